Source: an optimization exercise on an open RTL-to-GDS flow (aim: small area and a short achievable clock period). Production flows keep margins and buffers that such runs may drop. Only simulation tests tie the RTL to the original design; equivalence was not proved. Order is by start time. A run may have started before the one above it ended, and the first run may already hold edits. Some runs may be left out. An edit can pass the tests and still lose a function that they never use. Power is estimated from default activity; no workload was simulated.

`flow/run.sh`:
```
#!/bin/bash
# synth_recipe.tcl (not shown) runs the flow's synth.tcl, then flattens the netlist and writes it again
# the make line also repeats each setting of config.mk as NAME=value (left out here)
make -C /OpenROAD-flow-scripts/flow DESIGN_CONFIG=/design/flow/config.mk WORK_HOME=/design/flow/orfs CLKGATE_MAP_FILE= SYNTH_SCRIPT=/design/flow/synth_recipe.tcl finish
```
`flow/config.mk`:
```
export PLATFORM = sky130hd
export DESIGN_NAME = systolic_array_top
export DESIGN_NICKNAME = systolic_array_top
export VERILOG_FILES = /design/flow/design.v
export SDC_FILE = /design/flow/constraint.sdc
export NUM_CORES = 4
export LEC_CHECK = 0
export CAP_MARGIN = 20
export CORE_MARGIN = 2
export CORE_UTILIZATION = 40
export PLACE_DENSITY = 0.6
export SLEW_MARGIN = 20
```
`flow/constraint.sdc`:
```
create_clock -name core_clock -period 10.0 [get_ports {clk}]
set_input_delay 2.0000 -clock core_clock [delete_from_list [all_inputs] [get_ports {clk}]]
set_output_delay 2.0000 -clock core_clock [all_outputs]
set_load 0.01 [all_outputs]
```
`flow/design.v`:
```
module mac
#(
  parameter IFMAP_WIDTH = 16,
  parameter WEIGHT_WIDTH = 16,
  parameter OFMAP_WIDTH = 32
)(
  input clk,
  input rst_n,
  input en,
  input weight_wen,
  input signed [IFMAP_WIDTH - 1 : 0] ifmap_in,
  input signed [WEIGHT_WIDTH - 1 : 0] weight_in,
  input signed [OFMAP_WIDTH - 1 : 0] ofmap_in,
  output signed [IFMAP_WIDTH - 1 : 0] ifmap_out,
  output signed [OFMAP_WIDTH - 1 : 0] ofmap_out
);
  reg signed [WEIGHT_WIDTH - 1 : 0] weight_r;
  reg signed [IFMAP_WIDTH - 1 : 0] ifmap_r;
  reg signed [OFMAP_WIDTH - 1 : 0] ofmap_r;
  always @(posedge clk) begin
    if (!rst_n) begin
      weight_r <= 0;
      ifmap_r <= 0;
      ofmap_r <= 0;
    end else begin
      if (weight_wen) begin
        weight_r <= weight_in;
      end
      if (en) begin
        ifmap_r <= ifmap_in;
        ofmap_r <= weight_r * ifmap_in + ofmap_in;
      end
    end
  end
  assign ifmap_out = ifmap_r;
  assign ofmap_out = ofmap_r;
endmodule
module en_reg #(parameter DATA_WIDTH) (
  input clk,
  input rst_n,
  input en,
  input [DATA_WIDTH - 1 : 0] din,
  output [DATA_WIDTH - 1 : 0] dout
);
  reg [DATA_WIDTH - 1 : 0] r;
  always @ (posedge clk) begin
    if (rst_n) begin
      if (en) begin
        r <= din;
      end
    end else begin
      r <= 0;
    end
  end
  assign dout = r;
endmodule
module skew_registers
#(
  parameter DATA_WIDTH = 16,
  parameter N = 4
)(
  input clk,
  input rst_n,
  input en,
  input signed [N - 1 : 0] [DATA_WIDTH - 1 : 0] din,
  output signed [N - 1 : 0] [DATA_WIDTH - 1 : 0] dout
);
  wire signed [N : 0][N - 1 : 0] [DATA_WIDTH - 1 : 0] d_w;
  genvar y, x;
  generate
    for (y = 0; y < N; y = y + 1) begin: row
      for (x = 0; x < y; x = x + 1) begin: col
        if (x == 0) begin
          assign d_w[x][y] = din[y];
        end
        if (x == y - 1) begin
          assign dout[y] = d_w[x + 1][y];
        end
        en_reg #(.DATA_WIDTH(DATA_WIDTH)) skew_r (
          .clk(clk),
          .rst_n(rst_n),
          .en(en),
          .din(d_w[x][y]),
          .dout(d_w[x + 1][y])
        );
      end
    end
  endgenerate
  assign dout[0] = din[0];
endmodule
module systolic_array
#( 
  parameter IFMAP_WIDTH = 16,
  parameter WEIGHT_WIDTH = 16,
  parameter OFMAP_WIDTH = 32,
  parameter ARRAY_HEIGHT = 4,
  parameter ARRAY_WIDTH = 4
)(
  input clk,
  input rst_n,
  input en,
  input weight_en,
  input [ARRAY_HEIGHT - 1 : 0] weight_wen,
  input signed [ARRAY_HEIGHT - 1 : 0] [IFMAP_WIDTH - 1 : 0] ifmap_in,
  input signed [ARRAY_WIDTH - 1 : 0] [WEIGHT_WIDTH - 1 : 0] weight_in,
  input signed [ARRAY_WIDTH - 1 : 0] [OFMAP_WIDTH - 1 : 0] ofmap_in,
  output signed [ARRAY_WIDTH - 1 : 0] [OFMAP_WIDTH - 1 : 0] ofmap_out
);
  wire signed [ARRAY_WIDTH - 1 : 0] [WEIGHT_WIDTH - 1 : 0] weight_in_skewed;
  skew_registers
  #(
    .DATA_WIDTH(WEIGHT_WIDTH),
    .N(ARRAY_WIDTH)
  ) weight_in_skew_registers_inst (
    .clk(clk),
    .rst_n(rst_n),
    .en(weight_en),
    .din(weight_in),
    .dout(weight_in_skewed)
  );
  wire [ARRAY_WIDTH - 1 : 0][ARRAY_HEIGHT - 1 : 0] weight_wen_w; 
  genvar x, y; 
  generate
    for (x = 0; x < ARRAY_WIDTH; x = x + 1) begin: row_reg
      for (y = 0; y < ARRAY_HEIGHT; y = y + 1) begin: col_reg
        if (x == 0) begin
          assign weight_wen_w[x][y] = weight_wen[y];
        end else begin
          en_reg #(.DATA_WIDTH(1)) skew_r (
            .clk(clk),
            .rst_n(rst_n),
            .en(weight_en),
            .din(weight_wen_w[x - 1][y]),
            .dout(weight_wen_w[x][y])
          );
        end
      end
    end
  endgenerate
wire signed [ARRAY_WIDTH - 1 : 0][ARRAY_HEIGHT - 1 : 0] [IFMAP_WIDTH - 1 : 0] ifmap_w;
wire signed [ARRAY_WIDTH - 1 : 0][ARRAY_HEIGHT - 1 : 0] [OFMAP_WIDTH - 1 : 0] ofmap_w;
generate
  for (x = 0; x < ARRAY_WIDTH; x = x + 1) begin: col
    for (y = 0; y < ARRAY_HEIGHT; y = y + 1) begin: row
      if (x == 0 && y == 0) begin
        mac #(
          .IFMAP_WIDTH(IFMAP_WIDTH),
          .WEIGHT_WIDTH(WEIGHT_WIDTH),
          .OFMAP_WIDTH(OFMAP_WIDTH)
        ) mac_inst (
          .clk(clk),
          .rst_n(rst_n),
          .en(en),
          .weight_wen(weight_wen_w[x][y]),
          .ifmap_in(ifmap_in[y]),
          .weight_in(weight_in_skewed[x]),
          .ofmap_in(ofmap_in[x]),
          .ifmap_out(ifmap_w[x][y]),
          .ofmap_out(ofmap_w[x][y])
        );
      end else if (x == 0) begin
        mac #(
          .IFMAP_WIDTH(IFMAP_WIDTH),
          .WEIGHT_WIDTH(WEIGHT_WIDTH),
          .OFMAP_WIDTH(OFMAP_WIDTH)
        ) mac_inst (
          .clk(clk),
          .rst_n(rst_n),
          .en(en),
          .weight_wen(weight_wen_w[x][y]),
          .ifmap_in(ifmap_in[y]),
          .weight_in(weight_in_skewed[x]),
          .ofmap_in(ofmap_w[x][y-1]),
          .ifmap_out(ifmap_w[x][y]),
          .ofmap_out(ofmap_w[x][y])
        );
      end else if (y == 0) begin
        mac #(
          .IFMAP_WIDTH(IFMAP_WIDTH),
          .WEIGHT_WIDTH(WEIGHT_WIDTH),
          .OFMAP_WIDTH(OFMAP_WIDTH)
        ) mac_inst (
          .clk(clk),
          .rst_n(rst_n),
          .en(en),
          .weight_wen(weight_wen_w[x][y]),
          .ifmap_in(ifmap_w[x-1][y]),
          .weight_in(weight_in_skewed[x]),
          .ofmap_in(ofmap_in[x]),
          .ifmap_out(ifmap_w[x][y]),
          .ofmap_out(ofmap_w[x][y])
        );
      end else begin
        mac #(
          .IFMAP_WIDTH(IFMAP_WIDTH),
          .WEIGHT_WIDTH(WEIGHT_WIDTH),
          .OFMAP_WIDTH(OFMAP_WIDTH)
        ) mac_inst (
          .clk(clk),
          .rst_n(rst_n),
          .en(en),
          .weight_wen(weight_wen_w[x][y]),
          .ifmap_in(ifmap_w[x-1][y]),
          .weight_in(weight_in_skewed[x]),
          .ofmap_in(ofmap_w[x][y-1]),
          .ifmap_out(ifmap_w[x][y]),
          .ofmap_out(ofmap_w[x][y])
        );
      end
    end
  end
endgenerate
generate
  for (x = 0; x < ARRAY_WIDTH; x = x + 1) begin: output_conn
    assign ofmap_out[x] = ofmap_w[x][ARRAY_HEIGHT - 1];
  end
endgenerate
endmodule
module systolic_array_with_skew
#( 
  parameter IFMAP_WIDTH = 16,
  parameter WEIGHT_WIDTH = 16,
  parameter OFMAP_WIDTH = 32,
  parameter ARRAY_HEIGHT = 4,
  parameter ARRAY_WIDTH = 4
)(
  input clk,
  input rst_n,
  input en,
  input weight_en,
  input [ARRAY_HEIGHT - 1 : 0] weight_wen,
  input signed [ARRAY_HEIGHT - 1 : 0] [IFMAP_WIDTH - 1 : 0] ifmap_in,
  input signed [ARRAY_WIDTH - 1 : 0] [WEIGHT_WIDTH - 1 : 0] weight_in,
  input signed [ARRAY_WIDTH - 1 : 0] [OFMAP_WIDTH - 1 : 0] ofmap_in,
  output signed [ARRAY_WIDTH - 1 : 0] [OFMAP_WIDTH - 1 : 0] ofmap_out
);
  wire signed [ARRAY_HEIGHT - 1 : 0] [IFMAP_WIDTH - 1 : 0] ifmap;
  wire signed [ARRAY_WIDTH - 1 : 0] [OFMAP_WIDTH - 1 : 0] ofmap;
  wire signed [ARRAY_WIDTH - 1 : 0] [OFMAP_WIDTH - 1 : 0] ofmap_reversed;
  wire signed [ARRAY_WIDTH - 1 : 0] [OFMAP_WIDTH - 1 : 0] ofmap_out_reversed;
  skew_registers
  #(
    .DATA_WIDTH(IFMAP_WIDTH),
    .N(ARRAY_HEIGHT)
  ) ifmap_skew_registers (
    .clk(clk),
    .rst_n(rst_n),
    .en(en),
    .din(ifmap_in),
    .dout(ifmap)
  );
  systolic_array
  #( 
    .IFMAP_WIDTH(IFMAP_WIDTH),
    .WEIGHT_WIDTH(WEIGHT_WIDTH),
    .OFMAP_WIDTH(OFMAP_WIDTH),
    .ARRAY_HEIGHT(ARRAY_HEIGHT),
    .ARRAY_WIDTH(ARRAY_WIDTH)
  ) systolic_array_inst (
    .clk(clk),
    .rst_n(rst_n),
    .en(en),
    .weight_en(weight_en),
    .weight_wen(weight_wen),
    .ifmap_in(ifmap),
    .weight_in(weight_in),
    .ofmap_in(ofmap_in),
    .ofmap_out(ofmap)
  );
  skew_registers
  #(
    .DATA_WIDTH(OFMAP_WIDTH),
    .N(ARRAY_WIDTH)
  ) ofmap_skew_registers (
    .clk(clk),
    .rst_n(rst_n),
    .en(en),
    .din(ofmap_reversed),
    .dout(ofmap_out_reversed)
  );
  genvar x;
  generate
    for (x = 0; x < ARRAY_WIDTH; x++) begin: reverse 
      assign ofmap_reversed[x] = ofmap[ARRAY_WIDTH - 1 - x];
      assign ofmap_out[x] = ofmap_out_reversed[ARRAY_WIDTH - 1 - x];
    end
  endgenerate
endmodule
module systolic_array_top
#(
  parameter IFMAP_WIDTH = 16,
  parameter WEIGHT_WIDTH = 16,
  parameter OFMAP_WIDTH = 32,
  parameter ARRAY_HEIGHT = 4,
  parameter ARRAY_WIDTH = 4
)(
  input clk,
  input rst_n,
  input en,
  input weight_en,
  input [ARRAY_HEIGHT - 1 : 0] weight_wen,
  input [ARRAY_HEIGHT*IFMAP_WIDTH - 1 : 0] ifmap_in,
  input [ARRAY_WIDTH*WEIGHT_WIDTH - 1 : 0] weight_in,
  input [ARRAY_WIDTH*OFMAP_WIDTH - 1 : 0] ofmap_in,
  output [ARRAY_WIDTH*OFMAP_WIDTH - 1 : 0] ofmap_out
);
  systolic_array_with_skew
  #(
    .IFMAP_WIDTH(IFMAP_WIDTH),
    .WEIGHT_WIDTH(WEIGHT_WIDTH),
    .OFMAP_WIDTH(OFMAP_WIDTH),
    .ARRAY_HEIGHT(ARRAY_HEIGHT),
    .ARRAY_WIDTH(ARRAY_WIDTH)
  ) systolic_array_with_skew_inst (
    .clk(clk),
    .rst_n(rst_n),
    .en(en),
    .weight_en(weight_en),
    .weight_wen(weight_wen),
    .ifmap_in(ifmap_in),
    .weight_in(weight_in),
    .ofmap_in(ofmap_in),
    .ofmap_out(ofmap_out)
  );
endmodule
```
==> results.py, run 1 <==
metrics = {
    "sta": {
        "unrepaired_setup_endpoints_after_global_routing": "false",
        "tns_ns": 0,
        "slew_violations": 0,
        "worst-slew-pin-transition_ns": 1.17,
        "post-route-min-period_ns": 7.81,
        "maxSlewHeadroom": 0.219,
        "maximum_clock_frequency_mhz": 128,
        "finClkSkew_ns": 0.0777,
        "timing.final.setup_violations": 0,
        "post-route-period-util": 0.781,
        "hold_viol": 0,
    },
    "yosys": {
        "postSynthAreaPerCell_sq_um": 9.36,
        "synth-seq-area-share": 0.123,
        "synth_top_area_frac": 0.425,
        "post_synthesis_instance_area_sq_um": 220000,
        "synthFlopType": "dfxtp_1",
        "synth-edff-count": 0,
        "yosys_register_bits": 1356,
        "synth_fp_nets": 30000,
        "synthCells": 23500,
        "synth.yosys.warnings": 4,
        "synth_top_area_cell": "fa_1",
        "ys_top_cells_by_area": "fa_1 (42%), dfxtp_1 (12%), inv_1 (9.2%)",
        "count_of_distinct_cell_types_in_the_synthesized_netlist": 88,
        "ys_async_sr_fraction": 0,
    },
    "place": {
        "gp_congestion": 0.902,
        "buffer_ports.inserted": 391,
        "dp.final_hpwl_mm": 481,
    },
    "worst_setup_path": {
        "crit_path_end_kind": "flop",
        "path_max_fanout": 17,
        "cp-start-kind": "primary input",
        "worst-endpoint-arrival_ns": 8.61,
        "cell_by_cell_trace_of_the_critical_path": "clkdlybuf4s50_1, nand2_1, fa_1, inv_1, fa_1, inv_1, fa_1, inv_1, fa_1, fa_1, inv_1, fa_1, inv_1, ha_1, o21a_1, o2111ai_1, a211oi_1, nor2_1, o21ai_1, a311oi_1, xnor2_1, o21ai_1",
        "timing.critical_path.buf_inv": 6,
        "critical_path_required_ns": 10.80,
        "critPathTopFamily": "adder cells",
        "criticalPathCategory": "primary input to flop",
        "cp_slowest_cell": "clkdlybuf4s50_1",
        "critical-path-top-cell-by-count": "fa_1",
        "slowest_delay_ns": 1.12,
    },
    "grt": {
        "maximum_number_of_pins_on_one_net_before_global_route_repair": 174,
        "grt-ovfl-total": 0,
        "grt_antenna_before_repair": 35,
        "track_usage": 0.220,
        "grt_pass1_wl_mm": 959,
        "vias_in_the_first_global_route": 162000,
    },
    "route": {
        "drt_first_pass_iters": 6,
        "wl_met1_mm": 283,
        "wl_met2_mm": 266,
        "drcViolationCount": 0,
        "avgRoutedWirePerCell_um": 19.8,
        "top_signal_layer_used": "met5",
        "routed-wl-met3_mm": 41.8,
        "num_vias": 152000,
        "vias_per_cell": 4.96,
        "drt.antenna.violating_nets": 0,
        "wirelength_mm": 605,
        "drt_iter0_markers": 9414,
    },
    "clock_network": {
        "clock_sink_count": 1356,
        "clock_root_buffer_master": "clkbuf_16",
        "tritoncts.num_buffers": 182,
        "number_of_post_cts_setup_repair_buffers": 0,
        "cts_repair_resize_count": 0,
        "cts_tree": "yes",
        "clk_pin_slew_worst_paths_ns": 0.06,
        "ctsHtreeMaxLevel": 4,
        "holdBufCountCts": 0,
        "clock_path_buffers": 4,
        "clock_latency_ns": 0.93,
    },
    "final_layout": {
        "design.final.nets": 29700,
        "finish.utilization": 0.431,
        "drive_gt1_frac": 0.0222,
        "syn_to_final_growth_pct": 7.35,
    },
    "pwr": {
        "power.combinational.fraction": 0.358,
        "p_int_uw": 12800,
        "power_leakage_uw": 0.122,
        "clock_power_share": 0.338,
        "share_seq_of_total_power": 0.304,
        "max-vdd-ir-drop_v": 0.000166,
        "powerDensity_nw_per_um2": 86.8,
        "power_switching_share": 0.376,
        "netSwitchingPower_uw": 7720,
    },
    "outcome": {
        "run_status": "timing/DRC/antenna clean",
    },
    "die": {
        "die-area_sq_um": 557000,
        "die_y_um": 746,
        "initial_core_util": 0.402,
        "row_count": 272,
        "die_w_um": 746,
        "number_of_top_level_pins": 392,
        "floorplan.core_area_sq_um": 549000,
    },
    "hold_path": {
        "hp-class": "flop to flop",
    },
    "run": {
        "timing.max_cap.violations": 0,
    },
}
==> Yosys cell counts (10+ instances only) <==
library cell	count
o21a_1	86
a311oi_1	13
o41ai_1	15
and3_1	39
a31o_2	11
nand4_1	28
a2111oi_0	14
a31oi_1	46
o21bai_1	55
and2_1	1962
mux2i_1	1051
buf_4	128
nor3b_1	12
nand3_1	103
nand2_1	2223
buf_1	42
o211ai_1	36
xnor2_1	410
o21ai_1	188
nor3_1	96
dfxtp_1	1356
a21o_1	160
nor2_1	1597
o21ai_0	161
ha_1	1568
nand2b_1	113
o31a_1	14
o31ai_1	32
or2_2	11
fa_1	4672
nor4_1	14
a21oi_1	387
o2111ai_1	12
or3_1	37
a21boi_1	10
a211oi_1	108
clkbuf_1	901
inv_1	5394
xor2_1	173
a211o_1	19
nor2b_1	61
==> final cells by class <==
cell class / count / area [sq um]
inverter: 5394 / 20300
multi-input combinational: 15700 / 168000
sequential: 1356 / 27100
fill: 53400 / 312000
clock inverter: 92 / 1080
tap: 7261 / 9080
antenna: 14 / 35.0
clock buffer: 239 / 5130
timing repair buffer: 555 / 5310
==> cell usage in the layout (no fill, tap or decap), types with 388 or more instances in the layout <==
cell type and n:
mux2i_1 1051, fa_1 4672, xnor2_1 410, clkdlybuf4s50_1 388, nand2_1 2222, inv_1 5392
dfxtp_1 1355, and2_1 1962, ha_1 1568, nor2_1 1595
==> power by group through the flow <==
stage                     registers (uW)  logic (uW)  clock network, uW
final                               6240        7350               6940
after global routing                6260        8360               7350
after CTS                           6230        7390               7170
after detailed placement            6340        7350                  0
after global placement              6340        7220                  0
after floorplan                     5970        5500                  0
==> cells by family (layout without fill, tap and decap cells) <==
family,Yosys count,count (layout),synth area share
buffers and inverters,6465,6280,0.112
and+or+nand+nor,6338,6338,0.136
adders and majority gates,6240,6240,0.514
AOI/OAI and AO/OA,1490,1490,0.0438
DFF,1356,1356,0.123
muxes,1054,1054,0.0479
xor gates and xnor gates,583,583,0.0232
other,0,14,0
==> tightest hold or removal path, cell delays in order (launching register included) <==
cell and delay, ns:
dfxtp_1 0.31, nand2_1 0.05, o21ai_1 0.05
==> metrics by stage <==
stage,power [uW],cells,setup WS [ns],instance area [sq um],hold slack (ns)
after floorplan,11500,23500,2.39,220000,0.420
after global placement,13600,30300,1.36,230000,0.437
after detailed placement,13700,30300,1.31,230000,0.441
after CTS,20800,30600,2.32,236000,0.445
after global routing,22000,30600,1.96,236000,0.466
final,20500,30600,2.19,236000,0.447
==> final timing paths <==
| kind | startpoint | endpoint | slack [ns] | cells past startpoint |
|---|---|---|---|---|
| worst min-delay path | flop | flop | 0.45 | 2 |
| worst max-delay path | ifmap_in[7] | flop | 2.19 | 22 |
| worst max register to register | flop | flop | 2.50 | 22 |
| worst min register to register | flop | flop | 0.45 | 2 |
==> metal layers <==
layer | up-vias | track usage
li1 | 69300 | -
met1 | 77700 | 0.318
met2 | 4254 | 0.345
met3 | 714 | 0.0376
met4 | 8 | 0.0486
met5 | - | 0
==> run 2: changes to the inputs <==
==> flow/design.v (replaced) <==
module mac_core (
  input  [15:0] a,
  input  [7:0] neg, input [7:0] one, input [7:0] two,
  input  [31:0] p,
  output [31:0] s
);
  wire [16:0] ae = {a[15], a};
  wire [17:0] a2 = {a[15], a, 1'b0};
  wire [16:0] x0 = (({17{one[0]}} & ae) | ({17{two[0]}} & a2[16:0])) ^ {17{neg[0]}};
  wire [16:0] x1 = (({17{one[1]}} & ae) | ({17{two[1]}} & a2[16:0])) ^ {17{neg[1]}};
  wire [16:0] x2 = (({17{one[2]}} & ae) | ({17{two[2]}} & a2[16:0])) ^ {17{neg[2]}};
  wire [16:0] x3 = (({17{one[3]}} & ae) | ({17{two[3]}} & a2[16:0])) ^ {17{neg[3]}};
  wire [16:0] x4 = (({17{one[4]}} & ae) | ({17{two[4]}} & a2[16:0])) ^ {17{neg[4]}};
  wire [16:0] x5 = (({17{one[5]}} & ae) | ({17{two[5]}} & a2[16:0])) ^ {17{neg[5]}};
  wire [16:0] x6 = (({17{one[6]}} & ae) | ({17{two[6]}} & a2[16:0])) ^ {17{neg[6]}};
  wire [16:0] x7 = (({17{one[7]}} & ae) | ({17{two[7]}} & a2[16:0])) ^ {17{neg[7]}};
  wire t0s = p[14] ^ neg[7];
  wire t0c = p[14] & neg[7];
  wire t1s = p[15] ^ x0[15];
  wire t1c = p[15] & x0[15];
  wire t2s = ~(p[16] ^ ~x0[16]);
  wire t2c = p[16] | ~x0[16];
  wire t3s = ~p[17];
  wire t3c = p[17];
  wire t4s = p[8] ^ neg[4];
  wire t4c = p[8] & neg[4];
  wire t5s = p[9] ^ x0[9];
  wire t5c = p[9] & x0[9];
  wire t6s = p[10] ^ neg[5] ^ x0[10];
  wire t6c = (p[10] & neg[5]) | (x0[10] & (p[10] ^ neg[5]));
  wire t7s = x1[8] ^ x2[6];
  wire t7c = x1[8] & x2[6];
  wire t8s = p[11] ^ x0[11] ^ x1[9];
  wire t8c = (p[11] & x0[11]) | (x1[9] & (p[11] ^ x0[11]));
  wire t9s = x2[7] ^ x3[5];
  wire t9c = x2[7] & x3[5];
  wire t10s = p[12] ^ neg[6] ^ x0[12];
  wire t10c = (p[12] & neg[6]) | (x0[12] & (p[12] ^ neg[6]));
  wire t11s = x1[10] ^ x2[8] ^ x3[6];
  wire t11c = (x1[10] & x2[8]) | (x3[6] & (x1[10] ^ x2[8]));
  wire t12s = x4[4] ^ x5[2];
  wire t12c = x4[4] & x5[2];
  wire t13s = p[13] ^ x0[13] ^ x1[11];
  wire t13c = (p[13] & x0[13]) | (x1[11] & (p[13] ^ x0[13]));
  wire t14s = x2[9] ^ x3[7] ^ x4[5];
  wire t14c = (x2[9] & x3[7]) | (x4[5] & (x2[9] ^ x3[7]));
  wire t15s = x5[3] ^ x6[1];
  wire t15c = x5[3] & x6[1];
  wire t16s = t0s ^ x0[14] ^ x1[12];
  wire t16c = (t0s & x0[14]) | (x1[12] & (t0s ^ x0[14]));
  wire t17s = x2[10] ^ x3[8] ^ x4[6];
  wire t17c = (x2[10] & x3[8]) | (x4[6] & (x2[10] ^ x3[8]));
  wire t18s = x5[4] ^ x6[2] ^ x7[0];
  wire t18c = (x5[4] & x6[2]) | (x7[0] & (x5[4] ^ x6[2]));
  wire t19s = t0c ^ x1[13] ^ x2[11];
  wire t19c = (t0c & x1[13]) | (x2[11] & (t0c ^ x1[13]));
  wire t20s = x3[9] ^ x4[7] ^ x5[5];
  wire t20c = (x3[9] & x4[7]) | (x5[5] & (x3[9] ^ x4[7]));
  wire t21s = x6[3] ^ x7[1] ^ t1s;
  wire t21c = (x6[3] & x7[1]) | (t1s & (x6[3] ^ x7[1]));
  wire t22s = x1[14] ^ x2[12] ^ x3[10];
  wire t22c = (x1[14] & x2[12]) | (x3[10] & (x1[14] ^ x2[12]));
  wire t23s = x4[8] ^ x5[6] ^ x6[4];
  wire t23c = (x4[8] & x5[6]) | (x6[4] & (x4[8] ^ x5[6]));
  wire t24s = x7[2] ^ t1c ^ t2s;
  wire t24c = (x7[2] & t1c) | (t2s & (x7[2] ^ t1c));
  wire t25s = t3s ^ x1[15] ^ x2[13];
  wire t25c = (t3s & x1[15]) | (x2[13] & (t3s ^ x1[15]));
  wire t26s = x3[11] ^ x4[9] ^ x5[7];
  wire t26c = (x3[11] & x4[9]) | (x5[7] & (x3[11] ^ x4[9]));
  wire t27s = x6[5] ^ x7[3] ^ t2c;
  wire t27c = (x6[5] & x7[3]) | (t2c & (x6[5] ^ x7[3]));
  wire t28s = t3c ^ p[18] ^ ~x1[16];
  wire t28c = (t3c & p[18]) | (~x1[16] & (t3c ^ p[18]));
  wire t29s = x2[14] ^ x3[12] ^ x4[10];
  wire t29c = (x2[14] & x3[12]) | (x4[10] & (x2[14] ^ x3[12]));
  wire t30s = x5[8] ^ x6[6] ^ x7[4];
  wire t30c = (x5[8] & x6[6]) | (x7[4] & (x5[8] ^ x6[6]));
  wire t31s = ~(p[19] ^ x2[15]);
  wire t31c = p[19] | x2[15];
  wire t32s = x3[13] ^ x4[11] ^ x5[9];
  wire t32c = (x3[13] & x4[11]) | (x5[9] & (x3[13] ^ x4[11]));
  wire t33s = x6[7] ^ x7[5];
  wire t33c = x6[7] & x7[5];
  wire t34s = p[20] ^ ~x2[16] ^ x3[14];
  wire t34c = (p[20] & ~x2[16]) | (x3[14] & (p[20] ^ ~x2[16]));
  wire t35s = x4[12] ^ x5[10] ^ x6[8];
  wire t35c = (x4[12] & x5[10]) | (x6[8] & (x4[12] ^ x5[10]));
  wire t36s = ~(p[21] ^ x3[15]);
  wire t36c = p[21] | x3[15];
  wire t37s = x4[13] ^ x5[11];
  wire t37c = x4[13] & x5[11];
  wire t38s = p[22] ^ ~x3[16] ^ x4[14];
  wire t38c = (p[22] & ~x3[16]) | (x4[14] & (p[22] ^ ~x3[16]));
  wire t39s = ~p[23];
  wire t39c = p[23];
  wire t40s = p[4] ^ neg[2];
  wire t40c = p[4] & neg[2];
  wire t41s = p[5] ^ x0[5];
  wire t41c = p[5] & x0[5];
  wire t42s = p[6] ^ neg[3] ^ x0[6];
  wire t42c = (p[6] & neg[3]) | (x0[6] & (p[6] ^ neg[3]));
  wire t43s = x1[4] ^ x2[2];
  wire t43c = x1[4] & x2[2];
  wire t44s = p[7] ^ x0[7] ^ x1[5];
  wire t44c = (p[7] & x0[7]) | (x1[5] & (p[7] ^ x0[7]));
  wire t45s = x2[3] ^ x3[1];
  wire t45c = x2[3] & x3[1];
  wire t46s = t4s ^ x0[8] ^ x1[6];
  wire t46c = (t4s & x0[8]) | (x1[6] & (t4s ^ x0[8]));
  wire t47s = x2[4] ^ x3[2] ^ x4[0];
  wire t47c = (x2[4] & x3[2]) | (x4[0] & (x2[4] ^ x3[2]));
  wire t48s = t4c ^ x1[7] ^ x2[5];
  wire t48c = (t4c & x1[7]) | (x2[5] & (t4c ^ x1[7]));
  wire t49s = x3[3] ^ x4[1] ^ t5s;
  wire t49c = (x3[3] & x4[1]) | (t5s & (x3[3] ^ x4[1]));
  wire t50s = x3[4] ^ x4[2] ^ x5[0];
  wire t50c = (x3[4] & x4[2]) | (x5[0] & (x3[4] ^ x4[2]));
  wire t51s = t5c ^ t7s ^ t6s;
  wire t51c = (t5c & t7s) | (t6s & (t5c ^ t7s));
  wire t52s = x4[3] ^ x5[1] ^ t7c;
  wire t52c = (x4[3] & x5[1]) | (t7c & (x4[3] ^ x5[1]));
  wire t53s = t9s ^ t6c ^ t8s;
  wire t53c = (t9s & t6c) | (t8s & (t9s ^ t6c));
  wire t54s = x6[0] ^ t9c ^ t12s;
  wire t54c = (x6[0] & t9c) | (t12s & (x6[0] ^ t9c));
  wire t55s = t8c ^ t10s ^ t11s;
  wire t55c = (t8c & t10s) | (t11s & (t8c ^ t10s));
  wire t56s = t12c ^ t15s ^ t10c;
  wire t56c = (t12c & t15s) | (t10c & (t12c ^ t15s));
  wire t57s = t11c ^ t13s ^ t14s;
  wire t57c = (t11c & t13s) | (t14s & (t11c ^ t13s));
  wire t58s = t15c ^ t13c ^ t14c;
  wire t58c = (t15c & t13c) | (t14c & (t15c ^ t13c));
  wire t59s = t16s ^ t17s ^ t18s;
  wire t59c = (t16s & t17s) | (t18s & (t16s ^ t17s));
  wire t60s = t16c ^ t17c ^ t18c;
  wire t60c = (t16c & t17c) | (t18c & (t16c ^ t17c));
  wire t61s = t19s ^ t20s ^ t21s;
  wire t61c = (t19s & t20s) | (t21s & (t19s ^ t20s));
  wire t62s = t19c ^ t20c ^ t22s;
  wire t62c = (t19c & t20c) | (t22s & (t19c ^ t20c));
  wire t63s = t23s ^ t21c ^ t24s;
  wire t63c = (t23s & t21c) | (t24s & (t23s ^ t21c));
  wire t64s = t22c ^ t23c ^ t25s;
  wire t64c = (t22c & t23c) | (t25s & (t22c ^ t23c));
  wire t65s = t26s ^ t24c ^ t27s;
  wire t65c = (t26s & t24c) | (t27s & (t26s ^ t24c));
  wire t66s = t25c ^ t26c ^ t28s;
  wire t66c = (t25c & t26c) | (t28s & (t25c ^ t26c));
  wire t67s = t29s ^ t30s ^ t27c;
  wire t67c = (t29s & t30s) | (t27c & (t29s ^ t30s));
  wire t68s = t31s ^ t33s ^ t28c;
  wire t68c = (t31s & t33s) | (t28c & (t31s ^ t33s));
  wire t69s = t29c ^ t30c ^ t32s;
  wire t69c = (t29c & t30c) | (t32s & (t29c ^ t30c));
  wire t70s = x7[6] ^ t31c ^ t33c;
  wire t70c = (x7[6] & t31c) | (t33c & (x7[6] ^ t31c));
  wire t71s = t32c ^ t34s ^ t35s;
  wire t71c = (t32c & t34s) | (t35s & (t32c ^ t34s));
  wire t72s = x6[9] ^ x7[7] ^ t36s;
  wire t72c = (x6[9] & x7[7]) | (t36s & (x6[9] ^ x7[7]));
  wire t73s = t37s ^ t34c ^ t35c;
  wire t73c = (t37s & t34c) | (t35c & (t37s ^ t34c));
  wire t74s = x5[12] ^ x6[10] ^ x7[8];
  wire t74c = (x5[12] & x6[10]) | (x7[8] & (x5[12] ^ x6[10]));
  wire t75s = t36c ^ t37c ^ t38s;
  wire t75c = (t36c & t37c) | (t38s & (t36c ^ t37c));
  wire t76s = t39s ^ x4[15] ^ x5[13];
  wire t76c = (t39s & x4[15]) | (x5[13] & (t39s ^ x4[15]));
  wire t77s = x6[11] ^ x7[9] ^ t38c;
  wire t77c = (x6[11] & x7[9]) | (t38c & (x6[11] ^ x7[9]));
  wire t78s = t39c ^ p[24] ^ ~x4[16];
  wire t78c = (t39c & p[24]) | (~x4[16] & (t39c ^ p[24]));
  wire t79s = x5[14] ^ x6[12] ^ x7[10];
  wire t79c = (x5[14] & x6[12]) | (x7[10] & (x5[14] ^ x6[12]));
  wire t80s = ~(p[25] ^ x5[15]);
  wire t80c = p[25] | x5[15];
  wire t81s = x6[13] ^ x7[11];
  wire t81c = x6[13] & x7[11];
  wire t82s = p[26] ^ ~x5[16] ^ x6[14];
  wire t82c = (p[26] & ~x5[16]) | (x6[14] & (p[26] ^ ~x5[16]));
  wire t83s = ~p[27];
  wire t83c = p[27];
  wire t84s = p[2] ^ neg[1];
  wire t84c = p[2] & neg[1];
  wire t85s = p[3] ^ x0[3];
  wire t85c = p[3] & x0[3];
  wire t86s = t40s ^ x0[4] ^ x1[2];
  wire t86c = (t40s & x0[4]) | (x1[2] & (t40s ^ x0[4]));
  wire t87s = t40c ^ x1[3] ^ x2[1];
  wire t87c = (t40c & x1[3]) | (x2[1] & (t40c ^ x1[3]));
  wire t88s = x3[0] ^ t41c ^ t43s;
  wire t88c = (x3[0] & t41c) | (t43s & (x3[0] ^ t41c));
  wire t89s = t43c ^ t45s ^ t42c;
  wire t89c = (t43c & t45s) | (t42c & (t43c ^ t45s));
  wire t90s = t45c ^ t44c ^ t46s;
  wire t90c = (t45c & t44c) | (t46s & (t45c ^ t44c));
  wire t91s = t46c ^ t47c ^ t48s;
  wire t91c = (t46c & t47c) | (t48s & (t46c ^ t47c));
  wire t92s = t48c ^ t50s ^ t49c;
  wire t92c = (t48c & t50s) | (t49c & (t48c ^ t50s));
  wire t93s = t50c ^ t52s ^ t51c;
  wire t93c = (t50c & t52s) | (t51c & (t50c ^ t52s));
  wire t94s = t52c ^ t54s ^ t53c;
  wire t94c = (t52c & t54s) | (t53c & (t52c ^ t54s));
  wire t95s = t54c ^ t55c ^ t56s;
  wire t95c = (t54c & t55c) | (t56s & (t54c ^ t55c));
  wire t96s = t56c ^ t57c ^ t58s;
  wire t96c = (t56c & t57c) | (t58s & (t56c ^ t57c));
  wire t97s = t58c ^ t59c ^ t60s;
  wire t97c = (t58c & t59c) | (t60s & (t58c ^ t59c));
  wire t98s = t60c ^ t62s ^ t61c;
  wire t98c = (t60c & t62s) | (t61c & (t60c ^ t62s));
  wire t99s = t62c ^ t64s ^ t63c;
  wire t99c = (t62c & t64s) | (t63c & (t62c ^ t64s));
  wire t100s = t64c ^ t66s ^ t65c;
  wire t100c = (t64c & t66s) | (t65c & (t64c ^ t66s));
  wire t101s = t66c ^ t68s ^ t69s;
  wire t101c = (t66c & t68s) | (t69s & (t66c ^ t68s));
  wire t102s = t70s ^ t68c ^ t69c;
  wire t102c = (t70s & t68c) | (t69c & (t70s ^ t68c));
  wire t103s = t70c ^ t72s ^ t71c;
  wire t103c = (t70c & t72s) | (t71c & (t70c ^ t72s));
  wire t104s = t74s ^ t72c ^ t73c;
  wire t104c = (t74s & t72c) | (t73c & (t74s ^ t72c));
  wire t105s = t74c ^ t76s ^ t75c;
  wire t105c = (t74c & t76s) | (t75c & (t74c ^ t76s));
  wire t106s = t76c ^ t78s ^ t79s;
  wire t106c = (t76c & t78s) | (t79s & (t76c ^ t78s));
  wire t107s = t80s ^ t81s ^ t78c;
  wire t107c = (t80s & t81s) | (t78c & (t80s ^ t81s));
  wire t108s = x7[12] ^ t80c ^ t81c;
  wire t108c = (x7[12] & t80c) | (t81c & (x7[12] ^ t80c));
  wire t109s = t83s ^ x6[15] ^ x7[13];
  wire t109c = (t83s & x6[15]) | (x7[13] & (t83s ^ x6[15]));
  wire t110s = t83c ^ p[28] ^ ~x6[16];
  wire t110c = (t83c & p[28]) | (~x6[16] & (t83c ^ p[28]));
  wire t111s = ~p[29];
  wire t111c = p[29];
  wire t112s = p[0] ^ neg[0];
  wire t112c = p[0] & neg[0];
  wire t113s = p[1] ^ x0[1];
  wire t113c = p[1] & x0[1];
  wire t114s = t84s ^ x0[2] ^ x1[0];
  wire t114c = (t84s & x0[2]) | (x1[0] & (t84s ^ x0[2]));
  wire t115s = t84c ^ x1[1] ^ t85s;
  wire t115c = (t84c & x1[1]) | (t85s & (t84c ^ x1[1]));
  wire t116s = x2[0] ^ t85c ^ t86s;
  wire t116c = (x2[0] & t85c) | (t86s & (x2[0] ^ t85c));
  wire t117s = t41s ^ t86c ^ t87s;
  wire t117c = (t41s & t86c) | (t87s & (t41s ^ t86c));
  wire t118s = t87c ^ t42s ^ t88s;
  wire t118c = (t87c & t42s) | (t88s & (t87c ^ t42s));
  wire t119s = t44s ^ t88c ^ t89s;
  wire t119c = (t44s & t88c) | (t89s & (t44s ^ t88c));
  wire t120s = t47s ^ t89c ^ t90s;
  wire t120c = (t47s & t89c) | (t90s & (t47s ^ t89c));
  wire t121s = t49s ^ t90c ^ t91s;
  wire t121c = (t49s & t90c) | (t91s & (t49s ^ t90c));
  wire t122s = t91c ^ t51s ^ t92s;
  wire t122c = (t91c & t51s) | (t92s & (t91c ^ t51s));
  wire t123s = t53s ^ t92c ^ t93s;
  wire t123c = (t53s & t92c) | (t93s & (t53s ^ t92c));
  wire t124s = t55s ^ t93c ^ t94s;
  wire t124c = (t55s & t93c) | (t94s & (t55s ^ t93c));
  wire t125s = t57s ^ t94c ^ t95s;
  wire t125c = (t57s & t94c) | (t95s & (t57s ^ t94c));
  wire t126s = t59s ^ t95c ^ t96s;
  wire t126c = (t59s & t95c) | (t96s & (t59s ^ t95c));
  wire t127s = t61s ^ t96c ^ t97s;
  wire t127c = (t61s & t96c) | (t97s & (t61s ^ t96c));
  wire t128s = t63s ^ t97c ^ t98s;
  wire t128c = (t63s & t97c) | (t98s & (t63s ^ t97c));
  wire t129s = t65s ^ t98c ^ t99s;
  wire t129c = (t65s & t98c) | (t99s & (t65s ^ t98c));
  wire t130s = t67s ^ t99c ^ t100s;
  wire t130c = (t67s & t99c) | (t100s & (t67s ^ t99c));
  wire t131s = t67c ^ t101s ^ t100c;
  wire t131c = (t67c & t101s) | (t100c & (t67c ^ t101s));
  wire t132s = t71s ^ t101c ^ t102s;
  wire t132c = (t71s & t101c) | (t102s & (t71s ^ t101c));
  wire t133s = t73s ^ t102c ^ t103s;
  wire t133c = (t73s & t102c) | (t103s & (t73s ^ t102c));
  wire t134s = t75s ^ t103c ^ t104s;
  wire t134c = (t75s & t103c) | (t104s & (t75s ^ t103c));
  wire t135s = t77s ^ t104c ^ t105s;
  wire t135c = (t77s & t104c) | (t105s & (t77s ^ t104c));
  wire t136s = t77c ^ t106s ^ t105c;
  wire t136c = (t77c & t106s) | (t105c & (t77c ^ t106s));
  wire t137s = t79c ^ t106c ^ t107s;
  wire t137c = (t79c & t106c) | (t107s & (t79c ^ t106c));
  wire t138s = t82s ^ t108s ^ t107c;
  wire t138c = (t82s & t108s) | (t107c & (t82s ^ t108s));
  wire t139s = t82c ^ t109s ^ t108c;
  wire t139c = (t82c & t109s) | (t108c & (t82c ^ t109s));
  wire t140s = x7[14] ^ t109c ^ t110s;
  wire t140c = (x7[14] & t109c) | (t110s & (x7[14] ^ t109c));
  wire t141s = t111s ^ x7[15] ^ t110c;
  wire t141c = (t111s & x7[15]) | (t110c & (t111s ^ x7[15]));
  wire t142s = t111c ^ p[30] ^ ~x7[16];
  wire t142c = (t111c & p[30]) | (~x7[16] & (t111c ^ p[30]));
  wire t143s = ~p[31];
  wire t143c = p[31];
  wire [31:0] r0 = {t142c, t141c, t140c, t139c, t138c, t137c, t136c, t135c, t134c, t133c, t132c, t131c, t130c, t129c, t128c, t127c, t126c, t125c, t124c, t123c, t122c, t121c, t120c, t119c, t118c, t117c, t116c, t115c, t114c, t113c, t112c, t112s};
  wire [31:0] r1 = {t143s, t142s, t141s, t140s, t139s, t138s, t137s, t136s, t135s, t134s, t133s, t132s, t131s, t130s, t129s, t128s, t127s, t126s, t125s, t124s, t123s, t122s, t121s, t120s, t119s, t118s, t117s, t116s, t115s, t114s, t113s, x0[0]};
  assign s = r0 + r1;
endmodule
module mac_core_pin (
  input  [15:0] a,
  input  [7:0] neg, input [7:0] one, input [7:0] two,
  input  [31:0] p,
  output [31:0] s
);
  wire [16:0] ae = {a[15], a};
  wire [17:0] a2 = {a[15], a, 1'b0};
  wire [16:0] x0 = (({17{one[0]}} & ae) | ({17{two[0]}} & a2[16:0])) ^ {17{neg[0]}};
  wire [16:0] x1 = (({17{one[1]}} & ae) | ({17{two[1]}} & a2[16:0])) ^ {17{neg[1]}};
  wire [16:0] x2 = (({17{one[2]}} & ae) | ({17{two[2]}} & a2[16:0])) ^ {17{neg[2]}};
  wire [16:0] x3 = (({17{one[3]}} & ae) | ({17{two[3]}} & a2[16:0])) ^ {17{neg[3]}};
  wire [16:0] x4 = (({17{one[4]}} & ae) | ({17{two[4]}} & a2[16:0])) ^ {17{neg[4]}};
  wire [16:0] x5 = (({17{one[5]}} & ae) | ({17{two[5]}} & a2[16:0])) ^ {17{neg[5]}};
  wire [16:0] x6 = (({17{one[6]}} & ae) | ({17{two[6]}} & a2[16:0])) ^ {17{neg[6]}};
  wire [16:0] x7 = (({17{one[7]}} & ae) | ({17{two[7]}} & a2[16:0])) ^ {17{neg[7]}};
  wire t0s = neg[7] ^ x0[14];
  wire t0c = neg[7] & x0[14];
  wire t1s = x0[15] ^ x1[13];
  wire t1c = x0[15] & x1[13];
  wire t2s = ~(~x0[16] ^ x1[14]);
  wire t2c = ~x0[16] | x1[14];
  wire t3s = ~x1[15];
  wire t3c = x1[15];
  wire t4s = neg[4] ^ x0[8];
  wire t4c = neg[4] & x0[8];
  wire t5s = x0[9] ^ x1[7];
  wire t5c = x0[9] & x1[7];
  wire t6s = neg[5] ^ x0[10] ^ x1[8];
  wire t6c = (neg[5] & x0[10]) | (x1[8] & (neg[5] ^ x0[10]));
  wire t7s = x2[6] ^ x3[4];
  wire t7c = x2[6] & x3[4];
  wire t8s = x0[11] ^ x1[9] ^ x2[7];
  wire t8c = (x0[11] & x1[9]) | (x2[7] & (x0[11] ^ x1[9]));
  wire t9s = x3[5] ^ x4[3];
  wire t9c = x3[5] & x4[3];
  wire t10s = neg[6] ^ x0[12] ^ x1[10];
  wire t10c = (neg[6] & x0[12]) | (x1[10] & (neg[6] ^ x0[12]));
  wire t11s = x2[8] ^ x3[6] ^ x4[4];
  wire t11c = (x2[8] & x3[6]) | (x4[4] & (x2[8] ^ x3[6]));
  wire t12s = x5[2] ^ x6[0];
  wire t12c = x5[2] & x6[0];
  wire t13s = x0[13] ^ x1[11] ^ x2[9];
  wire t13c = (x0[13] & x1[11]) | (x2[9] & (x0[13] ^ x1[11]));
  wire t14s = x3[7] ^ x4[5] ^ x5[3];
  wire t14c = (x3[7] & x4[5]) | (x5[3] & (x3[7] ^ x4[5]));
  wire t15s = x6[1] ^ p[13];
  wire t15c = x6[1] & p[13];
  wire t16s = x1[12] ^ x2[10] ^ x3[8];
  wire t16c = (x1[12] & x2[10]) | (x3[8] & (x1[12] ^ x2[10]));
  wire t17s = x4[6] ^ x5[4] ^ x6[2];
  wire t17c = (x4[6] & x5[4]) | (x6[2] & (x4[6] ^ x5[4]));
  wire t18s = x7[0] ^ t0s ^ p[14];
  wire t18c = (x7[0] & t0s) | (p[14] & (x7[0] ^ t0s));
  wire t19s = x2[11] ^ x3[9] ^ x4[7];
  wire t19c = (x2[11] & x3[9]) | (x4[7] & (x2[11] ^ x3[9]));
  wire t20s = x5[5] ^ x6[3] ^ x7[1];
  wire t20c = (x5[5] & x6[3]) | (x7[1] & (x5[5] ^ x6[3]));
  wire t21s = t0c ^ t1s ^ p[15];
  wire t21c = (t0c & t1s) | (p[15] & (t0c ^ t1s));
  wire t22s = x2[12] ^ x3[10] ^ x4[8];
  wire t22c = (x2[12] & x3[10]) | (x4[8] & (x2[12] ^ x3[10]));
  wire t23s = x5[6] ^ x6[4] ^ x7[2];
  wire t23c = (x5[6] & x6[4]) | (x7[2] & (x5[6] ^ x6[4]));
  wire t24s = t1c ^ t2s ^ p[16];
  wire t24c = (t1c & t2s) | (p[16] & (t1c ^ t2s));
  wire t25s = x2[13] ^ x3[11] ^ x4[9];
  wire t25c = (x2[13] & x3[11]) | (x4[9] & (x2[13] ^ x3[11]));
  wire t26s = x5[7] ^ x6[5] ^ x7[3];
  wire t26c = (x5[7] & x6[5]) | (x7[3] & (x5[7] ^ x6[5]));
  wire t27s = t3s ^ t2c ^ p[17];
  wire t27c = (t3s & t2c) | (p[17] & (t3s ^ t2c));
  wire t28s = t3c ^ ~x1[16] ^ x2[14];
  wire t28c = (t3c & ~x1[16]) | (x2[14] & (t3c ^ ~x1[16]));
  wire t29s = x3[12] ^ x4[10] ^ x5[8];
  wire t29c = (x3[12] & x4[10]) | (x5[8] & (x3[12] ^ x4[10]));
  wire t30s = x6[6] ^ x7[4] ^ p[18];
  wire t30c = (x6[6] & x7[4]) | (p[18] & (x6[6] ^ x7[4]));
  wire t31s = ~(x2[15] ^ x3[13]);
  wire t31c = x2[15] | x3[13];
  wire t32s = x4[11] ^ x5[9] ^ x6[7];
  wire t32c = (x4[11] & x5[9]) | (x6[7] & (x4[11] ^ x5[9]));
  wire t33s = x7[5] ^ p[19];
  wire t33c = x7[5] & p[19];
  wire t34s = ~x2[16] ^ x3[14] ^ x4[12];
  wire t34c = (~x2[16] & x3[14]) | (x4[12] & (~x2[16] ^ x3[14]));
  wire t35s = x5[10] ^ x6[8] ^ x7[6];
  wire t35c = (x5[10] & x6[8]) | (x7[6] & (x5[10] ^ x6[8]));
  wire t36s = ~(x3[15] ^ x4[13]);
  wire t36c = x3[15] | x4[13];
  wire t37s = x5[11] ^ x6[9];
  wire t37c = x5[11] & x6[9];
  wire t38s = ~x3[16] ^ x4[14] ^ x5[12];
  wire t38c = (~x3[16] & x4[14]) | (x5[12] & (~x3[16] ^ x4[14]));
  wire t39s = ~x4[15];
  wire t39c = x4[15];
  wire t40s = neg[2] ^ x0[4];
  wire t40c = neg[2] & x0[4];
  wire t41s = x0[5] ^ x1[3];
  wire t41c = x0[5] & x1[3];
  wire t42s = neg[3] ^ x0[6] ^ x1[4];
  wire t42c = (neg[3] & x0[6]) | (x1[4] & (neg[3] ^ x0[6]));
  wire t43s = x2[2] ^ x3[0];
  wire t43c = x2[2] & x3[0];
  wire t44s = x0[7] ^ x1[5] ^ x2[3];
  wire t44c = (x0[7] & x1[5]) | (x2[3] & (x0[7] ^ x1[5]));
  wire t45s = x3[1] ^ p[7];
  wire t45c = x3[1] & p[7];
  wire t46s = x1[6] ^ x2[4] ^ x3[2];
  wire t46c = (x1[6] & x2[4]) | (x3[2] & (x1[6] ^ x2[4]));
  wire t47s = x4[0] ^ t4s ^ p[8];
  wire t47c = (x4[0] & t4s) | (p[8] & (x4[0] ^ t4s));
  wire t48s = x2[5] ^ x3[3] ^ x4[1];
  wire t48c = (x2[5] & x3[3]) | (x4[1] & (x2[5] ^ x3[3]));
  wire t49s = t4c ^ t5s ^ p[9];
  wire t49c = (t4c & t5s) | (p[9] & (t4c ^ t5s));
  wire t50s = x4[2] ^ x5[0] ^ t5c;
  wire t50c = (x4[2] & x5[0]) | (t5c & (x4[2] ^ x5[0]));
  wire t51s = t7s ^ t6s ^ p[10];
  wire t51c = (t7s & t6s) | (p[10] & (t7s ^ t6s));
  wire t52s = x5[1] ^ t7c ^ t9s;
  wire t52c = (x5[1] & t7c) | (t9s & (x5[1] ^ t7c));
  wire t53s = t6c ^ t8s ^ p[11];
  wire t53c = (t6c & t8s) | (p[11] & (t6c ^ t8s));
  wire t54s = t9c ^ t12s ^ t8c;
  wire t54c = (t9c & t12s) | (t8c & (t9c ^ t12s));
  wire t55s = t10s ^ t11s ^ p[12];
  wire t55c = (t10s & t11s) | (p[12] & (t10s ^ t11s));
  wire t56s = t12c ^ t10c ^ t11c;
  wire t56c = (t12c & t10c) | (t11c & (t12c ^ t10c));
  wire t57s = t13s ^ t14s ^ t15s;
  wire t57c = (t13s & t14s) | (t15s & (t13s ^ t14s));
  wire t58s = t13c ^ t14c ^ t16s;
  wire t58c = (t13c & t14c) | (t16s & (t13c ^ t14c));
  wire t59s = t17s ^ t15c ^ t18s;
  wire t59c = (t17s & t15c) | (t18s & (t17s ^ t15c));
  wire t60s = t16c ^ t17c ^ t19s;
  wire t60c = (t16c & t17c) | (t19s & (t16c ^ t17c));
  wire t61s = t20s ^ t18c ^ t21s;
  wire t61c = (t20s & t18c) | (t21s & (t20s ^ t18c));
  wire t62s = t19c ^ t20c ^ t22s;
  wire t62c = (t19c & t20c) | (t22s & (t19c ^ t20c));
  wire t63s = t23s ^ t21c ^ t24s;
  wire t63c = (t23s & t21c) | (t24s & (t23s ^ t21c));
  wire t64s = t22c ^ t23c ^ t25s;
  wire t64c = (t22c & t23c) | (t25s & (t22c ^ t23c));
  wire t65s = t26s ^ t24c ^ t27s;
  wire t65c = (t26s & t24c) | (t27s & (t26s ^ t24c));
  wire t66s = t25c ^ t26c ^ t28s;
  wire t66c = (t25c & t26c) | (t28s & (t25c ^ t26c));
  wire t67s = t29s ^ t27c ^ t30s;
  wire t67c = (t29s & t27c) | (t30s & (t29s ^ t27c));
  wire t68s = t31s ^ t28c ^ t29c;
  wire t68c = (t31s & t28c) | (t29c & (t31s ^ t28c));
  wire t69s = t32s ^ t33s ^ t30c;
  wire t69c = (t32s & t33s) | (t30c & (t32s ^ t33s));
  wire t70s = t31c ^ t32c ^ t34s;
  wire t70c = (t31c & t32c) | (t34s & (t31c ^ t32c));
  wire t71s = t35s ^ p[20] ^ t33c;
  wire t71c = (t35s & p[20]) | (t33c & (t35s ^ p[20]));
  wire t72s = x7[7] ^ t36s ^ t37s;
  wire t72c = (x7[7] & t36s) | (t37s & (x7[7] ^ t36s));
  wire t73s = t34c ^ t35c ^ p[21];
  wire t73c = (t34c & t35c) | (p[21] & (t34c ^ t35c));
  wire t74s = x6[10] ^ x7[8] ^ t36c;
  wire t74c = (x6[10] & x7[8]) | (t36c & (x6[10] ^ x7[8]));
  wire t75s = t37c ^ t38s ^ p[22];
  wire t75c = (t37c & t38s) | (p[22] & (t37c ^ t38s));
  wire t76s = x5[13] ^ x6[11] ^ x7[9];
  wire t76c = (x5[13] & x6[11]) | (x7[9] & (x5[13] ^ x6[11]));
  wire t77s = t39s ^ t38c ^ p[23];
  wire t77c = (t39s & t38c) | (p[23] & (t39s ^ t38c));
  wire t78s = t39c ^ ~x4[16] ^ x5[14];
  wire t78c = (t39c & ~x4[16]) | (x5[14] & (t39c ^ ~x4[16]));
  wire t79s = x6[12] ^ x7[10] ^ p[24];
  wire t79c = (x6[12] & x7[10]) | (p[24] & (x6[12] ^ x7[10]));
  wire t80s = ~(x5[15] ^ x6[13]);
  wire t80c = x5[15] | x6[13];
  wire t81s = x7[11] ^ p[25];
  wire t81c = x7[11] & p[25];
  wire t82s = ~x5[16] ^ x6[14] ^ x7[12];
  wire t82c = (~x5[16] & x6[14]) | (x7[12] & (~x5[16] ^ x6[14]));
  wire t83s = ~x6[15];
  wire t83c = x6[15];
  wire t84s = neg[1] ^ x0[2];
  wire t84c = neg[1] & x0[2];
  wire t85s = x0[3] ^ x1[1];
  wire t85c = x0[3] & x1[1];
  wire t86s = x1[2] ^ x2[0] ^ t40s;
  wire t86c = (x1[2] & x2[0]) | (t40s & (x1[2] ^ x2[0]));
  wire t87s = x2[1] ^ t40c ^ t41s;
  wire t87c = (x2[1] & t40c) | (t41s & (x2[1] ^ t40c));
  wire t88s = t41c ^ t43s ^ t42s;
  wire t88c = (t41c & t43s) | (t42s & (t41c ^ t43s));
  wire t89s = t43c ^ t42c ^ t44s;
  wire t89c = (t43c & t42c) | (t44s & (t43c ^ t42c));
  wire t90s = t44c ^ t46s ^ t45c;
  wire t90c = (t44c & t46s) | (t45c & (t44c ^ t46s));
  wire t91s = t46c ^ t48s ^ t47c;
  wire t91c = (t46c & t48s) | (t47c & (t46c ^ t48s));
  wire t92s = t48c ^ t50s ^ t49c;
  wire t92c = (t48c & t50s) | (t49c & (t48c ^ t50s));
  wire t93s = t50c ^ t52s ^ t51c;
  wire t93c = (t50c & t52s) | (t51c & (t50c ^ t52s));
  wire t94s = t52c ^ t54s ^ t53c;
  wire t94c = (t52c & t54s) | (t53c & (t52c ^ t54s));
  wire t95s = t54c ^ t56s ^ t55c;
  wire t95c = (t54c & t56s) | (t55c & (t54c ^ t56s));
  wire t96s = t56c ^ t58s ^ t57c;
  wire t96c = (t56c & t58s) | (t57c & (t56c ^ t58s));
  wire t97s = t58c ^ t60s ^ t59c;
  wire t97c = (t58c & t60s) | (t59c & (t58c ^ t60s));
  wire t98s = t60c ^ t62s ^ t61c;
  wire t98c = (t60c & t62s) | (t61c & (t60c ^ t62s));
  wire t99s = t62c ^ t64s ^ t63c;
  wire t99c = (t62c & t64s) | (t63c & (t62c ^ t64s));
  wire t100s = t64c ^ t66s ^ t65c;
  wire t100c = (t64c & t66s) | (t65c & (t64c ^ t66s));
  wire t101s = t66c ^ t68s ^ t67c;
  wire t101c = (t66c & t68s) | (t67c & (t66c ^ t68s));
  wire t102s = t68c ^ t70s ^ t71s;
  wire t102c = (t68c & t70s) | (t71s & (t68c ^ t70s));
  wire t103s = t72s ^ t70c ^ t73s;
  wire t103c = (t72s & t70c) | (t73s & (t72s ^ t70c));
  wire t104s = t72c ^ t74s ^ t73c;
  wire t104c = (t72c & t74s) | (t73c & (t72c ^ t74s));
  wire t105s = t76s ^ t74c ^ t75c;
  wire t105c = (t76s & t74c) | (t75c & (t76s ^ t74c));
  wire t106s = t76c ^ t78s ^ t77c;
  wire t106c = (t76c & t78s) | (t77c & (t76c ^ t78s));
  wire t107s = t80s ^ t78c ^ t81s;
  wire t107c = (t80s & t78c) | (t81s & (t80s ^ t78c));
  wire t108s = t80c ^ t82s ^ p[26];
  wire t108c = (t80c & t82s) | (p[26] & (t80c ^ t82s));
  wire t109s = x7[13] ^ t83s ^ t82c;
  wire t109c = (x7[13] & t83s) | (t82c & (x7[13] ^ t83s));
  wire t110s = t83c ^ ~x6[16] ^ x7[14];
  wire t110c = (t83c & ~x6[16]) | (x7[14] & (t83c ^ ~x6[16]));
  wire t111s = ~x7[15];
  wire t111c = x7[15];
  wire t112s = neg[0] ^ x0[0];
  wire t112c = neg[0] & x0[0];
  wire t113s = x0[1] ^ p[1];
  wire t113c = x0[1] & p[1];
  wire t114s = x1[0] ^ t84s ^ p[2];
  wire t114c = (x1[0] & t84s) | (p[2] & (x1[0] ^ t84s));
  wire t115s = t84c ^ t85s ^ p[3];
  wire t115c = (t84c & t85s) | (p[3] & (t84c ^ t85s));
  wire t116s = t85c ^ t86s ^ p[4];
  wire t116c = (t85c & t86s) | (p[4] & (t85c ^ t86s));
  wire t117s = t86c ^ t87s ^ p[5];
  wire t117c = (t86c & t87s) | (p[5] & (t86c ^ t87s));
  wire t118s = t87c ^ p[6] ^ t88s;
  wire t118c = (t87c & p[6]) | (t88s & (t87c ^ p[6]));
  wire t119s = t88c ^ t89s ^ t45s;
  wire t119c = (t88c & t89s) | (t45s & (t88c ^ t89s));
  wire t120s = t89c ^ t47s ^ t90s;
  wire t120c = (t89c & t47s) | (t90s & (t89c ^ t47s));
  wire t121s = t49s ^ t90c ^ t91s;
  wire t121c = (t49s & t90c) | (t91s & (t49s ^ t90c));
  wire t122s = t51s ^ t91c ^ t92s;
  wire t122c = (t51s & t91c) | (t92s & (t51s ^ t91c));
  wire t123s = t53s ^ t92c ^ t93s;
  wire t123c = (t53s & t92c) | (t93s & (t53s ^ t92c));
  wire t124s = t55s ^ t93c ^ t94s;
  wire t124c = (t55s & t93c) | (t94s & (t55s ^ t93c));
  wire t125s = t57s ^ t94c ^ t95s;
  wire t125c = (t57s & t94c) | (t95s & (t57s ^ t94c));
  wire t126s = t95c ^ t59s ^ t96s;
  wire t126c = (t95c & t59s) | (t96s & (t95c ^ t59s));
  wire t127s = t61s ^ t96c ^ t97s;
  wire t127c = (t61s & t96c) | (t97s & (t61s ^ t96c));
  wire t128s = t63s ^ t97c ^ t98s;
  wire t128c = (t63s & t97c) | (t98s & (t63s ^ t97c));
  wire t129s = t65s ^ t98c ^ t99s;
  wire t129c = (t65s & t98c) | (t99s & (t65s ^ t98c));
  wire t130s = t67s ^ t99c ^ t100s;
  wire t130c = (t67s & t99c) | (t100s & (t67s ^ t99c));
  wire t131s = t69s ^ t100c ^ t101s;
  wire t131c = (t69s & t100c) | (t101s & (t69s ^ t100c));
  wire t132s = t69c ^ t102s ^ t101c;
  wire t132c = (t69c & t102s) | (t101c & (t69c ^ t102s));
  wire t133s = t71c ^ t103s ^ t102c;
  wire t133c = (t71c & t103s) | (t102c & (t71c ^ t103s));
  wire t134s = t75s ^ t103c ^ t104s;
  wire t134c = (t75s & t103c) | (t104s & (t75s ^ t103c));
  wire t135s = t77s ^ t104c ^ t105s;
  wire t135c = (t77s & t104c) | (t105s & (t77s ^ t104c));
  wire t136s = t79s ^ t105c ^ t106s;
  wire t136c = (t79s & t105c) | (t106s & (t79s ^ t105c));
  wire t137s = t79c ^ t107s ^ t106c;
  wire t137c = (t79c & t107s) | (t106c & (t79c ^ t107s));
  wire t138s = t81c ^ t108s ^ t107c;
  wire t138c = (t81c & t108s) | (t107c & (t81c ^ t108s));
  wire t139s = p[27] ^ t109s ^ t108c;
  wire t139c = (p[27] & t109s) | (t108c & (p[27] ^ t109s));
  wire t140s = t110s ^ p[28] ^ t109c;
  wire t140c = (t110s & p[28]) | (t109c & (t110s ^ p[28]));
  wire t141s = t111s ^ t110c ^ p[29];
  wire t141c = (t111s & t110c) | (p[29] & (t111s ^ t110c));
  wire t142s = t111c ^ ~x7[16] ^ p[30];
  wire t142c = (t111c & ~x7[16]) | (p[30] & (t111c ^ ~x7[16]));
  wire t143s = ~p[31];
  wire t143c = p[31];
  wire [31:0] r0 = {t142c, t141c, t140c, t139c, t138c, t137c, t136c, t135c, t134c, t133c, t132c, t131c, t130c, t129c, t128c, t127c, t126c, t125c, t124c, t123c, t122c, t121c, t120c, t119c, t118c, t117c, t116c, t115c, t114c, t113c, t112c, t112s};
  wire [31:0] r1 = {t143s, t142s, t141s, t140s, t139s, t138s, t137s, t136s, t135s, t134s, t133s, t132s, t131s, t130s, t129s, t128s, t127s, t126s, t125s, t124s, t123s, t122s, t121s, t120s, t119s, t118s, t117s, t116s, t115s, t114s, t113s, p[0]};
  assign s = r0 + r1;
endmodule
module en_reg #(parameter DATA_WIDTH = 1) (
  input clk,
  input rst_n,
  input en,
  input [DATA_WIDTH - 1 : 0] din,
  output [DATA_WIDTH - 1 : 0] dout
);
  reg [DATA_WIDTH - 1 : 0] r;
  always @(posedge clk) begin
    if (!rst_n) r <= 0;
    else if (en) r <= din;
  end
  assign dout = r;
endmodule
module delay_line #(parameter DATA_WIDTH = 1, parameter N = 1) (
  input clk,
  input rst_n,
  input en,
  input [DATA_WIDTH - 1 : 0] din,
  output [DATA_WIDTH - 1 : 0] dout
);
  wire [DATA_WIDTH - 1 : 0] d [0 : N];
  assign d[0] = din;
  genvar i;
  generate
    for (i = 0; i < N; i = i + 1) begin : st
      en_reg #(.DATA_WIDTH(DATA_WIDTH)) r (
        .clk(clk), .rst_n(rst_n), .en(en), .din(d[i]), .dout(d[i + 1]));
    end
  endgenerate
  assign dout = d[N];
endmodule
module booth_enc (
  input  [15:0] w,
  output [7:0] neg,
  output [7:0] one,
  output [7:0] two
);
  wire [16:0] b = {w, 1'b0};
  genvar i;
  generate
    for (i = 0; i < 8; i = i + 1) begin : dig
      wire b0 = b[2 * i];
      wire b1 = b[2 * i + 1];
      wire b2 = b[2 * i + 2];
      assign one[i] = b1 ^ b0;
      assign two[i] = (b2 & ~b1 & ~b0) | (~b2 & b1 & b0);
      assign neg[i] = b2 & ~(b1 & b0);
    end
  endgenerate
endmodule
module mac_pe #(parameter PIN = 0) (
  input clk,
  input rst_n,
  input en,
  input wen,
  input [23:0] wenc_in,
  input [15:0] ifmap_in,
  input [31:0] ofmap_in,
  output [15:0] ifmap_out,
  output [31:0] ofmap_out
);
  reg [23:0] wenc_r;
  reg [15:0] ifmap_r;
  reg [31:0] ofmap_r;
  wire [31:0] sum;
  generate
    if (PIN) begin : cin
      mac_core_pin core (.a(ifmap_in), .neg(wenc_r[7:0]), .one(wenc_r[15:8]),
                         .two(wenc_r[23:16]), .p(ofmap_in), .s(sum));
    end else begin : creg
      mac_core core (.a(ifmap_in), .neg(wenc_r[7:0]), .one(wenc_r[15:8]),
                     .two(wenc_r[23:16]), .p(ofmap_in), .s(sum));
    end
  endgenerate
  always @(posedge clk) begin
    if (!rst_n) begin
      wenc_r <= 0;
      ifmap_r <= 0;
      ofmap_r <= 0;
    end else begin
      if (wen) wenc_r <= wenc_in;
      if (en) begin
        ifmap_r <= ifmap_in;
        ofmap_r <= sum;
      end
    end
  end
  assign ifmap_out = ifmap_r;
  assign ofmap_out = ofmap_r;
endmodule
module mac_pe_late (
  input clk,
  input rst_n,
  input en,
  input wen,
  input [15:0] weight_in,
  input [15:0] ifmap_in,
  input [31:0] late_in,
  output [15:0] ifmap_out,
  output [31:0] late_out
);
  reg [15:0] weight_r;
  reg [23:0] wsnap_r;
  reg [15:0] ifmap_r;
  reg [31:0] late_r;
  wire [7:0] neg, one, two;
  wire [31:0] sum;
  booth_enc enc (.w(weight_r), .neg(neg), .one(one), .two(two));
  mac_core core (.a(ifmap_r), .neg(wsnap_r[7:0]), .one(wsnap_r[15:8]),
                 .two(wsnap_r[23:16]), .p(late_in), .s(sum));
  always @(posedge clk) begin
    if (!rst_n) begin
      weight_r <= 0;
      wsnap_r <= 0;
      ifmap_r <= 0;
      late_r <= 0;
    end else begin
      if (wen) weight_r <= weight_in;
      if (en) begin
        wsnap_r <= {two, one, neg};
        ifmap_r <= ifmap_in;
        late_r <= sum;
      end
    end
  end
  assign ifmap_out = ifmap_r;
  assign late_out = late_r;
endmodule
module systolic_array_top (
  input clk,
  input rst_n,
  input en,
  input weight_en,
  input [3:0] weight_wen,
  input [63:0] ifmap_in,
  input [63:0] weight_in,
  input [127:0] ofmap_in,
  output [127:0] ofmap_out
);
  genvar x, y;
  wire [15:0] a_in [0:3];
  generate
    for (y = 0; y < 4; y = y + 1) begin : iskew
      delay_line #(.DATA_WIDTH(16), .N(y)) d (
        .clk(clk), .rst_n(rst_n), .en(en),
        .din(ifmap_in[16 * y +: 16]), .dout(a_in[y]));
    end
  endgenerate
  wire [23:0] wenc [1:3];
  generate
    for (x = 1; x < 4; x = x + 1) begin : wskew
      wire [15:0] w;
      wire [7:0] neg, one, two;
      delay_line #(.DATA_WIDTH(16), .N(x)) d (
        .clk(clk), .rst_n(rst_n), .en(weight_en),
        .din(weight_in[16 * x +: 16]), .dout(w));
      booth_enc enc (.w(w), .neg(neg), .one(one), .two(two));
      assign wenc[x] = {two, one, neg};
    end
  endgenerate
  wire [3:0] wen [0:3];
  assign wen[0] = weight_wen;
  generate
    for (x = 1; x < 4; x = x + 1) begin : wenskew
      en_reg #(.DATA_WIDTH(4)) r (
        .clk(clk), .rst_n(rst_n), .en(weight_en),
        .din(wen[x - 1]), .dout(wen[x]));
    end
  endgenerate
  wire [15:0] ifm [0:3][0:3];    
  wire [31:0] psum [0:3][0:3];   
  wire [31:0] ofmap_in0_r;
  en_reg #(.DATA_WIDTH(32)) pin0 (
    .clk(clk), .rst_n(rst_n), .en(en),
    .din(ofmap_in[31:0]), .dout(ofmap_in0_r));
  generate
    for (y = 0; y < 4; y = y + 1) begin : c0
      mac_pe_late pe (
        .clk(clk), .rst_n(rst_n), .en(en), .wen(weight_wen[y]),
        .weight_in(weight_in[15:0]), .ifmap_in(a_in[y]),
        .late_in(y == 0 ? ofmap_in0_r : psum[0][y == 0 ? 0 : y - 1]),
        .ifmap_out(ifm[0][y]), .late_out(psum[0][y]));
    end
  endgenerate
  generate
    for (x = 1; x < 4; x = x + 1) begin : cx
      for (y = 0; y < 4; y = y + 1) begin : ry
        mac_pe #(.PIN(y == 0)) pe (
          .clk(clk), .rst_n(rst_n), .en(en), .wen(wen[x][y]),
          .wenc_in(wenc[x]), .ifmap_in(ifm[x - 1][y]),
          .ofmap_in(y == 0 ? ofmap_in[32 * x +: 32] : psum[x][y == 0 ? 0 : y - 1]),
          .ifmap_out(ifm[x][y]), .ofmap_out(psum[x][y]));
      end
    end
  endgenerate
  generate
    for (x = 0; x < 4; x = x + 1) begin : oskew
      delay_line #(.DATA_WIDTH(32), .N(x == 0 ? 2 : 3 - x)) d (
        .clk(clk), .rst_n(rst_n), .en(en),
        .din(psum[x][3]), .dout(ofmap_out[32 * x +: 32]));
    end
  endgenerate
endmodule
==> results.py, run 2 <==
metrics = {
    "route": {
        "drt.antenna.violating_nets": 0,
        "top_signal_layer_used": "met5",
        "wirelength_mm": 506,
        "routed-wl-met3_mm": 46.2,
        "drt_first_pass_iters": 8,
        "drcViolationCount": 0,
        "wl_met2_mm": 205,
        "num_vias": 128000,
        "drt_iter0_markers": 12200,
        "vias_per_cell": 5.42,
        "avgRoutedWirePerCell_um": 21.4,
        "wl_met1_mm": 244,
    },
    "grt": {
        "vias_in_the_first_global_route": 125000,
        "grt_antenna_before_repair": 20,
        "maximum_number_of_pins_on_one_net_before_global_route_repair": 210,
        "grt-ovfl-total": 0,
        "grt_pass1_wl_mm": 779,
        "track_usage": 0.232,
    },
    "place": {
        "buffer_ports.inserted": 391,
        "placed_cell_area_sq_um": 174000,
        "gp_congestion": 0.906,
        "dp.final_hpwl_mm": 374,
    },
    "sta": {
        "maximum_clock_frequency_mhz": 153,
        "tns_ns": 0,
        "unrepaired_setup_endpoints_after_global_routing": "false",
        "post-route-min-period_ns": 6.52,
        "finClkSkew_ns": 0.102,
        "timing.final.setup_violations": 0,
        "post-route-period-util": 0.652,
        "hold_viol": 0,
        "slew_violations": 0,
        "maxSlewHeadroom": 0.167,
        "worst-slew-pin-transition_ns": 1.25,
    },
    "yosys": {
        "synth-edff-count": 0,
        "synth_top_family_by_area": "adder cells",
        "netlist_top_cells_count": "inv_1 (2391), a22oi_1 (1923), fa_1 (1872), xnor2_1 (1809), nor2_1 (1658)",
        "synth_xor_area_frac": 0.137,
        "synth_top_area_cell": "fa_1",
        "synth_adder_area_share": 0.292,
        "synth-seq-area-share": 0.185,
        "synth_top_area_frac": 0.223,
        "ys_top_cells_by_area": "fa_1 (22%), dfxtp_1 (18%), xnor2_1 (9.4%)",
        "synthCells": 18800,
        "synth.yosys.warnings": 14,
        "fraction_of_the_mapped_netlist_area_in_compound_gates": 0.159,
        "synth_fp_nets": 21900,
        "postSynthAreaPerCell_sq_um": 8.91,
        "synth.mux.area_fraction": 0.0665,
        "post_synthesis_instance_area_sq_um": 168000,
        "synthFlopType": "dfxtp_1",
        "synth_most_common_cell": "inv_1",
        "synthesized_area_fraction_occupied_by_and_or_nand_nor_cells": 0.0680,
        "yosys_register_bits": 1548,
        "ys_async_sr_fraction": 0,
        "count_of_distinct_cell_types_in_the_synthesized_netlist": 93,
    },
    "run": {
        "timing.max_cap.violations": 0,
    },
    "final_layout": {
        "area_of_all_sequential_standard_cells_sq_um": 31000,
        "syn_to_final_growth_pct": 7.99,
        "number_of_flip_flops_under_the_largest_register_name": 384,
        "largest_registers": "cx.ry.pe.ofmap_r (384), cx.ry.pe.wenc_r (288), oskew.d.st.r.r (160)",
        "multi_input_area_sq_um": 121000,
        "fin_area_sq_um": 181000,
        "layout_commonest_cell": "inv_1",
        "nFillCells": 40800,
        "design.final.nets": 21000,
        "drive_gt1_frac": 0.0397,
        "final_cell_mix": "inv_1 (2390), a22oi_1 (1923), fa_1 (1872)",
        "max_flop_register": "cx.ry.pe.ofmap_r",
    },
    "die": {
        "row_count": 237,
        "initial_core_util": 0.402,
        "floorplan.core_area_sq_um": 417000,
        "number_of_top_level_pins": 392,
        "die_w_um": 652,
        "die-area_sq_um": 425000,
        "die_y_um": 652,
    },
    "worst_setup_path": {
        "criticalPathCategory": "primary input to flop",
        "crit_path_end_kind": "flop",
        "cell_by_cell_trace_of_the_critical_path": "clkdlybuf4s50_1, fa_1, fa_1, fa_1, inv_1, fa_1, inv_1, ha_1, and2_4, a21o_1, a221oi_2, o21ai_1, a41o_1, o21ai_2, a21oi_2, a221o_1, a211o_1, or4_1, o21ai_1",
        "critical-path-top-cell-by-count": "fa_1",
        "cp_slowest_cell": "fa_1",
        "slowest_delay_ns": 0.54,
        "worst-endpoint-arrival_ns": 7.37,
        "regToRegSetupSlack_ns": 3.51,
        "path_max_fanout": 6,
        "cp-start-kind": "primary input",
        "critical_path_required_ns": 10.84,
    },
    "clock_network": {
        "clock_path_buffers": 4,
        "clock_latency_ns": 0.99,
        "clk_pin_slew_worst_paths_ns": 0.06,
        "clock_root_buffer_master": "clkbuf_16",
        "number_of_post_cts_setup_repair_buffers": 0,
        "clock_sink_count": 1548,
        "cts_tree": "yes",
        "cts_repair_resize_count": 0,
        "ctsHtreeMaxLevel": 4,
        "holdBufCountCts": 0,
        "tritoncts.num_buffers": 191,
    },
    "pwr": {
        "powerDensity_nw_per_um2": 160,
        "max-vdd-ir-drop_v": 0.000154,
        "power_leakage_uw": 0.0774,
    },
    "hold_path": {
        "hp-class": "flop to flop",
    },
    "outcome": {
        "run_status": "timing/DRC/antenna clean",
    },
}
==> run 2: cell count changes after synthesis, sizes merged, moves of 157 or more <==
cell,previous run,this run
clkbuf,901,1508
xnor2,410,1809
nand2,2223,592
o21ai,349,508
ha,1568,913
a22oi,6,1923
a21oi,387,544
xor2,173,816
inv,5394,2421
fa,4672,1872
dfxtp,1356,1548
and2,1963,21
==> run 2: worst paths after layout <==
kind / cells after the start / from / end
worst min-delay path: 2 / cx[3].ry[3].pe.ofmap_r[31] / cx[3].ry[3].pe.ofmap_r[31]
worst min register to register: 2 / cx[3].ry[3].pe.ofmap_r[31] / cx[3].ry[3].pe.ofmap_r[31]
worst max register to register: 20 / c0[0].pe.ifmap_r[4] / c0[0].pe.late_r[30]
worst max-delay path: 19 / ofmap_in[78] / cx[2].ry[0].pe.ofmap_r[31]
==> run 2: stage by stage <==
stage	hold slack, ns	std cells	power (uW)	utilization	worst slack, ns
2_1_floorplan	0.425	18800	17900	-	3.29
3_3_place_gp	0.434	23300	21500	0.418	2.50
3_5_place_dp	0.439	23300	21700	0.418	2.54
4_1_cts	0.446	23600	29200	0.434	3.54
5_1_grt	0.463	23600	31300	0.434	3.23
6_report	0.442	23600	29100	0.434	3.48
==> run 2: area by class of cell <==
cell class / count / area share
timing repair buffer: 697 / 0.0349
tap: 5497 / 0.0380
antenna: 7 / 0.0000967
clock inverter: 89 / 0.00667
multi-input combinational: 13100 / 0.669
clock buffer: 257 / 0.0299
inverter: 2424 / 0.0503
sequential: 1548 / 0.171
==> run 2: cells by family after synthesis <==
group	after synthesis
multiplexers	1114
buffers and inverters	4158
adder cells (fa/ha/maj)	2785
XOR/XNOR	2625
flip-flops	1548
AO/OA/AOI/OAI	3867
AND/OR/NAND/NOR	2737
==> run 2: critical path, delay by kind of cell <==
kind | cells | cell delay [ns]
buf+inv | 3 | 0.55
simple gates | 2 | 0.60
fa+ha+maj | 5 | 2.39
compound gates | 9 | 1.81
==> run 2: power breakdown <==
| group | switching [uW] | internal [uW] |
|---|---|---|
| Sequential | 717 | 6790 |
| Combinational | 8210 | 5930 |
| Clock | 3020 | 4390 |
| Total | 11900 | 17100 |
==> run 2: per-layer routing <==
metal	vias to the layer above	global-route usage
met3	614	0.0543
met1	62500	0.352
met2	4901	0.331
met5	-	0
li1	60100	-
met4	12	0.0488
==> run 3: changes to the inputs <==
==> flow/design.v (replaced) <==
module mac_core (
  input  [15:0] a,
  input  [7:0] neg, input [7:0] one, input [7:0] two,
  input  [31:0] p,
  input  [6:0] pc,
  output [6:0] sc,
  output [31:0] s
);
  wire [16:0] ae = {a[15], a};
  wire [17:0] a2 = {a[15], a, 1'b0};
  wire [16:0] x0 = (({17{one[0]}} & ae) | ({17{two[0]}} & a2[16:0])) ^ {17{neg[0]}};
  wire [16:0] x1 = (({17{one[1]}} & ae) | ({17{two[1]}} & a2[16:0])) ^ {17{neg[1]}};
  wire [16:0] x2 = (({17{one[2]}} & ae) | ({17{two[2]}} & a2[16:0])) ^ {17{neg[2]}};
  wire [16:0] x3 = (({17{one[3]}} & ae) | ({17{two[3]}} & a2[16:0])) ^ {17{neg[3]}};
  wire [16:0] x4 = (({17{one[4]}} & ae) | ({17{two[4]}} & a2[16:0])) ^ {17{neg[4]}};
  wire [16:0] x5 = (({17{one[5]}} & ae) | ({17{two[5]}} & a2[16:0])) ^ {17{neg[5]}};
  wire [16:0] x6 = (({17{one[6]}} & ae) | ({17{two[6]}} & a2[16:0])) ^ {17{neg[6]}};
  wire [16:0] x7 = (({17{one[7]}} & ae) | ({17{two[7]}} & a2[16:0])) ^ {17{neg[7]}};
  wire t0s = p[12] ^ pc[2];
  wire t0c = p[12] & pc[2];
  wire t1s = p[14] ^ neg[7];
  wire t1c = p[14] & neg[7];
  wire t2s = p[15] ^ x0[15];
  wire t2c = p[15] & x0[15];
  wire t3s = ~(p[16] ^ pc[3]);
  wire t3c = p[16] | pc[3];
  wire t4s = ~x0[16] ^ x1[14];
  wire t4c = ~x0[16] & x1[14];
  wire t5s = ~(p[17] ^ x1[15]);
  wire t5c = p[17] | x1[15];
  wire t6s = p[8] ^ pc[1] ^ neg[4];
  wire t6c = (p[8] & pc[1]) | (neg[4] & (p[8] ^ pc[1]));
  wire t7s = p[9] ^ x0[9];
  wire t7c = p[9] & x0[9];
  wire t8s = p[10] ^ neg[5] ^ x0[10];
  wire t8c = (p[10] & neg[5]) | (x0[10] & (p[10] ^ neg[5]));
  wire t9s = x1[8] ^ x2[6];
  wire t9c = x1[8] & x2[6];
  wire t10s = p[11] ^ x0[11] ^ x1[9];
  wire t10c = (p[11] & x0[11]) | (x1[9] & (p[11] ^ x0[11]));
  wire t11s = x2[7] ^ x3[5];
  wire t11c = x2[7] & x3[5];
  wire t12s = neg[6] ^ t0s ^ x0[12];
  wire t12c = (neg[6] & t0s) | (x0[12] & (neg[6] ^ t0s));
  wire t13s = x1[10] ^ x2[8] ^ x3[6];
  wire t13c = (x1[10] & x2[8]) | (x3[6] & (x1[10] ^ x2[8]));
  wire t14s = x4[4] ^ x5[2];
  wire t14c = x4[4] & x5[2];
  wire t15s = p[13] ^ t0c ^ x0[13];
  wire t15c = (p[13] & t0c) | (x0[13] & (p[13] ^ t0c));
  wire t16s = x1[11] ^ x2[9] ^ x3[7];
  wire t16c = (x1[11] & x2[9]) | (x3[7] & (x1[11] ^ x2[9]));
  wire t17s = x4[5] ^ x5[3] ^ x6[1];
  wire t17c = (x4[5] & x5[3]) | (x6[1] & (x4[5] ^ x5[3]));
  wire t18s = t1s ^ x0[14] ^ x1[12];
  wire t18c = (t1s & x0[14]) | (x1[12] & (t1s ^ x0[14]));
  wire t19s = x2[10] ^ x3[8] ^ x4[6];
  wire t19c = (x2[10] & x3[8]) | (x4[6] & (x2[10] ^ x3[8]));
  wire t20s = x5[4] ^ x6[2] ^ x7[0];
  wire t20c = (x5[4] & x6[2]) | (x7[0] & (x5[4] ^ x6[2]));
  wire t21s = t1c ^ x1[13] ^ x2[11];
  wire t21c = (t1c & x1[13]) | (x2[11] & (t1c ^ x1[13]));
  wire t22s = x3[9] ^ x4[7] ^ x5[5];
  wire t22c = (x3[9] & x4[7]) | (x5[5] & (x3[9] ^ x4[7]));
  wire t23s = x6[3] ^ x7[1] ^ t2s;
  wire t23c = (x6[3] & x7[1]) | (t2s & (x6[3] ^ x7[1]));
  wire t24s = t3s ^ x2[12] ^ x3[10];
  wire t24c = (t3s & x2[12]) | (x3[10] & (t3s ^ x2[12]));
  wire t25s = x4[8] ^ x5[6] ^ x6[4];
  wire t25c = (x4[8] & x5[6]) | (x6[4] & (x4[8] ^ x5[6]));
  wire t26s = x7[2] ^ t2c ^ t4s;
  wire t26c = (x7[2] & t2c) | (t4s & (x7[2] ^ t2c));
  wire t27s = t3c ^ x2[13] ^ x3[11];
  wire t27c = (t3c & x2[13]) | (x3[11] & (t3c ^ x2[13]));
  wire t28s = x4[9] ^ x5[7] ^ x6[5];
  wire t28c = (x4[9] & x5[7]) | (x6[5] & (x4[9] ^ x5[7]));
  wire t29s = x7[3] ^ t4c ^ t5s;
  wire t29c = (x7[3] & t4c) | (t5s & (x7[3] ^ t4c));
  wire t30s = p[18] ^ ~x1[16] ^ x2[14];
  wire t30c = (p[18] & ~x1[16]) | (x2[14] & (p[18] ^ ~x1[16]));
  wire t31s = x3[12] ^ x4[10] ^ x5[8];
  wire t31c = (x3[12] & x4[10]) | (x5[8] & (x3[12] ^ x4[10]));
  wire t32s = x6[6] ^ x7[4] ^ t5c;
  wire t32c = (x6[6] & x7[4]) | (t5c & (x6[6] ^ x7[4]));
  wire t33s = ~(p[19] ^ x2[15]);
  wire t33c = p[19] | x2[15];
  wire t34s = x3[13] ^ x4[11] ^ x5[9];
  wire t34c = (x3[13] & x4[11]) | (x5[9] & (x3[13] ^ x4[11]));
  wire t35s = x6[7] ^ x7[5];
  wire t35c = x6[7] & x7[5];
  wire t36s = p[20] ^ pc[4] ^ ~x2[16];
  wire t36c = (p[20] & pc[4]) | (~x2[16] & (p[20] ^ pc[4]));
  wire t37s = x3[14] ^ x4[12] ^ x5[10];
  wire t37c = (x3[14] & x4[12]) | (x5[10] & (x3[14] ^ x4[12]));
  wire t38s = x6[8] ^ x7[6];
  wire t38c = x6[8] & x7[6];
  wire t39s = ~(p[21] ^ x3[15]);
  wire t39c = p[21] | x3[15];
  wire t40s = x4[13] ^ x5[11] ^ x6[9];
  wire t40c = (x4[13] & x5[11]) | (x6[9] & (x4[13] ^ x5[11]));
  wire t41s = p[22] ^ ~x3[16] ^ x4[14];
  wire t41c = (p[22] & ~x3[16]) | (x4[14] & (p[22] ^ ~x3[16]));
  wire t42s = ~p[23];
  wire t42c = p[23];
  wire t43s = p[24] ^ pc[5];
  wire t43c = p[24] & pc[5];
  wire t44s = p[4] ^ pc[0] ^ neg[2];
  wire t44c = (p[4] & pc[0]) | (neg[2] & (p[4] ^ pc[0]));
  wire t45s = p[5] ^ x0[5];
  wire t45c = p[5] & x0[5];
  wire t46s = p[6] ^ neg[3] ^ x0[6];
  wire t46c = (p[6] & neg[3]) | (x0[6] & (p[6] ^ neg[3]));
  wire t47s = x1[4] ^ x2[2];
  wire t47c = x1[4] & x2[2];
  wire t48s = p[7] ^ x0[7] ^ x1[5];
  wire t48c = (p[7] & x0[7]) | (x1[5] & (p[7] ^ x0[7]));
  wire t49s = x2[3] ^ x3[1];
  wire t49c = x2[3] & x3[1];
  wire t50s = x0[8] ^ x1[6] ^ x2[4];
  wire t50c = (x0[8] & x1[6]) | (x2[4] & (x0[8] ^ x1[6]));
  wire t51s = x3[2] ^ x4[0] ^ t6s;
  wire t51c = (x3[2] & x4[0]) | (t6s & (x3[2] ^ x4[0]));
  wire t52s = x1[7] ^ x2[5] ^ x3[3];
  wire t52c = (x1[7] & x2[5]) | (x3[3] & (x1[7] ^ x2[5]));
  wire t53s = x4[1] ^ t6c ^ t7s;
  wire t53c = (x4[1] & t6c) | (t7s & (x4[1] ^ t6c));
  wire t54s = x3[4] ^ x4[2] ^ x5[0];
  wire t54c = (x3[4] & x4[2]) | (x5[0] & (x3[4] ^ x4[2]));
  wire t55s = t7c ^ t9s ^ t8s;
  wire t55c = (t7c & t9s) | (t8s & (t7c ^ t9s));
  wire t56s = x4[3] ^ x5[1] ^ t9c;
  wire t56c = (x4[3] & x5[1]) | (t9c & (x4[3] ^ x5[1]));
  wire t57s = t11s ^ t8c ^ t10s;
  wire t57c = (t11s & t8c) | (t10s & (t11s ^ t8c));
  wire t58s = x6[0] ^ t11c ^ t14s;
  wire t58c = (x6[0] & t11c) | (t14s & (x6[0] ^ t11c));
  wire t59s = t10c ^ t12s ^ t13s;
  wire t59c = (t10c & t12s) | (t13s & (t10c ^ t12s));
  wire t60s = t14c ^ t12c ^ t13c;
  wire t60c = (t14c & t12c) | (t13c & (t14c ^ t12c));
  wire t61s = t15s ^ t16s ^ t17s;
  wire t61c = (t15s & t16s) | (t17s & (t15s ^ t16s));
  wire t62s = t15c ^ t16c ^ t17c;
  wire t62c = (t15c & t16c) | (t17c & (t15c ^ t16c));
  wire t63s = t18s ^ t19s ^ t20s;
  wire t63c = (t18s & t19s) | (t20s & (t18s ^ t19s));
  wire t64s = t18c ^ t19c ^ t20c;
  wire t64c = (t18c & t19c) | (t20c & (t18c ^ t19c));
  wire t65s = t21s ^ t22s ^ t23s;
  wire t65c = (t21s & t22s) | (t23s & (t21s ^ t22s));
  wire t66s = t21c ^ t22c ^ t24s;
  wire t66c = (t21c & t22c) | (t24s & (t21c ^ t22c));
  wire t67s = t25s ^ t23c ^ t26s;
  wire t67c = (t25s & t23c) | (t26s & (t25s ^ t23c));
  wire t68s = t24c ^ t25c ^ t27s;
  wire t68c = (t24c & t25c) | (t27s & (t24c ^ t25c));
  wire t69s = t28s ^ t26c ^ t29s;
  wire t69c = (t28s & t26c) | (t29s & (t28s ^ t26c));
  wire t70s = t27c ^ t28c ^ t30s;
  wire t70c = (t27c & t28c) | (t30s & (t27c ^ t28c));
  wire t71s = t31s ^ t29c ^ t32s;
  wire t71c = (t31s & t29c) | (t32s & (t31s ^ t29c));
  wire t72s = t33s ^ t35s ^ t30c;
  wire t72c = (t33s & t35s) | (t30c & (t33s ^ t35s));
  wire t73s = t31c ^ t34s ^ t32c;
  wire t73c = (t31c & t34s) | (t32c & (t31c ^ t34s));
  wire t74s = t33c ^ t35c ^ t38s;
  wire t74c = (t33c & t35c) | (t38s & (t33c ^ t35c));
  wire t75s = t34c ^ t36s ^ t37s;
  wire t75c = (t34c & t36s) | (t37s & (t34c ^ t36s));
  wire t76s = x7[7] ^ t38c ^ t39s;
  wire t76c = (x7[7] & t38c) | (t39s & (x7[7] ^ t38c));
  wire t77s = t36c ^ t37c ^ t40s;
  wire t77c = (t36c & t37c) | (t40s & (t36c ^ t37c));
  wire t78s = x5[12] ^ x6[10] ^ x7[8];
  wire t78c = (x5[12] & x6[10]) | (x7[8] & (x5[12] ^ x6[10]));
  wire t79s = t39c ^ t40c ^ t41s;
  wire t79c = (t39c & t40c) | (t41s & (t39c ^ t40c));
  wire t80s = t42s ^ x4[15] ^ x5[13];
  wire t80c = (t42s & x4[15]) | (x5[13] & (t42s ^ x4[15]));
  wire t81s = x6[11] ^ x7[9] ^ t41c;
  wire t81c = (x6[11] & x7[9]) | (t41c & (x6[11] ^ x7[9]));
  wire t82s = t42c ^ t43s ^ ~x4[16];
  wire t82c = (t42c & t43s) | (~x4[16] & (t42c ^ t43s));
  wire t83s = x5[14] ^ x6[12] ^ x7[10];
  wire t83c = (x5[14] & x6[12]) | (x7[10] & (x5[14] ^ x6[12]));
  wire t84s = ~(p[25] ^ t43c);
  wire t84c = p[25] | t43c;
  wire t85s = x5[15] ^ x6[13] ^ x7[11];
  wire t85c = (x5[15] & x6[13]) | (x7[11] & (x5[15] ^ x6[13]));
  wire t86s = p[26] ^ ~x5[16] ^ x6[14];
  wire t86c = (p[26] & ~x5[16]) | (x6[14] & (p[26] ^ ~x5[16]));
  wire t87s = ~p[27];
  wire t87c = p[27];
  wire t88s = p[28] ^ pc[6];
  wire t88c = p[28] & pc[6];
  wire t89s = p[2] ^ neg[1];
  wire t89c = p[2] & neg[1];
  wire t90s = p[3] ^ x0[3];
  wire t90c = p[3] & x0[3];
  wire t91s = x0[4] ^ x1[2] ^ x2[0];
  wire t91c = (x0[4] & x1[2]) | (x2[0] & (x0[4] ^ x1[2]));
  wire t92s = x1[3] ^ x2[1] ^ t44c;
  wire t92c = (x1[3] & x2[1]) | (t44c & (x1[3] ^ x2[1]));
  wire t93s = x3[0] ^ t45c ^ t47s;
  wire t93c = (x3[0] & t45c) | (t47s & (x3[0] ^ t45c));
  wire t94s = t47c ^ t49s ^ t46c;
  wire t94c = (t47c & t49s) | (t46c & (t47c ^ t49s));
  wire t95s = t49c ^ t48c ^ t50s;
  wire t95c = (t49c & t48c) | (t50s & (t49c ^ t48c));
  wire t96s = t50c ^ t52s ^ t51c;
  wire t96c = (t50c & t52s) | (t51c & (t50c ^ t52s));
  wire t97s = t52c ^ t54s ^ t53c;
  wire t97c = (t52c & t54s) | (t53c & (t52c ^ t54s));
  wire t98s = t54c ^ t56s ^ t55c;
  wire t98c = (t54c & t56s) | (t55c & (t54c ^ t56s));
  wire t99s = t56c ^ t58s ^ t57c;
  wire t99c = (t56c & t58s) | (t57c & (t56c ^ t58s));
  wire t100s = t58c ^ t59c ^ t60s;
  wire t100c = (t58c & t59c) | (t60s & (t58c ^ t59c));
  wire t101s = t60c ^ t61c ^ t62s;
  wire t101c = (t60c & t61c) | (t62s & (t60c ^ t61c));
  wire t102s = t62c ^ t63c ^ t64s;
  wire t102c = (t62c & t63c) | (t64s & (t62c ^ t63c));
  wire t103s = t64c ^ t66s ^ t65c;
  wire t103c = (t64c & t66s) | (t65c & (t64c ^ t66s));
  wire t104s = t66c ^ t68s ^ t67c;
  wire t104c = (t66c & t68s) | (t67c & (t66c ^ t68s));
  wire t105s = t68c ^ t70s ^ t69c;
  wire t105c = (t68c & t70s) | (t69c & (t68c ^ t70s));
  wire t106s = t70c ^ t72s ^ t71c;
  wire t106c = (t70c & t72s) | (t71c & (t70c ^ t72s));
  wire t107s = t74s ^ t72c ^ t75s;
  wire t107c = (t74s & t72c) | (t75s & (t74s ^ t72c));
  wire t108s = t74c ^ t76s ^ t75c;
  wire t108c = (t74c & t76s) | (t75c & (t74c ^ t76s));
  wire t109s = t78s ^ t76c ^ t77c;
  wire t109c = (t78s & t76c) | (t77c & (t78s ^ t76c));
  wire t110s = t78c ^ t80s ^ t79c;
  wire t110c = (t78c & t80s) | (t79c & (t78c ^ t80s));
  wire t111s = t80c ^ t82s ^ t83s;
  wire t111c = (t80c & t82s) | (t83s & (t80c ^ t82s));
  wire t112s = t84s ^ t82c ^ t83c;
  wire t112c = (t84s & t82c) | (t83c & (t84s ^ t82c));
  wire t113s = t84c ^ x7[12] ^ t85c;
  wire t113c = (t84c & x7[12]) | (t85c & (t84c ^ x7[12]));
  wire t114s = t87s ^ x6[15] ^ x7[13];
  wire t114c = (t87s & x6[15]) | (x7[13] & (t87s ^ x6[15]));
  wire t115s = t87c ^ t88s ^ ~x6[16];
  wire t115c = (t87c & t88s) | (~x6[16] & (t87c ^ t88s));
  wire t116s = ~(p[29] ^ t88c);
  wire t116c = p[29] | t88c;
  wire t117s = p[0] ^ neg[0];
  wire t117c = p[0] & neg[0];
  wire t118s = p[1] ^ x0[1];
  wire t118c = p[1] & x0[1];
  wire t119s = t89s ^ x0[2] ^ x1[0];
  wire t119c = (t89s & x0[2]) | (x1[0] & (t89s ^ x0[2]));
  wire t120s = t89c ^ x1[1] ^ t90s;
  wire t120c = (t89c & x1[1]) | (t90s & (t89c ^ x1[1]));
  wire t121s = t44s ^ t90c ^ t91s;
  wire t121c = (t44s & t90c) | (t91s & (t44s ^ t90c));
  wire t122s = t45s ^ t91c ^ t92s;
  wire t122c = (t45s & t91c) | (t92s & (t45s ^ t91c));
  wire t123s = t46s ^ t92c ^ t93s;
  wire t123c = (t46s & t92c) | (t93s & (t46s ^ t92c));
  wire t124s = t48s ^ t93c ^ t94s;
  wire t124c = (t48s & t93c) | (t94s & (t48s ^ t93c));
  wire t125s = t51s ^ t94c ^ t95s;
  wire t125c = (t51s & t94c) | (t95s & (t51s ^ t94c));
  wire t126s = t53s ^ t95c ^ t96s;
  wire t126c = (t53s & t95c) | (t96s & (t53s ^ t95c));
  wire t127s = t55s ^ t96c ^ t97s;
  wire t127c = (t55s & t96c) | (t97s & (t55s ^ t96c));
  wire t128s = t57s ^ t97c ^ t98s;
  wire t128c = (t57s & t97c) | (t98s & (t57s ^ t97c));
  wire t129s = t59s ^ t98c ^ t99s;
  wire t129c = (t59s & t98c) | (t99s & (t59s ^ t98c));
  wire t130s = t61s ^ t99c ^ t100s;
  wire t130c = (t61s & t99c) | (t100s & (t61s ^ t99c));
  wire t131s = t63s ^ t100c ^ t101s;
  wire t131c = (t63s & t100c) | (t101s & (t63s ^ t100c));
  wire t132s = t65s ^ t101c ^ t102s;
  wire t132c = (t65s & t101c) | (t102s & (t65s ^ t101c));
  wire t133s = t67s ^ t102c ^ t103s;
  wire t133c = (t67s & t102c) | (t103s & (t67s ^ t102c));
  wire t134s = t69s ^ t103c ^ t104s;
  wire t134c = (t69s & t103c) | (t104s & (t69s ^ t103c));
  wire t135s = t71s ^ t104c ^ t105s;
  wire t135c = (t71s & t104c) | (t105s & (t71s ^ t104c));
  wire t136s = t73s ^ t105c ^ t106s;
  wire t136c = (t73s & t105c) | (t106s & (t73s ^ t105c));
  wire t137s = t73c ^ t107s ^ t106c;
  wire t137c = (t73c & t107s) | (t106c & (t73c ^ t107s));
  wire t138s = t77s ^ t107c ^ t108s;
  wire t138c = (t77s & t107c) | (t108s & (t77s ^ t107c));
  wire t139s = t79s ^ t108c ^ t109s;
  wire t139c = (t79s & t108c) | (t109s & (t79s ^ t108c));
  wire t140s = t81s ^ t109c ^ t110s;
  wire t140c = (t81s & t109c) | (t110s & (t81s ^ t109c));
  wire t141s = t81c ^ t111s ^ t110c;
  wire t141c = (t81c & t111s) | (t110c & (t81c ^ t111s));
  wire t142s = t85s ^ t111c ^ t112s;
  wire t142c = (t85s & t111c) | (t112s & (t85s ^ t111c));
  wire t143s = t86s ^ t112c ^ t113s;
  wire t143c = (t86s & t112c) | (t113s & (t86s ^ t112c));
  wire t144s = t86c ^ t114s ^ t113c;
  wire t144c = (t86c & t114s) | (t113c & (t86c ^ t114s));
  wire t145s = x7[14] ^ t114c ^ t115s;
  wire t145c = (x7[14] & t114c) | (t115s & (x7[14] ^ t114c));
  wire t146s = x7[15] ^ t116s ^ t115c;
  wire t146c = (x7[15] & t116s) | (t115c & (x7[15] ^ t116s));
  wire t147s = p[30] ^ t116c ^ ~x7[16];
  wire t147c = (p[30] & t116c) | (~x7[16] & (p[30] ^ t116c));
  wire t148s = ~p[31];
  wire t148c = p[31];
  wire [31:0] r0 = {t147c, t146c, t145c, t144c, t143c, t142c, t141c, t140c, t139c, t138c, t137c, t136c, t135c, t134c, t133c, t132c, t131c, t130c, t129c, t128c, t127c, t126c, t125c, t124c, t123c, t122c, t121c, t120c, t119c, t118c, t117c, t117s};
  wire [31:0] r1 = {t148s, t147s, t146s, t145s, t144s, t143s, t142s, t141s, t140s, t139s, t138s, t137s, t136s, t135s, t134s, t133s, t132s, t131s, t130s, t129s, t128s, t127s, t126s, t125s, t124s, t123s, t122s, t121s, t120s, t119s, t118s, x0[0]};
  assign {sc[0], s[3:0]} = {1'b0, r0[3:0]} + {1'b0, r1[3:0]};
  assign {sc[1], s[7:4]} = {1'b0, r0[7:4]} + {1'b0, r1[7:4]};
  assign {sc[2], s[11:8]} = {1'b0, r0[11:8]} + {1'b0, r1[11:8]};
  assign {sc[3], s[15:12]} = {1'b0, r0[15:12]} + {1'b0, r1[15:12]};
  assign {sc[4], s[19:16]} = {1'b0, r0[19:16]} + {1'b0, r1[19:16]};
  assign {sc[5], s[23:20]} = {1'b0, r0[23:20]} + {1'b0, r1[23:20]};
  assign {sc[6], s[27:24]} = {1'b0, r0[27:24]} + {1'b0, r1[27:24]};
  assign s[31:28] = r0[31:28] + r1[31:28];
endmodule
module mac_core_np (
  input  [15:0] a,
  input  [7:0] neg, input [7:0] one, input [7:0] two,
  output [6:0] sc,
  output [31:0] s
);
  wire [16:0] ae = {a[15], a};
  wire [17:0] a2 = {a[15], a, 1'b0};
  wire [16:0] x0 = (({17{one[0]}} & ae) | ({17{two[0]}} & a2[16:0])) ^ {17{neg[0]}};
  wire [16:0] x1 = (({17{one[1]}} & ae) | ({17{two[1]}} & a2[16:0])) ^ {17{neg[1]}};
  wire [16:0] x2 = (({17{one[2]}} & ae) | ({17{two[2]}} & a2[16:0])) ^ {17{neg[2]}};
  wire [16:0] x3 = (({17{one[3]}} & ae) | ({17{two[3]}} & a2[16:0])) ^ {17{neg[3]}};
  wire [16:0] x4 = (({17{one[4]}} & ae) | ({17{two[4]}} & a2[16:0])) ^ {17{neg[4]}};
  wire [16:0] x5 = (({17{one[5]}} & ae) | ({17{two[5]}} & a2[16:0])) ^ {17{neg[5]}};
  wire [16:0] x6 = (({17{one[6]}} & ae) | ({17{two[6]}} & a2[16:0])) ^ {17{neg[6]}};
  wire [16:0] x7 = (({17{one[7]}} & ae) | ({17{two[7]}} & a2[16:0])) ^ {17{neg[7]}};
  wire t0s = neg[5] ^ x0[10];
  wire t0c = neg[5] & x0[10];
  wire t1s = x0[11] ^ x1[9];
  wire t1c = x0[11] & x1[9];
  wire t2s = neg[6] ^ x0[12] ^ x1[10];
  wire t2c = (neg[6] & x0[12]) | (x1[10] & (neg[6] ^ x0[12]));
  wire t3s = x2[8] ^ x3[6];
  wire t3c = x2[8] & x3[6];
  wire t4s = x0[13] ^ x1[11] ^ x2[9];
  wire t4c = (x0[13] & x1[11]) | (x2[9] & (x0[13] ^ x1[11]));
  wire t5s = x3[7] ^ x4[5];
  wire t5c = x3[7] & x4[5];
  wire t6s = neg[7] ^ x0[14] ^ x1[12];
  wire t6c = (neg[7] & x0[14]) | (x1[12] & (neg[7] ^ x0[14]));
  wire t7s = x2[10] ^ x3[8] ^ x4[6];
  wire t7c = (x2[10] & x3[8]) | (x4[6] & (x2[10] ^ x3[8]));
  wire t8s = x5[4] ^ x6[2];
  wire t8c = x5[4] & x6[2];
  wire t9s = x0[15] ^ x1[13] ^ x2[11];
  wire t9c = (x0[15] & x1[13]) | (x2[11] & (x0[15] ^ x1[13]));
  wire t10s = x3[9] ^ x4[7] ^ x5[5];
  wire t10c = (x3[9] & x4[7]) | (x5[5] & (x3[9] ^ x4[7]));
  wire t11s = x6[3] ^ x7[1];
  wire t11c = x6[3] & x7[1];
  wire t12s = ~(~x0[16] ^ x1[14]);
  wire t12c = ~x0[16] | x1[14];
  wire t13s = x2[12] ^ x3[10] ^ x4[8];
  wire t13c = (x2[12] & x3[10]) | (x4[8] & (x2[12] ^ x3[10]));
  wire t14s = x5[6] ^ x6[4] ^ x7[2];
  wire t14c = (x5[6] & x6[4]) | (x7[2] & (x5[6] ^ x6[4]));
  wire t15s = ~(x1[15] ^ x2[13]);
  wire t15c = x1[15] | x2[13];
  wire t16s = x3[11] ^ x4[9] ^ x5[7];
  wire t16c = (x3[11] & x4[9]) | (x5[7] & (x3[11] ^ x4[9]));
  wire t17s = x6[5] ^ x7[3];
  wire t17c = x6[5] & x7[3];
  wire t18s = ~x1[16] ^ x2[14] ^ x3[12];
  wire t18c = (~x1[16] & x2[14]) | (x3[12] & (~x1[16] ^ x2[14]));
  wire t19s = x4[10] ^ x5[8] ^ x6[6];
  wire t19c = (x4[10] & x5[8]) | (x6[6] & (x4[10] ^ x5[8]));
  wire t20s = ~(x2[15] ^ x3[13]);
  wire t20c = x2[15] | x3[13];
  wire t21s = x4[11] ^ x5[9];
  wire t21c = x4[11] & x5[9];
  wire t22s = ~x2[16] ^ x3[14] ^ x4[12];
  wire t22c = (~x2[16] & x3[14]) | (x4[12] & (~x2[16] ^ x3[14]));
  wire t23s = ~x3[15];
  wire t23c = x3[15];
  wire t24s = neg[3] ^ x0[6];
  wire t24c = neg[3] & x0[6];
  wire t25s = x0[7] ^ x1[5];
  wire t25c = x0[7] & x1[5];
  wire t26s = neg[4] ^ x0[8] ^ x1[6];
  wire t26c = (neg[4] & x0[8]) | (x1[6] & (neg[4] ^ x0[8]));
  wire t27s = x2[4] ^ x3[2];
  wire t27c = x2[4] & x3[2];
  wire t28s = x0[9] ^ x1[7] ^ x2[5];
  wire t28c = (x0[9] & x1[7]) | (x2[5] & (x0[9] ^ x1[7]));
  wire t29s = x3[3] ^ x4[1];
  wire t29c = x3[3] & x4[1];
  wire t30s = x1[8] ^ x2[6] ^ x3[4];
  wire t30c = (x1[8] & x2[6]) | (x3[4] & (x1[8] ^ x2[6]));
  wire t31s = x4[2] ^ x5[0] ^ t0s;
  wire t31c = (x4[2] & x5[0]) | (t0s & (x4[2] ^ x5[0]));
  wire t32s = x2[7] ^ x3[5] ^ x4[3];
  wire t32c = (x2[7] & x3[5]) | (x4[3] & (x2[7] ^ x3[5]));
  wire t33s = x5[1] ^ t0c ^ t1s;
  wire t33c = (x5[1] & t0c) | (t1s & (x5[1] ^ t0c));
  wire t34s = x4[4] ^ x5[2] ^ x6[0];
  wire t34c = (x4[4] & x5[2]) | (x6[0] & (x4[4] ^ x5[2]));
  wire t35s = t1c ^ t3s ^ t2s;
  wire t35c = (t1c & t3s) | (t2s & (t1c ^ t3s));
  wire t36s = x5[3] ^ x6[1] ^ t3c;
  wire t36c = (x5[3] & x6[1]) | (t3c & (x5[3] ^ x6[1]));
  wire t37s = t5s ^ t2c ^ t4s;
  wire t37c = (t5s & t2c) | (t4s & (t5s ^ t2c));
  wire t38s = x7[0] ^ t5c ^ t8s;
  wire t38c = (x7[0] & t5c) | (t8s & (x7[0] ^ t5c));
  wire t39s = t4c ^ t6s ^ t7s;
  wire t39c = (t4c & t6s) | (t7s & (t4c ^ t6s));
  wire t40s = t8c ^ t11s ^ t6c;
  wire t40c = (t8c & t11s) | (t6c & (t8c ^ t11s));
  wire t41s = t7c ^ t9s ^ t10s;
  wire t41c = (t7c & t9s) | (t10s & (t7c ^ t9s));
  wire t42s = t11c ^ t12s ^ t9c;
  wire t42c = (t11c & t12s) | (t9c & (t11c ^ t12s));
  wire t43s = t10c ^ t13s ^ t14s;
  wire t43c = (t10c & t13s) | (t14s & (t10c ^ t13s));
  wire t44s = t12c ^ t15s ^ t17s;
  wire t44c = (t12c & t15s) | (t17s & (t12c ^ t15s));
  wire t45s = t13c ^ t14c ^ t16s;
  wire t45c = (t13c & t14c) | (t16s & (t13c ^ t14c));
  wire t46s = x7[4] ^ t15c ^ t17c;
  wire t46c = (x7[4] & t15c) | (t17c & (x7[4] ^ t15c));
  wire t47s = t16c ^ t18s ^ t19s;
  wire t47c = (t16c & t18s) | (t19s & (t16c ^ t18s));
  wire t48s = x6[7] ^ x7[5] ^ t20s;
  wire t48c = (x6[7] & x7[5]) | (t20s & (x6[7] ^ x7[5]));
  wire t49s = t21s ^ t18c ^ t19c;
  wire t49c = (t21s & t18c) | (t19c & (t21s ^ t18c));
  wire t50s = x5[10] ^ x6[8] ^ x7[6];
  wire t50c = (x5[10] & x6[8]) | (x7[6] & (x5[10] ^ x6[8]));
  wire t51s = t20c ^ t21c ^ t22s;
  wire t51c = (t20c & t21c) | (t22s & (t20c ^ t21c));
  wire t52s = x4[13] ^ x5[11] ^ x6[9];
  wire t52c = (x4[13] & x5[11]) | (x6[9] & (x4[13] ^ x5[11]));
  wire t53s = x7[7] ^ t23s ^ t22c;
  wire t53c = (x7[7] & t23s) | (t22c & (x7[7] ^ t23s));
  wire t54s = t23c ^ ~x3[16] ^ x4[14];
  wire t54c = (t23c & ~x3[16]) | (x4[14] & (t23c ^ ~x3[16]));
  wire t55s = x5[12] ^ x6[10] ^ x7[8];
  wire t55c = (x5[12] & x6[10]) | (x7[8] & (x5[12] ^ x6[10]));
  wire t56s = ~(x4[15] ^ x5[13]);
  wire t56c = x4[15] | x5[13];
  wire t57s = x6[11] ^ x7[9];
  wire t57c = x6[11] & x7[9];
  wire t58s = ~x4[16] ^ x5[14] ^ x6[12];
  wire t58c = (~x4[16] & x5[14]) | (x6[12] & (~x4[16] ^ x5[14]));
  wire t59s = ~x5[15];
  wire t59c = x5[15];
  wire t60s = neg[2] ^ x0[4];
  wire t60c = neg[2] & x0[4];
  wire t61s = x0[5] ^ x1[3];
  wire t61c = x0[5] & x1[3];
  wire t62s = x1[4] ^ x2[2] ^ x3[0];
  wire t62c = (x1[4] & x2[2]) | (x3[0] & (x1[4] ^ x2[2]));
  wire t63s = x2[3] ^ x3[1] ^ t24c;
  wire t63c = (x2[3] & x3[1]) | (t24c & (x2[3] ^ x3[1]));
  wire t64s = x4[0] ^ t25c ^ t27s;
  wire t64c = (x4[0] & t25c) | (t27s & (x4[0] ^ t25c));
  wire t65s = t27c ^ t29s ^ t26c;
  wire t65c = (t27c & t29s) | (t26c & (t27c ^ t29s));
  wire t66s = t29c ^ t28c ^ t30s;
  wire t66c = (t29c & t28c) | (t30s & (t29c ^ t28c));
  wire t67s = t30c ^ t32s ^ t31c;
  wire t67c = (t30c & t32s) | (t31c & (t30c ^ t32s));
  wire t68s = t32c ^ t34s ^ t33c;
  wire t68c = (t32c & t34s) | (t33c & (t32c ^ t34s));
  wire t69s = t34c ^ t36s ^ t35c;
  wire t69c = (t34c & t36s) | (t35c & (t34c ^ t36s));
  wire t70s = t36c ^ t38s ^ t37c;
  wire t70c = (t36c & t38s) | (t37c & (t36c ^ t38s));
  wire t71s = t38c ^ t39c ^ t40s;
  wire t71c = (t38c & t39c) | (t40s & (t38c ^ t39c));
  wire t72s = t40c ^ t41c ^ t42s;
  wire t72c = (t40c & t41c) | (t42s & (t40c ^ t41c));
  wire t73s = t44s ^ t42c ^ t43c;
  wire t73c = (t44s & t42c) | (t43c & (t44s ^ t42c));
  wire t74s = t44c ^ t46s ^ t45c;
  wire t74c = (t44c & t46s) | (t45c & (t44c ^ t46s));
  wire t75s = t46c ^ t48s ^ t47c;
  wire t75c = (t46c & t48s) | (t47c & (t46c ^ t48s));
  wire t76s = t50s ^ t48c ^ t49c;
  wire t76c = (t50s & t48c) | (t49c & (t50s ^ t48c));
  wire t77s = t50c ^ t52s ^ t51c;
  wire t77c = (t50c & t52s) | (t51c & (t50c ^ t52s));
  wire t78s = t52c ^ t54s ^ t55s;
  wire t78c = (t52c & t54s) | (t55s & (t52c ^ t54s));
  wire t79s = t56s ^ t57s ^ t54c;
  wire t79c = (t56s & t57s) | (t54c & (t56s ^ t57s));
  wire t80s = x7[10] ^ t56c ^ t57c;
  wire t80c = (x7[10] & t56c) | (t57c & (x7[10] ^ t56c));
  wire t81s = x6[13] ^ x7[11] ^ t59s;
  wire t81c = (x6[13] & x7[11]) | (t59s & (x6[13] ^ x7[11]));
  wire t82s = t59c ^ ~x5[16] ^ x6[14];
  wire t82c = (t59c & ~x5[16]) | (x6[14] & (t59c ^ ~x5[16]));
  wire t83s = ~x6[15];
  wire t83c = x6[15];
  wire t84s = neg[1] ^ x0[2];
  wire t84c = neg[1] & x0[2];
  wire t85s = x0[3] ^ x1[1];
  wire t85c = x0[3] & x1[1];
  wire t86s = x1[2] ^ x2[0] ^ t60s;
  wire t86c = (x1[2] & x2[0]) | (t60s & (x1[2] ^ x2[0]));
  wire t87s = x2[1] ^ t60c ^ t61s;
  wire t87c = (x2[1] & t60c) | (t61s & (x2[1] ^ t60c));
  wire t88s = t61c ^ t24s ^ t62s;
  wire t88c = (t61c & t24s) | (t62s & (t61c ^ t24s));
  wire t89s = t25s ^ t62c ^ t63s;
  wire t89c = (t25s & t62c) | (t63s & (t25s ^ t62c));
  wire t90s = t26s ^ t63c ^ t64s;
  wire t90c = (t26s & t63c) | (t64s & (t26s ^ t63c));
  wire t91s = t28s ^ t64c ^ t65s;
  wire t91c = (t28s & t64c) | (t65s & (t28s ^ t64c));
  wire t92s = t31s ^ t65c ^ t66s;
  wire t92c = (t31s & t65c) | (t66s & (t31s ^ t65c));
  wire t93s = t33s ^ t66c ^ t67s;
  wire t93c = (t33s & t66c) | (t67s & (t33s ^ t66c));
  wire t94s = t35s ^ t67c ^ t68s;
  wire t94c = (t35s & t67c) | (t68s & (t35s ^ t67c));
  wire t95s = t37s ^ t68c ^ t69s;
  wire t95c = (t37s & t68c) | (t69s & (t37s ^ t68c));
  wire t96s = t39s ^ t69c ^ t70s;
  wire t96c = (t39s & t69c) | (t70s & (t39s ^ t69c));
  wire t97s = t41s ^ t70c ^ t71s;
  wire t97c = (t41s & t70c) | (t71s & (t41s ^ t70c));
  wire t98s = t43s ^ t71c ^ t72s;
  wire t98c = (t43s & t71c) | (t72s & (t43s ^ t71c));
  wire t99s = t45s ^ t72c ^ t73s;
  wire t99c = (t45s & t72c) | (t73s & (t45s ^ t72c));
  wire t100s = t47s ^ t73c ^ t74s;
  wire t100c = (t47s & t73c) | (t74s & (t47s ^ t73c));
  wire t101s = t49s ^ t74c ^ t75s;
  wire t101c = (t49s & t74c) | (t75s & (t49s ^ t74c));
  wire t102s = t51s ^ t75c ^ t76s;
  wire t102c = (t51s & t75c) | (t76s & (t51s ^ t75c));
  wire t103s = t53s ^ t76c ^ t77s;
  wire t103c = (t53s & t76c) | (t77s & (t53s ^ t76c));
  wire t104s = t53c ^ t78s ^ t77c;
  wire t104c = (t53c & t78s) | (t77c & (t53c ^ t78s));
  wire t105s = t55c ^ t78c ^ t79s;
  wire t105c = (t55c & t78c) | (t79s & (t55c ^ t78c));
  wire t106s = t58s ^ t80s ^ t79c;
  wire t106c = (t58s & t80s) | (t79c & (t58s ^ t80s));
  wire t107s = t58c ^ t81s ^ t80c;
  wire t107c = (t58c & t81s) | (t80c & (t58c ^ t81s));
  wire t108s = x7[12] ^ t81c ^ t82s;
  wire t108c = (x7[12] & t81c) | (t82s & (x7[12] ^ t81c));
  wire t109s = x7[13] ^ t83s ^ t82c;
  wire t109c = (x7[13] & t83s) | (t82c & (x7[13] ^ t83s));
  wire t110s = t83c ^ ~x6[16] ^ x7[14];
  wire t110c = (t83c & ~x6[16]) | (x7[14] & (t83c ^ ~x6[16]));
  wire t111s = ~x7[15];
  wire t111c = x7[15];
  wire [31:0] r0 = {1'b1, t111c, t110c, t109c, t108c, t107c, t106c, t105c, t104c, t103c, t102c, t101c, t100c, t99c, t98c, t97c, t96c, t95c, t94c, t93c, t92c, t91c, t90c, t89c, t88c, t87c, t86c, t85c, t84c, t84s, x0[1], neg[0]};
  wire [31:0] r1 = {1'b0, ~x7[16], t111s, t110s, t109s, t108s, t107s, t106s, t105s, t104s, t103s, t102s, t101s, t100s, t99s, t98s, t97s, t96s, t95s, t94s, t93s, t92s, t91s, t90s, t89s, t88s, t87s, t86s, t85s, x1[0], 1'b0, x0[0]};
  assign {sc[0], s[3:0]} = {1'b0, r0[3:0]} + {1'b0, r1[3:0]};
  assign {sc[1], s[7:4]} = {1'b0, r0[7:4]} + {1'b0, r1[7:4]};
  assign {sc[2], s[11:8]} = {1'b0, r0[11:8]} + {1'b0, r1[11:8]};
  assign {sc[3], s[15:12]} = {1'b0, r0[15:12]} + {1'b0, r1[15:12]};
  assign {sc[4], s[19:16]} = {1'b0, r0[19:16]} + {1'b0, r1[19:16]};
  assign {sc[5], s[23:20]} = {1'b0, r0[23:20]} + {1'b0, r1[23:20]};
  assign {sc[6], s[27:24]} = {1'b0, r0[27:24]} + {1'b0, r1[27:24]};
  assign s[31:28] = r0[31:28] + r1[31:28];
endmodule
module mac_core_q (
  input  [15:0] a,
  input  [7:0] neg, input [7:0] one, input [7:0] two,
  input  [31:0] p,
  input  [31:0] q,
  input  [6:0] pc,
  output [6:0] sc,
  output [31:0] s
);
  wire [16:0] ae = {a[15], a};
  wire [17:0] a2 = {a[15], a, 1'b0};
  wire [16:0] x0 = (({17{one[0]}} & ae) | ({17{two[0]}} & a2[16:0])) ^ {17{neg[0]}};
  wire [16:0] x1 = (({17{one[1]}} & ae) | ({17{two[1]}} & a2[16:0])) ^ {17{neg[1]}};
  wire [16:0] x2 = (({17{one[2]}} & ae) | ({17{two[2]}} & a2[16:0])) ^ {17{neg[2]}};
  wire [16:0] x3 = (({17{one[3]}} & ae) | ({17{two[3]}} & a2[16:0])) ^ {17{neg[3]}};
  wire [16:0] x4 = (({17{one[4]}} & ae) | ({17{two[4]}} & a2[16:0])) ^ {17{neg[4]}};
  wire [16:0] x5 = (({17{one[5]}} & ae) | ({17{two[5]}} & a2[16:0])) ^ {17{neg[5]}};
  wire [16:0] x6 = (({17{one[6]}} & ae) | ({17{two[6]}} & a2[16:0])) ^ {17{neg[6]}};
  wire [16:0] x7 = (({17{one[7]}} & ae) | ({17{two[7]}} & a2[16:0])) ^ {17{neg[7]}};
  wire t0s = p[12] ^ q[12] ^ pc[2];
  wire t0c = (p[12] & q[12]) | (pc[2] & (p[12] ^ q[12]));
  wire t1s = p[13] ^ q[13];
  wire t1c = p[13] & q[13];
  wire t2s = p[14] ^ q[14] ^ neg[7];
  wire t2c = (p[14] & q[14]) | (neg[7] & (p[14] ^ q[14]));
  wire t3s = x0[14] ^ x1[12];
  wire t3c = x0[14] & x1[12];
  wire t4s = p[15] ^ q[15] ^ x0[15];
  wire t4c = (p[15] & q[15]) | (x0[15] & (p[15] ^ q[15]));
  wire t5s = x1[13] ^ x2[11];
  wire t5c = x1[13] & x2[11];
  wire t6s = ~(p[16] ^ q[16]);
  wire t6c = p[16] | q[16];
  wire t7s = pc[3] ^ ~x0[16] ^ x1[14];
  wire t7c = (pc[3] & ~x0[16]) | (x1[14] & (pc[3] ^ ~x0[16]));
  wire t8s = x2[12] ^ x3[10];
  wire t8c = x2[12] & x3[10];
  wire t9s = ~(p[17] ^ q[17]);
  wire t9c = p[17] | q[17];
  wire t10s = x1[15] ^ x2[13] ^ x3[11];
  wire t10c = (x1[15] & x2[13]) | (x3[11] & (x1[15] ^ x2[13]));
  wire t11s = p[18] ^ q[18] ^ ~x1[16];
  wire t11c = (p[18] & q[18]) | (~x1[16] & (p[18] ^ q[18]));
  wire t12s = ~p[19];
  wire t12c = p[19];
  wire t13s = p[20] ^ q[20];
  wire t13c = p[20] & q[20];
  wire t14s = p[4] ^ q[4];
  wire t14c = p[4] & q[4];
  wire t15s = p[6] ^ q[6];
  wire t15c = p[6] & q[6];
  wire t16s = p[7] ^ q[7];
  wire t16c = p[7] & q[7];
  wire t17s = p[8] ^ q[8] ^ pc[1];
  wire t17c = (p[8] & q[8]) | (pc[1] & (p[8] ^ q[8]));
  wire t18s = neg[4] ^ x0[8] ^ x1[6];
  wire t18c = (neg[4] & x0[8]) | (x1[6] & (neg[4] ^ x0[8]));
  wire t19s = p[9] ^ q[9] ^ x0[9];
  wire t19c = (p[9] & q[9]) | (x0[9] & (p[9] ^ q[9]));
  wire t20s = x1[7] ^ x2[5];
  wire t20c = x1[7] & x2[5];
  wire t21s = p[10] ^ q[10] ^ neg[5];
  wire t21c = (p[10] & q[10]) | (neg[5] & (p[10] ^ q[10]));
  wire t22s = x0[10] ^ x1[8] ^ x2[6];
  wire t22c = (x0[10] & x1[8]) | (x2[6] & (x0[10] ^ x1[8]));
  wire t23s = x3[4] ^ x4[2];
  wire t23c = x3[4] & x4[2];
  wire t24s = p[11] ^ q[11] ^ x0[11];
  wire t24c = (p[11] & q[11]) | (x0[11] & (p[11] ^ q[11]));
  wire t25s = x1[9] ^ x2[7] ^ x3[5];
  wire t25c = (x1[9] & x2[7]) | (x3[5] & (x1[9] ^ x2[7]));
  wire t26s = x4[3] ^ x5[1];
  wire t26c = x4[3] & x5[1];
  wire t27s = neg[6] ^ x0[12] ^ x1[10];
  wire t27c = (neg[6] & x0[12]) | (x1[10] & (neg[6] ^ x0[12]));
  wire t28s = x2[8] ^ x3[6] ^ x4[4];
  wire t28c = (x2[8] & x3[6]) | (x4[4] & (x2[8] ^ x3[6]));
  wire t29s = x5[2] ^ x6[0] ^ t0s;
  wire t29c = (x5[2] & x6[0]) | (t0s & (x5[2] ^ x6[0]));
  wire t30s = t1s ^ x0[13] ^ x1[11];
  wire t30c = (t1s & x0[13]) | (x1[11] & (t1s ^ x0[13]));
  wire t31s = x2[9] ^ x3[7] ^ x4[5];
  wire t31c = (x2[9] & x3[7]) | (x4[5] & (x2[9] ^ x3[7]));
  wire t32s = x5[3] ^ x6[1] ^ t0c;
  wire t32c = (x5[3] & x6[1]) | (t0c & (x5[3] ^ x6[1]));
  wire t33s = t1c ^ x2[10] ^ x3[8];
  wire t33c = (t1c & x2[10]) | (x3[8] & (t1c ^ x2[10]));
  wire t34s = x4[6] ^ x5[4] ^ x6[2];
  wire t34c = (x4[6] & x5[4]) | (x6[2] & (x4[6] ^ x5[4]));
  wire t35s = x7[0] ^ t2s ^ t3s;
  wire t35c = (x7[0] & t2s) | (t3s & (x7[0] ^ t2s));
  wire t36s = x3[9] ^ x4[7] ^ x5[5];
  wire t36c = (x3[9] & x4[7]) | (x5[5] & (x3[9] ^ x4[7]));
  wire t37s = x6[3] ^ x7[1] ^ t2c;
  wire t37c = (x6[3] & x7[1]) | (t2c & (x6[3] ^ x7[1]));
  wire t38s = t3c ^ t5s ^ t4s;
  wire t38c = (t3c & t5s) | (t4s & (t3c ^ t5s));
  wire t39s = t6s ^ x4[8] ^ x5[6];
  wire t39c = (t6s & x4[8]) | (x5[6] & (t6s ^ x4[8]));
  wire t40s = x6[4] ^ x7[2] ^ t5c;
  wire t40c = (x6[4] & x7[2]) | (t5c & (x6[4] ^ x7[2]));
  wire t41s = t8s ^ t4c ^ t7s;
  wire t41c = (t8s & t4c) | (t7s & (t8s ^ t4c));
  wire t42s = t6c ^ t9s ^ x4[9];
  wire t42c = (t6c & t9s) | (x4[9] & (t6c ^ t9s));
  wire t43s = x5[7] ^ x6[5] ^ x7[3];
  wire t43c = (x5[7] & x6[5]) | (x7[3] & (x5[7] ^ x6[5]));
  wire t44s = t8c ^ t7c ^ t10s;
  wire t44c = (t8c & t7c) | (t10s & (t8c ^ t7c));
  wire t45s = t9c ^ x2[14] ^ x3[12];
  wire t45c = (t9c & x2[14]) | (x3[12] & (t9c ^ x2[14]));
  wire t46s = x4[10] ^ x5[8] ^ x6[6];
  wire t46c = (x4[10] & x5[8]) | (x6[6] & (x4[10] ^ x5[8]));
  wire t47s = x7[4] ^ t10c ^ t11s;
  wire t47c = (x7[4] & t10c) | (t11s & (x7[4] ^ t10c));
  wire t48s = q[19] ^ t12s ^ x2[15];
  wire t48c = (q[19] & t12s) | (x2[15] & (q[19] ^ t12s));
  wire t49s = x3[13] ^ x4[11] ^ x5[9];
  wire t49c = (x3[13] & x4[11]) | (x5[9] & (x3[13] ^ x4[11]));
  wire t50s = x6[7] ^ x7[5] ^ t11c;
  wire t50c = (x6[7] & x7[5]) | (t11c & (x6[7] ^ x7[5]));
  wire t51s = t12c ^ pc[4] ^ t13s;
  wire t51c = (t12c & pc[4]) | (t13s & (t12c ^ pc[4]));
  wire t52s = ~x2[16] ^ x3[14] ^ x4[12];
  wire t52c = (~x2[16] & x3[14]) | (x4[12] & (~x2[16] ^ x3[14]));
  wire t53s = x5[10] ^ x6[8] ^ x7[6];
  wire t53c = (x5[10] & x6[8]) | (x7[6] & (x5[10] ^ x6[8]));
  wire t54s = ~(p[21] ^ q[21]);
  wire t54c = p[21] | q[21];
  wire t55s = t13c ^ x3[15] ^ x4[13];
  wire t55c = (t13c & x3[15]) | (x4[13] & (t13c ^ x3[15]));
  wire t56s = x5[11] ^ x6[9] ^ x7[7];
  wire t56c = (x5[11] & x6[9]) | (x7[7] & (x5[11] ^ x6[9]));
  wire t57s = p[22] ^ q[22] ^ ~x3[16];
  wire t57c = (p[22] & q[22]) | (~x3[16] & (p[22] ^ q[22]));
  wire t58s = x4[14] ^ x5[12] ^ x6[10];
  wire t58c = (x4[14] & x5[12]) | (x6[10] & (x4[14] ^ x5[12]));
  wire t59s = ~(p[23] ^ q[23]);
  wire t59c = p[23] | q[23];
  wire t60s = x4[15] ^ x5[13];
  wire t60c = x4[15] & x5[13];
  wire t61s = p[24] ^ q[24] ^ pc[5];
  wire t61c = (p[24] & q[24]) | (pc[5] & (p[24] ^ q[24]));
  wire t62s = ~x4[16] ^ x5[14];
  wire t62c = ~x4[16] & x5[14];
  wire t63s = ~(p[25] ^ q[25]);
  wire t63c = p[25] | q[25];
  wire t64s = p[2] ^ q[2];
  wire t64c = p[2] & q[2];
  wire t65s = p[3] ^ q[3];
  wire t65c = p[3] & q[3];
  wire t66s = pc[0] ^ neg[2] ^ t14s;
  wire t66c = (pc[0] & neg[2]) | (t14s & (pc[0] ^ neg[2]));
  wire t67s = x0[4] ^ x1[2];
  wire t67c = x0[4] & x1[2];
  wire t68s = p[5] ^ q[5] ^ t14c;
  wire t68c = (p[5] & q[5]) | (t14c & (p[5] ^ q[5]));
  wire t69s = x0[5] ^ x1[3] ^ x2[1];
  wire t69c = (x0[5] & x1[3]) | (x2[1] & (x0[5] ^ x1[3]));
  wire t70s = neg[3] ^ t15s ^ x0[6];
  wire t70c = (neg[3] & t15s) | (x0[6] & (neg[3] ^ t15s));
  wire t71s = x1[4] ^ x2[2] ^ x3[0];
  wire t71c = (x1[4] & x2[2]) | (x3[0] & (x1[4] ^ x2[2]));
  wire t72s = t15c ^ t16s ^ x0[7];
  wire t72c = (t15c & t16s) | (x0[7] & (t15c ^ t16s));
  wire t73s = x1[5] ^ x2[3] ^ x3[1];
  wire t73c = (x1[5] & x2[3]) | (x3[1] & (x1[5] ^ x2[3]));
  wire t74s = t16c ^ x2[4] ^ x3[2];
  wire t74c = (t16c & x2[4]) | (x3[2] & (t16c ^ x2[4]));
  wire t75s = x4[0] ^ t17s ^ t18s;
  wire t75c = (x4[0] & t17s) | (t18s & (x4[0] ^ t17s));
  wire t76s = x3[3] ^ x4[1] ^ t17c;
  wire t76c = (x3[3] & x4[1]) | (t17c & (x3[3] ^ x4[1]));
  wire t77s = t20s ^ t18c ^ t19s;
  wire t77c = (t20s & t18c) | (t19s & (t20s ^ t18c));
  wire t78s = x5[0] ^ t21s ^ t20c;
  wire t78c = (x5[0] & t21s) | (t20c & (x5[0] ^ t21s));
  wire t79s = t23s ^ t19c ^ t22s;
  wire t79c = (t23s & t19c) | (t22s & (t23s ^ t19c));
  wire t80s = t21c ^ t23c ^ t26s;
  wire t80c = (t21c & t23c) | (t26s & (t21c ^ t23c));
  wire t81s = t22c ^ t24s ^ t25s;
  wire t81c = (t22c & t24s) | (t25s & (t22c ^ t24s));
  wire t82s = t26c ^ t24c ^ t25c;
  wire t82c = (t26c & t24c) | (t25c & (t26c ^ t24c));
  wire t83s = t27s ^ t28s ^ t29s;
  wire t83c = (t27s & t28s) | (t29s & (t27s ^ t28s));
  wire t84s = t27c ^ t28c ^ t30s;
  wire t84c = (t27c & t28c) | (t30s & (t27c ^ t28c));
  wire t85s = t31s ^ t29c ^ t32s;
  wire t85c = (t31s & t29c) | (t32s & (t31s ^ t29c));
  wire t86s = t30c ^ t31c ^ t32c;
  wire t86c = (t30c & t31c) | (t32c & (t30c ^ t31c));
  wire t87s = t33s ^ t34s ^ t35s;
  wire t87c = (t33s & t34s) | (t35s & (t33s ^ t34s));
  wire t88s = t33c ^ t34c ^ t36s;
  wire t88c = (t33c & t34c) | (t36s & (t33c ^ t34c));
  wire t89s = t37s ^ t35c ^ t38s;
  wire t89c = (t37s & t35c) | (t38s & (t37s ^ t35c));
  wire t90s = t36c ^ t39s ^ t37c;
  wire t90c = (t36c & t39s) | (t37c & (t36c ^ t39s));
  wire t91s = t40s ^ t38c ^ t41s;
  wire t91c = (t40s & t38c) | (t41s & (t40s ^ t38c));
  wire t92s = t39c ^ t42s ^ t43s;
  wire t92c = (t39c & t42s) | (t43s & (t39c ^ t42s));
  wire t93s = t40c ^ t41c ^ t44s;
  wire t93c = (t40c & t41c) | (t44s & (t40c ^ t41c));
  wire t94s = t42c ^ t43c ^ t45s;
  wire t94c = (t42c & t43c) | (t45s & (t42c ^ t43c));
  wire t95s = t46s ^ t44c ^ t47s;
  wire t95c = (t46s & t44c) | (t47s & (t46s ^ t44c));
  wire t96s = t45c ^ t46c ^ t48s;
  wire t96c = (t45c & t46c) | (t48s & (t45c ^ t46c));
  wire t97s = t49s ^ t47c ^ t50s;
  wire t97c = (t49s & t47c) | (t50s & (t49s ^ t47c));
  wire t98s = t51s ^ t48c ^ t49c;
  wire t98c = (t51s & t48c) | (t49c & (t51s ^ t48c));
  wire t99s = t52s ^ t53s ^ t50c;
  wire t99c = (t52s & t53s) | (t50c & (t52s ^ t53s));
  wire t100s = t54s ^ t51c ^ t52c;
  wire t100c = (t54s & t51c) | (t52c & (t54s ^ t51c));
  wire t101s = t53c ^ t55s ^ t56s;
  wire t101c = (t53c & t55s) | (t56s & (t53c ^ t55s));
  wire t102s = t54c ^ x7[8] ^ t55c;
  wire t102c = (t54c & x7[8]) | (t55c & (t54c ^ x7[8]));
  wire t103s = t56c ^ t57s ^ t58s;
  wire t103c = (t56c & t57s) | (t58s & (t56c ^ t57s));
  wire t104s = t59s ^ x6[11] ^ x7[9];
  wire t104c = (t59s & x6[11]) | (x7[9] & (t59s ^ x6[11]));
  wire t105s = t60s ^ t57c ^ t58c;
  wire t105c = (t60s & t57c) | (t58c & (t60s ^ t57c));
  wire t106s = t59c ^ x6[12] ^ x7[10];
  wire t106c = (t59c & x6[12]) | (x7[10] & (t59c ^ x6[12]));
  wire t107s = t61s ^ t60c ^ t62s;
  wire t107c = (t61s & t60c) | (t62s & (t61s ^ t60c));
  wire t108s = t63s ^ x5[15] ^ x6[13];
  wire t108c = (t63s & x5[15]) | (x6[13] & (t63s ^ x5[15]));
  wire t109s = x7[11] ^ t61c ^ t62c;
  wire t109c = (x7[11] & t61c) | (t62c & (x7[11] ^ t61c));
  wire t110s = p[26] ^ q[26] ^ t63c;
  wire t110c = (p[26] & q[26]) | (t63c & (p[26] ^ q[26]));
  wire t111s = ~x5[16] ^ x6[14] ^ x7[12];
  wire t111c = (~x5[16] & x6[14]) | (x7[12] & (~x5[16] ^ x6[14]));
  wire t112s = ~(p[27] ^ q[27]);
  wire t112c = p[27] | q[27];
  wire t113s = x6[15] ^ x7[13];
  wire t113c = x6[15] & x7[13];
  wire t114s = p[28] ^ q[28] ^ pc[6];
  wire t114c = (p[28] & q[28]) | (pc[6] & (p[28] ^ q[28]));
  wire t115s = ~x6[16] ^ x7[14];
  wire t115c = ~x6[16] & x7[14];
  wire t116s = ~(p[29] ^ q[29]);
  wire t116c = p[29] | q[29];
  wire t117s = p[0] ^ q[0];
  wire t117c = p[0] & q[0];
  wire t118s = p[1] ^ q[1];
  wire t118c = p[1] & q[1];
  wire t119s = neg[1] ^ t64s ^ x0[2];
  wire t119c = (neg[1] & t64s) | (x0[2] & (neg[1] ^ t64s));
  wire t120s = t64c ^ t65s ^ x0[3];
  wire t120c = (t64c & t65s) | (x0[3] & (t64c ^ t65s));
  wire t121s = t65c ^ x2[0] ^ t67s;
  wire t121c = (t65c & x2[0]) | (t67s & (t65c ^ x2[0]));
  wire t122s = t67c ^ t66c ^ t68s;
  wire t122c = (t67c & t66c) | (t68s & (t67c ^ t66c));
  wire t123s = t68c ^ t69c ^ t70s;
  wire t123c = (t68c & t69c) | (t70s & (t68c ^ t69c));
  wire t124s = t70c ^ t71c ^ t72s;
  wire t124c = (t70c & t71c) | (t72s & (t70c ^ t71c));
  wire t125s = t72c ^ t73c ^ t74s;
  wire t125c = (t72c & t73c) | (t74s & (t72c ^ t73c));
  wire t126s = t74c ^ t76s ^ t75c;
  wire t126c = (t74c & t76s) | (t75c & (t74c ^ t76s));
  wire t127s = t76c ^ t78s ^ t77c;
  wire t127c = (t76c & t78s) | (t77c & (t76c ^ t78s));
  wire t128s = t78c ^ t80s ^ t79c;
  wire t128c = (t78c & t80s) | (t79c & (t78c ^ t80s));
  wire t129s = t80c ^ t81c ^ t82s;
  wire t129c = (t80c & t81c) | (t82s & (t80c ^ t81c));
  wire t130s = t82c ^ t84s ^ t83c;
  wire t130c = (t82c & t84s) | (t83c & (t82c ^ t84s));
  wire t131s = t84c ^ t85c ^ t86s;
  wire t131c = (t84c & t85c) | (t86s & (t84c ^ t85c));
  wire t132s = t86c ^ t88s ^ t87c;
  wire t132c = (t86c & t88s) | (t87c & (t86c ^ t88s));
  wire t133s = t88c ^ t90s ^ t89c;
  wire t133c = (t88c & t90s) | (t89c & (t88c ^ t90s));
  wire t134s = t92s ^ t90c ^ t91c;
  wire t134c = (t92s & t90c) | (t91c & (t92s ^ t90c));
  wire t135s = t92c ^ t94s ^ t93c;
  wire t135c = (t92c & t94s) | (t93c & (t92c ^ t94s));
  wire t136s = t94c ^ t96s ^ t95c;
  wire t136c = (t94c & t96s) | (t95c & (t94c ^ t96s));
  wire t137s = t96c ^ t98s ^ t97c;
  wire t137c = (t96c & t98s) | (t97c & (t96c ^ t98s));
  wire t138s = t98c ^ t100s ^ t101s;
  wire t138c = (t98c & t100s) | (t101s & (t98c ^ t100s));
  wire t139s = t100c ^ t101c ^ t102s;
  wire t139c = (t100c & t101c) | (t102s & (t100c ^ t101c));
  wire t140s = t104s ^ t102c ^ t103c;
  wire t140c = (t104s & t102c) | (t103c & (t104s ^ t102c));
  wire t141s = t104c ^ t106s ^ t107s;
  wire t141c = (t104c & t106s) | (t107s & (t104c ^ t106s));
  wire t142s = t106c ^ t108s ^ t107c;
  wire t142c = (t106c & t108s) | (t107c & (t106c ^ t108s));
  wire t143s = t110s ^ t108c ^ t111s;
  wire t143c = (t110s & t108c) | (t111s & (t110s ^ t108c));
  wire t144s = t112s ^ t110c ^ t113s;
  wire t144c = (t112s & t110c) | (t113s & (t112s ^ t110c));
  wire t145s = t112c ^ t114s ^ t113c;
  wire t145c = (t112c & t114s) | (t113c & (t112c ^ t114s));
  wire t146s = t116s ^ x7[15] ^ t114c;
  wire t146c = (t116s & x7[15]) | (t114c & (t116s ^ x7[15]));
  wire t147s = p[30] ^ q[30] ^ t116c;
  wire t147c = (p[30] & q[30]) | (t116c & (p[30] ^ q[30]));
  wire t148s = ~p[31];
  wire t148c = p[31];
  wire t149s = neg[0] ^ t117s;
  wire t149c = neg[0] & t117s;
  wire t150s = t117c ^ t118s ^ x0[1];
  wire t150c = (t117c & t118s) | (x0[1] & (t117c ^ t118s));
  wire t151s = t118c ^ x1[0] ^ t119s;
  wire t151c = (t118c & x1[0]) | (t119s & (t118c ^ x1[0]));
  wire t152s = x1[1] ^ t119c ^ t120s;
  wire t152c = (x1[1] & t119c) | (t120s & (x1[1] ^ t119c));
  wire t153s = t66s ^ t120c ^ t121s;
  wire t153c = (t66s & t120c) | (t121s & (t66s ^ t120c));
  wire t154s = t69s ^ t121c ^ t122s;
  wire t154c = (t69s & t121c) | (t122s & (t69s ^ t121c));
  wire t155s = t71s ^ t122c ^ t123s;
  wire t155c = (t71s & t122c) | (t123s & (t71s ^ t122c));
  wire t156s = t73s ^ t123c ^ t124s;
  wire t156c = (t73s & t123c) | (t124s & (t73s ^ t123c));
  wire t157s = t124c ^ t125s ^ t75s;
  wire t157c = (t124c & t125s) | (t75s & (t124c ^ t125s));
  wire t158s = t125c ^ t77s ^ t126s;
  wire t158c = (t125c & t77s) | (t126s & (t125c ^ t77s));
  wire t159s = t79s ^ t126c ^ t127s;
  wire t159c = (t79s & t126c) | (t127s & (t79s ^ t126c));
  wire t160s = t81s ^ t127c ^ t128s;
  wire t160c = (t81s & t127c) | (t128s & (t81s ^ t127c));
  wire t161s = t83s ^ t128c ^ t129s;
  wire t161c = (t83s & t128c) | (t129s & (t83s ^ t128c));
  wire t162s = t85s ^ t129c ^ t130s;
  wire t162c = (t85s & t129c) | (t130s & (t85s ^ t129c));
  wire t163s = t87s ^ t130c ^ t131s;
  wire t163c = (t87s & t130c) | (t131s & (t87s ^ t130c));
  wire t164s = t131c ^ t89s ^ t132s;
  wire t164c = (t131c & t89s) | (t132s & (t131c ^ t89s));
  wire t165s = t91s ^ t132c ^ t133s;
  wire t165c = (t91s & t132c) | (t133s & (t91s ^ t132c));
  wire t166s = t93s ^ t133c ^ t134s;
  wire t166c = (t93s & t133c) | (t134s & (t93s ^ t133c));
  wire t167s = t95s ^ t134c ^ t135s;
  wire t167c = (t95s & t134c) | (t135s & (t95s ^ t134c));
  wire t168s = t97s ^ t135c ^ t136s;
  wire t168c = (t97s & t135c) | (t136s & (t97s ^ t135c));
  wire t169s = t99s ^ t136c ^ t137s;
  wire t169c = (t99s & t136c) | (t137s & (t99s ^ t136c));
  wire t170s = t99c ^ t138s ^ t137c;
  wire t170c = (t99c & t138s) | (t137c & (t99c ^ t138s));
  wire t171s = t103s ^ t138c ^ t139s;
  wire t171c = (t103s & t138c) | (t139s & (t103s ^ t138c));
  wire t172s = t105s ^ t139c ^ t140s;
  wire t172c = (t105s & t139c) | (t140s & (t105s ^ t139c));
  wire t173s = t105c ^ t141s ^ t140c;
  wire t173c = (t105c & t141s) | (t140c & (t105c ^ t141s));
  wire t174s = t109s ^ t141c ^ t142s;
  wire t174c = (t109s & t141c) | (t142s & (t109s ^ t141c));
  wire t175s = t109c ^ t143s ^ t142c;
  wire t175c = (t109c & t143s) | (t142c & (t109c ^ t143s));
  wire t176s = t111c ^ t144s ^ t143c;
  wire t176c = (t111c & t144s) | (t143c & (t111c ^ t144s));
  wire t177s = t115s ^ t144c ^ t145s;
  wire t177c = (t115s & t144c) | (t145s & (t115s ^ t144c));
  wire t178s = t115c ^ t146s ^ t145c;
  wire t178c = (t115c & t146s) | (t145c & (t115c ^ t146s));
  wire t179s = ~x7[16] ^ t147s ^ t146c;
  wire t179c = (~x7[16] & t147s) | (t146c & (~x7[16] ^ t147s));
  wire t180s = q[31] ^ t148s ^ t147c;
  wire t180c = (q[31] & t148s) | (t147c & (q[31] ^ t148s));
  wire [31:0] r0 = {t179c, t178c, t177c, t176c, t175c, t174c, t173c, t172c, t171c, t170c, t169c, t168c, t167c, t166c, t165c, t164c, t163c, t162c, t161c, t160c, t159c, t158c, t157c, t156c, t155c, t154c, t153c, t152c, t151c, t150c, t149c, t149s};
  wire [31:0] r1 = {t180s, t179s, t178s, t177s, t176s, t175s, t174s, t173s, t172s, t171s, t170s, t169s, t168s, t167s, t166s, t165s, t164s, t163s, t162s, t161s, t160s, t159s, t158s, t157s, t156s, t155s, t154s, t153s, t152s, t151s, t150s, x0[0]};
  assign {sc[0], s[3:0]} = {1'b0, r0[3:0]} + {1'b0, r1[3:0]};
  assign {sc[1], s[7:4]} = {1'b0, r0[7:4]} + {1'b0, r1[7:4]};
  assign {sc[2], s[11:8]} = {1'b0, r0[11:8]} + {1'b0, r1[11:8]};
  assign {sc[3], s[15:12]} = {1'b0, r0[15:12]} + {1'b0, r1[15:12]};
  assign {sc[4], s[19:16]} = {1'b0, r0[19:16]} + {1'b0, r1[19:16]};
  assign {sc[5], s[23:20]} = {1'b0, r0[23:20]} + {1'b0, r1[23:20]};
  assign {sc[6], s[27:24]} = {1'b0, r0[27:24]} + {1'b0, r1[27:24]};
  assign s[31:28] = r0[31:28] + r1[31:28];
endmodule
module mac_core_last (
  input  [15:0] a,
  input  [7:0] neg, input [7:0] one, input [7:0] two,
  input  [31:0] p,
  input  [6:0] pc,
  output [0:0] sc,
  output [31:0] s
);
  wire [16:0] ae = {a[15], a};
  wire [17:0] a2 = {a[15], a, 1'b0};
  wire [16:0] x0 = (({17{one[0]}} & ae) | ({17{two[0]}} & a2[16:0])) ^ {17{neg[0]}};
  wire [16:0] x1 = (({17{one[1]}} & ae) | ({17{two[1]}} & a2[16:0])) ^ {17{neg[1]}};
  wire [16:0] x2 = (({17{one[2]}} & ae) | ({17{two[2]}} & a2[16:0])) ^ {17{neg[2]}};
  wire [16:0] x3 = (({17{one[3]}} & ae) | ({17{two[3]}} & a2[16:0])) ^ {17{neg[3]}};
  wire [16:0] x4 = (({17{one[4]}} & ae) | ({17{two[4]}} & a2[16:0])) ^ {17{neg[4]}};
  wire [16:0] x5 = (({17{one[5]}} & ae) | ({17{two[5]}} & a2[16:0])) ^ {17{neg[5]}};
  wire [16:0] x6 = (({17{one[6]}} & ae) | ({17{two[6]}} & a2[16:0])) ^ {17{neg[6]}};
  wire [16:0] x7 = (({17{one[7]}} & ae) | ({17{two[7]}} & a2[16:0])) ^ {17{neg[7]}};
  wire t0s = p[12] ^ pc[2];
  wire t0c = p[12] & pc[2];
  wire t1s = p[14] ^ neg[7];
  wire t1c = p[14] & neg[7];
  wire t2s = p[15] ^ x0[15];
  wire t2c = p[15] & x0[15];
  wire t3s = ~(p[16] ^ pc[3]);
  wire t3c = p[16] | pc[3];
  wire t4s = ~x0[16] ^ x1[14];
  wire t4c = ~x0[16] & x1[14];
  wire t5s = ~(p[17] ^ x1[15]);
  wire t5c = p[17] | x1[15];
  wire t6s = p[8] ^ pc[1] ^ neg[4];
  wire t6c = (p[8] & pc[1]) | (neg[4] & (p[8] ^ pc[1]));
  wire t7s = p[9] ^ x0[9];
  wire t7c = p[9] & x0[9];
  wire t8s = p[10] ^ neg[5] ^ x0[10];
  wire t8c = (p[10] & neg[5]) | (x0[10] & (p[10] ^ neg[5]));
  wire t9s = x1[8] ^ x2[6];
  wire t9c = x1[8] & x2[6];
  wire t10s = p[11] ^ x0[11] ^ x1[9];
  wire t10c = (p[11] & x0[11]) | (x1[9] & (p[11] ^ x0[11]));
  wire t11s = x2[7] ^ x3[5];
  wire t11c = x2[7] & x3[5];
  wire t12s = neg[6] ^ t0s ^ x0[12];
  wire t12c = (neg[6] & t0s) | (x0[12] & (neg[6] ^ t0s));
  wire t13s = x1[10] ^ x2[8] ^ x3[6];
  wire t13c = (x1[10] & x2[8]) | (x3[6] & (x1[10] ^ x2[8]));
  wire t14s = x4[4] ^ x5[2];
  wire t14c = x4[4] & x5[2];
  wire t15s = p[13] ^ t0c ^ x0[13];
  wire t15c = (p[13] & t0c) | (x0[13] & (p[13] ^ t0c));
  wire t16s = x1[11] ^ x2[9] ^ x3[7];
  wire t16c = (x1[11] & x2[9]) | (x3[7] & (x1[11] ^ x2[9]));
  wire t17s = x4[5] ^ x5[3] ^ x6[1];
  wire t17c = (x4[5] & x5[3]) | (x6[1] & (x4[5] ^ x5[3]));
  wire t18s = t1s ^ x0[14] ^ x1[12];
  wire t18c = (t1s & x0[14]) | (x1[12] & (t1s ^ x0[14]));
  wire t19s = x2[10] ^ x3[8] ^ x4[6];
  wire t19c = (x2[10] & x3[8]) | (x4[6] & (x2[10] ^ x3[8]));
  wire t20s = x5[4] ^ x6[2] ^ x7[0];
  wire t20c = (x5[4] & x6[2]) | (x7[0] & (x5[4] ^ x6[2]));
  wire t21s = t1c ^ x1[13] ^ x2[11];
  wire t21c = (t1c & x1[13]) | (x2[11] & (t1c ^ x1[13]));
  wire t22s = x3[9] ^ x4[7] ^ x5[5];
  wire t22c = (x3[9] & x4[7]) | (x5[5] & (x3[9] ^ x4[7]));
  wire t23s = x6[3] ^ x7[1] ^ t2s;
  wire t23c = (x6[3] & x7[1]) | (t2s & (x6[3] ^ x7[1]));
  wire t24s = t3s ^ x2[12] ^ x3[10];
  wire t24c = (t3s & x2[12]) | (x3[10] & (t3s ^ x2[12]));
  wire t25s = x4[8] ^ x5[6] ^ x6[4];
  wire t25c = (x4[8] & x5[6]) | (x6[4] & (x4[8] ^ x5[6]));
  wire t26s = x7[2] ^ t2c ^ t4s;
  wire t26c = (x7[2] & t2c) | (t4s & (x7[2] ^ t2c));
  wire t27s = t3c ^ x2[13] ^ x3[11];
  wire t27c = (t3c & x2[13]) | (x3[11] & (t3c ^ x2[13]));
  wire t28s = x4[9] ^ x5[7] ^ x6[5];
  wire t28c = (x4[9] & x5[7]) | (x6[5] & (x4[9] ^ x5[7]));
  wire t29s = x7[3] ^ t4c ^ t5s;
  wire t29c = (x7[3] & t4c) | (t5s & (x7[3] ^ t4c));
  wire t30s = p[18] ^ ~x1[16] ^ x2[14];
  wire t30c = (p[18] & ~x1[16]) | (x2[14] & (p[18] ^ ~x1[16]));
  wire t31s = x3[12] ^ x4[10] ^ x5[8];
  wire t31c = (x3[12] & x4[10]) | (x5[8] & (x3[12] ^ x4[10]));
  wire t32s = x6[6] ^ x7[4] ^ t5c;
  wire t32c = (x6[6] & x7[4]) | (t5c & (x6[6] ^ x7[4]));
  wire t33s = ~(p[19] ^ x2[15]);
  wire t33c = p[19] | x2[15];
  wire t34s = x3[13] ^ x4[11] ^ x5[9];
  wire t34c = (x3[13] & x4[11]) | (x5[9] & (x3[13] ^ x4[11]));
  wire t35s = x6[7] ^ x7[5];
  wire t35c = x6[7] & x7[5];
  wire t36s = p[20] ^ pc[4] ^ ~x2[16];
  wire t36c = (p[20] & pc[4]) | (~x2[16] & (p[20] ^ pc[4]));
  wire t37s = x3[14] ^ x4[12] ^ x5[10];
  wire t37c = (x3[14] & x4[12]) | (x5[10] & (x3[14] ^ x4[12]));
  wire t38s = x6[8] ^ x7[6];
  wire t38c = x6[8] & x7[6];
  wire t39s = ~(p[21] ^ x3[15]);
  wire t39c = p[21] | x3[15];
  wire t40s = x4[13] ^ x5[11] ^ x6[9];
  wire t40c = (x4[13] & x5[11]) | (x6[9] & (x4[13] ^ x5[11]));
  wire t41s = p[22] ^ ~x3[16] ^ x4[14];
  wire t41c = (p[22] & ~x3[16]) | (x4[14] & (p[22] ^ ~x3[16]));
  wire t42s = ~p[23];
  wire t42c = p[23];
  wire t43s = p[24] ^ pc[5];
  wire t43c = p[24] & pc[5];
  wire t44s = p[4] ^ pc[0] ^ neg[2];
  wire t44c = (p[4] & pc[0]) | (neg[2] & (p[4] ^ pc[0]));
  wire t45s = p[5] ^ x0[5];
  wire t45c = p[5] & x0[5];
  wire t46s = p[6] ^ neg[3] ^ x0[6];
  wire t46c = (p[6] & neg[3]) | (x0[6] & (p[6] ^ neg[3]));
  wire t47s = x1[4] ^ x2[2];
  wire t47c = x1[4] & x2[2];
  wire t48s = p[7] ^ x0[7] ^ x1[5];
  wire t48c = (p[7] & x0[7]) | (x1[5] & (p[7] ^ x0[7]));
  wire t49s = x2[3] ^ x3[1];
  wire t49c = x2[3] & x3[1];
  wire t50s = x0[8] ^ x1[6] ^ x2[4];
  wire t50c = (x0[8] & x1[6]) | (x2[4] & (x0[8] ^ x1[6]));
  wire t51s = x3[2] ^ x4[0] ^ t6s;
  wire t51c = (x3[2] & x4[0]) | (t6s & (x3[2] ^ x4[0]));
  wire t52s = x1[7] ^ x2[5] ^ x3[3];
  wire t52c = (x1[7] & x2[5]) | (x3[3] & (x1[7] ^ x2[5]));
  wire t53s = x4[1] ^ t6c ^ t7s;
  wire t53c = (x4[1] & t6c) | (t7s & (x4[1] ^ t6c));
  wire t54s = x3[4] ^ x4[2] ^ x5[0];
  wire t54c = (x3[4] & x4[2]) | (x5[0] & (x3[4] ^ x4[2]));
  wire t55s = t7c ^ t9s ^ t8s;
  wire t55c = (t7c & t9s) | (t8s & (t7c ^ t9s));
  wire t56s = x4[3] ^ x5[1] ^ t9c;
  wire t56c = (x4[3] & x5[1]) | (t9c & (x4[3] ^ x5[1]));
  wire t57s = t11s ^ t8c ^ t10s;
  wire t57c = (t11s & t8c) | (t10s & (t11s ^ t8c));
  wire t58s = x6[0] ^ t11c ^ t14s;
  wire t58c = (x6[0] & t11c) | (t14s & (x6[0] ^ t11c));
  wire t59s = t10c ^ t12s ^ t13s;
  wire t59c = (t10c & t12s) | (t13s & (t10c ^ t12s));
  wire t60s = t14c ^ t12c ^ t13c;
  wire t60c = (t14c & t12c) | (t13c & (t14c ^ t12c));
  wire t61s = t15s ^ t16s ^ t17s;
  wire t61c = (t15s & t16s) | (t17s & (t15s ^ t16s));
  wire t62s = t15c ^ t16c ^ t17c;
  wire t62c = (t15c & t16c) | (t17c & (t15c ^ t16c));
  wire t63s = t18s ^ t19s ^ t20s;
  wire t63c = (t18s & t19s) | (t20s & (t18s ^ t19s));
  wire t64s = t18c ^ t19c ^ t20c;
  wire t64c = (t18c & t19c) | (t20c & (t18c ^ t19c));
  wire t65s = t21s ^ t22s ^ t23s;
  wire t65c = (t21s & t22s) | (t23s & (t21s ^ t22s));
  wire t66s = t21c ^ t22c ^ t24s;
  wire t66c = (t21c & t22c) | (t24s & (t21c ^ t22c));
  wire t67s = t25s ^ t23c ^ t26s;
  wire t67c = (t25s & t23c) | (t26s & (t25s ^ t23c));
  wire t68s = t24c ^ t25c ^ t27s;
  wire t68c = (t24c & t25c) | (t27s & (t24c ^ t25c));
  wire t69s = t28s ^ t26c ^ t29s;
  wire t69c = (t28s & t26c) | (t29s & (t28s ^ t26c));
  wire t70s = t27c ^ t28c ^ t30s;
  wire t70c = (t27c & t28c) | (t30s & (t27c ^ t28c));
  wire t71s = t31s ^ t29c ^ t32s;
  wire t71c = (t31s & t29c) | (t32s & (t31s ^ t29c));
  wire t72s = t33s ^ t35s ^ t30c;
  wire t72c = (t33s & t35s) | (t30c & (t33s ^ t35s));
  wire t73s = t31c ^ t34s ^ t32c;
  wire t73c = (t31c & t34s) | (t32c & (t31c ^ t34s));
  wire t74s = t33c ^ t35c ^ t38s;
  wire t74c = (t33c & t35c) | (t38s & (t33c ^ t35c));
  wire t75s = t34c ^ t36s ^ t37s;
  wire t75c = (t34c & t36s) | (t37s & (t34c ^ t36s));
  wire t76s = x7[7] ^ t38c ^ t39s;
  wire t76c = (x7[7] & t38c) | (t39s & (x7[7] ^ t38c));
  wire t77s = t36c ^ t37c ^ t40s;
  wire t77c = (t36c & t37c) | (t40s & (t36c ^ t37c));
  wire t78s = x5[12] ^ x6[10] ^ x7[8];
  wire t78c = (x5[12] & x6[10]) | (x7[8] & (x5[12] ^ x6[10]));
  wire t79s = t39c ^ t40c ^ t41s;
  wire t79c = (t39c & t40c) | (t41s & (t39c ^ t40c));
  wire t80s = t42s ^ x4[15] ^ x5[13];
  wire t80c = (t42s & x4[15]) | (x5[13] & (t42s ^ x4[15]));
  wire t81s = x6[11] ^ x7[9] ^ t41c;
  wire t81c = (x6[11] & x7[9]) | (t41c & (x6[11] ^ x7[9]));
  wire t82s = t42c ^ t43s ^ ~x4[16];
  wire t82c = (t42c & t43s) | (~x4[16] & (t42c ^ t43s));
  wire t83s = x5[14] ^ x6[12] ^ x7[10];
  wire t83c = (x5[14] & x6[12]) | (x7[10] & (x5[14] ^ x6[12]));
  wire t84s = ~(p[25] ^ t43c);
  wire t84c = p[25] | t43c;
  wire t85s = x5[15] ^ x6[13] ^ x7[11];
  wire t85c = (x5[15] & x6[13]) | (x7[11] & (x5[15] ^ x6[13]));
  wire t86s = p[26] ^ ~x5[16] ^ x6[14];
  wire t86c = (p[26] & ~x5[16]) | (x6[14] & (p[26] ^ ~x5[16]));
  wire t87s = ~p[27];
  wire t87c = p[27];
  wire t88s = p[28] ^ pc[6];
  wire t88c = p[28] & pc[6];
  wire t89s = p[2] ^ neg[1];
  wire t89c = p[2] & neg[1];
  wire t90s = p[3] ^ x0[3];
  wire t90c = p[3] & x0[3];
  wire t91s = x0[4] ^ x1[2] ^ x2[0];
  wire t91c = (x0[4] & x1[2]) | (x2[0] & (x0[4] ^ x1[2]));
  wire t92s = x1[3] ^ x2[1] ^ t44c;
  wire t92c = (x1[3] & x2[1]) | (t44c & (x1[3] ^ x2[1]));
  wire t93s = x3[0] ^ t45c ^ t47s;
  wire t93c = (x3[0] & t45c) | (t47s & (x3[0] ^ t45c));
  wire t94s = t47c ^ t49s ^ t46c;
  wire t94c = (t47c & t49s) | (t46c & (t47c ^ t49s));
  wire t95s = t49c ^ t48c ^ t50s;
  wire t95c = (t49c & t48c) | (t50s & (t49c ^ t48c));
  wire t96s = t50c ^ t52s ^ t51c;
  wire t96c = (t50c & t52s) | (t51c & (t50c ^ t52s));
  wire t97s = t52c ^ t54s ^ t53c;
  wire t97c = (t52c & t54s) | (t53c & (t52c ^ t54s));
  wire t98s = t54c ^ t56s ^ t55c;
  wire t98c = (t54c & t56s) | (t55c & (t54c ^ t56s));
  wire t99s = t56c ^ t58s ^ t57c;
  wire t99c = (t56c & t58s) | (t57c & (t56c ^ t58s));
  wire t100s = t58c ^ t59c ^ t60s;
  wire t100c = (t58c & t59c) | (t60s & (t58c ^ t59c));
  wire t101s = t60c ^ t61c ^ t62s;
  wire t101c = (t60c & t61c) | (t62s & (t60c ^ t61c));
  wire t102s = t62c ^ t63c ^ t64s;
  wire t102c = (t62c & t63c) | (t64s & (t62c ^ t63c));
  wire t103s = t64c ^ t66s ^ t65c;
  wire t103c = (t64c & t66s) | (t65c & (t64c ^ t66s));
  wire t104s = t66c ^ t68s ^ t67c;
  wire t104c = (t66c & t68s) | (t67c & (t66c ^ t68s));
  wire t105s = t68c ^ t70s ^ t69c;
  wire t105c = (t68c & t70s) | (t69c & (t68c ^ t70s));
  wire t106s = t70c ^ t72s ^ t71c;
  wire t106c = (t70c & t72s) | (t71c & (t70c ^ t72s));
  wire t107s = t74s ^ t72c ^ t75s;
  wire t107c = (t74s & t72c) | (t75s & (t74s ^ t72c));
  wire t108s = t74c ^ t76s ^ t75c;
  wire t108c = (t74c & t76s) | (t75c & (t74c ^ t76s));
  wire t109s = t78s ^ t76c ^ t77c;
  wire t109c = (t78s & t76c) | (t77c & (t78s ^ t76c));
  wire t110s = t78c ^ t80s ^ t79c;
  wire t110c = (t78c & t80s) | (t79c & (t78c ^ t80s));
  wire t111s = t80c ^ t82s ^ t83s;
  wire t111c = (t80c & t82s) | (t83s & (t80c ^ t82s));
  wire t112s = t84s ^ t82c ^ t83c;
  wire t112c = (t84s & t82c) | (t83c & (t84s ^ t82c));
  wire t113s = t84c ^ x7[12] ^ t85c;
  wire t113c = (t84c & x7[12]) | (t85c & (t84c ^ x7[12]));
  wire t114s = t87s ^ x6[15] ^ x7[13];
  wire t114c = (t87s & x6[15]) | (x7[13] & (t87s ^ x6[15]));
  wire t115s = t87c ^ t88s ^ ~x6[16];
  wire t115c = (t87c & t88s) | (~x6[16] & (t87c ^ t88s));
  wire t116s = ~(p[29] ^ t88c);
  wire t116c = p[29] | t88c;
  wire t117s = p[0] ^ neg[0];
  wire t117c = p[0] & neg[0];
  wire t118s = p[1] ^ x0[1];
  wire t118c = p[1] & x0[1];
  wire t119s = t89s ^ x0[2] ^ x1[0];
  wire t119c = (t89s & x0[2]) | (x1[0] & (t89s ^ x0[2]));
  wire t120s = t89c ^ x1[1] ^ t90s;
  wire t120c = (t89c & x1[1]) | (t90s & (t89c ^ x1[1]));
  wire t121s = t44s ^ t90c ^ t91s;
  wire t121c = (t44s & t90c) | (t91s & (t44s ^ t90c));
  wire t122s = t45s ^ t91c ^ t92s;
  wire t122c = (t45s & t91c) | (t92s & (t45s ^ t91c));
  wire t123s = t46s ^ t92c ^ t93s;
  wire t123c = (t46s & t92c) | (t93s & (t46s ^ t92c));
  wire t124s = t48s ^ t93c ^ t94s;
  wire t124c = (t48s & t93c) | (t94s & (t48s ^ t93c));
  wire t125s = t51s ^ t94c ^ t95s;
  wire t125c = (t51s & t94c) | (t95s & (t51s ^ t94c));
  wire t126s = t53s ^ t95c ^ t96s;
  wire t126c = (t53s & t95c) | (t96s & (t53s ^ t95c));
  wire t127s = t55s ^ t96c ^ t97s;
  wire t127c = (t55s & t96c) | (t97s & (t55s ^ t96c));
  wire t128s = t57s ^ t97c ^ t98s;
  wire t128c = (t57s & t97c) | (t98s & (t57s ^ t97c));
  wire t129s = t59s ^ t98c ^ t99s;
  wire t129c = (t59s & t98c) | (t99s & (t59s ^ t98c));
  wire t130s = t61s ^ t99c ^ t100s;
  wire t130c = (t61s & t99c) | (t100s & (t61s ^ t99c));
  wire t131s = t63s ^ t100c ^ t101s;
  wire t131c = (t63s & t100c) | (t101s & (t63s ^ t100c));
  wire t132s = t65s ^ t101c ^ t102s;
  wire t132c = (t65s & t101c) | (t102s & (t65s ^ t101c));
  wire t133s = t67s ^ t102c ^ t103s;
  wire t133c = (t67s & t102c) | (t103s & (t67s ^ t102c));
  wire t134s = t69s ^ t103c ^ t104s;
  wire t134c = (t69s & t103c) | (t104s & (t69s ^ t103c));
  wire t135s = t71s ^ t104c ^ t105s;
  wire t135c = (t71s & t104c) | (t105s & (t71s ^ t104c));
  wire t136s = t73s ^ t105c ^ t106s;
  wire t136c = (t73s & t105c) | (t106s & (t73s ^ t105c));
  wire t137s = t73c ^ t107s ^ t106c;
  wire t137c = (t73c & t107s) | (t106c & (t73c ^ t107s));
  wire t138s = t77s ^ t107c ^ t108s;
  wire t138c = (t77s & t107c) | (t108s & (t77s ^ t107c));
  wire t139s = t79s ^ t108c ^ t109s;
  wire t139c = (t79s & t108c) | (t109s & (t79s ^ t108c));
  wire t140s = t81s ^ t109c ^ t110s;
  wire t140c = (t81s & t109c) | (t110s & (t81s ^ t109c));
  wire t141s = t81c ^ t111s ^ t110c;
  wire t141c = (t81c & t111s) | (t110c & (t81c ^ t111s));
  wire t142s = t85s ^ t111c ^ t112s;
  wire t142c = (t85s & t111c) | (t112s & (t85s ^ t111c));
  wire t143s = t86s ^ t112c ^ t113s;
  wire t143c = (t86s & t112c) | (t113s & (t86s ^ t112c));
  wire t144s = t86c ^ t114s ^ t113c;
  wire t144c = (t86c & t114s) | (t113c & (t86c ^ t114s));
  wire t145s = x7[14] ^ t114c ^ t115s;
  wire t145c = (x7[14] & t114c) | (t115s & (x7[14] ^ t114c));
  wire t146s = x7[15] ^ t116s ^ t115c;
  wire t146c = (x7[15] & t116s) | (t115c & (x7[15] ^ t116s));
  wire t147s = p[30] ^ t116c ^ ~x7[16];
  wire t147c = (p[30] & t116c) | (~x7[16] & (p[30] ^ t116c));
  wire t148s = ~p[31];
  wire t148c = p[31];
  wire [31:0] r0 = {t147c, t146c, t145c, t144c, t143c, t142c, t141c, t140c, t139c, t138c, t137c, t136c, t135c, t134c, t133c, t132c, t131c, t130c, t129c, t128c, t127c, t126c, t125c, t124c, t123c, t122c, t121c, t120c, t119c, t118c, t117c, t117s};
  wire [31:0] r1 = {t148s, t147s, t146s, t145s, t144s, t143s, t142s, t141s, t140s, t139s, t138s, t137s, t136s, t135s, t134s, t133s, t132s, t131s, t130s, t129s, t128s, t127s, t126s, t125s, t124s, t123s, t122s, t121s, t120s, t119s, t118s, x0[0]};
  assign {sc[0], s[15:0]} = {1'b0, r0[15:0]} + {1'b0, r1[15:0]};
  assign s[31:16] = r0[31:16] + r1[31:16];
endmodule
module pcs_resolve (
  input  [38:0] v,
  output [31:0] y
);
  assign y = v[31:0] + {1'b0, 1'b0, 1'b0, v[38], 1'b0, 1'b0, 1'b0, v[37], 1'b0, 1'b0, 1'b0, v[36], 1'b0, 1'b0, 1'b0, v[35], 1'b0, 1'b0, 1'b0, v[34], 1'b0, 1'b0, 1'b0, v[33], 1'b0, 1'b0, 1'b0, v[32], 1'b0, 1'b0, 1'b0, 1'b0};
endmodule
module en_reg #(parameter DATA_WIDTH = 1) (
  input clk,
  input rst_n,
  input en,
  input [DATA_WIDTH - 1 : 0] din,
  output [DATA_WIDTH - 1 : 0] dout
);
  reg [DATA_WIDTH - 1 : 0] r;
  wire load = rst_n & en;
  wire hold = rst_n & ~en;
  always @(posedge clk)
    r <= ({DATA_WIDTH{load}} & din) | ({DATA_WIDTH{hold}} & r);
  assign dout = r;
endmodule
module delay_line #(parameter DATA_WIDTH = 1, parameter N = 1) (
  input clk,
  input rst_n,
  input en,
  input [DATA_WIDTH - 1 : 0] din,
  output [DATA_WIDTH - 1 : 0] dout
);
  wire [DATA_WIDTH - 1 : 0] d [0 : N];
  assign d[0] = din;
  genvar i;
  generate
    for (i = 0; i < N; i = i + 1) begin : st
      en_reg #(.DATA_WIDTH(DATA_WIDTH)) r (
        .clk(clk), .rst_n(rst_n), .en(en), .din(d[i]), .dout(d[i + 1]));
    end
  endgenerate
  assign dout = d[N];
endmodule
module booth_enc (
  input  [15:0] w,
  output [7:0] neg,
  output [7:0] one,
  output [7:0] two
);
  wire [16:0] b = {w, 1'b0};
  genvar i;
  generate
    for (i = 0; i < 8; i = i + 1) begin : dig
      wire b0 = b[2 * i];
      wire b1 = b[2 * i + 1];
      wire b2 = b[2 * i + 2];
      assign one[i] = b1 ^ b0;
      assign two[i] = (b2 & ~b1 & ~b0) | (~b2 & b1 & b0);
      assign neg[i] = b2 & ~(b1 & b0);
    end
  endgenerate
endmodule
module mac_pe #(parameter KIND = 0) (
  input clk,
  input rst_n,
  input en,
  input wen,
  input [23:0] wenc_in,
  input [15:0] ifmap_in,
  input [39 - 1:0] ofmap_in,
  input [31:0] q_in,
  output [15:0] ifmap_out,
  output [39 - 1:0] ofmap_out
);
  wire [23:0] wenc_r;
  wire [15:0] ifmap_r;
  wire [39 - 1:0] ofmap_r;
  wire [31:0] sum;
  wire [7 - 1:0] sc;
  wire sc16;   
  generate
    if (KIND == 1) begin : cnp
      mac_core_np core (.a(ifmap_in), .neg(wenc_r[7:0]), .one(wenc_r[15:8]),
                        .two(wenc_r[23:16]), .sc(sc), .s(sum));
    end else if (KIND == 2) begin : cq
      mac_core_q core (.a(ifmap_in), .neg(wenc_r[7:0]), .one(wenc_r[15:8]),
                       .two(wenc_r[23:16]), .p(ofmap_in[31:0]), .pc(ofmap_in[39 - 1:32]),
                       .q(q_in), .sc(sc), .s(sum));
    end else if (KIND == 3) begin : clast
      mac_core_last core (.a(ifmap_in), .neg(wenc_r[7:0]), .one(wenc_r[15:8]),
                          .two(wenc_r[23:16]), .p(ofmap_in[31:0]), .pc(ofmap_in[39 - 1:32]),
                          .sc(sc16), .s(sum));
      assign sc = 0;
    end else begin : creg
      mac_core core (.a(ifmap_in), .neg(wenc_r[7:0]), .one(wenc_r[15:8]),
                     .two(wenc_r[23:16]), .p(ofmap_in[31:0]), .pc(ofmap_in[39 - 1:32]),
                     .sc(sc), .s(sum));
    end
  endgenerate
  en_reg #(.DATA_WIDTH(24)) wenc_q (.clk(clk), .rst_n(rst_n), .en(wen), .din(wenc_in), .dout(wenc_r));
  en_reg #(.DATA_WIDTH(16)) ifmap_q (.clk(clk), .rst_n(rst_n), .en(en), .din(ifmap_in), .dout(ifmap_r));
  generate
    if (KIND == 3) begin : olast
      wire [32:0] r;
      en_reg #(.DATA_WIDTH(33)) ofmap_q (.clk(clk), .rst_n(rst_n), .en(en), .din({sc16, sum}), .dout(r));
      assign ofmap_r = {3'b0, r[32], 3'b0, r[31:0]};
    end else begin : onorm
      en_reg #(.DATA_WIDTH(39)) ofmap_q (.clk(clk), .rst_n(rst_n), .en(en), .din({sc, sum}), .dout(ofmap_r));
    end
  endgenerate
  assign ifmap_out = ifmap_r;
  assign ofmap_out = ofmap_r;
endmodule
module mac_pe_late (
  input clk,
  input rst_n,
  input en,
  input wen,
  input [15:0] weight_in,
  input [15:0] ifmap_in,
  input [39 - 1:0] late_in,
  output [15:0] ifmap_out,
  output [39 - 1:0] late_out
);
  wire [15:0] weight_r;
  wire [23:0] wsnap_r;
  wire [15:0] ifmap_r;
  wire [39 - 1:0] late_r;
  wire [7:0] neg, one, two;
  wire [31:0] sum;
  wire [7 - 1:0] sc;
  booth_enc enc (.w(weight_r), .neg(neg), .one(one), .two(two));
  mac_core core (.a(ifmap_r), .neg(wsnap_r[7:0]), .one(wsnap_r[15:8]),
                 .two(wsnap_r[23:16]), .p(late_in[31:0]), .pc(late_in[39 - 1:32]),
                 .sc(sc), .s(sum));
  en_reg #(.DATA_WIDTH(16)) weight_q (.clk(clk), .rst_n(rst_n), .en(wen), .din(weight_in), .dout(weight_r));
  en_reg #(.DATA_WIDTH(24)) wsnap_q (.clk(clk), .rst_n(rst_n), .en(en), .din({two, one, neg}), .dout(wsnap_r));
  en_reg #(.DATA_WIDTH(16)) ifmap_q (.clk(clk), .rst_n(rst_n), .en(en), .din(ifmap_in), .dout(ifmap_r));
  en_reg #(.DATA_WIDTH(39)) late_q (.clk(clk), .rst_n(rst_n), .en(en), .din({sc, sum}), .dout(late_r));
  assign ifmap_out = ifmap_r;
  assign late_out = late_r;
endmodule
module systolic_array_top (
  input clk,
  input rst_n,
  input en,
  input weight_en,
  input [3:0] weight_wen,
  input [63:0] ifmap_in,
  input [63:0] weight_in,
  input [127:0] ofmap_in,
  output [127:0] ofmap_out
);
  genvar x, y;
  wire [15:0] a_in [0:3];
  generate
    for (y = 0; y < 4; y = y + 1) begin : iskew
      delay_line #(.DATA_WIDTH(16), .N(y)) d (
        .clk(clk), .rst_n(rst_n), .en(en),
        .din(ifmap_in[16 * y +: 16]), .dout(a_in[y]));
    end
  endgenerate
  wire [23:0] wenc [1:3];
  generate
    for (x = 1; x < 4; x = x + 1) begin : wskew
      wire [15:0] w;
      wire [7:0] neg, one, two;
      delay_line #(.DATA_WIDTH(16), .N(x)) d (
        .clk(clk), .rst_n(rst_n), .en(weight_en),
        .din(weight_in[16 * x +: 16]), .dout(w));
      booth_enc enc (.w(w), .neg(neg), .one(one), .two(two));
      assign wenc[x] = {two, one, neg};
    end
  endgenerate
  wire [3:0] wen [0:3];
  assign wen[0] = weight_wen;
  generate
    for (x = 1; x < 4; x = x + 1) begin : wenskew
      en_reg #(.DATA_WIDTH(4)) r (
        .clk(clk), .rst_n(rst_n), .en(weight_en),
        .din(wen[x - 1]), .dout(wen[x]));
    end
  endgenerate
  wire [15:0] ifm [0:3][0:3];        
  wire [39 - 1:0] psum [0:3][0:3];  
  wire [31:0] ofmap_in0_r;
  en_reg #(.DATA_WIDTH(32)) pin0 (
    .clk(clk), .rst_n(rst_n), .en(en),
    .din(ofmap_in[31:0]), .dout(ofmap_in0_r));
  generate
    for (y = 0; y < 4; y = y + 1) begin : c0
      mac_pe_late pe (
        .clk(clk), .rst_n(rst_n), .en(en), .wen(weight_wen[y]),
        .weight_in(weight_in[15:0]), .ifmap_in(a_in[y]),
        .late_in(y == 0 ? {{7{1'b0}}, ofmap_in0_r} : psum[0][y == 0 ? 0 : y - 1]),
        .ifmap_out(ifm[0][y]), .late_out(psum[0][y]));
    end
  endgenerate
  generate
    for (x = 1; x < 4; x = x + 1) begin : cx
      wire [31:0] pin_r;
      en_reg #(.DATA_WIDTH(32)) pin (
        .clk(clk), .rst_n(rst_n), .en(en),
        .din(ofmap_in[32 * x +: 32]), .dout(pin_r));
      for (y = 0; y < 4; y = y + 1) begin : ry
        mac_pe #(.KIND(y == 0 ? 1 : (y == 1 ? 2 : (x == 3 && y == 3 ? 3 : 0)))) pe (
          .clk(clk), .rst_n(rst_n), .en(en), .wen(wen[x][y]),
          .wenc_in(wenc[x]), .ifmap_in(ifm[x - 1][y]),
          .ofmap_in(psum[x][y == 0 ? 0 : y - 1]), .q_in(pin_r),
          .ifmap_out(ifm[x][y]), .ofmap_out(psum[x][y]));
      end
    end
  endgenerate
  generate
    for (x = 0; x < 4; x = x + 1) begin : oskew
      wire [31:0] res;
      pcs_resolve rv (.v(psum[x][3]), .y(res));
      delay_line #(.DATA_WIDTH(32), .N(x == 0 ? 2 : 3 - x)) d (
        .clk(clk), .rst_n(rst_n), .en(en),
        .din(res), .dout(ofmap_out[32 * x +: 32]));
    end
  endgenerate
endmodule
--- a/flow/config.mk
+++ b/flow/config.mk
@@ -7,2 +7,3 @@
 export LEC_CHECK = 0
+export ABC_AREA = 1
 export CAP_MARGIN = 20
@@ -11,2 +12,3 @@
 export PLACE_DENSITY = 0.6
+export SETUP_SLACK_MARGIN = 5
 export SLEW_MARGIN = 20
==> results.py, run 3 <==
metrics = {
    "outcome": {
        "run_status": "timing/DRC/antenna clean",
    },
    "final_layout": {
        "syn_to_final_growth_pct": 10.3,
        "largest_registers": "cx.ry.pe.onorm.ofmap_q.r (429), cx.ry.pe.wenc_q.r (288), oskew.d.st.r.r (160)",
        "layout_commonest_cell": "inv_1",
        "drive_gt1_frac": 0.0573,
        "layoutNonFillerInstCount": 24000,
        "number_of_flip_flops_under_the_largest_register_name": 429,
        "design.final.nets": 21700,
        "finish.utilization": 0.443,
        "fin_area_sq_um": 180000,
        "nFillCells": 40000,
        "max_flop_register": "cx.ry.pe.onorm.ofmap_q.r",
        "final_cell_mix": "inv_1 (3431), o22ai_1 (2722), xor2_1 (2310)",
    },
    "sta": {
        "post-route-min-period_ns": 4.91,
        "slew_violations": 0,
        "timing.final.setup_violations": 0,
        "tns_ns": 0,
        "hold_viol": 0,
        "worst-slew-pin-transition_ns": 1.12,
        "maxSlewHeadroom": 0.248,
        "post-route-period-util": 0.491,
        "unrepaired_setup_endpoints_after_global_routing": "true",
        "finClkSkew_ns": 0.0861,
        "maximum_clock_frequency_mhz": 204,
    },
    "worst_setup_path": {
        "cp_slowest_cell": "clkinv_1",
        "criticalPathCategory": "flop to flop",
        "cp-start-kind": "flop",
        "cp-startpoint": "cx[2].ry[0].pe.ifmap_q.r[7]",
        "critical_path_required_ns": 10.85,
        "critical-path-top-cell-by-count": "fa_1",
        "cell_by_cell_trace_of_the_critical_path": "clkinv_1, o22ai_1, xor2_1, fa_1, inv_1, fa_1, fa_1, fa_1, ha_1, fa_1, nand2_1, a21oi_1, o21ai_1, nand2_1",
        "timing.critical_path.to": "cx[3].ry[0].pe.onorm.ofmap_q.r[37]",
        "r2r.worst_path.cells": 14,
        "regToRegSetupSlack_ns": 5.09,
        "slowest_delay_ns": 0.53,
        "path_max_fanout": 17,
        "worstReg2RegStart": "cx[2].ry[0].pe.ifmap_q.r[7]",
        "worst-endpoint-arrival_ns": 5.76,
        "critical_path.reg2reg.endpoint": "cx[3].ry[0].pe.onorm.ofmap_q.r[37]",
        "crit_path_end_kind": "flop",
    },
    "route": {
        "wirelength_mm": 566,
        "drt.antenna.violating_nets": 0,
        "drt_first_pass_iters": 8,
        "num_vias": 133000,
        "drt_iter0_markers": 12800,
        "avgRoutedWirePerCell_um": 23.6,
        "drcViolationCount": 0,
        "vias_per_cell": 5.53,
    },
    "yosys": {
        "ys_async_sr_fraction": 0,
        "ys_top_cells_by_area": "fa_1 (25%), dfxtp_1 (22%), xor2_1 (12%)",
        "synth_top_area_cell": "fa_1",
        "count_of_distinct_cell_types_in_the_synthesized_netlist": 44,
        "postSynthAreaPerCell_sq_um": 8.77,
        "yosys_register_bits": 1750,
        "netlist_top_cells_count": "inv_1 (3485), o22ai_1 (2723), xor2_1 (2311), fa_1 (2036), dfxtp_1 (1750)",
        "synth_most_common_cell": "inv_1",
        "synth_fp_nets": 21800,
        "synthCells": 18600,
        "synthFlopType": "dfxtp_1",
        "synth.yosys.warnings": 14,
        "synth_top_area_frac": 0.250,
        "synth-seq-area-share": 0.215,
        "synth-edff-count": 0,
        "post_synthesis_instance_area_sq_um": 163000,
    },
    "clock_network": {
        "clock_sink_count": 1750,
        "tritoncts.num_buffers": 215,
        "clock_latency_ns": 0.97,
        "holdBufCountCts": 0,
        "clock_root_buffer_master": "clkbuf_16",
        "ctsHtreeMaxLevel": 4,
        "clk_pin_slew_worst_paths_ns": 0.07,
        "clock_path_buffers": 4,
        "cts_tree": "yes",
    },
    "grt": {
        "grt_antenna_before_repair": 21,
        "grt-ovfl-total": 0,
        "vias_in_the_first_global_route": 130000,
        "track_usage": 0.265,
        "maximum_number_of_pins_on_one_net_before_global_route_repair": 170,
        "grt_pass1_wl_mm": 841,
    },
    "place": {
        "gp_congestion": 0.954,
        "placed_cell_area_sq_um": 170000,
        "dp.final_hpwl_mm": 421,
        "placedCellCount": 23400,
        "buffer_ports.inserted": 391,
    },
    "die": {
        "die-area_sq_um": 412000,
        "initial_core_util": 0.401,
        "die_w_um": 642,
        "floorplan.core_area_sq_um": 406000,
        "number_of_top_level_pins": 392,
        "die_y_um": 642,
        "row_count": 234,
    },
    "run": {
        "timing.max_cap.violations": 0,
    },
    "hold_path": {
        "timing.hold.worst_path_depth": 2,
        "hp-class": "flop to flop",
    },
    "pwr": {
        "power_leakage_uw": 0.0820,
        "powerDensity_nw_per_um2": 151,
        "max-vdd-ir-drop_v": 0.000138,
        "overall_power_uw": 27200,
    },
}
## run 3: changes by cell type in the layout (fill, tap and decap cells not counted), moves of 297 or more
cell and delta:
nand2_1 +1105, xor2_1 +1494, a22oi_1 -1923, nor2_1 -1319, a21o_1 -297, o22ai_1 +2719, o21ai_0 +430, inv_1 +1041
mux2i_1 -1112, xnor2_1 -1786
## run 3: power breakdown
| group | leakage (uW) | internal, uW | switching [uW] |
|---|---|---|---|
| Combinational | 0.0641 | 4080 | 6660 |
| Sequential | 0.0143 | 7610 | 498 |
| Clock | 0.00360 | 4830 | 3500 |
| Total | 0.0820 | 16500 | 10700 |
## run 3: final cells by class
type	instances	area, sq um	area share
diodes	16	40.0	0.000223
multi-input cells	11900	109000	0.606
well taps	5428	6790	0.0378
inverters	3776	14700	0.0819
clock buffers	279	6010	0.0335
clock inverters	113	1390	0.00774
repair buffers	742	6780	0.0378
flip-flops and latches	1750	35100	0.195
## run 3: cell families (layout without fill, tap and decap cells)
| kind of cell | after synthesis | in the layout | synth area share |
|---|---|---|---|
| adder cells (fa/ha/maj) | 3002 | 3002 | 0.325 |
| AO/OA/AOI/OAI | 4230 | 4230 | 0.161 |
| buffers and inverters | 4902 | 4910 | 0.117 |
| flip-flops | 1750 | 1750 | 0.215 |
| AND/OR/NAND/NOR | 2339 | 2339 | 0.0569 |
| XOR/XNOR | 2334 | 2334 | 0.126 |
| other | 0 | 16 | 0 |
## run 3: what timing repair did
item	in CTS	in global routing
endpoints found under the setup margin	105	94
resized for setup	63	187
pin swaps	0	1
setup buffers	8	212
## run 3: worst min path at each step
stage	start	to	slack, ns
2_1_floorplan	oskew[0].d.st[0].r.r[18]	oskew[0].d.st[1].r.r[18]	0.43
3_3_place_gp	oskew[1].d.st[1].r.r[20]	oskew[1].d.st[1].r.r[20]	0.43
3_5_place_dp	oskew[1].d.st[1].r.r[18]	oskew[1].d.st[1].r.r[18]	0.43
4_1_cts	oskew[1].d.st[1].r.r[18]	oskew[1].d.st[1].r.r[18]	0.45
5_1_grt	oskew[1].d.st[1].r.r[18]	oskew[1].d.st[1].r.r[18]	0.46
6_report	oskew[1].d.st[1].r.r[18]	oskew[1].d.st[1].r.r[18]	0.44
## run 3: critical path: cells and delay by family (launching register included)
kind | cells | cell delay, ns
buf+inv | 2 | 0.59
simple gates | 2 | 0.19
fa+ha+maj | 6 | 2.61
xor+xnor | 1 | 0.13
flops | 1 | 0.31
compound gates | 3 | 0.95
## run 3: per-stage QoR
step           hold WS [ns]  setup WS, ns
6_report              0.443          5.09
3_5_place_dp          0.432          4.14
4_1_cts               0.445          5.00
3_3_place_gp          0.430          4.25
2_1_floorplan         0.426          5.30
5_1_grt               0.462          4.93
## run 3: metal layers
metal / track usage / vias to the layer above / share of wire
met5: 0 / - / 0.00031
met1: 0.357 / 65100 / 0.41
li1: - / 59900 / -
met4: 0.132 / 26 / 0.057
met2: 0.402 / 6341 / 0.43
met3: 0.0571 / 1348 / 0.095
==> run 4: changes to the inputs <==
--- a/flow/config.mk
+++ b/flow/config.mk
@@ -10,4 +10,4 @@
 export CORE_MARGIN = 2
-export CORE_UTILIZATION = 40
-export PLACE_DENSITY = 0.6
+export CORE_UTILIZATION = 60
+export PLACE_DENSITY = 0.75
 export SETUP_SLACK_MARGIN = 5
==> results.py, run 4 <==
metrics = {
    "sta": {
        "final.hold.worst_slack_ns": 0.449,
        "finClkSkew_ns": 0.0582,
        "maximum_clock_frequency_mhz": 203,
        "tns_ns": 0,
        "slew_violations": 0,
        "unrepaired_setup_endpoints_after_global_routing": "true",
        "finalWorstSetupSlack_ns": 5.08,
        "maxSlewHeadroom": 0.199,
        "post-route-period-util": 0.492,
        "timing.final.setup_violations": 0,
        "hold_viol": 0,
        "worst-slew-pin-transition_ns": 1.20,
        "post-route-min-period_ns": 4.92,
    },
    "yosys": {
        "synth-seq-area-share": 0.215,
        "post_synthesis_instance_area_sq_um": 163000,
        "count_of_distinct_cell_types_in_the_synthesized_netlist": 44,
        "synth_fp_nets": 21800,
        "synth-edff-count": 0,
        "ys_async_sr_fraction": 0,
        "synth_top_area_frac": 0.250,
        "postSynthAreaPerCell_sq_um": 8.77,
        "synth.yosys.warnings": 14,
        "synth_top_area_cell": "fa_1",
        "netlist_top_cells_count": "inv_1 (3485), o22ai_1 (2723), xor2_1 (2311), fa_1 (2036), dfxtp_1 (1750)",
        "ys_top_cells_by_area": "fa_1 (25%), dfxtp_1 (22%), xor2_1 (12%)",
        "synth_most_common_cell": "inv_1",
        "synthCells": 18600,
        "synthFlopType": "dfxtp_1",
        "yosys_register_bits": 1750,
    },
    "route": {
        "drt.antenna.violating_nets": 0,
        "num_vias": 136000,
        "wirelength_mm": 530,
        "avgRoutedWirePerCell_um": 24.0,
        "drt_iter0_markers": 16700,
        "vias_per_cell": 6.15,
        "drt_first_pass_iters": 8,
        "drcViolationCount": 0,
    },
    "final_layout": {
        "syn_to_final_growth_pct": 8.38,
        "nFillCells": 22200,
        "final_cell_mix": "inv_1 (3448), o22ai_1 (2719), xor2_1 (2309)",
        "largest_registers": "cx.ry.pe.onorm.ofmap_q.r (429), cx.ry.pe.wenc_q.r (288), oskew.d.st.r.r (160)",
        "max_flop_register": "cx.ry.pe.onorm.ofmap_q.r",
        "finish.utilization": 0.653,
        "number_of_flip_flops_under_the_largest_register_name": 429,
        "layout_commonest_cell": "inv_1",
        "drive_gt1_frac": 0.0533,
        "design.final.nets": 21600,
    },
    "clock_network": {
        "clock_latency_ns": 0.94,
        "clock_sink_count": 1750,
        "tritoncts.num_buffers": 199,
        "cts_tree": "yes",
        "ctsHtreeMaxLevel": 4,
        "clk_pin_slew_worst_paths_ns": 0.06,
        "clock_path_buffers": 4,
        "clock_root_buffer_master": "clkbuf_16",
        "holdBufCountCts": 0,
    },
    "outcome": {
        "run_status": "timing/DRC/antenna clean",
    },
    "place": {
        "buffer_ports.inserted": 391,
        "dp.final_hpwl_mm": 389,
        "place_ws_ns": 4.47,
        "gp_congestion": 1.02,
    },
    "run": {
        "timing.max_cap.violations": 0,
    },
    "die": {
        "die_w_um": 525,
        "die_y_um": 525,
        "row_count": 191,
        "die-area_sq_um": 276000,
        "floorplan.core_area_sq_um": 270000,
        "initial_core_util": 0.602,
        "number_of_top_level_pins": 392,
    },
    "grt": {
        "maximum_number_of_pins_on_one_net_before_global_route_repair": 185,
        "grt_pass1_wl_mm": 797,
        "grt_antenna_before_repair": 29,
        "track_usage": 0.372,
        "grt-ovfl-total": 0,
        "vias_in_the_first_global_route": 131000,
    },
    "worst_setup_path": {
        "criticalPathCategory": "flop to primary output",
        "path_max_fanout": 3,
        "cp-start-kind": "flop",
        "critical_path_required_ns": 8.00,
        "crit_path_end_kind": "primary output",
        "worst-endpoint-arrival_ns": 2.92,
    },
    "pwr": {
        "power_leakage_uw": 0.0815,
        "powerDensity_nw_per_um2": 150,
        "max-vdd-ir-drop_v": 0.000169,
    },
    "hold_path": {
        "hp-class": "flop to flop",
    },
}
==> run 4: final timing paths <==
path                                                 end  slack [ns]                          startpoint  cells after the start
worst max-delay path                      ofmap_out[125]        5.08  cx[3].ry[3].pe.olast.ofmap_q.r[32]                      7
worst max register to register     c0[3].pe.late_q.r[38]        5.09               c0[3].pe.wsnap_q.r[6]                     15
worst min-delay path            oskew[0].d.st[1].r.r[20]        0.45            oskew[0].d.st[1].r.r[20]                      2
worst min register to register  oskew[0].d.st[1].r.r[20]        0.45            oskew[0].d.st[1].r.r[20]                      2
==> run 4: cell type report <==
type / instances / area [sq um] / share of cell area
Timing Repair Buffer: 716 / 6500 / 0.0369
Timing Repair inverter: 2 / 10.0 / 0.0000567
Clock inverter: 93 / 1280 / 0.00726
Multi-Input combinational cell: 11900 / 109000 / 0.616
Clock buffer: 269 / 5620 / 0.0318
Sequential cell: 1750 / 35100 / 0.199
Inverter: 3776 / 14600 / 0.0830
Tap cell: 3570 / 4470 / 0.0253
Antenna cell: 27 / 67.6 / 0.000383
==> run 4: where the power goes <==
group | total (uW) | switching, uW | internal, uW | leakage [uW]
clock | 7830 | 3290 | 4540 | 0.00336
combinational | 10500 | 6470 | 4060 | 0.0639
sequential | 8120 | 508 | 7610 | 0.0143
==> run 4: kinds of logic (layout without fill, tap and decap cells) <==
logic type      Yosys count  in the layout  share of synthesized area
xor+xnor               2334           2334                      0.126
compound gates         4230           4230                      0.161
flops                  1750           1750                      0.215
simple gates           2339           2339                     0.0569
buf+inv                4902           4856                      0.117
fa+ha+maj              3002           3002                      0.325
other cells               0             27                          0
==> run 4: what timing repair did <==
action / 4_1_cts / 5_1_grt
endpoints found under the setup margin: 79 / 94
pin swaps: 0 / 2
setup buffers: 2 / 207
cloned: 0 / 2
resized for setup: 43 / 172
==> run 4: routing by layer <==
layer / wire length [um] / vias to the layer above / GRT usage
met5: 283 / - / 0.00139
met1: 206000 / 65400 / 0.497
met4: 34000 / 34 / 0.203
met3: 68300 / 1887 / 0.114
li1: - / 59800 / -
met2: 222000 / 8851 / 0.539
==> run 4: per-stage QoR <==
| step | area, sq um | total power (uW) | cells |
|---|---|---|---|
| floorplan | 163000 | 15100 | 18600 |
| global placement | 167000 | 18200 | 21500 |
| detailed placement | 167000 | 18500 | 21500 |
| CTS | 174000 | 26300 | 21900 |
| global route | 176000 | 28100 | 22100 |
| finish | 176000 | 26500 | 22100 |
==> run 4: worst max-delay path, cell delays in order, from the launching register on <==
cell	delay (ns)
dfxtp_1	0.34
ha_1	0.20
nand3_2	0.13
nor3_4	0.27
nand3_2	0.16
nor3_1	0.21
xor2_1	0.16
clkdlybuf4s50_1	0.54

re-timing with driven ports:
No port has a modelled driver above. Below, the same layouts with a new extraction and two added sets of constraints.
Step 1: set_driving_cell puts a clkbuf_16 on clk and a buf_2 on each other input, an assumption about the parent block.
Step 2 also shifts input and output timing later by t, the mid clock arrival at the registers, as if the neighbouring blocks saw the same clock.
Slacks: no drivers / after step 1 / after step 2; pairs: no drivers / after step 1.
run	shift t [ns]	setup WS [ns]	latest minus earliest clock arrival (ns)	worst register clock-pin slew, ns	worst slew at a driven data input, ns
run 1	1.037	2.188 / 2.283 / 1.246	0.110 / 0.110	0.07 / 0.07	0.20
run 2	1.038	3.475 / 3.514 / 2.521	0.120 / 0.119	0.08 / 0.08	0.17
run 3	1.055	5.094 / 5.094 / 4.292	0.110 / 0.110	0.08 / 0.08	0.17
run 4	1.016	5.081 / 4.975 / 4.622	0.064 / 0.065	0.07 / 0.07	0.12
After both steps setup and hold are still met in every run listed. For run 2, which loses most, drivers alone change the setup slack by +0.039 ns; drivers and shift together by -0.954 ns.
